What follows belongs to an exercise in optimizing a design on an open flow for small area; a production flow would make more cautious choices. Where RTL was checked, it was by simulation tests only, not by an equivalence proof against the original. Order is by start time. A run may have started before the one above it ended, and the first run may already hold edits. Some runs may be left out. An edit can pass the tests and still lose a function that they never use. For runs 3 and 4, only the layout was checked, not whether the RTL still works. Power figures rest on the tool's default switching activity, not on a simulated workload. The clock port is modelled as an ideal driver; clocking choices that lean on that would not hold on a real chip.

[design/flow/design.v]
`timescale 1ns / 1ps
module rot_event(rst,clk,rot_a,rot_b,rot_event
    );
input rst;
input clk,rot_a,rot_b;
output rot_event;
reg rot_event;
always @(posedge clk) begin
	if(rst)
		rot_event <= 0;
	else begin
	if(rot_a == 1 & rot_b==1)
		rot_event <= 1;
	if(rot_a == 0 & rot_b==0)
		rot_event <= 0;
	end
end
endmodule
`timescale 1ns / 1ps
module regist(rst,z,clk,y,rot_event,first,second,cnt,inst
    );
input rst;
input clk,rot_event;
input [3:0] y;
input z;
output [127:0] first;
output [127:0] second;
output [10:0] cnt;
output [2:0] inst;
reg [2:0] inst;
reg [4:0] write_add;
reg [4:0] read_add1;
reg [4:0] read_add2;
reg [15:0] write_data;
reg prev;
reg [10:0] cnt;
reg [15:0] regist [0:31];
reg [127:0] first;
reg [127:0] second;
reg [15:0] a;
reg [15:0] b;
reg [15:0] c;
reg [3:0] shift;
always @(posedge clk) begin
	if(rst) begin
		prev <= 0;
		cnt <= 0;
	end
	else begin
	if(z==1)
		cnt<=0;
	if(prev==0 & rot_event==1) begin
		if(cnt==0)
			cnt<=1;
		if(cnt==1) begin
			inst<=y[2:0];
			cnt<=cnt+1;
		end
		if(inst==0) begin
			if(cnt==2) begin
				write_add[3:0] <= y;
				cnt<=cnt+1;
			end
			else if(cnt==3) begin
				write_add[4]<= y[0];
				cnt<=cnt+1;
			end
			else if(cnt==4) begin
				write_data[3:0]<= y;
				cnt<=cnt+1;
			end
			else if(cnt==5) begin
				write_data[7:4]<= y;
				cnt<=cnt+1;
			end
			else if(cnt==6) begin
				write_data[11:8]<= y;
				cnt<=cnt+1;
			end
			else if(cnt==7) begin
				write_data[15:12]<= y;
				cnt<=cnt+1;
			end
			else if(cnt==8) begin
				regist[write_add]<= write_data;
				first[127:120] <= write_add[4]+48;
				first[119:112] <= write_add[3]+48;
				first[111:104] <= write_add[2]+48;
				first[103:96] <= write_add[1]+48;
				first[95:88] <= write_add[0]+48;
				first[87:0] <= "           ";
				second[127:120] <= write_data[15]+48;
				second[119:112] <= write_data[14]+48;
				second[111:104] <= write_data[13]+48;
				second[103:96] <= write_data[12]+48;
				second[95:88] <= write_data[11]+48;
				second[87:80] <= write_data[10]+48;
				second[79:72] <= write_data[9]+48;
				second[71:64] <= write_data[8]+48;
				second[63:56] <= write_data[7]+48;
				second[55:48] <= write_data[6]+48;
				second[47:40] <= write_data[5]+48;
				second[39:32] <= write_data[4]+48;
				second[31:24] <= write_data[3]+48;
				second[23:16] <= write_data[2]+48;
				second[15:8] <= write_data[1]+48;
				second[7:0] <= write_data[0]+48;
				cnt <= cnt+1;
			end
			else if(cnt==9) begin
				cnt <=0;
			end	
		end
		else if(inst==1) begin
			if(cnt==2) begin
				read_add1[3:0] <= y;
				cnt<=cnt+1;
			end
			else if(cnt==3) begin
				read_add1[4]<= y[0];
				cnt<=cnt+1;
			end
			else if(cnt==4) begin
				a<=regist[read_add1];
				cnt<=cnt+1;
			end
			else if(cnt==5) begin
				first[127:120] <= read_add1[4]+48;
				first[119:112] <= read_add1[3]+48;
				first[111:104] <= read_add1[2]+48;
				first[103:96] <= read_add1[1]+48;
				first[95:88] <= read_add1[0]+48;
				first[87:0] <= "           ";
				second[127:120] <= a[15]+48;
				second[119:112] <= a[14]+48;
				second[111:104] <= a[13]+48;
				second[103:96] <= a[12]+48;
				second[95:88] <= a[11]+48;
				second[87:80] <= a[10]+48;
				second[79:72] <= a[9]+48;
				second[71:64] <= a[8]+48;
				second[63:56] <= a[7]+48;
				second[55:48] <= a[6]+48;
				second[47:40] <= a[5]+48;
				second[39:32] <= a[4]+48;
				second[31:24] <= a[3]+48;
				second[23:16] <= a[2]+48;
				second[15:8] <= a[1]+48;
				second[7:0] <= a[0]+48;
				cnt <= cnt+1;
			end
			else if(cnt==6) begin
				cnt <= 0;
			end
		end
		else if(inst==2) begin
			if(cnt==2) begin
				read_add1[3:0] <= y;
				cnt<=cnt+1;
			end
			else if(cnt==3) begin
				read_add1[4]<= y[0];
				cnt<=cnt+1;
			end
			else if(cnt==4) begin
				read_add2[3:0] <= y;
				cnt<=cnt+1;
			end
			else if(cnt==5) begin
				read_add2[4]<= y[0];
				cnt<=cnt+1;
			end
			else if(cnt==6) begin
				a<=regist[read_add1];
				b<=regist[read_add2];
				cnt<=cnt+1;
			end
			else if(cnt==7) begin
				first[127:120] <= a[15]+48;
				first[119:112] <= a[14]+48;
				first[111:104] <= a[13]+48;
				first[103:96] <= a[12]+48;
				first[95:88] <= a[11]+48;
				first[87:80] <= a[10]+48;
				first[79:72] <= a[9]+48;
				first[71:64] <= a[8]+48;
				first[63:56] <= a[7]+48;
				first[55:48] <= a[6]+48;
				first[47:40] <= a[5]+48;
				first[39:32] <= a[4]+48;
				first[31:24] <= a[3]+48;
				first[23:16] <= a[2]+48;
				first[15:8] <= a[1]+48;
				first[7:0] <= a[0]+48;
				second[127:120] <= b[15]+48;
				second[119:112] <= b[14]+48;
				second[111:104] <= b[13]+48;
				second[103:96] <= b[12]+48;
				second[95:88] <= b[11]+48;
				second[87:80] <= b[10]+48;
				second[79:72] <= b[9]+48;
				second[71:64] <= b[8]+48;
				second[63:56] <= b[7]+48;
				second[55:48] <= b[6]+48;
				second[47:40] <= b[5]+48;
				second[39:32] <= b[4]+48;
				second[31:24] <= b[3]+48;
				second[23:16] <= b[2]+48;
				second[15:8] <= b[1]+48;
				second[7:0] <= b[0]+48;
				cnt <= cnt+1;
			end
			else if(cnt==8) begin
				cnt <= 0;
			end
		end
		else if(inst==3) begin
			if(cnt==2) begin
				read_add1[3:0] <= y;
				cnt<=cnt+1;
			end
			else if(cnt==3) begin
				read_add1[4]<= y[0];
				cnt<=cnt+1;
			end
			else if(cnt==4) begin
				write_add[3:0] <= y;
				cnt<=cnt+1;
			end
			else if(cnt==5) begin
				write_add[4]<= y[0];
				a<=regist[read_add1];
				cnt<=cnt+1;
			end
			else if(cnt==6) begin
				write_data[3:0]<= y;
				cnt<=cnt+1;
			end
			else if(cnt==7) begin
				write_data[7:4]<= y;
				cnt<=cnt+1;
			end
			else if(cnt==8) begin
				write_data[11:8]<= y;
				cnt<=cnt+1;
			end
			else if(cnt==9) begin
				write_data[15:12]<= y;
				cnt<=cnt+1;
			end
			else if(cnt==10) begin
				regist[write_add]<= write_data;
				first[127:120] <= read_add1[4]+48;
				first[119:112] <= read_add1[3]+48;
				first[111:104] <= read_add1[2]+48;
				first[103:96] <= read_add1[1]+48;
				first[95:88] <= read_add1[0]+48;
				first[87:0] <= "           ";
				second[127:120] <= a[15]+48;
				second[119:112] <= a[14]+48;
				second[111:104] <= a[13]+48;
				second[103:96] <= a[12]+48;
				second[95:88] <= a[11]+48;
				second[87:80] <= a[10]+48;
				second[79:72] <= a[9]+48;
				second[71:64] <= a[8]+48;
				second[63:56] <= a[7]+48;
				second[55:48] <= a[6]+48;
				second[47:40] <= a[5]+48;
				second[39:32] <= a[4]+48;
				second[31:24] <= a[3]+48;
				second[23:16] <= a[2]+48;
				second[15:8] <= a[1]+48;
				second[7:0] <= a[0]+48;
				cnt <= cnt+1;
			end
			else if(cnt==11) begin
				cnt <= 0;
			end
		end
		else if(inst==4) begin
			if(cnt==2) begin
				read_add1[3:0] <= y;
				cnt<=cnt+1;
			end
			else if(cnt==3) begin
				read_add1[4]<= y[0];
				cnt<=cnt+1;
			end
			else if(cnt==4) begin
				read_add2[3:0] <= y;
				cnt<=cnt+1;
			end
			else if(cnt==5) begin
				read_add2[4]<= y[0];
				cnt<=cnt+1;
			end
			else if(cnt==6) begin
				write_add[3:0] <= y;
				cnt<=cnt+1;
			end
			else if(cnt==7) begin
				write_add[4]<= y[0];
				a<=regist[read_add1];
				b<=regist[read_add2];
				cnt<=cnt+1;
			end
			else if(cnt==8) begin
				write_data[3:0]<= y;
				cnt<=cnt+1;
			end
			else if(cnt==9) begin
				write_data[7:4]<= y;
				cnt<=cnt+1;
			end
			else if(cnt==10) begin
				write_data[11:8]<= y;
				cnt<=cnt+1;
			end
			else if(cnt==11) begin
				write_data[15:12]<= y;
				cnt<=cnt+1;
			end
			else if(cnt==12) begin
				regist[write_add]<= write_data;
				first[127:120] <= a[15]+48;
				first[119:112] <= a[14]+48;
				first[111:104] <= a[13]+48;
				first[103:96] <= a[12]+48;
				first[95:88] <= a[11]+48;
				first[87:80] <= a[10]+48;
				first[79:72] <= a[9]+48;
				first[71:64] <= a[8]+48;
				first[63:56] <= a[7]+48;
				first[55:48] <= a[6]+48;
				first[47:40] <= a[5]+48;
				first[39:32] <= a[4]+48;
				first[31:24] <= a[3]+48;
				first[23:16] <= a[2]+48;
				first[15:8] <= a[1]+48;
				first[7:0] <= a[0]+48;
				second[127:120] <= b[15]+48;
				second[119:112] <= b[14]+48;
				second[111:104] <= b[13]+48;
				second[103:96] <= b[12]+48;
				second[95:88] <= b[11]+48;
				second[87:80] <= b[10]+48;
				second[79:72] <= b[9]+48;
				second[71:64] <= b[8]+48;
				second[63:56] <= b[7]+48;
				second[55:48] <= b[6]+48;
				second[47:40] <= b[5]+48;
				second[39:32] <= b[4]+48;
				second[31:24] <= b[3]+48;
				second[23:16] <= b[2]+48;
				second[15:8] <= b[1]+48;
				second[7:0] <= b[0]+48;
				cnt <= cnt+1;
			end
			else if(cnt==13) begin
				cnt <= 0;
			end
		end
		else if(inst==5) begin
			if(cnt==2) begin
				read_add1[3:0] <= y;
				cnt<=cnt+1;
			end
			else if(cnt==3) begin
				read_add1[4]<= y[0];
				cnt<=cnt+1;
			end
			else if(cnt==4) begin
				read_add2[3:0] <= y;
				cnt<=cnt+1;
			end
			else if(cnt==5) begin
				read_add2[4]<= y[0];
				cnt<=cnt+1;
			end
			else if(cnt==6) begin
				write_add[3:0] <= y;
				a<=regist[read_add1];
				b<=regist[read_add2];
				cnt<=cnt+1;
			end
			else if(cnt==7) begin
				write_add[4]<= y[0];
				c<= a+b;
				cnt<=cnt+1;
			end
			else if(cnt==8) begin
				regist[write_add]<= c;
				first[127:120] <= write_add[4]+48;
				first[119:112] <= write_add[3]+48;
				first[111:104] <= write_add[2]+48;
				first[103:96] <= write_add[1]+48;
				first[95:88] <= write_add[0]+48;
				first[87:0] <= "           ";
				second[127:120] <= c[15]+48;
				second[119:112] <= c[14]+48;
				second[111:104] <= c[13]+48;
				second[103:96] <= c[12]+48;
				second[95:88] <= c[11]+48;
				second[87:80] <= c[10]+48;
				second[79:72] <= c[9]+48;
				second[71:64] <= c[8]+48;
				second[63:56] <= c[7]+48;
				second[55:48] <= c[6]+48;
				second[47:40] <= c[5]+48;
				second[39:32] <= c[4]+48;
				second[31:24] <= c[3]+48;
				second[23:16] <= c[2]+48;
				second[15:8] <= c[1]+48;
				second[7:0] <= c[0]+48;
				cnt <= cnt+1;
			end
			else if(cnt==9) begin
				cnt <= 0;
			end
		end
		else if(inst==6) begin
			if(cnt==2) begin
				read_add1[3:0] <= y;
				cnt<=cnt+1;
			end
			else if(cnt==3) begin
				read_add1[4]<= y[0];
				cnt<=cnt+1;
			end
			else if(cnt==4) begin
				read_add2[3:0] <= y;
				cnt<=cnt+1;
			end
			else if(cnt==5) begin
				read_add2[4]<= y[0];
				cnt<=cnt+1;
			end
			else if(cnt==6) begin
				write_add[3:0] <= y;
				a<=regist[read_add1];
				b<=regist[read_add2];
				cnt<=cnt+1;
			end
			else if(cnt==7) begin
				write_add[4]<= y[0];
				c<= a-b;
				cnt<=cnt+1;
			end
			else if(cnt==8) begin
				regist[write_add]<= c;
				first[127:120] <= write_add[4]+48;
				first[119:112] <= write_add[3]+48;
				first[111:104] <= write_add[2]+48;
				first[103:96] <= write_add[1]+48;
				first[95:88] <= write_add[0]+48;
				first[87:0] <= "           ";
				second[127:120] <= c[15]+48;
				second[119:112] <= c[14]+48;
				second[111:104] <= c[13]+48;
				second[103:96] <= c[12]+48;
				second[95:88] <= c[11]+48;
				second[87:80] <= c[10]+48;
				second[79:72] <= c[9]+48;
				second[71:64] <= c[8]+48;
				second[63:56] <= c[7]+48;
				second[55:48] <= c[6]+48;
				second[47:40] <= c[5]+48;
				second[39:32] <= c[4]+48;
				second[31:24] <= c[3]+48;
				second[23:16] <= c[2]+48;
				second[15:8] <= c[1]+48;
				second[7:0] <= c[0]+48;
				cnt <= cnt+1;
			end
			else if(cnt==9) begin
				cnt <= 0;
			end
		end		
		else if(inst==7) begin
			if(cnt==2) begin
				read_add1[3:0] <= y;
				cnt<=cnt+1;
			end
			else if(cnt==3) begin
				read_add1[4]<= y[0];
				cnt<=cnt+1;
			end
			else if(cnt==4) begin
				shift<=y;
				cnt<=cnt+1;
			end
			else if(cnt==5) begin
				write_add[3:0] <= y;
				a<=regist[read_add1];
				cnt<=cnt+1;
			end
			else if(cnt==6) begin
				write_add[4]<= y[0];
				c<= (a << shift);
				cnt<=cnt+1;
			end
			else if(cnt==7) begin
				regist[write_add]<= c;
				first[127:120] <= write_add[4]+48;
				first[119:112] <= write_add[3]+48;
				first[111:104] <= write_add[2]+48;
				first[103:96] <= write_add[1]+48;
				first[95:88] <= write_add[0]+48;
				first[87:0] <= "           ";
				second[127:120] <= c[15]+48;
				second[119:112] <= c[14]+48;
				second[111:104] <= c[13]+48;
				second[103:96] <= c[12]+48;
				second[95:88] <= c[11]+48;
				second[87:80] <= c[10]+48;
				second[79:72] <= c[9]+48;
				second[71:64] <= c[8]+48;
				second[63:56] <= c[7]+48;
				second[55:48] <= c[6]+48;
				second[47:40] <= c[5]+48;
				second[39:32] <= c[4]+48;
				second[31:24] <= c[3]+48;
				second[23:16] <= c[2]+48;
				second[15:8] <= c[1]+48;
				second[7:0] <= c[0]+48;
				cnt <= cnt+1;
			end
			else if(cnt==8) begin
				cnt <= 0;
			end
		end
	end
	prev <= rot_event;
	end
end
endmodule
`timescale 1ns / 1ps
module driver(rst,cnti,inst,first,second,clk,LCD_RS,LCD_W,LCD_E,data
    );
    input [2:0] inst;
	input [10:0] cnti;
input [127:0] first;
input [127:0] second;
input rst;
input clk;
output LCD_RS,LCD_W,LCD_E;
output [3:0] data;
reg LCD_RS,LCD_W,LCD_E;
reg [3:0] data;
reg [3:0] cnt;
reg [5:0] state;
reg [5:0] lstep;
reg [2:0] temp;
reg [8:0] pos;
reg [8:0] pos1;
reg [5:0] count;
always @(posedge clk) begin
	if(rst) begin
cnt <= 0;
state <= 1;
lstep <= 0;
temp <= 0;
pos <= 127;
pos1 <= 127;
count <= 0;
LCD_RS <= 0;
LCD_W <= 0;
LCD_E <= 0;
data <= 0;
	end
	else begin
	cnt <= cnt + 1;
	if( (cnti==9 && inst==0) || (cnti==6 && inst==1) || (cnti==8 && inst==2) || (cnti==11 && inst==3) || (cnti==13 && inst==4) || (cnti==9 && inst==5) || (cnti==9 && inst==6) || (cnti==8 && inst==7)) begin
	if(state == 1) begin
		if(cnt == 15) begin
			cnt <= 0;
			if(temp == 3) begin
				if(lstep == 0) begin
					LCD_E <= 0; lstep <= 1;
				end
				else if(lstep == 1) begin
					LCD_RS <= 0;LCD_W <= 0;data <= 4'b0010;
					lstep <= 2;
				end
				else if(lstep == 2) begin
					LCD_E <= 1;
					state <= 2;lstep <= 0;
				end
			end
			else begin
				if(lstep == 0) begin
					LCD_E <= 0;	lstep <= 1;
				end
				else if(lstep == 1) begin
					LCD_RS <= 0;LCD_W <= 0; data <= 4'b0011;
					lstep <= 2;
				end
				else if(lstep == 2) begin
					LCD_E <= 1; lstep <= 0;
					temp <= temp + 1;
				end
			end
		end
	end
	else if(state == 2) begin
		if(cnt == 15) begin
			cnt <= 0;
			if(lstep == 0) begin
				LCD_E <= 0;lstep <= 1;
			end
			else if(lstep == 1) begin
				LCD_RS <= 0;LCD_W <= 0; data <= 4'b0010;
				lstep <= 2;
			end
			else if(lstep == 2) begin
				LCD_E <= 1; lstep <= 3;
			end
			else if(lstep == 3) begin
				LCD_E <= 0;lstep <= 4;
			end
			else if(lstep == 4) begin
				LCD_RS <= 0;LCD_W <= 0; data <= 4'b1000;
				lstep <= 5;
			end
			else if(lstep == 5) begin
				LCD_E <= 1; lstep <= 0; state <= 3;
			end
		end
	end
	else if(state == 3) begin
		if(cnt == 15) begin
			cnt <= 0;
			if(lstep == 0) begin
				LCD_E <= 0;lstep <= 1;
			end
			else if(lstep == 1) begin
				LCD_RS <= 0;LCD_W <= 0; data <= 4'b0000;
				lstep <= 2;
			end
			else if(lstep == 2) begin
				LCD_E <= 1; lstep <= 3;
			end
			else if(lstep == 3) begin
				LCD_E <= 0;lstep <= 4;
			end
			else if(lstep == 4) begin
				LCD_RS <= 0;LCD_W <= 0; data <= 4'b0110;
				lstep <= 5;
			end
			else if(lstep == 5) begin
				LCD_E <= 1; lstep <= 0; state <= 4;
			end
		end
	end
	else if(state == 4) begin
		if(cnt == 15) begin
			cnt <= 0;
			if(lstep == 0) begin
				LCD_E <= 0;lstep <= 1;
			end
			else if(lstep == 1) begin
				LCD_RS <= 0;LCD_W <= 0; data <= 4'b0000;
				lstep <= 2;
			end
			else if(lstep == 2) begin
				LCD_E <= 1; lstep <= 3;
			end
			else if(lstep == 3) begin
				LCD_E <= 0;lstep <= 4;
			end
			else if(lstep == 4) begin
				LCD_RS <= 0;LCD_W <= 0; data <= 4'b1100;
				lstep <= 5;
			end
			else if(lstep == 5) begin
				LCD_E <= 1; lstep <= 0; state <= 5;
			end
		end
	end
	else if(state == 5) begin
		if(cnt == 15) begin
			cnt <= 0;
			if(lstep == 0) begin
				LCD_E <= 0;lstep <= 1;
			end
			else if(lstep == 1) begin
				LCD_RS <= 0;LCD_W <= 0; data <= 4'b0000;
				lstep <= 2;
			end
			else if(lstep == 2) begin
				LCD_E <= 1; lstep <= 3;
			end
			else if(lstep == 3) begin
				LCD_E <= 0;lstep <= 4;
			end
			else if(lstep == 4) begin
				LCD_RS <= 0;LCD_W <= 0; data <= 4'b0001;
				lstep <= 5;
			end
			else if(lstep == 5) begin
				LCD_E <= 1; lstep <= 0; state <= 6;
			end
		end
	end
	else if(state == 6) begin
		if(cnt == 15) begin
			cnt <= 0;
			if(lstep == 0) begin
				LCD_E <= 0;lstep <= 1;
			end
			else if(lstep == 1) begin
				LCD_RS <= 0;LCD_W <= 0; data <= 4'b1000;
				lstep <= 2;
			end
			else if(lstep == 2) begin
				LCD_E <= 1; lstep <= 3;
			end
			else if(lstep == 3) begin
				LCD_E <= 0;lstep <= 4;
			end
			else if(lstep == 4) begin
				LCD_RS <= 0;LCD_W <= 0; data <= 4'b0000;
				lstep <= 5;
			end
			else if(lstep == 5) begin
				LCD_E <= 1; lstep <= 0; state <= 7;
			end
		end
	end
	else if(state == 7) begin
		if(cnt == 15) begin
			cnt <= 0;
			if(count != 16) begin
				if(lstep == 0) begin
					LCD_E <= 0;lstep <= 1;
				end
				else if(lstep == 1) begin
					LCD_RS <= 1;LCD_W <= 0; data <= first[pos-:4];
					lstep <= 2;
				end
				else if(lstep == 2) begin
						LCD_E <= 1; lstep <= 3;pos <= pos - 4;
					end
				else if(lstep == 3) begin
					LCD_E <= 0;lstep <= 4;
				end
				else if(lstep == 4) begin
					LCD_RS <= 1;LCD_W <= 0; data <= first[pos-:4];
					lstep <= 5;
				end
				else if(lstep == 5) begin
					LCD_E <= 1; lstep <= 0; pos <= pos - 4;count <= count + 1;
				end
			end
			else begin
				pos <= 127;state <= 8; count <= 0;
			end
		end
	end
	else if(state == 8) begin
		if(cnt == 15) begin
			cnt <= 0;
			if(lstep == 0) begin
				LCD_E <= 0;lstep <= 1;
			end
			else if(lstep == 1) begin
				LCD_RS <= 0;LCD_W <= 0; data <= 4'b1100;
				lstep <= 2;
			end
			else if(lstep == 2) begin
				LCD_E <= 1; lstep <= 3;
			end
			else if(lstep == 3) begin
				LCD_E <= 0;lstep <= 4;
			end
			else if(lstep == 4) begin
				LCD_RS <= 0;LCD_W <= 0; data <= 4'b0000;
				lstep <= 5;
			end
			else if(lstep == 5) begin
				LCD_E <= 1; lstep <= 0; state <= 9;
			end
		end
	end
	else if(state == 9) begin
		if(cnt == 15) begin
			cnt <= 0;
			if(count != 16) begin
				if(lstep == 0) begin
					LCD_E <= 0;lstep <= 1;
				end
				else if(lstep == 1) begin
					LCD_RS <= 1;LCD_W <= 0; data <= second[pos1-:4];
					lstep <= 2;
				end
				else if(lstep == 2) begin
						LCD_E <= 1; lstep <= 3;pos1 <= pos1 - 4;
					end
				else if(lstep == 3) begin
					LCD_E <= 0;lstep <= 4;
				end
				else if(lstep == 4) begin
					LCD_RS <= 1;LCD_W <= 0; data <= second[pos1-:4];
					lstep <= 5;
				end
				else if(lstep == 5) begin
					LCD_E <= 1; lstep <= 0; pos1 <= pos1 - 4;count <= count + 1;
				end
			end
			else begin
				LCD_E <= 0;
				cnt <= 0;
state <= 1;
lstep <= 0;
temp <= 0;
pos <= 127;
pos1 <= 127;
count <= 0;
			end
		end
	end
	end
	end
end
endmodule
`timescale 1ns / 1ps
module top(rst,z,clk,rot_a,rot_b,y,LCD_RS,LCD_W,LCD_E,data
    );
input rst;
input clk,rot_a,rot_b;
input [3:0] y;
input z;
output LCD_RS,LCD_W,LCD_E;
output [3:0] data;
wire LCD_RS,LCD_W,LCD_E;
wire [3:0] data;
wire rot_event;
wire [127:0] first;
wire [127:0] second;
wire [10:0] cnti;
wire [2:0] inst;
rot_event u1(rst,clk,rot_a,rot_b,rot_event);
regist u2(rst,z,clk,y,rot_event,first,second,cnti,inst);
driver de(rst,cnti,inst,first,second,clk,LCD_RS,LCD_W,LCD_E,data);
endmodule
[design/flow/run.sh]
#!/bin/bash
# synth_recipe.tcl (not shown) runs the flow's synth.tcl, then flattens the netlist and writes it again
# the make line also repeats each setting of config.mk as NAME=value (left out here)
make -C /OpenROAD-flow-scripts/flow DESIGN_CONFIG=/design/flow/config.mk WORK_HOME=/design/flow/orfs CLKGATE_MAP_FILE= SYNTH_SCRIPT=/design/flow/synth_recipe.tcl finish
[design/flow/config.mk]
export PLATFORM = sky130hd
export DESIGN_NAME = top
export DESIGN_NICKNAME = top
export VERILOG_FILES = /design/flow/design.v
export SDC_FILE = /design/flow/constraint.sdc
export NUM_CORES = 4
export LEC_CHECK = 0
export CAP_MARGIN = 20
export CORE_MARGIN = 2
export CORE_UTILIZATION = 40
export SLEW_MARGIN = 20
[design/flow/constraint.sdc]
create_clock -name core_clock -period 8.0 [get_ports {clk}]
set_input_delay 1.6000 -clock core_clock [delete_from_list [all_inputs] [get_ports {clk}]]
set_output_delay 1.6000 -clock core_clock [all_outputs]
set_load 0.01 [all_outputs]
==> results of run 1 <==
worst register-to-register path: cells and delay by family, from the launching register on:
family	cells	cell delay, ps
adders and majority gates	2	1750
AOI/OAI and AO/OA	2	450
DFF	1	960
buffers and inverters	2	640
muxes	3	1120
final timing paths:
path	end	start	slack (ps)	depth (start not counted)
worst min register to register	de.cnt[0]	de.cnt[0]	450	1
worst min-delay path	de.cnt[0]	de.cnt[0]	450	1
worst max-delay path	de.data[2]	de.pos[0]	2910	9
worst max register to register	de.data[2]	de.pos[0]	2910	9
synthesized netlist by cell type (all sizes together), types with 69 or more instances:
cell,instances,area (um2)
edfxtp,854,25600
mux4,449,10100
nand2,287,1080
nor2,252,953
a21oi,177,886
clkbuf,174,653
o21ai,117,586
mux2i,114,1140
and2,101,632
and3,90,563
buf,87,382
dfxtp,69,1380
cells by family after synthesis:
family,count (synthesis),share of synthesized area
flops,923,0.547
simple gates,1011,0.102
mux,599,0.236
compound gates,532,0.0686
buf+inv,318,0.0253
fa+ha+maj,50,0.0130
xor+xnor,46,0.00876
registers in the layout, summed over array words and instances, names as in the netlist, 4 cells and up, named ones only:
name,flops
de.lstep,6
de.state,4
de.count,6
u2.a,16
u2.cnt,11
u2.shift,4
u2.b,16
de.pos,8
u2.write_add,5
u2.regist,512
de.pos1,8
u2.first,128
u2.read_add2,5
u2.c,16
u2.write_data,16
de.cnt,4
de.data,4
u2.second,128
u2.read_add1,5
final cells by class:
type / count / area (um2)
multi-input combinational: 2238 / 21300
inverter: 57 / 214
timing repair buffer: 92 / 782
sequential: 923 / 27100
clock buffer: 118 / 2590
tap: 1625 / 2030
fill: 10700 / 67500
clock inverter: 63 / 737
metrics by stage:
| stage | total power [mW] | area (um2) |
|---|---|---|
| floorplan | 5.66 | 49400 |
| CTS | 10.5 | 54700 |
| global placement | 5.79 | 51400 |
| detailed placement | 5.80 | 51400 |
| global route | 10.7 | 54700 |
| finish | 10.4 | 54700 |
report_power, final:
part | switching, mW | internal [mW]
clock | 2.00 | 2.74
combinational | 0.246 | 0.191
sequential | 0.0321 | 5.23
total | 2.28 | 8.16
per-layer routing:
metal | global-route usage | vias to the layer above | wire, um
met2 | 0.331 | 1304 | 63000
met4 | 0.0762 | 0 | 5320
met5 | 0 | - | 0
met3 | 0.0303 | 276 | 9170
li1 | - | 13700 | -
met1 | 0.308 | 16000 | 57700
==> load_flow_metrics.sql, run 1 <==
INSERT INTO impl_metrics (metric_group, metric, value, unit) VALUES
('cts', 'hold_buffers', '0', ''),
('sta', 'period_share', '0.636', ''),
('cells_and_area', 'mostFrequentLayoutCells', 'sky130_fd_sc_hd__edfxtp_1 (854), sky130_fd_sc_hd__mux4_2 (449), sky130_fd_sc_hd__nand2_1 (286)', ''),
('cts', 'cts_resized', '0', ''),
('placed_design', 'port_buffers', '15', ''),
('die', 'fp.coreArea', '122000', 'um2'),
('cts', 'clock_tree.buffer_depth', '3', ''),
('cts', 'cts_max_level', '3', ''),
('synth', 'postSynthCellCount', '3479', ''),
('critical_path', 'crit_path_frequent_cell', 'sky130_fd_sc_hd__mux4_2', ''),
('cells_and_area', 'num-nets-final', '3471', ''),
('cts', 'numClockSinks', '923', ''),
('global_route', 'antenna_violations_before_repair', '1', ''),
('synth', 'synthesis.area', '49400', 'um2'),
('synth', 'ys_warn_count', '3', ''),
('cells_and_area', 'syn_to_final_growth', '10.8', '%'),
('cts', 'clock_latency', '740', 'ps'),
('cells_and_area', 'antennaDiodeCount', '0', ''),
('synth', 'synth-seq-area-share', '0.547', ''),
('global_route', 'first_global_vias', '30300', ''),
('placed_design', 'place.gp.congestion', '0.923', ''),
('sta', 'max_clock_freq', '196', 'MHz'),
('critical_path', 'crit_required', '8560', 'ps'),
('critical_path', 'timing.critical_path.slowest_stage_cell', 'sky130_fd_sc_hd__dfxtp_4', ''),
('sta', 'rsz0062_at_grt', 'false', ''),
('sta', 'fin_crit', '5090', 'ps'),
('placed_design', 'hpwlAfterDp', '84.4', 'mm'),
('routing', 'detail_route.iter0.violations', '3600', ''),
('cells_and_area', 'finish.cell_count_without_fillers', '5116', ''),
('min_path', 'hold_path.class', 'reg2reg', ''),
('cts', 'clock_tree_from_tritoncts', 'yes', ''),
('outcome', 'status', 'timing/DRC/antenna clean', ''),
('placed_design', 'place_inst', '4933', ''),
('routing', 'drt-total-wl', '135', 'mm'),
('global_route', 'grt_start_max_net_pins', '129', ''),
('routing', 'length_of_the_first_detailed_routing_pass_in_iterations', '6', ''),
('sta', 'finalWorstSetupSlack', '2910', 'ps'),
('routing', 'route.vias.total', '31300', ''),
('synth', 'synth_ff_type', 'sky130_fd_sc_hd__edfxtp_1', ''),
('power', 'power-per-cell-area', '191', 'nW/um2'),
('cells_and_area', 'layout-drive-gt1-share', '0.227', ''),
('routing', 'ant_nets', '0', ''),
('critical_path', 'worst_setup_path_end_kind', 'flop', ''),
('sta', 'minimum_hold_slack', '449', 'ps'),
('global_route', 'global_route.usage.total', '0.213', ''),
('die', 'io_pins', '16', ''),
('die', 'std_cell_rows', '128', ''),
('cts', 'tritoncts.num_buffers', '100', ''),
('sta', 'timing.clock.skew', '39.5', 'ps'),
('flow_run', 'drv.max_cap_violation_count', '0', ''),
('die', 'initial_utilization', '0.404', ''),
('synth', 'synthArstFlopShare', '0', ''),
('routing', 'via_per_inst', '6.12', ''),
('routing', 'route.detailed.drc', '0', ''),
('global_route', 'global_route_wire_length_before_repair', '203', 'mm'),
('die', 'fp.dieArea', '126000', 'um2'),
('routing', 'drt-wirelength-per-cell', '26.4', 'um'),
('sta', 'setup_viol', '0', ''),
('critical_path', 'path_cells', 'ha_4, inv_1, ha_1, buf_4, mux4_2, mux4_2, mux2_2, o21ai_0, a311oi_1', ''),
('synth', 'synthesis.area_per_instance', '14.2', 'um2'),
('critical_path', 'timing.critical_path.fanout_max', '73', ''),
('cells_and_area', 'layout_commonest_cell', 'sky130_fd_sc_hd__edfxtp_1', ''),
('synth', 'mappedNetlistNets', '3538', ''),
('die', 'width_of_the_chip', '356', 'um'),
('critical_path', 'slowest_delay', '960', 'ps'),
('global_route', 'global_route.overflow_total', '0', ''),
('cts', 'cts.root.buffer_cell', 'sky130_fd_sc_hd__clkbuf_16', ''),
('critical_path', 'worst_path_dominant_cell_family', 'adder cells', ''),
('synth', 'post_synth_num_cell_types', '92', ''),
('sta', 'totalNegativeSetupSlack', '0', 'ps'),
('sta', 'hold_violations', '0', '');
==> run 2, diff against run 1 <==
==> design/flow/design.v (replaced) <==
module rot_event(rst,clk,rot_a,rot_b,rot_event);
input rst;
input clk,rot_a,rot_b;
output rot_event;
reg rot_event;
always @(posedge clk) begin
	if(rst)
		rot_event <= 0;
	else begin
		if(rot_a & rot_b)
			rot_event <= 1;
		if(~rot_a & ~rot_b)
			rot_event <= 0;
	end
end
endmodule
module regist(rst,z,clk,y,rot_event,cidx,line2,run,tbit,tspace);
input rst;
input clk,rot_event;
input [3:0] y;
input z;
input [3:0] cidx;
input line2;
output run;
output tbit;
output tspace;
reg prev;
reg [3:0] S;
reg [2:0] op;
reg [4:0] A;
reg [4:0] Wa;
reg [15:0] F;
reg [15:0] G;
reg [15:0] W;
reg pend;
reg [4:0] ph;
reg [511:0] ring;
wire ev = rot_event & ~prev & ~rst;
reg [3:0] T;
always @* begin
	case(op)
		3'd0: T = 4'd9;
		3'd1: T = 4'd6;
		3'd2: T = 4'd8;
		3'd3: T = 4'd11;
		3'd4: T = 4'd13;
		3'd5: T = 4'd9;
		3'd6: T = 4'd9;
		default: T = 4'd8;
	endcase
end
wire done = (S == T);
wire last = (S == T - 4'd1);
wire op0 = (op == 3'd0);
wire op1 = (op == 3'd1);
wire op2 = (op == 3'd2);
wire op3 = (op == 3'd3);
wire op4 = (op == 3'd4);
wire op5 = (op == 3'd5);
wire op6 = (op == 3'd6);
wire op7 = (op == 3'd7);
wire two = op2 | op4 | op5 | op6;    
assign run = done;
always @(posedge clk) begin
	if(rst) begin
		prev <= 0;
		S <= 0;
	end
	else begin
		prev <= rot_event;
		if(ev)
			S <= done ? 4'd0 : S + 4'd1;
		else if(z)
			S <= 0;
	end
end
always @(posedge clk) begin
	if(ev && S == 4'd1)
		op <= y[2:0];
end
wire winA = (S == 4'd4) | (S == 4'd5);
wire winB = (S == 4'd6) | (S == 4'd7);
wire [4:0] asel = pend ? Wa : (winB ? W[4:0] : A);
wire [4:0] j = asel + ph;
wire hit4 = (j[1:0] == 2'b11);
wire hit8 = (j[2:0] == 3'b111);
wire [15:0] Rd = ring[{j[4:2], 6'd48} +: 16];
always @(posedge clk) begin
	ph <= ph + 5'd1;
end
genvar p;
generate
	for(p = 0; p < 32; p = p + 1) begin : slot
		if(p % 8 == 0) begin : wr
			wire we = pend & hit8 & (j[4:3] == (p / 8 + 3) % 4);
			always @(posedge clk)
				ring[16*p +: 16] <= we ? W : ring[16*((p+31)%32) +: 16];
		end
		else begin : sh
			always @(posedge clk)
				ring[16*p +: 16] <= ring[16*(p-1) +: 16];
		end
	end
endgenerate
always @(posedge clk) begin
	if(ev && last && !op1 && !op2)
		pend <= 1;
	else if(hit8)
		pend <= 0;
end
always @(posedge clk) begin
	if(ev && S == 4'd2)
		A[3:0] <= y;
	if(ev && S == 4'd3)
		A[4] <= y[0];
end
always @(posedge clk) begin
	if(ev) begin
		if(op0 && S == 4'd3)
			Wa <= {y[0], A[3:0]};
		if((op3 && S == 4'd4) || ((op4 | op5 | op6) && S == 4'd6) || (op7 && S == 4'd5))
			Wa[3:0] <= y;
		if((op3 && S == 4'd5) || ((op4 | op5 | op6) && S == 4'd7) || (op7 && S == 4'd6))
			Wa[4] <= y[0];
	end
end
always @(posedge clk) begin
	if(hit4 && winA && two)
		F <= Rd;
	if(hit4 && ((winA && (op1 | op3 | op7)) || (winB && two)))
		G <= Rd;
end
wire [15:0] ax = op7 ? 16'd0 : F;
wire [15:0] ay = op7 ? (G << W[3:0]) : (op6 ? ~G : G);
wire [15:0] sum = ax + ay + {15'd0, op6};
wire [1:0] ni = {S[1] ^ op3, S[0]};
always @(posedge clk) begin
	if(ev && last && (op5 | op6 | op7))
		W <= sum;
	else if(ev && S >= 4'd4 && S <= T - 4'd2)
		W[4*ni +: 4] <= y;
end
wire amode = ~(op2 | op4);
wire [4:0] adr = (op5 | op6 | op7) ? Wa : A;
wire [15:0] l2 = (op0 | op5 | op6 | op7) ? W : G;
wire [3:0] ci = ~cidx;
assign tspace = ~line2 & amode & (cidx > 4'd4);
assign tbit = line2 ? l2[ci] : (amode ? adr[3'd4 - cidx[2:0]] : F[ci]);
endmodule
module driver(rst,clk,run,tbit,tspace,cidx,line2,LCD_RS,LCD_W,LCD_E,data);
input rst;
input clk;
input run;
input tbit;
input tspace;
output [3:0] cidx;
output line2;
output LCD_RS,LCD_W,LCD_E;
output [3:0] data;
reg LCD_RS;
reg [3:0] data;
reg [3:0] tmr;
reg [6:0] m;
reg [1:0] ss;
assign cidx = m[4:1];
assign line2 = m[6];
assign LCD_W = 1'b0;
assign LCD_E = (ss == 2'd3) | ((ss == 2'd0) & (m != 7'd18));
reg [3:0] nib;
always @* begin
	if(m[5])
		nib = m[0] ? {3'b000, tbit & ~tspace} : {3'b001, ~tspace};
	else begin
		case({m[6], m[4:0]})
			6'd18, 6'd19, 6'd20: nib = 4'h3;
			6'd21, 6'd22: nib = 4'h2;
			6'd23, 6'd30: nib = 4'h8;
			6'd25: nib = 4'h6;
			6'd27, 6'd62: nib = 4'hC;
			6'd29: nib = 4'h1;
			default: nib = 4'h0;
		endcase
	end
end
always @(posedge clk) begin
	if(rst) begin
		tmr <= 0;
		m <= 7'd18;
		ss <= 0;
		LCD_RS <= 0;
		data <= 0;
	end
	else begin
		tmr <= tmr + 4'd1;
		if(run && tmr == 4'd15) begin
			case(ss)
				2'd0: ss <= 2'd1;
				2'd1: begin
					ss <= 2'd2;
					LCD_RS <= m[5];
					data <= nib;
				end
				2'd2: begin
					if(m[5:0] == 6'd63)
						ss <= 2'd3;
					else begin
						ss <= 2'd0;
						m <= m + 7'd1;
					end
				end
				default: begin
					ss <= 2'd0;
					m <= m[6] ? 7'd18 : 7'd94;
				end
			endcase
		end
	end
end
endmodule
module top(rst,z,clk,rot_a,rot_b,y,LCD_RS,LCD_W,LCD_E,data);
input rst;
input clk,rot_a,rot_b;
input [3:0] y;
input z;
output LCD_RS,LCD_W,LCD_E;
output [3:0] data;
wire rot_event;
wire run, tbit, tspace, line2;
wire [3:0] cidx;
rot_event u1(rst,clk,rot_a,rot_b,rot_event);
regist u2(rst,z,clk,y,rot_event,cidx,line2,run,tbit,tspace);
driver de(rst,clk,run,tbit,tspace,cidx,line2,LCD_RS,LCD_W,LCD_E,data);
endmodule
==> run 2 against run 1 <==
First-iteration DRC count fell by 79%. Final cell count fell by 60%. Maximum frequency increased by 12%. Clock-buffer cell count down 36. Global-route usage shrank 5.4 points. Die area down 61%. Clock power decreased by 42%. Area after synthesis fell by 62%. Total power shrank 44%. Critical path type unchanged. Clock skew down 20 ps. Register-to-register slack better by 540 ps.
==> load_flow_metrics.sql, run 2 <==
INSERT INTO impl_metrics (metric_group, metric, value, unit) VALUES
('outcome', 'status', 'timing/DRC/antenna clean', ''),
('synth', 'synthesis.area_per_instance', '13.7', 'um2'),
('power', 'power_frac_clock', '0.471', ''),
('routing', 'via_per_inst', '5.05', ''),
('critical_path', 'worst_path_dominant_cell_family', 'simple AND/OR/NAND/NOR gates', ''),
('sta', 'finalWorstSetupSlack', '3440', 'ps'),
('synth', 'yosysTopAreaCell', 'sky130_fd_sc_hd__dfxtp_1', ''),
('critical_path', 'critPathBufInv', '3', ''),
('min_path', 'min_delay_path_depth', '0', ''),
('synth', 'synth_ff_type', 'sky130_fd_sc_hd__dfxtp_1', ''),
('synth', 'synth_enable_flop_cells', '61', ''),
('routing', 'drt-total-wl', '39.0', 'mm'),
('critical_path', 'cp_data_arrival_time', '5050', 'ps'),
('routing', 'route.vias.total', '10500', ''),
('sta', 'rsz0062_at_grt', 'false', ''),
('critical_path', 'path_depth', '15', ''),
('cts', 'cts_max_level', '2', ''),
('synth', 'ys_warn_count', '3', ''),
('cts', 'cts_resized', '0', ''),
('sta', 'totalNegativeSetupSlack', '0', 'ps'),
('synth', 'yosys.area.top_type_share', '0.570', ''),
('routing', 'drt-wirelength-per-cell', '18.8', 'um'),
('power', 'power.net_switching', '1.16', 'mW'),
('die', 'floorplan.die.height', '222', 'um'),
('die', 'initial_utilization', '0.407', ''),
('synth', 'postSynthCellCount', '1390', ''),
('placed_design', 'hpwlAfterDp', '25.2', 'mm'),
('critical_path', 'r2r.worst_path.cells', '15', ''),
('synth', 'mappedNetlistNets', '1442', ''),
('flow_run', 'drv.max_cap_violation_count', '0', ''),
('critical_path', 'timing.critical_path.from_type', 'flop', ''),
('cts', 'clk_pin_slew_worst_paths', '60', 'ps'),
('sta', 'period_share', '0.569', ''),
('synth', 'synth-seq-cells', '603', ''),
('power', 'switching_share', '0.198', ''),
('synth', 'synth-seq-area-share', '0.667', ''),
('global_route', 'global_route.usage.total', '0.159', ''),
('placed_design', 'place.gp.congestion', '0.900', ''),
('critical_path', 'path_cells', 'inv_1, ha_1, nor2_1, nor2_1, mux2i_1, o21ai_0, ha_1, inv_1, fa_1, xor2_4, buf_4, nor2_1, nand3b_1, and2b_2, mux2_2', ''),
('critical_path', 'timing.critical_path.fanout_max', '33', ''),
('cells_and_area', 'syn_to_final_growth', '14.5', '%'),
('power', 'power.internal', '4.70', 'mW'),
('cts', 'clock_latency', '610', 'ps'),
('global_route', 'global_route.overflow_total', '0', ''),
('cells_and_area', 'antennaDiodeCount', '0', ''),
('cts', 'clock_tree.buffer_depth', '3', ''),
('placed_design', 'dp_worst_setup_slack', '3060', 'ps'),
('cts', 'cts.root.buffer_cell', 'sky130_fd_sc_hd__clkbuf_16', ''),
('sta', 'setup_viol', '0', ''),
('critical_path', 'slowest_delay', '680', 'ps'),
('routing', 'ant_nets', '0', ''),
('cts', 'tritoncts.num_buffers', '57', ''),
('cells_and_area', 'layout-drive-gt1-share', '0.182', ''),
('cells_and_area', 'mostFrequentLayoutCells', 'sky130_fd_sc_hd__dfxtp_1 (542), sky130_fd_sc_hd__mux2_2 (76), sky130_fd_sc_hd__edfxtp_1 (61)', ''),
('placed_design', 'port_buffers', '14', ''),
('global_route', 'first_global_vias', '10500', ''),
('min_path', 'hold_path.class', 'reg2reg', ''),
('critical_path', 'critical_path_class', 'reg2reg', ''),
('critical_path', 'crit_path_frequent_cell', 'sky130_fd_sc_hd__nor2_1', ''),
('global_route', 'global_route_wire_length_before_repair', '61.3', 'mm'),
('sta', 'hold_violations', '0', ''),
('sta', 'max_clock_freq', '220', 'MHz'),
('cells_and_area', 'largest_register', 'u2.ring', ''),
('cells_and_area', 'num-nets-final', '1470', ''),
('cells_and_area', 'largest_register_ff_count', '512', ''),
('power', 'seq_power_share', '0.522', ''),
('critical_path', 'timing.critical_path.slowest_stage_cell', 'sky130_fd_sc_hd__and2b_2', ''),
('synth', 'post-synth-top-count-cell', 'sky130_fd_sc_hd__dfxtp_1', ''),
('die', 'fp.coreArea', '46800', 'um2'),
('cts', 'clock_tree_from_tritoncts', 'yes', ''),
('cts', 'cts_setup_buffers', '0', ''),
('cts', 'hold_buffers', '0', ''),
('power', 'comb_power_share', '0.007', ''),
('synth', 'most_common_library_cells_after_synthesis', 'sky130_fd_sc_hd__dfxtp_1 (542), sky130_fd_sc_hd__mux2_2 (76), sky130_fd_sc_hd__edfxtp_1 (61)', ''),
('sta', 'timing.clock.skew', '19.4', 'ps'),
('routing', 'route.detailed.drc', '0', ''),
('sta', 'slew_violations', '0', ''),
('routing', 'detail_route.iter0.violations', '774', ''),
('die', 'io_pins', '16', ''),
('synth', 'ys_top_cells_by_area', 'sky130_fd_sc_hd__dfxtp_1 (57%), sky130_fd_sc_hd__edfxtp_1 (9.6%), sky130_fd_sc_hd__mux4_2 (6.2%), sky130_fd_sc_hd__mux2_2 (4.5%), sky130_fd_sc_hd__ha_1 (2.6%)', ''),
('global_route', 'antenna_violations_before_repair', '0', ''),
('synth', 'synthesis.area', '19000', 'um2'),
('synth', 'post_synth_num_cell_types', '70', ''),
('routing', 'length_of_the_first_detailed_routing_pass_in_iterations', '5', ''),
('synth', 'synthArstFlopShare', '0', ''),
('sta', 'fin_crit', '4560', 'ps'),
('die', 'width_of_the_chip', '222', 'um'),
('cells_and_area', 'layout_commonest_cell', 'sky130_fd_sc_hd__dfxtp_1', ''),
('global_route', 'grt_start_max_net_pins', '35', ''),
('power', 'total_leakage_power', '8.49', 'nW'),
('sta', 'slew_headroom', '0.326', ''),
('power', 'ir_worst_vdd', '0.190', 'mV'),
('power', 'power-per-cell-area', '269', 'nW/um2'),
('sta', 'minimum_hold_slack', '320', 'ps'),
('critical_path', 'worst_setup_path_end_kind', 'flop', ''),
('die', 'fp.dieArea', '49300', 'um2'),
('cts', 'numClockSinks', '603', ''),
('die', 'std_cell_rows', '79', ''),
('sta', 'tightest_slew', '1010', 'ps'),
('critical_path', 'crit_required', '8490', 'ps');
[run 2: cell count changes after synthesis, moves of 72 or more]
cell,before,now
sky130_fd_sc_hd__mux4_2,449,52
sky130_fd_sc_hd__o21ai_0,109,37
sky130_fd_sc_hd__and3_1,90,12
sky130_fd_sc_hd__nor2_1,251,60
sky130_fd_sc_hd__clkbuf_1,174,33
sky130_fd_sc_hd__and2_1,100,19
sky130_fd_sc_hd__a21oi_1,177,57
sky130_fd_sc_hd__nand2_1,287,55
sky130_fd_sc_hd__dfxtp_1,69,542
sky130_fd_sc_hd__edfxtp_1,854,61
sky130_fd_sc_hd__mux2i_1,114,31
[run 2: power groups by stage]
| stage | Sequential (mW) | Combinational (mW) | Clock [mW] |
|---|---|---|---|
| final | 3.06 | 0.0385 | 2.76 |
| after global routing | 3.06 | 0.0418 | 2.94 |
| after CTS | 3.06 | 0.0387 | 2.83 |
| after detailed placement | 3.13 | 0.0386 | 0 |
| after global placement | 3.13 | 0.0377 | 0 |
| after floorplan | 3.13 | 0.0238 | 0 |
[run 2: final timing paths]
path | slack, ps | endpoint | from
worst min register to register | 320 | u2.ring[161] | u2.ring[145]
worst max-delay path | 3440 | u2.ring[129] | u2.S[0]
worst min-delay path | 320 | u2.ring[161] | u2.ring[145]
worst max register to register | 3440 | u2.ring[129] | u2.S[0]
[run 2: layout make-up]
type	count	area (um2)
multi-input cells	693	5970
inverters	32	120
well taps	607	759
clock buffers	82	1710
clock inverters	23	265
fillers	4100	25000
repair buffers	31	268
flip-flops and latches	603	12700
[run 2: logic make-up (layout without fill, tap and decap cells)]
| logic type | Yosys count | in the layout | synth area share |
|---|---|---|---|
| other | 1 | 1 | 0.000197 |
| AND/OR/NAND/NOR | 251 | 251 | 0.0664 |
| XOR/XNOR | 43 | 43 | 0.0212 |
| flip-flops | 603 | 603 | 0.667 |
| AO/OA/AOI/OAI | 186 | 186 | 0.0630 |
| adder cells (fa/ha/maj) | 43 | 43 | 0.0295 |
| multiplexers | 169 | 169 | 0.131 |
| buffers and inverters | 94 | 168 | 0.0223 |
[run 2: per-layer routing]
layer	routed length (um)	vias up	GRT usage	share of wire
met4	1500	0	0.0706	0.038
met5	0	-	0	0
met1	18400	5100	0.222	0.47
met3	2100	87	0.0296	0.054
li1	-	4991	-	-
met2	17000	284	0.242	0.44
[run 2: per-stage QoR]
| step | instance area, um2 | total power [mW] | std cells | utilization |
|---|---|---|---|---|
| after CTS | 21800 | 5.93 | 2071 | 0.466 |
| after floorplan | 19000 | 3.15 | 1390 | - |
| final | 21800 | 5.86 | 2071 | 0.466 |
| after global routing | 21800 | 6.05 | 2071 | 0.466 |
| after global placement | 19800 | 3.17 | 1966 | 0.423 |
| after detailed placement | 19800 | 3.17 | 1966 | 0.423 |
[run 2: worst register-to-register path, delay by kind of cell, from the launching register on]
family / cells / cell delay (ps)
xor gates and xnor gates: 1 / 180
muxes: 2 / 550
and+or+nand+nor: 5 / 1590
buffers and inverters: 3 / 650
AOI/OAI and AO/OA: 1 / 190
DFF: 1 / 390
adders and majority gates: 3 / 930
==> run 3, diff against run 2 <==
--- a/design/flow/design.v
+++ b/design/flow/design.v
@@ -80,7 +80,7 @@
 end
 wire winA = (S == 4'd4) | (S == 4'd5);
 wire winB = (S == 4'd6) | (S == 4'd7);
-wire [4:0] asel = pend ? Wa : (winB ? W[4:0] : A);
+wire [4:0] asel = pend ? Wa : ((winB & two) ? W[4:0] : A);
 wire [4:0] j = asel + ph;
 wire hit4 = (j[1:0] == 2'b11);
 wire hit8 = (j[2:0] == 3'b111);
@@ -124,15 +124,25 @@
 			Wa[4] <= y[0];
 	end
 end
+wire winS = (S == 4'd5) | (S == 4'd6);
+wire [15:0] Rs = Rd << (W[3:0] & {4{op7}});
 always @(posedge clk) begin
 	if(hit4 && winA && two)
-		F <= Rd;
-	if(hit4 && ((winA && (op1 | op3 | op7)) || (winB && two)))
-		G <= Rd;
-end
-wire [15:0] ax = op7 ? 16'd0 : F;
-wire [15:0] ay = op7 ? (G << W[3:0]) : (op6 ? ~G : G);
-wire [15:0] sum = ax + ay + {15'd0, op6};
+		F <= Rs;
+	if(hit4 && ((winA && (op1 | op3)) || (winS && op7) || (winB && two)))
+		G <= Rs;
+end
+wire [15:0] ax = F & {16{~op7}};
+wire [15:0] ay = G ^ {16{op6}};
+wire [16:0] cy;
+assign cy[0] = op6;
+genvar b;
+generate
+	for(b = 0; b < 16; b = b + 1) begin : add
+		assign cy[b+1] = (ax[b] & ay[b]) | (ax[b] & cy[b]) | (ay[b] & cy[b]);
+	end
+endgenerate
+wire [15:0] sum = ax ^ ay ^ cy[15:0];
 wire [1:0] ni = {S[1] ^ op3, S[0]};
 always @(posedge clk) begin
 	if(ev && last && (op5 | op6 | op7))
@@ -141,11 +151,15 @@
 		W[4*ni +: 4] <= y;
 end
 wire amode = ~(op2 | op4);
-wire [4:0] adr = (op5 | op6 | op7) ? Wa : A;
-wire [15:0] l2 = (op0 | op5 | op6 | op7) ? W : G;
 wire [3:0] ci = ~cidx;
+wire [2:0] ai = 3'd4 - cidx[2:0];
+wire bW = W[ci];
+wire bG = G[ci];
+wire bF = F[ci];
+wire bA = A[ai];
+wire bWa = Wa[ai];
 assign tspace = ~line2 & amode & (cidx > 4'd4);
-assign tbit = line2 ? l2[ci] : (amode ? adr[3'd4 - cidx[2:0]] : F[ci]);
+assign tbit = line2 ? ((op0 | op5 | op6 | op7) ? bW : bG) : (amode ? ((op5 | op6 | op7) ? bWa : bA) : bF);
 endmodule
 module driver(rst,clk,run,tbit,tspace,cidx,line2,LCD_RS,LCD_W,LCD_E,data);
 input rst;
==> design/flow/config.mk (replaced) <==
export PLATFORM = sky130hd
export DESIGN_NAME = top
export DESIGN_NICKNAME = top
export VERILOG_FILES = /design/flow/design.v
export SDC_FILE = /design/flow/constraint.sdc
export NUM_CORES = 4
export LEC_CHECK = 0
export CAP_MARGIN = 0
export CORE_MARGIN = 2
export CORE_UTILIZATION = 40
export CTS_BUF_LIST = sky130_fd_sc_hd__clkbuf_16
export CTS_CLUSTER_DIAMETER = 60
export CTS_CLUSTER_SIZE = 30
export SLEW_MARGIN = 0
==> run 3 against run 2 <==
Highest routed layer unchanged. Final cell count fell by 3.4%. Clock-buffer cell count fell by 45. Register-to-register slack worse by 2900 ps. Worst setup slack got worse by 2900 ps. Total power decreased by 9.3%. Sequential power about the same. Wire length is 9.3% lower. Largest power group unchanged. Design area is 5.3% lower. Core utilization down 1.1 points. Critical path depth is 8 higher. Non-clock buffer count decreased by 1. Global-route usage shrank 0.74 points.
==> load_flow_metrics.sql, run 3 <==
INSERT INTO impl_metrics (metric_group, metric, value, unit) VALUES
('outcome', 'status', 'timing/DRC/antenna clean', ''),
('cells_and_area', 'num-nets-final', '1423', ''),
('critical_path', 'critPathBufInv', '1', ''),
('cts', 'clock_tree_from_tritoncts', 'yes', ''),
('synth', 'synthesis.area_per_instance', '13.6', 'um2'),
('sta', 'slew_headroom', '0.314', ''),
('min_path', 'hold_path.class', 'reg2reg', ''),
('sta', 'slew_violations', '0', ''),
('cts', 'cts_resized', '0', ''),
('die', 'initial_utilization', '0.406', ''),
('critical_path', 'r2r.worst_path.cells', '23', ''),
('global_route', 'first_global_vias', '9466', ''),
('flow_run', 'drv.max_cap_violation_count', '0', ''),
('critical_path', 'worst_path_dominant_cell_family', 'adder cells', ''),
('sta', 'timing.clock.skew', '33.4', 'ps'),
('synth', 'synth-seq-area-share', '0.689', ''),
('die', 'io_pins', '16', ''),
('cts', 'cts.root.buffer_cell', 'sky130_fd_sc_hd__clkbuf_16', ''),
('cts', 'numClockSinks', '603', ''),
('cts', 'clk_pin_slew_worst_paths', '100', 'ps'),
('synth', 'mappedNetlistNets', '1405', ''),
('global_route', 'global_route_wire_length_before_repair', '55.3', 'mm'),
('synth', 'yosys.area.top_type_share', '0.590', ''),
('power', 'ir_worst_vdd', '0.205', 'mV'),
('global_route', 'global_route.overflow_total', '0', ''),
('critical_path', 'path_cells', 'nor2b_1, nand2_1, o21ai_0, fa_1, inv_1, fa_1, fa_1, fa_1, fa_1, fa_1, fa_1, fa_1, fa_1, fa_1, fa_1, fa_1, fa_1, fa_1, xnor2_1, xnor2_1, xnor2_1, nor2_1, a21oi_1', ''),
('synth', 'most_common_library_cells_after_synthesis', 'sky130_fd_sc_hd__dfxtp_1 (542), sky130_fd_sc_hd__nand2_1 (110), sky130_fd_sc_hd__o21ai_0 (78)', ''),
('sta', 'rsz0062_at_grt', 'false', ''),
('cells_and_area', 'finish.utilization', '0.454', ''),
('routing', 'drt-total-wl', '35.4', 'mm'),
('die', 'floorplan.die.height', '218', 'um'),
('cts', 'cts_setup_buffers', '0', ''),
('sta', 'hold_violations', '0', ''),
('synth', 'post-synth-top-count-cell', 'sky130_fd_sc_hd__dfxtp_1', ''),
('synth', 'synth_ff_type', 'sky130_fd_sc_hd__dfxtp_1', ''),
('die', 'std_cell_rows', '78', ''),
('critical_path', 'slowest_delay', '540', 'ps'),
('routing', 'ant_nets', '0', ''),
('placed_design', 'place.gp.congestion', '0.885', ''),
('placed_design', 'port_buffers', '14', ''),
('cts', 'clock_latency', '580', 'ps'),
('synth', 'synthesis.area', '18400', 'um2'),
('routing', 'length_of_the_first_detailed_routing_pass_in_iterations', '5', ''),
('cts', 'clock_tree.buffer_depth', '3', ''),
('die', 'fp.dieArea', '47700', 'um2'),
('synth', 'synthArstFlopShare', '0', ''),
('routing', 'route.detailed.drc', '0', ''),
('sta', 'period_share', '0.930', ''),
('global_route', 'antenna_violations_before_repair', '0', ''),
('routing', 'route.vias.total', '9725', ''),
('synth', 'postSynthCellCount', '1355', ''),
('cts', 'tritoncts.num_buffers', '36', ''),
('sta', 'setup_viol', '0', ''),
('critical_path', 'timing.critical_path.slowest_stage_cell', 'sky130_fd_sc_hd__edfxtp_1', ''),
('routing', 'drt-wirelength-per-cell', '17.7', 'um'),
('critical_path', 'crit_path_frequent_cell', 'sky130_fd_sc_hd__fa_1', ''),
('min_path', 'min_delay_path_depth', '0', ''),
('global_route', 'grt_start_max_net_pins', '34', ''),
('sta', 'fin_crit', '7440', 'ps'),
('cts', 'hold_buffers', '0', ''),
('cts', 'cts_max_level', '2', ''),
('sta', 'max_clock_freq', '134', 'MHz'),
('critical_path', 'timing.critical_path.fanout_max', '12', ''),
('cells_and_area', 'antennaDiodeCount', '0', ''),
('synth', 'ys_warn_count', '3', ''),
('cells_and_area', 'layout-drive-gt1-share', '0.144', ''),
('die', 'width_of_the_chip', '218', 'um'),
('cells_and_area', 'largest_register_ff_count', '512', ''),
('synth', 'post_synth_num_cell_types', '65', ''),
('global_route', 'global_route.usage.total', '0.152', ''),
('sta', 'tightest_slew', '1030', 'ps'),
('critical_path', 'cp_data_arrival_time', '7750', 'ps'),
('cells_and_area', 'mostFrequentLayoutCells', 'sky130_fd_sc_hd__dfxtp_1 (542), sky130_fd_sc_hd__nand2_1 (110), sky130_fd_sc_hd__o21ai_0 (78)', ''),
('sta', 'totalNegativeSetupSlack', '0', 'ps'),
('synth', 'synth-seq-cells', '603', ''),
('critical_path', 'timing.critical_path.from_type', 'flop', ''),
('cells_and_area', 'largest_register', 'u2.ring', ''),
('placed_design', 'hpwlAfterDp', '23.9', 'mm'),
('synth', 'synth_enable_flop_cells', '61', ''),
('critical_path', 'crit_required', '8310', 'ps'),
('synth', 'ys_top_cells_by_area', 'sky130_fd_sc_hd__dfxtp_1 (59%), sky130_fd_sc_hd__edfxtp_1 (10%), sky130_fd_sc_hd__mux4_2 (5.8%), sky130_fd_sc_hd__mux2_2 (3.6%), sky130_fd_sc_hd__nand2_1 (2.2%)', ''),
('synth', 'yosysTopAreaCell', 'sky130_fd_sc_hd__dfxtp_1', ''),
('cells_and_area', 'layout_commonest_cell', 'sky130_fd_sc_hd__dfxtp_1', ''),
('power', 'total_leakage_power', '7.88', 'nW'),
('critical_path', 'critical_path_class', 'reg2reg', ''),
('routing', 'via_per_inst', '4.86', ''),
('critical_path', 'worst_setup_path_end_kind', 'flop', ''),
('critical_path', 'path_depth', '23', ''),
('cells_and_area', 'syn_to_final_growth', '12.0', '%'),
('die', 'fp.coreArea', '45400', 'um2'),
('routing', 'detail_route.iter0.violations', '779', ''),
('power', 'power-per-cell-area', '258', 'nW/um2');
[run 3: path summary, 6_finish.rpt]
| kind | from | slack [ps] | to |
|---|---|---|---|
| setup / recovery | u2.op[0] | 560 | u2.W[15] |
| hold / removal | u2.ring[204] | 310 | u2.ring[220] |
| setup reg to reg | u2.op[0] | 560 | u2.W[15] |
| hold reg to reg | u2.ring[204] | 310 | u2.ring[220] |
[run 3: kinds of logic (layout without fill, tap and decap cells)]
| logic type | count (synthesis) | count (layout) | share of synthesized area |
|---|---|---|---|
| compound gates | 167 | 167 | 0.0550 |
| xor+xnor | 39 | 39 | 0.0196 |
| fa+ha+maj | 41 | 41 | 0.0340 |
| buf+inv | 81 | 126 | 0.0183 |
| flops | 603 | 603 | 0.689 |
| mux | 132 | 132 | 0.108 |
| other cells | 1 | 1 | 0.000204 |
| simple gates | 291 | 291 | 0.0758 |
[run 3: worst register-to-register path: stages (launching register included)]
cell and delay, ps:
sky130_fd_sc_hd__edfxtp_1 540, sky130_fd_sc_hd__nor2b_1 280, sky130_fd_sc_hd__nand2_1 160, sky130_fd_sc_hd__o21ai_0 290, sky130_fd_sc_hd__fa_1 220, sky130_fd_sc_hd__inv_1 50, sky130_fd_sc_hd__fa_1 370, sky130_fd_sc_hd__fa_1 380
sky130_fd_sc_hd__fa_1 390, sky130_fd_sc_hd__fa_1 380, sky130_fd_sc_hd__fa_1 390, sky130_fd_sc_hd__fa_1 430, sky130_fd_sc_hd__fa_1 400, sky130_fd_sc_hd__fa_1 390, sky130_fd_sc_hd__fa_1 390, sky130_fd_sc_hd__fa_1 390
sky130_fd_sc_hd__fa_1 410, sky130_fd_sc_hd__fa_1 390, sky130_fd_sc_hd__fa_1 390, sky130_fd_sc_hd__xnor2_1 180, sky130_fd_sc_hd__xnor2_1 160, sky130_fd_sc_hd__xnor2_1 80, sky130_fd_sc_hd__nor2_1 90, sky130_fd_sc_hd__a21oi_1 50
[run 3: through the flow]
step	std cells	worst slack, ps	cell area, um2	hold WS [ps]	total power, mW
3_3_place_gp	1935	705	19300	310	3.24
3_5_place_dp	1935	619	19300	312	3.24
5_1_grt	2000	294	20600	311	5.50
4_1_cts	2000	636	20600	313	5.38
6_report	2000	560	20600	312	5.31
2_1_floorplan	1355	496	18400	310	3.21
[run 3: area by class of cell]
class                           instances  area [um2]
Inverter                               31         116
Clock inverter                         28         438
Clock buffer                           37         926
Fill cell                            3976       24800
Tap cell                              600         751
Multi-Input combinational cell        671        5440
Sequential cell                       603       12700
Timing Repair Buffer                   30         260
[run 3: where the power goes]
| group | leakage, nW | switching (mW) | internal (mW) |
|---|---|---|---|
| Clock | 0.657 | 1.14 | 1.01 |
| Sequential | 4.93 | 0.00979 | 3.07 |
| Combinational | 2.29 | 0.0516 | 0.0365 |
[run 3: routing by layer]
| layer | vias up | share of wire | GRT usage |
|---|---|---|---|
| met5 | - | 0 | 0 |
| li1 | 4721 | - | - |
| met1 | 4754 | 0.49 | 0.218 |
| met4 | 0 | 0.026 | 0.0544 |
| met2 | 198 | 0.44 | 0.232 |
| met3 | 52 | 0.046 | 0.0259 |
==> run 4, diff against run 3 <==
--- a/design/flow/config.mk
+++ b/design/flow/config.mk
@@ -8,7 +8,7 @@
 export CAP_MARGIN = 0
 export CORE_MARGIN = 2
 export CORE_UTILIZATION = 40
-export CTS_BUF_LIST = sky130_fd_sc_hd__clkbuf_16
-export CTS_CLUSTER_DIAMETER = 60
-export CTS_CLUSTER_SIZE = 30
+export CTS_BUF_LIST = sky130_fd_sc_hd__clkbuf_8 sky130_fd_sc_hd__clkbuf_16
+export CTS_CLUSTER_DIAMETER = 40
+export CTS_CLUSTER_SIZE = 16
 export SLEW_MARGIN = 0
==> run 4 against run 3 <==
Hold slack worse by 2.2 ps. First-iteration DRC count up 7.8%. Final cell count up 2.6%. Maximum frequency up 0.94%. Clock-buffer cell count up 34. Synthesized cell count unchanged. Worst setup slack better by 69 ps. Sequential cell count unchanged. Sequential power about the same. Critical endpoint unchanged.
==> load_flow_metrics.sql, run 4 <==
INSERT INTO impl_metrics (metric_group, metric, value, unit) VALUES
('outcome', 'status', 'timing/DRC/antenna clean', ''),
('placed_design', 'port_buffers', '14', ''),
('routing', 'drt-wirelength-per-cell', '17.5', 'um'),
('critical_path', 'regToRegStartpoint', 'u2.op[0]', ''),
('critical_path', 'worstReg2RegEnd', 'u2.W[15]', ''),
('synth', 'synthArstFlopShare', '0', ''),
('die', 'io_pins', '16', ''),
('routing', 'drt-total-wl', '35.9', 'mm'),
('cells_and_area', 'num-nets-final', '1454', ''),
('die', 'std_cell_rows', '78', ''),
('min_path', 'timing.hold.worst_endpoint', 'u2.ring[341]', ''),
('synth', 'ys_warn_count', '3', ''),
('power', 'power.total', '6.26', 'mW'),
('cts', 'hold_buffers', '0', ''),
('cts', 'cts.root.buffer_cell', 'sky130_fd_sc_hd__clkbuf_16', ''),
('synth', 'synth_enable_flop_cells', '61', ''),
('power', 'power-per-cell-area', '291', 'nW/um2'),
('global_route', 'global_route_wire_length_before_repair', '56.7', 'mm'),
('cts', 'clk_pin_slew_worst_paths', '60', 'ps'),
('synth', 'post_synth_and_or_nand_nor_area_fraction', '0.0758', ''),
('cells_and_area', 'finish.utilization', '0.475', ''),
('synth', 'synthesis.area_per_instance', '13.6', 'um2'),
('cts', 'clock_latency', '580', 'ps'),
('critical_path', 'timing.critical_path.slowest_stage_cell', 'sky130_fd_sc_hd__edfxtp_1', ''),
('critical_path', 'timing.critical_path.fanout_max', '14', ''),
('synth', 'post_synth_num_cell_types', '65', ''),
('sta', 'slew_headroom', '0.305', ''),
('synth', 'synthesis.area', '18400', 'um2'),
('sta', 'period_share', '0.921', ''),
('critical_path', 'path_cells', 'nor2b_1, nand2_1, buf_4, xor2_1, fa_1, fa_1, fa_1, fa_1, fa_1, fa_1, fa_1, fa_1, fa_1, fa_1, fa_1, fa_1, fa_1, xnor2_1, xnor2_1, xnor2_1, nor2_1, a21oi_1', ''),
('synth', 'synth-compound-area-share', '0.0550', ''),
('global_route', 'global_route.overflow_total', '0', ''),
('cells_and_area', 'final_cell_area', '21500', 'um2'),
('sta', 'finalWorstSetupSlack', '629', 'ps'),
('synth', 'synthAdderAreaFrac', '0.0340', ''),
('placed_design', 'place.gp.congestion', '0.885', ''),
('synth', 'synth.mux.area_fraction', '0.108', ''),
('cells_and_area', 'nFillCells', '3917', ''),
('flow_run', 'drv.max_cap_violation_count', '0', ''),
('synth', 'yosysTopAreaCell', 'sky130_fd_sc_hd__dfxtp_1', ''),
('min_path', 'worstHoldStart', 'u2.ring[325]', ''),
('cts', 'cts_setup_buffers', '0', ''),
('synth', 'ys_top_cells_by_area', 'sky130_fd_sc_hd__dfxtp_1 (59%), sky130_fd_sc_hd__edfxtp_1 (10%), sky130_fd_sc_hd__mux4_2 (5.8%), sky130_fd_sc_hd__mux2_2 (3.6%), sky130_fd_sc_hd__nand2_1 (2.2%)', ''),
('routing', 'ant_nets', '0', ''),
('routing', 'length_of_the_first_detailed_routing_pass_in_iterations', '6', ''),
('cells_and_area', 'syn_to_final_growth', '17.1', '%'),
('global_route', 'first_global_vias', '9828', ''),
('critical_path', 'timing.reg2reg.setup_slack', '630', 'ps'),
('critical_path', 'crit_path_frequent_cell', 'sky130_fd_sc_hd__fa_1', ''),
('sta', 'max_clock_freq', '136', 'MHz'),
('min_path', 'min_delay_path_depth', '0', ''),
('placed_design', 'hpwlAfterDp', '23.9', 'mm'),
('synth', 'yosys.area.top_type_share', '0.590', ''),
('synth', 'postSynthCellCount', '1355', ''),
('routing', 'detail_route.iter0.violations', '840', ''),
('global_route', 'global_route.usage.total', '0.156', ''),
('die', 'initial_utilization', '0.406', ''),
('sta', 'timing.clock.skew', '32.8', 'ps'),
('die', 'fp.coreArea', '45400', 'um2'),
('global_route', 'antenna_violations_before_repair', '0', ''),
('die', 'width_of_the_chip', '218', 'um'),
('routing', 'route.vias.total', '9976', ''),
('routing', 'via_per_inst', '4.86', ''),
('synth', 'synth_ff_type', 'sky130_fd_sc_hd__dfxtp_1', ''),
('placed_design', 'dp_worst_setup_slack', '619', 'ps'),
('critical_path', 'cp_data_arrival_time', '7660', 'ps'),
('cells_and_area', 'mostFrequentLayoutCells', 'sky130_fd_sc_hd__dfxtp_1 (542), sky130_fd_sc_hd__nand2_1 (110), sky130_fd_sc_hd__o21ai_0 (78)', ''),
('power', 'ir_worst_vdd', '0.164', 'mV'),
('sta', 'rsz0062_at_grt', 'false', ''),
('cts', 'numClockSinks', '603', ''),
('critical_path', 'worst_setup_path_end_kind', 'flop', ''),
('cells_and_area', 'layout_commonest_cell', 'sky130_fd_sc_hd__dfxtp_1', ''),
('synth', 'mappedNetlistNets', '1405', ''),
('sta', 'slew_violations', '0', ''),
('cts', 'clock_tree_from_tritoncts', 'yes', ''),
('cts', 'cts_max_level', '3', ''),
('sta', 'minimum_hold_slack', '309', 'ps'),
('synth', 'synth_top_family_by_area', 'multiplexers', ''),
('cells_and_area', 'layout-drive-gt1-share', '0.170', ''),
('sta', 'fin_crit', '7370', 'ps'),
('cells_and_area', 'largest_register_ff_count', '512', ''),
('sta', 'hold_violations', '0', ''),
('critical_path', 'timing.critical_path.from_type', 'flop', ''),
('synth', 'most_common_library_cells_after_synthesis', 'sky130_fd_sc_hd__dfxtp_1 (542), sky130_fd_sc_hd__nand2_1 (110), sky130_fd_sc_hd__o21ai_0 (78)', ''),
('cts', 'clock_tree.buffer_depth', '3', ''),
('cells_and_area', 'largest_register', 'u2.ring', ''),
('sta', 'tightest_slew', '1040', 'ps'),
('global_route', 'grt_start_max_net_pins', '34', ''),
('synth', 'synth-seq-area-share', '0.689', ''),
('die', 'floorplan.die.height', '218', 'um'),
('sta', 'totalNegativeSetupSlack', '0', 'ps'),
('die', 'fp.dieArea', '47700', 'um2'),
('sta', 'setup_viol', '0', ''),
('synth', 'post-synth-top-count-cell', 'sky130_fd_sc_hd__dfxtp_1', ''),
('critical_path', 'crit_required', '8290', 'ps'),
('power', 'total_leakage_power', '8.36', 'nW'),
('critical_path', 'critical_path_class', 'reg2reg', ''),
('min_path', 'hold_path.class', 'reg2reg', ''),
('placed_design', 'place_inst', '1935', ''),
('synth', 'synth_xor_area_frac', '0.0196', ''),
('cells_and_area', 'finish.cell_count_without_fillers', '2052', ''),
('cts', 'cts_resized', '0', ''),
('cts', 'tritoncts.num_buffers', '67', ''),
('routing', 'route.detailed.drc', '0', ''),
('cells_and_area', 'antennaDiodeCount', '0', ''),
('synth', 'synth-seq-cells', '603', ''),
('critical_path', 'r2r.worst_path.cells', '22', ''),
('placed_design', 'post_dp_cell_area', '19300', 'um2'),
('critical_path', 'slowest_delay', '520', 'ps');
[run 4: cell counts after synthesis]
No cell type changed its count.
[run 4: metal layers]
metal	routed length [um]	global-route usage	up-vias
li1	-	-	4827
met1	17200	0.220	4842
met2	15800	0.235	241
met3	2040	0.0330	66
met4	835	0.0580	0
met5	0	0	-
[run 4: worst max-delay path, delay by kind of cell (launching register included)]
family	cells	cell delay [ps]
compound gates	1	50
simple gates	3	520
flops	1	520
buf+inv	1	260
fa+ha+maj	13	5130
xor+xnor	4	600
[run 4: worst max-delay path by stage]
stage,to,slack (ps),start,depth (start not counted)
final,u2.W[15],630,u2.op[0],22
after detailed placement,u2.W[15],620,u2.op[1],23
after global placement,u2.W[15],710,u2.op[1],23
after CTS,u2.W[15],620,u2.op[1],23
after global routing,u2.W[15],280,u2.op[0],23
after floorplan,u2.W[15],500,u2.op[0],25
[run 4: logic make-up (layout without fill, tap and decap cells)]
kind of cell	Yosys count	after routing
AOI/OAI and AO/OA	167	167
xor gates and xnor gates	39	39
adders and majority gates	41	41
buffers and inverters	81	178
DFF	603	603
muxes	132	132
other	1	1
and+or+nand+nor	291	291
[run 4: cell type report]
| cell class | instances | area [um2] | area share |
|---|---|---|---|
| Sequential cell | 603 | 12700 | 0.589 |
| Inverter | 31 | 116 | 0.00540 |
| Clock buffer | 71 | 1750 | 0.0814 |
| Multi-Input combinational cell | 671 | 5440 | 0.253 |
| Tap cell | 600 | 751 | 0.0348 |
| Clock inverter | 46 | 538 | 0.0250 |
| Timing Repair Buffer | 30 | 260 | 0.0121 |
[run 4: where the power goes]
group	switching, mW	internal, mW	total, mW
registers	0.00979	3.07	3.08
clock network	1.24	1.85	3.09
logic	0.0513	0.0365	0.0878
total	1.30	4.96	6.26
==> run 5, diff against run 4 <==
--- a/design/flow/design.v
+++ b/design/flow/design.v
@@ -108,32 +108,32 @@
 	else if(hit8)
 		pend <= 0;
 end
-always @(posedge clk) begin
-	if(ev && S == 4'd2)
+wire wlo = (op3 && S == 4'd4) || ((op4 | op5 | op6) && S == 4'd6) || (op7 && S == 4'd5);
+wire whi = (op3 && S == 4'd5) || ((op4 | op5 | op6) && S == 4'd7) || (op7 && S == 4'd6);
+always @(posedge clk) begin
+	if(ev && (S == 4'd2 || (wlo && (op5 | op6 | op7))))
 		A[3:0] <= y;
-	if(ev && S == 4'd3)
+	if(ev && (S == 4'd3 || (whi && (op5 | op6 | op7))))
 		A[4] <= y[0];
 end
 always @(posedge clk) begin
 	if(ev) begin
 		if(op0 && S == 4'd3)
 			Wa <= {y[0], A[3:0]};
-		if((op3 && S == 4'd4) || ((op4 | op5 | op6) && S == 4'd6) || (op7 && S == 4'd5))
+		if(wlo)
 			Wa[3:0] <= y;
-		if((op3 && S == 4'd5) || ((op4 | op5 | op6) && S == 4'd7) || (op7 && S == 4'd6))
+		if(whi)
 			Wa[4] <= y[0];
 	end
 end
-wire winS = (S == 4'd5) | (S == 4'd6);
-wire [15:0] Rs = Rd << (W[3:0] & {4{op7}});
 always @(posedge clk) begin
 	if(hit4 && winA && two)
-		F <= Rs;
-	if(hit4 && ((winA && (op1 | op3)) || (winS && op7) || (winB && two)))
-		G <= Rs;
+		F <= Rd;
+	if(hit4 && ((winA && (op1 | op3 | op7)) || (winB && two)))
+		G <= Rd;
 end
 wire [15:0] ax = F & {16{~op7}};
-wire [15:0] ay = G ^ {16{op6}};
+wire [15:0] ay = (G << (W[3:0] & {4{op7}})) ^ {16{op6}};
 wire [16:0] cy;
 assign cy[0] = op6;
 genvar b;
@@ -152,14 +152,13 @@
 end
 wire amode = ~(op2 | op4);
 wire [3:0] ci = ~cidx;
-wire [2:0] ai = 3'd4 - cidx[2:0];
+wire [4:0] Ar = {A[0], A[1], A[2], A[3], A[4]};
 wire bW = W[ci];
 wire bG = G[ci];
 wire bF = F[ci];
-wire bA = A[ai];
-wire bWa = Wa[ai];
+wire bA = Ar[cidx[2:0]];
 assign tspace = ~line2 & amode & (cidx > 4'd4);
-assign tbit = line2 ? ((op0 | op5 | op6 | op7) ? bW : bG) : (amode ? ((op5 | op6 | op7) ? bWa : bA) : bF);
+assign tbit = line2 ? ((op0 | op5 | op6 | op7) ? bW : bG) : (amode ? bA : bF);
 endmodule
 module driver(rst,clk,run,tbit,tspace,cidx,line2,LCD_RS,LCD_W,LCD_E,data);
 input rst;
==> design/flow/config.mk (replaced) <==
export PLATFORM = sky130hd
export DESIGN_NAME = top
export DESIGN_NICKNAME = top
export VERILOG_FILES = /design/flow/design.v
export SDC_FILE = /design/flow/constraint.sdc
export NUM_CORES = 4
export LEC_CHECK = 0
export CAP_MARGIN = 0
export CORE_MARGIN = 2
export CORE_UTILIZATION = 60
export CTS_BUF_LIST = sky130_fd_sc_hd__clkbuf_16
export CTS_CLUSTER_DIAMETER = 60
export CTS_CLUSTER_SIZE = 40
export PLACE_DENSITY = 0.75
export SLEW_MARGIN = 0
==> run 5 against run 4 <==
Via count down 2.6%. Sequential share of layout area grew 3.5 points. Global-route usage up 7.2 points. Total power down 18%. Clock skew up 14 ps. Final cell count is 14% lower. Highest routed layer unchanged. Sequential power hardly changed. Design area decreased by 5.7%. Combinational power shrank 18%. Hold slack improved by 13 ps. First-iteration DRC count down 16%. Area after synthesis increased by 0.26%.
==> load_flow_metrics.sql, run 5 <==
INSERT INTO impl_metrics (metric_group, metric, value, unit) VALUES
('sta', 'setup_viol', '0', ''),
('power', 'ir_worst_vdd', '0.170', 'mV'),
('cells_and_area', 'num-nets-final', '1396', ''),
('cts', 'numClockSinks', '603', ''),
('synth', 'synth_ff_type', 'sky130_fd_sc_hd__dfxtp_1', ''),
('die', 'initial_utilization', '0.606', ''),
('die', 'fp.coreArea', '30400', 'um2'),
('min_path', 'hold_path.class', 'reg2reg', ''),
('cts', 'cts_setup_buffers', '0', ''),
('synth', 'post_synth_num_cell_types', '74', ''),
('sta', 'max_clock_freq', '135', 'MHz'),
('placed_design', 'place.gp.congestion', '0.910', ''),
('cells_and_area', 'finish.cell_count_without_fillers', '1768', ''),
('synth', 'synthesis.area_per_instance', '13.9', 'um2'),
('critical_path', 'worstSetupStartpoint', 'u2.op[2]', ''),
('critical_path', 'r2r.worst_path.cells', '23', ''),
('synth', 'ys_warn_count', '3', ''),
('power', 'power.internal', '3.95', 'mW'),
('synth', 'synth-seq-cells', '603', ''),
('synth', 'synthArstFlopShare', '0', ''),
('routing', 'via_per_inst', '5.49', ''),
('cells_and_area', 'largest_register_ff_count', '512', ''),
('critical_path', 'worst_setup_path_end_kind', 'flop', ''),
('synth', 'most_common_library_cells_after_synthesis', 'sky130_fd_sc_hd__dfxtp_1 (542), sky130_fd_sc_hd__mux2_2 (90), sky130_fd_sc_hd__nand2_1 (75)', ''),
('cts', 'clock_tree_from_tritoncts', 'yes', ''),
('critical_path', 'timing.critical_path.from_type', 'flop', ''),
('global_route', 'global_route.usage.total', '0.227', ''),
('cts', 'cts.root.buffer_cell', 'sky130_fd_sc_hd__clkbuf_16', ''),
('power', 'seq_power_share', '0.603', ''),
('routing', 'detail_route.iter0.violations', '709', ''),
('critical_path', 'regToRegStartpoint', 'u2.op[2]', ''),
('global_route', 'antenna_violations_before_repair', '0', ''),
('cts', 'clock_latency', '600', 'ps'),
('synth', 'synth-seq-area-share', '0.687', ''),
('synth', 'synthesis.area', '18500', 'um2'),
('cells_and_area', 'largest_register', 'u2.ring', ''),
('min_path', 'min_delay_path_depth', '0', ''),
('die', 'io_pins', '16', ''),
('power', 'power-per-cell-area', '251', 'nW/um2'),
('critical_path', 'crit_required', '8340', 'ps'),
('power', 'comb_power_share', '0.014', ''),
('power', 'power.net_switching', '1.16', 'mW'),
('critical_path', 'critical_path_class', 'reg2reg', ''),
('routing', 'ant_nets', '0', ''),
('synth', 'yosysTopAreaCell', 'sky130_fd_sc_hd__dfxtp_1', ''),
('sta', 'slew_violations', '0', ''),
('routing', 'length_of_the_first_detailed_routing_pass_in_iterations', '5', ''),
('routing', 'route.detailed.drc', '0', ''),
('synth', 'ys_top_cells_by_area', 'sky130_fd_sc_hd__dfxtp_1 (59%), sky130_fd_sc_hd__edfxtp_1 (9.9%), sky130_fd_sc_hd__mux2_2 (5.5%), sky130_fd_sc_hd__mux4_2 (3.3%), sky130_fd_sc_hd__mux2i_1 (2.3%)', ''),
('routing', 'drt-wirelength-per-cell', '20.1', 'um'),
('flow_run', 'drv.max_cap_violation_count', '0', ''),
('die', 'std_cell_rows', '64', ''),
('routing', 'drt-total-wl', '35.5', 'mm'),
('global_route', 'first_global_vias', '9699', ''),
('placed_design', 'post_dp_cell_area', '19100', 'um2'),
('power', 'power_frac_clock', '0.383', ''),
('cells_and_area', 'mostFrequentLayoutCells', 'sky130_fd_sc_hd__dfxtp_1 (542), sky130_fd_sc_hd__mux2_2 (90), sky130_fd_sc_hd__nand2_1 (75)', ''),
('synth', 'postSynthCellCount', '1331', ''),
('synth', 'yosys.area.top_type_share', '0.588', ''),
('cts', 'tritoncts.num_buffers', '30', ''),
('cells_and_area', 'antennaDiodeCount', '0', ''),
('die', 'fp.dieArea', '32200', 'um2'),
('sta', 'slew_headroom', '0.374', ''),
('outcome', 'status', 'timing/DRC/antenna clean', ''),
('cts', 'clk_pin_slew_worst_paths', '120', 'ps'),
('global_route', 'global_route_wire_length_before_repair', '55.5', 'mm'),
('critical_path', 'cp_data_arrival_time', '7750', 'ps'),
('sta', 'totalNegativeSetupSlack', '0', 'ps'),
('placed_design', 'place_inst', '1712', ''),
('sta', 'fin_crit', '7400', 'ps'),
('min_path', 'worstHoldStart', 'u2.ring[32]', ''),
('die', 'floorplan.die.height', '179', 'um'),
('critical_path', 'timing.critical_path.fanout_max', '21', ''),
('placed_design', 'port_buffers', '14', ''),
('global_route', 'global_route.overflow_total', '0', ''),
('synth', 'mappedNetlistNets', '1379', ''),
('critical_path', 'timing.reg2reg.setup_slack', '600', 'ps'),
('cts', 'cts_max_level', '1', ''),
('cells_and_area', 'syn_to_final_growth', '10.2', '%'),
('cells_and_area', 'layout-drive-gt1-share', '0.161', ''),
('cts', 'hold_buffers', '0', ''),
('sta', 'timing.clock.skew', '47.0', 'ps'),
('power', 'total_leakage_power', '8.04', 'nW'),
('cells_and_area', 'layout_commonest_cell', 'sky130_fd_sc_hd__dfxtp_1', ''),
('die', 'width_of_the_chip', '179', 'um'),
('min_path', 'timing.hold.worst_endpoint', 'u2.ring[48]', ''),
('sta', 'period_share', '0.926', ''),
('sta', 'rsz0062_at_grt', 'false', ''),
('cts', 'clock_tree.buffer_depth', '3', ''),
('power', 'switching_share', '0.227', ''),
('sta', 'tightest_slew', '937', 'ps'),
('global_route', 'grt_start_max_net_pins', '41', ''),
('routing', 'route.vias.total', '9714', ''),
('sta', 'hold_violations', '0', ''),
('critical_path', 'worstReg2RegEnd', 'u2.W[15]', ''),
('sta', 'minimum_hold_slack', '322', 'ps'),
('cts', 'cts_resized', '0', ''),
('synth', 'synth_enable_flop_cells', '61', ''),
('cells_and_area', 'final_cell_area', '20300', 'um2'),
('placed_design', 'hpwlAfterDp', '23.7', 'mm'),
('synth', 'post-synth-top-count-cell', 'sky130_fd_sc_hd__dfxtp_1', '');
run 5: changes by cell type in the layout (fill, tap and decap cells not counted), moves of 17 or more:
| cell | delta |
|---|---|
| sky130_fd_sc_hd__mux2_2 | +31 |
| sky130_fd_sc_hd__mux2i_1 | +18 |
| sky130_fd_sc_hd__o21ai_0 | -35 |
| sky130_fd_sc_hd__nand2_1 | -35 |
| sky130_fd_sc_hd__nand3_1 | -17 |
| sky130_fd_sc_hd__clkbuf_16 | -38 |
| sky130_fd_sc_hd__mux4_2 | -20 |
run 5: logic make-up after synthesis:
family                   Yosys count  synth area share
XOR/XNOR                          38            0.0193
AO/OA/AOI/OAI                    149            0.0498
buffers and inverters             83            0.0194
multiplexers                     173             0.125
flip-flops                       603             0.687
other                              1          0.000203
adder cells (fa/ha/maj)           39            0.0326
AND/OR/NAND/NOR                  245            0.0668
run 5: how the worst max path moves through the flow:
| stage | cells past startpoint | endpoint | slack, ps |
|---|---|---|---|
| after global placement | 24 | u2.W[15] | 750 |
| final | 23 | u2.W[15] | 600 |
| after detailed placement | 23 | u2.W[15] | 610 |
| after CTS | 24 | u2.W[15] | 620 |
| after floorplan | 25 | u2.W[15] | 490 |
| after global routing | 24 | u2.W[15] | 230 |
run 5: power by group through the flow:
stage	Sequential (mW)	Combinational, mW	Clock [mW]
final	3.08	0.0717	1.96
after CTS	3.08	0.0730	1.99
after floorplan	3.14	0.0482	0
after global placement	3.15	0.0709	0
after global routing	3.08	0.0777	2.12
after detailed placement	3.15	0.0719	0
run 5: layout make-up:
| type | instances | area (um2) |
|---|---|---|
| Fill cell | 2175 | 10100 |
| Multi-Input combinational cell | 645 | 5460 |
| Clock inverter | 25 | 484 |
| Inverter | 31 | 116 |
| Timing Repair Buffer | 37 | 313 |
| Clock buffer | 31 | 776 |
| Tap cell | 396 | 495 |
| Sequential cell | 603 | 12700 |
run 5: per-stage QoR:
step	setup slack, ps	utilization	power (mW)
final	596	0.668	5.11
after detailed placement	615	0.627	3.22
after global placement	753	0.627	3.22
after CTS	623	0.668	5.15
after floorplan	489	-	3.19
after global routing	228	0.668	5.28
run 5: critical path, stage by stage, from the launching register on:
cell,delay (ps)
sky130_fd_sc_hd__edfxtp_1,400
sky130_fd_sc_hd__buf_4,220
sky130_fd_sc_hd__nand4_2,180
sky130_fd_sc_hd__buf_4,260
sky130_fd_sc_hd__mux2i_1,280
sky130_fd_sc_hd__mux2i_1,150
sky130_fd_sc_hd__nor2b_1,170
sky130_fd_sc_hd__xnor2_1,160
sky130_fd_sc_hd__fa_1,410
sky130_fd_sc_hd__fa_1,390
sky130_fd_sc_hd__fa_1,400
sky130_fd_sc_hd__fa_1,390
sky130_fd_sc_hd__fa_1,390
sky130_fd_sc_hd__fa_1,390
sky130_fd_sc_hd__fa_1,390
sky130_fd_sc_hd__fa_1,390
sky130_fd_sc_hd__fa_1,390
sky130_fd_sc_hd__fa_1,400
sky130_fd_sc_hd__fa_1,400
sky130_fd_sc_hd__fa_1,400
sky130_fd_sc_hd__xnor2_1,210
sky130_fd_sc_hd__xnor2_1,160
sky130_fd_sc_hd__xnor2_1,150
sky130_fd_sc_hd__o21ai_1,70
run 5: routing by layer:
layer	global-route usage	share of wire	up-vias
met1	0.321	0.46	4743
met4	0.0961	0.044	0
li1	-	-	4632
met2	0.356	0.44	264
met5	0	0	-
met3	0.0297	0.050	75
==> run 6, diff against run 5 <==
==> design/flow/flow/run.sh (new file) <==
#!/bin/bash
# Own layout flow: the standard synthesis, then the combinational logic between
# the standard synthesis's flip-flops re-mapped for area (the flip-flops, their
# names and cell types are kept as they are), then the standard layout steps.
set -euo pipefail
work=$(pwd)
res=$work/orfs/results/${FLOW_PLATFORM:-sky130hd}/top/base
yosys_bin=yosys
if [[ -x "$FLOW_HOME/../tools/install/yosys/bin/yosys" ]]; then
  yosys_bin="$FLOW_HOME/../tools/install/yosys/bin/yosys"
fi

bash standard.sh synth > "$work/flow_synth.log" 2>&1

cp "$res/1_2_yosys.v" "$work/std_netlist.v"
LIB="$FLOW_HOME/platforms/sky130hd/lib/sky130_fd_sc_hd__tt_025C_1v80.lib" \
  IN="$work/std_netlist.v" OUT="$work/remap_netlist.v" \
  "$yosys_bin" -c "$work/flow/remap.tcl" > "$work/flow_remap.log" 2>&1

cp "$work/remap_netlist.v" "$res/1_2_yosys.v"
rm -f "$res/1_synth.odb" "$res/1_synth.sdc"

bash standard.sh finish > "$work/flow_finish.log" 2>&1
==> design/flow/flow/remap.tcl (new file) <==
yosys -import
set lib $::env(LIB)
set dont_use {
  sky130_fd_sc_hd__probe_p_8 sky130_fd_sc_hd__probec_p_8 sky130_fd_sc_hd__lpflow_bleeder_1
  sky130_fd_sc_hd__lpflow_clkbufkapwr_1 sky130_fd_sc_hd__lpflow_clkbufkapwr_16
  sky130_fd_sc_hd__lpflow_clkbufkapwr_2 sky130_fd_sc_hd__lpflow_clkbufkapwr_4
  sky130_fd_sc_hd__lpflow_clkbufkapwr_8 sky130_fd_sc_hd__lpflow_clkinvkapwr_1
  sky130_fd_sc_hd__lpflow_clkinvkapwr_16 sky130_fd_sc_hd__lpflow_clkinvkapwr_2
  sky130_fd_sc_hd__lpflow_clkinvkapwr_4 sky130_fd_sc_hd__lpflow_clkinvkapwr_8
  sky130_fd_sc_hd__lpflow_decapkapwr_12 sky130_fd_sc_hd__lpflow_decapkapwr_3
  sky130_fd_sc_hd__lpflow_decapkapwr_4 sky130_fd_sc_hd__lpflow_decapkapwr_6
  sky130_fd_sc_hd__lpflow_decapkapwr_8 sky130_fd_sc_hd__lpflow_inputiso0n_1
  sky130_fd_sc_hd__lpflow_inputiso0p_1 sky130_fd_sc_hd__lpflow_inputiso1n_1
  sky130_fd_sc_hd__lpflow_inputiso1p_1 sky130_fd_sc_hd__lpflow_inputisolatch_1
  sky130_fd_sc_hd__lpflow_isobufsrc_1 sky130_fd_sc_hd__lpflow_isobufsrc_16
  sky130_fd_sc_hd__lpflow_isobufsrc_2 sky130_fd_sc_hd__lpflow_isobufsrc_4
  sky130_fd_sc_hd__lpflow_isobufsrc_8 sky130_fd_sc_hd__lpflow_isobufsrckapwr_16
  sky130_fd_sc_hd__lpflow_lsbuf_lh_hl_isowell_tap_1 sky130_fd_sc_hd__lpflow_lsbuf_lh_hl_isowell_tap_2
  sky130_fd_sc_hd__lpflow_lsbuf_lh_hl_isowell_tap_4 sky130_fd_sc_hd__lpflow_lsbuf_lh_isowell_4
  sky130_fd_sc_hd__lpflow_lsbuf_lh_isowell_tap_1 sky130_fd_sc_hd__lpflow_lsbuf_lh_isowell_tap_2
  sky130_fd_sc_hd__lpflow_lsbuf_lh_isowell_tap_4
}
set du_args {}
foreach c $dont_use { lappend du_args -dont_use $c }

read_liberty -ignore_miss_func $lib
read_verilog $::env(IN)
hierarchy -top top
# every sequential cell and the tie cell stay as the standard synthesis made them
blackbox sky130_fd_sc_hd__conb_1
foreach c {dfxtp_1 dfxtp_2 dfxtp_4 edfxtp_1 dfrtp_1 dfrtp_2 dfrtp_4 dfstp_1 dfstp_2 dfstp_4 dfxbp_1 dfxbp_2 dfrbp_1 dfrbp_2 dfsbp_1 dfsbp_2 edfxbp_1 sdfxtp_1 dfbbp_1 dfbbn_1 dfrtn_1 dlxtp_1 dlxtn_1} {
  blackbox sky130_fd_sc_hd__$c
}
flatten
opt_clean -purge
tee -o $::env(OUT).before.txt stat -liberty $lib
abc -liberty $lib {*}$du_args -script "+strash;dch -f;amap;strash;dch -f;amap;"
opt_clean -purge
hilomap -singleton -hicell sky130_fd_sc_hd__conb_1 HI -locell sky130_fd_sc_hd__conb_1 LO
splitnets
opt_clean -purge
tee -o $::env(OUT).after.txt stat -liberty $lib
read_liberty -lib -ignore_redef $lib
check -assert
select -module top
write_verilog -noattr -nohex -nodec -selected $::env(OUT)
==> design/flow/standard.sh (new file) <==
#!/bin/bash
# synth_recipe.tcl (not shown) runs the flow's synth.tcl, then flattens the netlist and writes it again
# the make line also repeats each setting of config.mk as NAME=value (left out here)
make -C /OpenROAD-flow-scripts/flow DESIGN_CONFIG=/design/flow/config.mk WORK_HOME=/design/flow/orfs CLKGATE_MAP_FILE= SYNTH_SCRIPT=/design/flow/synth_recipe.tcl "${@:-finish}"
--- a/design/flow/config.mk
+++ b/design/flow/config.mk
@@ -7,9 +7,8 @@
 export LEC_CHECK = 0
 export CAP_MARGIN = 0
 export CORE_MARGIN = 2
-export CORE_UTILIZATION = 60
+export CORE_UTILIZATION = 40
 export CTS_BUF_LIST = sky130_fd_sc_hd__clkbuf_16
 export CTS_CLUSTER_DIAMETER = 60
-export CTS_CLUSTER_SIZE = 40
-export PLACE_DENSITY = 0.75
+export CTS_CLUSTER_SIZE = 30
 export SLEW_MARGIN = 0
removed: design/flow/run.sh
==> run 6 against run 5 <==
Still clean. Final cell count increased by 18%. Via count increased by 14%. Area after synthesis decreased by 7.0%. Core utilization fell by 21 points. Clock-buffer cell count grew 4. Register-to-register slack better by 430 ps. Clock power is essentially flat. Combinational power is 56% higher. Worst setup slack better by 430 ps. Global-route usage fell by 4.8 points. Non-clock buffer count increased by 1. Total power grew 0.77%. Critical path type unchanged.
==> load_flow_metrics.sql, run 6 <==
INSERT INTO impl_metrics (metric_group, metric, value, unit) VALUES
('global_route', 'global_route_wire_length_before_repair', '61.3', 'mm'),
('cts', 'clock_latency', '560', 'ps'),
('outcome', 'status', 'timing/DRC/antenna clean', ''),
('synth', 'postSynthCellCount', '1453', ''),
('cts', 'clock_tree_from_tritoncts', 'yes', ''),
('die', 'std_cell_rows', '75', ''),
('cells_and_area', 'final_cell_area', '19400', 'um2'),
('die', 'fp.dieArea', '44600', 'um2'),
('critical_path', 'slowest_delay', '480', 'ps'),
('cells_and_area', 'layout_commonest_cell', 'sky130_fd_sc_hd__dfxtp_1', ''),
('die', 'floorplan.die.height', '211', 'um'),
('global_route', 'global_route.usage.total', '0.179', ''),
('synth', 'synthesis.area_per_instance', '11.8', 'um2'),
('placed_design', 'post_dp_cell_area', '18200', 'um2'),
('cts', 'hold_buffers', '0', ''),
('cells_and_area', 'syn_to_final_growth', '12.9', '%'),
('global_route', 'first_global_vias', '10400', ''),
('critical_path', 'cp_data_arrival_time', '7280', 'ps'),
('sta', 'setup_viol', '0', ''),
('cells_and_area', 'finish.utilization', '0.460', ''),
('critical_path', 'crit_required', '8310', 'ps'),
('critical_path', 'worst_path_dominant_cell_family', 'compound AO/OA/AOI/OAI gates', ''),
('cells_and_area', 'finish.cell_count_without_fillers', '2089', ''),
('sta', 'rsz0062_at_grt', 'false', ''),
('die', 'io_pins', '16', ''),
('cts', 'cts_max_level', '2', ''),
('cells_and_area', 'multi_input_gate_area', '4130', 'um2'),
('placed_design', 'dp_worst_setup_slack', '369', 'ps'),
('cells_and_area', 'largest_register_ff_count', '512', ''),
('cells_and_area', 'mostFrequentLayoutCells', 'sky130_fd_sc_hd__dfxtp_1 (542), sky130_fd_sc_hd__nor2_1 (153), sky130_fd_sc_hd__nand2_1 (109)', ''),
('sta', 'fin_crit', '6980', 'ps'),
('routing', 'detail_route.iter0.violations', '1116', ''),
('critical_path', 'critPathBufInv', '7', ''),
('cts', 'numClockSinks', '603', ''),
('sta', 'slew_violations', '0', ''),
('sta', 'tightest_slew', '854', 'ps'),
('sta', 'finalWorstSetupSlack', '1020', 'ps'),
('critical_path', 'worst_setup_path_end_kind', 'flop', ''),
('routing', 'length_of_the_first_detailed_routing_pass_in_iterations', '6', ''),
('sta', 'max_clock_freq', '143', 'MHz'),
('min_path', 'hold_path.class', 'reg2reg', ''),
('die', 'width_of_the_chip', '211', 'um'),
('power', 'total_leakage_power', '6.98', 'nW'),
('sta', 'hold_violations', '0', ''),
('placed_design', 'place.gp.congestion', '0.933', ''),
('synth', 'ys_warn_count', '3', ''),
('sta', 'period_share', '0.872', ''),
('flow_run', 'drv.max_cap_violation_count', '0', ''),
('die', 'initial_utilization', '0.407', ''),
('cts', 'cts.root.buffer_cell', 'sky130_fd_sc_hd__clkbuf_16', ''),
('cts', 'clk_pin_slew_worst_paths', '100', 'ps'),
('sta', 'totalNegativeSetupSlack', '0', 'ps'),
('routing', 'drt-total-wl', '39.8', 'mm'),
('placed_design', 'port_buffers', '14', ''),
('sta', 'slew_headroom', '0.416', ''),
('synth', 'mappedNetlistNets', '1462', ''),
('cells_and_area', 'largest_register', 'u2.ring', ''),
('routing', 'ant_nets', '0', ''),
('routing', 'via_per_inst', '5.30', ''),
('sta', 'timing.clock.skew', '35.3', 'ps'),
('placed_design', 'hpwlAfterDp', '26.7', 'mm'),
('placed_design', 'place_inst', '2027', ''),
('cells_and_area', 'antennaDiodeCount', '0', ''),
('critical_path', 'timing.critical_path.slowest_stage_cell', 'sky130_fd_sc_hd__edfxtp_1', ''),
('power', 'power.total', '5.15', 'mW'),
('power', 'power-per-cell-area', '266', 'nW/um2'),
('global_route', 'antenna_violations_before_repair', '0', ''),
('cts', 'tritoncts.num_buffers', '34', ''),
('global_route', 'grt_start_max_net_pins', '35', ''),
('critical_path', 'timing.critical_path.fanout_max', '15', ''),
('routing', 'route.vias.total', '11100', ''),
('cts', 'clock_tree.buffer_depth', '3', ''),
('cells_and_area', 'num-nets-final', '1536', ''),
('cells_and_area', 'layout-drive-gt1-share', '0.0568', ''),
('cells_and_area', 'seqCellArea', '12700', 'um2'),
('sta', 'minimum_hold_slack', '323', 'ps'),
('routing', 'drt-wirelength-per-cell', '19.1', 'um'),
('synth', 'synthesis.area', '17200', 'um2'),
('global_route', 'global_route.overflow_total', '0', ''),
('power', 'ir_worst_vdd', '0.136', 'mV'),
('critical_path', 'crit_path_frequent_cell', 'sky130_fd_sc_hd__nor2_1', ''),
('critical_path', 'timing.critical_path.from_type', 'flop', ''),
('routing', 'route.detailed.drc', '0', ''),
('cells_and_area', 'nFillCells', '3836', ''),
('critical_path', 'critical_path_class', 'reg2reg', ''),
('die', 'fp.coreArea', '42100', 'um2');
-- run 6: final cells by class --
class                           count  area share
Multi-Input combinational cell    751       0.213
Clock inverter                     24      0.0153
Sequential cell                   603       0.655
Tap cell                          539      0.0348
Inverter                           99      0.0196
Timing Repair Buffer               38      0.0165
Clock buffer                       35      0.0452
-- run 6: final timing paths --
kind          startpoint           to  slack [ps]  cells after the start
max             u2.op[1]     u2.W[15]        1020                     36
min          u2.ring[10]  u2.ring[26]         320                      0
max reg2reg     u2.op[1]     u2.W[15]        1020                     36
min reg2reg  u2.ring[10]  u2.ring[26]         320                      0
-- run 6: power by group --
group	internal [mW]	switching, mW	total (mW)
sequential	3.07	0.00677	3.07
combinational	0.0350	0.0772	0.112
clock	0.905	1.06	1.96
-- run 6: what timing repair did --
item / CTS / global route
buffers inserted: 0 / 3
resized for setup: 0 / 4
endpoints found under the setup margin: 0 / 5
-- run 6: per-layer routing --
metal	share of wire	vias to the layer above	wire (um)	GRT usage
met2	0.43	376	17300	0.269
met1	0.47	5287	18900	0.255
met5	0	-	0	0
li1	-	5357	-	-
met4	0.031	0	1250	0.0665
met3	0.062	60	2480	0.0384
==> run 7, diff against run 6 <==
--- a/design/flow/flow/run.sh
+++ b/design/flow/flow/run.sh
@@ -20,4 +20,6 @@
 cp "$work/remap_netlist.v" "$res/1_2_yosys.v"
 rm -f "$res/1_synth.odb" "$res/1_synth.sdc"
 
+# clock tree: large leaf clusters on clkbuf_16, no dummy load cells
+export CTS_ARGS="-sink_clustering_enable -repair_clock_nets -dont_use_dummy_load -sink_clustering_size 34 -sink_clustering_max_diameter 55 -buf_list sky130_fd_sc_hd__clkbuf_16"
 bash standard.sh finish > "$work/flow_finish.log" 2>&1
==> run 7 against run 6 <==
Die area is the same. Wire length decreased by 0.43%. Via count down 0.60%. Synthesized cell count is the same. Combinational power about the same. Sequential power about the same. Critical path type unchanged. Critical endpoint unchanged. Largest cell class unchanged. Largest power group unchanged. Highest routed layer unchanged.
==> load_flow_metrics.sql, run 7 <==
INSERT INTO impl_metrics (metric_group, metric, value, unit) VALUES
('global_route', 'global_route_wire_length_before_repair', '61.0', 'mm'),
('critical_path', 'timing.reg2reg.setup_slack', '1020', 'ps'),
('critical_path', 'slowest_delay', '470', 'ps'),
('placed_design', 'hpwlAfterDp', '26.7', 'mm'),
('sta', 'slew_violations', '0', ''),
('sta', 'rsz0062_at_grt', 'false', ''),
('critical_path', 'worst_setup_path_end_kind', 'flop', ''),
('cts', 'hold_buffers', '0', ''),
('critical_path', 'r2r.worst_path.cells', '36', ''),
('synth', 'mappedNetlistNets', '1462', ''),
('critical_path', 'crit_path_frequent_cell', 'sky130_fd_sc_hd__nor2_1', ''),
('global_route', 'global_route.overflow_total', '0', ''),
('die', 'fp.coreArea', '42100', 'um2'),
('cts', 'clock_latency', '560', 'ps'),
('synth', 'synthesis.area_per_instance', '11.8', 'um2'),
('sta', 'setup_viol', '0', ''),
('min_path', 'hold_path.class', 'reg2reg', ''),
('sta', 'hold_violations', '0', ''),
('critical_path', 'timing.critical_path.fanout_max', '15', ''),
('placed_design', 'port_buffers', '14', ''),
('die', 'floorplan.die.height', '211', 'um'),
('cts', 'clock_tree_from_tritoncts', 'yes', ''),
('sta', 'fin_crit', '6980', 'ps'),
('cells_and_area', 'num-nets-final', '1539', ''),
('die', 'std_cell_rows', '75', ''),
('cells_and_area', 'mostFrequentLayoutCells', 'sky130_fd_sc_hd__dfxtp_1 (542), sky130_fd_sc_hd__nor2_1 (153), sky130_fd_sc_hd__nand2_1 (109)', ''),
('die', 'fp.dieArea', '44600', 'um2'),
('routing', 'drt-total-wl', '39.7', 'mm'),
('global_route', 'antenna_violations_before_repair', '0', ''),
('routing', 'ant_nets', '0', ''),
('critical_path', 'worstReg2RegEnd', 'u2.W[15]', ''),
('critical_path', 'critical_path_class', 'reg2reg', ''),
('sta', 'slew_headroom', '0.410', ''),
('synth', 'synthesis.area', '17200', 'um2'),
('critical_path', 'timing.critical_path.from_type', 'flop', ''),
('cells_and_area', 'antennaDiodeCount', '0', ''),
('cts', 'cts_max_level', '2', ''),
('cts', 'clk_pin_slew_worst_paths', '110', 'ps'),
('cells_and_area', 'nFillCells', '3851', ''),
('synth', 'postSynthCellCount', '1453', ''),
('cts', 'clock_tree.buffer_depth', '3', ''),
('sta', 'totalNegativeSetupSlack', '0', 'ps'),
('placed_design', 'place.gp.congestion', '0.933', ''),
('power', 'power.total', '4.89', 'mW'),
('cells_and_area', 'largest_register', 'u2.ring', ''),
('power', 'power-per-cell-area', '256', 'nW/um2'),
('routing', 'detail_route.iter0.violations', '1099', ''),
('sta', 'timing.clock.skew', '71.1', 'ps'),
('cells_and_area', 'layout-drive-gt1-share', '0.0452', ''),
('routing', 'route.vias.total', '11000', ''),
('sta', 'minimum_hold_slack', '277', 'ps'),
('critical_path', 'worstSetupStartpoint', 'u2.op[1]', ''),
('cells_and_area', 'largest_register_ff_count', '512', ''),
('cells_and_area', 'syn_to_final_growth', '11.4', '%'),
('global_route', 'first_global_vias', '10400', ''),
('global_route', 'global_route.usage.total', '0.179', ''),
('synth', 'ys_warn_count', '3', ''),
('cells_and_area', 'layout_commonest_cell', 'sky130_fd_sc_hd__dfxtp_1', ''),
('sta', 'period_share', '0.873', ''),
('die', 'initial_utilization', '0.407', ''),
('critical_path', 'regToRegStartpoint', 'u2.op[1]', ''),
('routing', 'via_per_inst', '5.33', ''),
('routing', 'route.detailed.drc', '0', ''),
('cts', 'cts.root.buffer_cell', 'sky130_fd_sc_hd__clkbuf_16', ''),
('critical_path', 'endpoint', 'u2.W[15]', ''),
('outcome', 'status', 'timing/DRC/antenna clean', ''),
('critical_path', 'timing.critical_path.slowest_stage_cell', 'sky130_fd_sc_hd__edfxtp_1', ''),
('sta', 'tightest_slew', '862', 'ps'),
('critical_path', 'cp_data_arrival_time', '7270', 'ps'),
('cts', 'tritoncts.num_buffers', '37', ''),
('routing', 'length_of_the_first_detailed_routing_pass_in_iterations', '6', ''),
('power', 'ir_worst_vdd', '0.133', 'mV'),
('cts', 'numClockSinks', '603', ''),
('die', 'io_pins', '16', ''),
('power', 'total_leakage_power', '6.85', 'nW'),
('global_route', 'grt_start_max_net_pins', '35', ''),
('flow_run', 'drv.max_cap_violation_count', '0', ''),
('critical_path', 'crit_required', '8290', 'ps'),
('routing', 'drt-wirelength-per-cell', '19.2', 'um'),
('sta', 'max_clock_freq', '143', 'MHz'),
('die', 'width_of_the_chip', '211', 'um');
run 7: worst min-delay path by stage:
stage,slack [ps],endpoint,from,cells past startpoint
after floorplan,310,u2.ring[100],u2.ring[84],0
after global placement,310,u2.ring[425],u2.ring[409],0
after detailed placement,310,u2.ring[496],u2.ring[480],0
after CTS,280,u2.ring[36],u2.ring[20],0
after global routing,290,u2.ring[36],u2.ring[20],0
final,280,u2.ring[36],u2.ring[20],0
run 7: per-stage QoR:
step           instances  utilization  cell area, um2  setup slack [ps]
6_report            2067        0.454           19100              1020
5_1_grt             2067        0.454           19100              81.1
4_1_cts             2064        0.453           19100               388
3_5_place_dp        2027        0.431           18200               369
3_3_place_gp        2027        0.431           18200               646
2_1_floorplan       1453            -           17200               690
run 7: report_power, final:
part	leakage (nW)	internal (mW)	switching, mW
sequential	4.93	3.07	0.00669
clock	0.456	0.822	0.884
combinational	1.46	0.0350	0.0767
run 7: layout make-up:
cell class              instances  area, um2  share of cell area
flip-flops and latches        603      12700               0.663
multi-input cells             751       4130               0.216
clock buffers                  37        926              0.0484
well taps                     539        674              0.0353
inverters                      99        379              0.0198
repair buffers                 38        320              0.0168
run 7: layer usage:
| layer | global-route usage | vias to the layer above | part of all wire |
|---|---|---|---|
| met3 | 0.0361 | 87 | 0.058 |
| met5 | 0 | - | 0 |
| met2 | 0.268 | 365 | 0.43 |
| met4 | 0.0716 | 0 | 0.037 |
| li1 | - | 5343 | - |
| met1 | 0.254 | 5219 | 0.47 |
run 7: timing repair:
action,in CTS,in global routing
buffers inserted,0,3
endpoints found under the setup margin,0,5
hold endpoints to repair,0,0
resized for setup,0,4
run 7: critical path: cells and delay by family (launching register included):
family / cells / cell delay [ps]
compound gates: 15 / 3090
simple gates: 14 / 1760
buf+inv: 7 / 1450
flops: 1 / 470
==> run 8, diff against run 7 <==
--- a/design/flow/flow/run.sh
+++ b/design/flow/flow/run.sh
@@ -21,5 +21,5 @@
 rm -f "$res/1_synth.odb" "$res/1_synth.sdc"
 
 # clock tree: large leaf clusters on clkbuf_16, no dummy load cells
-export CTS_ARGS="-sink_clustering_enable -repair_clock_nets -dont_use_dummy_load -sink_clustering_size 34 -sink_clustering_max_diameter 55 -buf_list sky130_fd_sc_hd__clkbuf_16"
+export CTS_ARGS="-sink_clustering_enable -repair_clock_nets -dont_use_dummy_load -sink_clustering_size 37 -sink_clustering_max_diameter 62 -buf_list sky130_fd_sc_hd__clkbuf_16"
 bash standard.sh finish > "$work/flow_finish.log" 2>&1
==> run 8 against run 7 <==
Still clean on timing, DRC and antenna. Wire length is essentially flat. Design area shrank 0.92%. Hold slack gained 16 ps. First-iteration DRC count shrank 4.7%. Non-clock buffer count is the same. Sequential share of layout area grew 0.61 points. Critical path type unchanged. Highest routed layer unchanged.
==> load_flow_metrics.sql, run 8 <==
INSERT INTO impl_metrics (metric_group, metric, value, unit) VALUES
('die', 'io_pins', '16', ''),
('sta', 'finalWorstSetupSlack', '974', 'ps'),
('critical_path', 'slowest_delay', '470', 'ps'),
('cells_and_area', 'final_cell_area', '18900', 'um2'),
('cells_and_area', 'antennaDiodeCount', '0', ''),
('sta', 'slew_violations', '0', ''),
('sta', 'timing.clock.skew', '68.7', 'ps'),
('sta', 'hold_violations', '0', ''),
('cells_and_area', 'mostFrequentLayoutCells', 'sky130_fd_sc_hd__dfxtp_1 (542), sky130_fd_sc_hd__nor2_1 (153), sky130_fd_sc_hd__nand2_1 (109)', ''),
('critical_path', 'worstReg2RegEnd', 'u2.W[15]', ''),
('critical_path', 'cp_data_arrival_time', '7360', 'ps'),
('cts', 'clock_latency', '620', 'ps'),
('cts', 'clock_tree.buffer_depth', '3', ''),
('cells_and_area', 'num-nets-final', '1532', ''),
('critical_path', 'regToRegStartpoint', 'u2.op[1]', ''),
('power', 'total_leakage_power', '6.76', 'nW'),
('placed_design', 'place.gp.congestion', '0.933', ''),
('critical_path', 'crit_path_frequent_cell', 'sky130_fd_sc_hd__nor2_1', ''),
('placed_design', 'place_inst', '2027', ''),
('min_path', 'min_delay_path_depth', '0', ''),
('synth', 'ys_warn_count', '3', ''),
('routing', 'drt-wirelength-per-cell', '19.3', 'um'),
('cts', 'tritoncts.num_buffers', '30', ''),
('cts', 'cts_max_level', '1', ''),
('sta', 'fin_crit', '7030', 'ps'),
('cells_and_area', 'nFillCells', '3860', ''),
('die', 'fp.coreArea', '42100', 'um2'),
('sta', 'minimum_hold_slack', '293', 'ps'),
('critical_path', 'timing.reg2reg.setup_slack', '970', 'ps'),
('critical_path', 'worst_setup_path_end_kind', 'flop', ''),
('power', 'seq_power_share', '0.652', ''),
('synth', 'postSynthCellCount', '1453', ''),
('global_route', 'grt_start_max_net_pins', '38', ''),
('cells_and_area', 'finish.cell_count_without_fillers', '2060', ''),
('routing', 'ant_nets', '0', ''),
('cells_and_area', 'seqCellArea', '12700', 'um2'),
('critical_path', 'critical_path_class', 'reg2reg', ''),
('placed_design', 'dp_worst_setup_slack', '369', 'ps'),
('critical_path', 'timing.critical_path.fanout_max', '18', ''),
('min_path', 'hold_path.class', 'reg2reg', ''),
('die', 'width_of_the_chip', '211', 'um'),
('placed_design', 'hpwlAfterDp', '26.7', 'mm'),
('sta', 'slew_headroom', '0.404', ''),
('power', 'power.net_switching', '0.947', 'mW'),
('flow_run', 'drv.max_cap_violation_count', '0', ''),
('synth', 'synthesis.area_per_instance', '11.8', 'um2'),
('critical_path', 'crit_required', '8330', 'ps'),
('cells_and_area', 'layout_commonest_cell', 'sky130_fd_sc_hd__dfxtp_1', ''),
('sta', 'setup_viol', '0', ''),
('routing', 'detail_route.iter0.violations', '1047', ''),
('critical_path', 'r2r.worst_path.cells', '37', ''),
('routing', 'length_of_the_first_detailed_routing_pass_in_iterations', '6', ''),
('cts', 'clock_tree_from_tritoncts', 'yes', ''),
('sta', 'totalNegativeSetupSlack', '0', 'ps'),
('critical_path', 'timing.critical_path.from_type', 'flop', ''),
('cells_and_area', 'largest_register', 'u2.ring', ''),
('cells_and_area', 'layout-drive-gt1-share', '0.0408', ''),
('cells_and_area', 'largest_register_ff_count', '512', ''),
('routing', 'drt-total-wl', '39.7', 'mm'),
('min_path', 'worstHoldStart', 'u2.ring[135]', ''),
('global_route', 'first_global_vias', '10300', ''),
('die', 'std_cell_rows', '75', ''),
('global_route', 'antenna_violations_before_repair', '0', ''),
('critical_path', 'worstSetupStartpoint', 'u2.op[1]', ''),
('global_route', 'global_route.usage.total', '0.177', ''),
('sta', 'period_share', '0.878', ''),
('die', 'floorplan.die.height', '211', 'um'),
('sta', 'rsz0062_at_grt', 'false', ''),
('power', 'ir_worst_vdd', '0.169', 'mV'),
('cts', 'numClockSinks', '603', ''),
('cells_and_area', 'syn_to_final_growth', '10.4', '%'),
('cts', 'clk_pin_slew_worst_paths', '110', 'ps'),
('global_route', 'global_route.overflow_total', '0', ''),
('sta', 'max_clock_freq', '142', 'MHz'),
('die', 'initial_utilization', '0.407', ''),
('critical_path', 'timing.critical_path.slowest_stage_cell', 'sky130_fd_sc_hd__edfxtp_1', ''),
('die', 'fp.dieArea', '44600', 'um2'),
('power', 'comb_power_share', '0.024', ''),
('sta', 'tightest_slew', '872', 'ps'),
('routing', 'via_per_inst', '5.31', ''),
('power', 'power-per-cell-area', '249', 'nW/um2'),
('cts', 'cts.root.buffer_cell', 'sky130_fd_sc_hd__clkbuf_16', ''),
('outcome', 'status', 'timing/DRC/antenna clean', ''),
('routing', 'route.vias.total', '10900', ''),
('min_path', 'timing.hold.worst_endpoint', 'u2.ring[151]', ''),
('power', 'switching_share', '0.201', ''),
('power', 'power.internal', '3.77', 'mW'),
('global_route', 'global_route_wire_length_before_repair', '60.7', 'mm'),
('placed_design', 'post_dp_cell_area', '18200', 'um2'),
('cells_and_area', 'multi_input_gate_area', '4130', 'um2'),
('placed_design', 'port_buffers', '14', ''),
('power', 'power_frac_clock', '0.324', ''),
('synth', 'synthesis.area', '17200', 'um2'),
('synth', 'mappedNetlistNets', '1462', ''),
('routing', 'route.detailed.drc', '0', '');
run 8: cell types whose count changed in the layout (fill, tap and decap cells not counted):
cell,previous run,this run
sky130_fd_sc_hd__clkbuf_16,37,30
run 8: metal layers:
layer / wire length, um / global-route usage
met4: 1300 / 0.0636
met5: 0 / 0
met1: 19000 / 0.253
met2: 17100 / 0.269
met3: 2260 / 0.0321
run 8: metrics by stage:
stage	power (mW)	utilization
floorplan	3.20	-
global placement	3.25	0.431
detailed placement	3.25	0.431
CTS	4.76	0.449
global route	4.88	0.450
finish	4.71	0.450
run 8: timing repair:
| item | 4_1_cts | 5_1_grt |
|---|---|---|
| hold buffers | 0 | 0 |
| setup buffers | 0 | 3 |
| hold endpoints to repair | 0 | 0 |
| setup endpoints to repair | 0 | 5 |
| resized for setup | 0 | 4 |
run 8: worst max-delay path, delay by kind of cell (launching register included):
family | cells | cell delay, ps
compound gates | 15 | 3020
buf+inv | 7 | 1460
flops | 1 | 470
simple gates | 15 | 1840
run 8: area by class of cell:
type,instances,share of cell area
sequential,603,0.670
timing repair buffer,38,0.0169
inverter,99,0.0200
tap,539,0.0356
clock buffer,30,0.0396
multi-input combinational,751,0.218
run 8: power groups by stage:
stage / sequential, mW / combinational, mW / clock (mW)
2_1_floorplan: 3.14 / 0.0630 / 0
3_3_place_gp: 3.14 / 0.111 / 0
3_5_place_dp: 3.14 / 0.112 / 0
4_1_cts: 3.07 / 0.112 / 1.57
5_1_grt: 3.08 / 0.121 / 1.68
6_report: 3.07 / 0.112 / 1.53
run 8: how the worst max path moves through the flow:
stage | end | slack, ps | cells after the start
3_5_place_dp | u2.W[15] | 370 | 36
4_1_cts | u2.W[15] | 370 | 36
3_3_place_gp | u2.W[15] | 650 | 36
5_1_grt | u2.W[15] | 60 | 37
6_report | u2.W[15] | 970 | 37
2_1_floorplan | u2.F[2] | 690 | 17
==> run 9, diff against run 8 <==
--- a/design/flow/config.mk
+++ b/design/flow/config.mk
@@ -7,8 +7,9 @@
 export LEC_CHECK = 0
 export CAP_MARGIN = 0
 export CORE_MARGIN = 2
-export CORE_UTILIZATION = 40
+export CORE_UTILIZATION = 55
 export CTS_BUF_LIST = sky130_fd_sc_hd__clkbuf_16
 export CTS_CLUSTER_DIAMETER = 60
 export CTS_CLUSTER_SIZE = 30
+export PLACE_DENSITY = 0.7
 export SLEW_MARGIN = 0
==> run 9 against run 8 <==
Still clean. Clock skew is 12 ps higher. Combinational power hardly changed. Maximum frequency is 2.0% lower. Hold slack better by 9.8 ps. Area after synthesis stayed put. Critical endpoint unchanged. Largest cell class unchanged. Highest routed layer unchanged.
==> load_flow_metrics.sql, run 9 <==
INSERT INTO impl_metrics (metric_group, metric, value, unit) VALUES
('routing', 'drt-wirelength-per-cell', '19.8', 'um'),
('placed_design', 'place_inst', '1881', ''),
('synth', 'synthesis.area_per_instance', '11.8', 'um2'),
('critical_path', 'slowest_delay', '480', 'ps'),
('power', 'power_frac_clock', '0.317', ''),
('cts', 'hold_buffers', '0', ''),
('sta', 'timing.clock.skew', '80.5', 'ps'),
('cts', 'clock_tree.buffer_depth', '3', ''),
('sta', 'fin_crit', '7170', 'ps'),
('die', 'io_pins', '16', ''),
('die', 'std_cell_rows', '64', ''),
('cts', 'clock_latency', '600', 'ps'),
('routing', 'met3_wirelength', '2.35', 'mm'),
('placed_design', 'dp_worst_setup_slack', '558', 'ps'),
('sta', 'setup_viol', '0', ''),
('sta', 'period_share', '0.896', ''),
('min_path', 'hold_path.class', 'reg2reg', ''),
('cells_and_area', 'antennaDiodeCount', '0', ''),
('routing', 'route.met2.wl', '16.0', 'mm'),
('outcome', 'status', 'timing/DRC/antenna clean', ''),
('critical_path', 'worst_setup_path_end_kind', 'flop', ''),
('synth', 'mappedNetlistNets', '1462', ''),
('sta', 'slew_violations', '0', ''),
('placed_design', 'place.gp.congestion', '0.957', ''),
('routing', 'ant_nets', '0', ''),
('die', 'floorplan.die.height', '181', 'um'),
('routing', 'length_of_the_first_detailed_routing_pass_in_iterations', '8', ''),
('cts', 'cts_max_level', '1', ''),
('cts', 'clock_tree_from_tritoncts', 'yes', ''),
('min_path', 'worstHoldStart', 'u2.ring[268]', ''),
('critical_path', 'r2r.worst_path.cells', '35', ''),
('routing', 'via_per_inst', '5.75', ''),
('sta', 'totalNegativeSetupSlack', '0', 'ps'),
('cells_and_area', 'largest_register_ff_count', '512', ''),
('min_path', 'timing.hold.worst_endpoint', 'u2.ring[284]', ''),
('cells_and_area', 'num-nets-final', '1531', ''),
('sta', 'max_clock_freq', '139', 'MHz'),
('critical_path', 'timing.critical_path.slowest_stage_cell', 'sky130_fd_sc_hd__edfxtp_1', ''),
('routing', 'route.detailed.drc', '0', ''),
('die', 'fp.coreArea', '30700', 'um2'),
('power', 'power-per-cell-area', '249', 'nW/um2'),
('routing', 'detail_route.iter0.violations', '1063', ''),
('sta', 'hold_violations', '0', ''),
('critical_path', 'crit_path_frequent_cell', 'sky130_fd_sc_hd__nor2_1', ''),
('routing', 'route.vias.total', '11000', ''),
('synth', 'synthesis.area', '17200', 'um2'),
('global_route', 'grt_start_max_net_pins', '40', ''),
('cts', 'numClockSinks', '603', ''),
('min_path', 'min_delay_path_depth', '0', ''),
('global_route', 'antenna_violations_before_repair', '0', ''),
('power', 'ir_worst_vdd', '0.174', 'mV'),
('cells_and_area', 'nFillCells', '2465', ''),
('global_route', 'first_global_vias', '10200', ''),
('critical_path', 'crit_required', '8290', 'ps'),
('critical_path', 'timing.critical_path.fanout_max', '15', ''),
('die', 'width_of_the_chip', '181', 'um'),
('sta', 'finalWorstSetupSlack', '829', 'ps'),
('die', 'initial_utilization', '0.559', ''),
('critical_path', 'timing.critical_path.from_type', 'flop', ''),
('routing', 'met1Wirelength', '17.9', 'mm'),
('cells_and_area', 'largest_register', 'u2.ring', ''),
('critical_path', 'regToRegStartpoint', 'u2.op[1]', ''),
('power', 'switching_share', '0.196', ''),
('power', 'power.internal', '3.75', 'mW'),
('synth', 'ys_warn_count', '3', ''),
('sta', 'tightest_slew', '897', 'ps'),
('synth', 'postSynthCellCount', '1453', ''),
('power', 'power.net_switching', '0.916', 'mW'),
('sta', 'slew_headroom', '0.397', ''),
('cts', 'tritoncts.num_buffers', '29', ''),
('global_route', 'global_route.overflow_total', '0', ''),
('cells_and_area', 'syn_to_final_growth', '9.20', '%'),
('routing', 'topRoutingLayerUsed', 'met4', ''),
('die', 'fp.dieArea', '32600', 'um2'),
('critical_path', 'critical_path_class', 'reg2reg', ''),
('cts', 'clk_pin_slew_worst_paths', '120', 'ps'),
('placed_design', 'hpwlAfterDp', '25.4', 'mm'),
('flow_run', 'drv.max_cap_violation_count', '0', ''),
('cts', 'cts.root.buffer_cell', 'sky130_fd_sc_hd__clkbuf_16', ''),
('cells_and_area', 'layout-drive-gt1-share', '0.0408', ''),
('power', 'seq_power_share', '0.659', ''),
('critical_path', 'timing.reg2reg.setup_slack', '830', 'ps'),
('placed_design', 'port_buffers', '14', ''),
('power', 'total_leakage_power', '6.75', 'nW'),
('cells_and_area', 'mostFrequentLayoutCells', 'sky130_fd_sc_hd__dfxtp_1 (542), sky130_fd_sc_hd__nor2_1 (152), sky130_fd_sc_hd__nand2_1 (109)', ''),
('power', 'comb_power_share', '0.024', ''),
('cells_and_area', 'layout_commonest_cell', 'sky130_fd_sc_hd__dfxtp_1', ''),
('global_route', 'global_route_wire_length_before_repair', '58.6', 'mm'),
('cells_and_area', 'finish.cell_count_without_fillers', '1916', ''),
('critical_path', 'cp_data_arrival_time', '7470', 'ps'),
('global_route', 'global_route.usage.total', '0.229', ''),
('critical_path', 'worstReg2RegEnd', 'u2.W[15]', ''),
('routing', 'drt-total-wl', '38.0', 'mm');
[run 9: worst max-delay path: cells and delay by family (launching register included)]
family | cells | cell delay (ps)
AO/OA/AOI/OAI | 15 | 3120
buffers and inverters | 6 | 1390
flip-flops | 1 | 480
AND/OR/NAND/NOR | 14 | 1900
[run 9: routing by layer]
metal | vias to the layer above | track usage
li1 | 5345 | -
met1 | 5246 | 0.340
met2 | 349 | 0.336
met3 | 85 | 0.0317
met4 | 0 | 0.102
met5 | - | 0
[run 9: area by class of cell]
cell class | instances | area [um2] | area share
multi-input cells | 751 | 4130 | 0.220
well taps | 396 | 495 | 0.0264
repair buffers | 38 | 320 | 0.0171
inverters | 99 | 379 | 0.0202
flip-flops and latches | 603 | 12700 | 0.677
clock buffers | 29 | 726 | 0.0387
[run 9: how the worst max path moves through the flow]
stage             start        to  slack, ps  cells past startpoint
6_report       u2.op[1]  u2.W[15]        830                     35
3_3_place_gp   u2.op[1]  u2.W[15]        770                     36
4_1_cts        u2.op[1]  u2.W[15]        540                     36
3_5_place_dp   u2.op[1]  u2.W[15]        560                     36
5_1_grt        u2.op[1]  u2.W[15]        -30                     35
2_1_floorplan  u2.op[1]   u2.F[2]        690                     17
[run 9: timing repair]
action	4_1_cts	5_1_grt
buffers inserted	0	6
gates resized for setup	0	4
endpoints found under the hold margin	0	0
setup endpoints to repair	0	4
[run 9: through the flow]
step / cell area, um2 / util / power (mW) / hold slack, ps
2_1_floorplan: 17200 / - / 3.20 / 310
3_3_place_gp: 17900 / 0.585 / 3.25 / 310
3_5_place_dp: 17900 / 0.585 / 3.25 / 312
4_1_cts: 18700 / 0.609 / 4.70 / 305
5_1_grt: 18700 / 0.611 / 4.82 / 303
6_report: 18700 / 0.611 / 4.66 / 303
[run 9: power groups by stage]
stage          Combinational (mW)  Clock, mW  Sequential, mW
2_1_floorplan              0.0630          0            3.14
3_3_place_gp                0.108          0            3.14
3_5_place_dp                0.109          0            3.14
4_1_cts                     0.110       1.51            3.07
5_1_grt                     0.120       1.62            3.08
6_report                    0.110       1.48            3.07
==> run 10, diff against run 9 <==
--- a/design/flow/flow/run.sh
+++ b/design/flow/flow/run.sh
@@ -22,4 +22,6 @@
 
 # clock tree: large leaf clusters on clkbuf_16, no dummy load cells
 export CTS_ARGS="-sink_clustering_enable -repair_clock_nets -dont_use_dummy_load -sink_clustering_size 37 -sink_clustering_max_diameter 62 -buf_list sky130_fd_sc_hd__clkbuf_16"
+# port buffers: the smallest buffer cell
+export BUFFER_PORTS_ARGS="-buffer_cell sky130_fd_sc_hd__buf_1"
 bash standard.sh finish > "$work/flow_finish.log" 2>&1
--- a/design/flow/config.mk
+++ b/design/flow/config.mk
@@ -7,9 +7,8 @@
 export LEC_CHECK = 0
 export CAP_MARGIN = 0
 export CORE_MARGIN = 2
-export CORE_UTILIZATION = 55
+export CORE_UTILIZATION = 40
 export CTS_BUF_LIST = sky130_fd_sc_hd__clkbuf_16
 export CTS_CLUSTER_DIAMETER = 60
 export CTS_CLUSTER_SIZE = 30
-export PLACE_DENSITY = 0.7
 export SLEW_MARGIN = 0
==> run 10 against run 9 <==
Still clean. Sequential cell count is the same. Area after synthesis is the same. Die area is 37% higher. Sequential share of layout area down 0.41 points. Worst setup slack better by 210 ps. Hold slack got worse by 44 ps. First-iteration DRC count down 1.9%. Highest routed layer unchanged.
==> load_flow_metrics.sql, run 10 <==
INSERT INTO impl_metrics (metric_group, metric, value, unit) VALUES
('outcome', 'status', 'timing/DRC/antenna clean', ''),
('sta', 'fin_crit', '6960', 'ps'),
('routing', 'route.detailed.drc', '0', ''),
('global_route', 'global_route.usage.total', '0.171', ''),
('cells_and_area', 'final_cell_area', '18800', 'um2'),
('synth', 'synthesis.area_per_instance', '11.8', 'um2'),
('global_route', 'first_global_vias', '10200', ''),
('global_route', 'antenna_violations_before_repair', '0', ''),
('cells_and_area', 'antennaDiodeCount', '0', ''),
('routing', 'detail_route.iter0.violations', '1043', ''),
('routing', 'via_per_inst', '5.35', ''),
('sta', 'hold_violations', '0', ''),
('critical_path', 'slowest_delay', '480', 'ps'),
('cts', 'clk_pin_slew_worst_paths', '120', 'ps'),
('sta', 'tightest_slew', '996', 'ps'),
('die', 'fp.dieArea', '44600', 'um2'),
('synth', 'postSynthCellCount', '1453', ''),
('cells_and_area', 'largest_register', 'u2.ring', ''),
('cells_and_area', 'finish.utilization', '0.447', ''),
('power', 'ir_worst_vdd', '0.132', 'mV'),
('critical_path', 'worst_setup_path_end_kind', 'flop', ''),
('sta', 'max_clock_freq', '144', 'MHz'),
('cells_and_area', 'layout-drive-gt1-share', '0.0395', ''),
('cells_and_area', 'largest_register_ff_count', '512', ''),
('min_path', 'hold_path.class', 'reg2reg', ''),
('routing', 'drt-total-wl', '38.4', 'mm'),
('flow_run', 'drv.max_cap_violation_count', '0', ''),
('sta', 'timing.clock.skew', '86.4', 'ps'),
('critical_path', 'cp_data_arrival_time', '7260', 'ps'),
('critical_path', 'timing.critical_path.from_type', 'flop', ''),
('global_route', 'global_route_wire_length_before_repair', '59.0', 'mm'),
('power', 'power-per-cell-area', '251', 'nW/um2'),
('routing', 'route.met2.wl', '16.6', 'mm'),
('sta', 'setup_viol', '0', ''),
('synth', 'mappedNetlistNets', '1462', ''),
('routing', 'met3_wirelength', '2.24', 'mm'),
('synth', 'ys_warn_count', '3', ''),
('power', 'total_leakage_power', '6.72', 'nW'),
('cts', 'clock_tree.buffer_depth', '3', ''),
('die', 'std_cell_rows', '75', ''),
('placed_design', 'hpwlAfterDp', '25.3', 'mm'),
('sta', 'rsz0062_at_grt', 'false', ''),
('routing', 'met1Wirelength', '18.2', 'mm'),
('critical_path', 'crit_path_frequent_cell', 'sky130_fd_sc_hd__nor2_1', ''),
('routing', 'drt-wirelength-per-cell', '18.6', 'um'),
('die', 'fp.coreArea', '42100', 'um2'),
('sta', 'minimum_hold_slack', '259', 'ps'),
('critical_path', 'timing.critical_path.fanout_max', '15', ''),
('placed_design', 'place.gp.congestion', '0.949', ''),
('routing', 'route.vias.total', '11000', ''),
('sta', 'slew_headroom', '0.332', ''),
('global_route', 'grt_start_max_net_pins', '38', ''),
('critical_path', 'timing.critical_path.slowest_stage_cell', 'sky130_fd_sc_hd__edfxtp_1', ''),
('cts', 'hold_buffers', '0', ''),
('cts', 'numClockSinks', '603', ''),
('cells_and_area', 'nFillCells', '3849', ''),
('cts', 'cts_max_level', '1', ''),
('die', 'width_of_the_chip', '211', 'um'),
('cts', 'cts.root.buffer_cell', 'sky130_fd_sc_hd__clkbuf_16', ''),
('routing', 'topRoutingLayerUsed', 'met4', ''),
('cts', 'tritoncts.num_buffers', '31', ''),
('sta', 'totalNegativeSetupSlack', '0', 'ps'),
('cts', 'clock_latency', '630', 'ps'),
('global_route', 'global_route.overflow_total', '0', ''),
('sta', 'period_share', '0.870', ''),
('cells_and_area', 'mostFrequentLayoutCells', 'sky130_fd_sc_hd__dfxtp_1 (542), sky130_fd_sc_hd__nor2_1 (153), sky130_fd_sc_hd__nand2_1 (109)', ''),
('die', 'io_pins', '16', ''),
('placed_design', 'port_buffers', '14', ''),
('placed_design', 'place_inst', '2022', ''),
('cells_and_area', 'num-nets-final', '1529', ''),
('die', 'floorplan.die.height', '211', 'um'),
('placed_design', 'dp_worst_setup_slack', '515', 'ps'),
('critical_path', 'crit_required', '8300', 'ps'),
('power', 'power.total', '4.73', 'mW'),
('cells_and_area', 'layout_commonest_cell', 'sky130_fd_sc_hd__dfxtp_1', ''),
('cells_and_area', 'seqCellArea', '12700', 'um2'),
('critical_path', 'critical_path_class', 'reg2reg', ''),
('cells_and_area', 'finish.cell_count_without_fillers', '2057', ''),
('cts', 'clock_tree_from_tritoncts', 'yes', ''),
('sta', 'finalWorstSetupSlack', '1040', 'ps'),
('cells_and_area', 'multi_input_gate_area', '4130', 'um2'),
('routing', 'ant_nets', '0', ''),
('sta', 'slew_violations', '0', ''),
('cells_and_area', 'syn_to_final_growth', '9.86', '%'),
('synth', 'synthesis.area', '17200', 'um2'),
('routing', 'length_of_the_first_detailed_routing_pass_in_iterations', '9', ''),
('die', 'initial_utilization', '0.407', ''),
('placed_design', 'post_dp_cell_area', '18000', 'um2');
run 10: final timing paths:
path	startpoint	end	slack [ps]	cells after the start
setup / recovery	u2.op[1]	u2.W[15]	1040	36
hold / removal	u2.ring[345]	u2.ring[361]	260	0
setup reg to reg	u2.op[1]	u2.W[15]	1040	36
hold reg to reg	u2.ring[345]	u2.ring[361]	260	0
run 10: where the power goes:
group          internal [mW]  switching [mW]
Sequential              3.07         0.00659
Clock                  0.685           0.862
Combinational         0.0319          0.0762
Total                   3.78           0.944
run 10: timing repair:
item	in CTS	in global routing
resized for setup	0	5
setup endpoints to repair	0	3
setup buffers	0	4
run 10: cell type report:
type / instances / share of cell area
clock buffer: 31 / 0.0412
inverter: 99 / 0.0201
multi-input combinational: 751 / 0.219
sequential: 603 / 0.673
tap: 539 / 0.0358
timing repair buffer: 34 / 0.0108
run 10: critical path: cells and delay by family (launching register included):
kind	cells	cell delay (ps)
flip-flops	1	480
buffers and inverters	7	1470
AND/OR/NAND/NOR	14	1720
AO/OA/AOI/OAI	15	3030
run 10: per-layer routing:
metal  up-vias  global-route usage
met2       329               0.265
met1      5252               0.244
met5         -                   0
met3        91              0.0275
met4         0              0.0568
li1       5331                   -
==> run 11, diff against run 10 <==
--- a/design/flow/flow/run.sh
+++ b/design/flow/flow/run.sh
@@ -21,7 +21,7 @@
 rm -f "$res/1_synth.odb" "$res/1_synth.sdc"
 
 # clock tree: large leaf clusters on clkbuf_16, no dummy load cells
-export CTS_ARGS="-sink_clustering_enable -repair_clock_nets -dont_use_dummy_load -sink_clustering_size 37 -sink_clustering_max_diameter 62 -buf_list sky130_fd_sc_hd__clkbuf_16"
+export CTS_ARGS="-sink_clustering_enable -repair_clock_nets -dont_use_dummy_load -sink_clustering_size 32 -sink_clustering_max_diameter 100 -buf_list sky130_fd_sc_hd__clkbuf_16"
 # port buffers: the smallest buffer cell
 export BUFFER_PORTS_ARGS="-buffer_cell sky130_fd_sc_hd__buf_1"
 bash standard.sh finish > "$work/flow_finish.log" 2>&1
==> run 11 against run 10 <==
Sequential power barely moved. Combinational power barely moved. Clock skew fell by 31 ps. Largest cell class unchanged. Final cell count fell by 0.39%. Still clean on timing, DRC and antenna. Largest power group unchanged. Clock-buffer cell count fell by 8. Hold slack improved by 17 ps. Via count fell by 1.0%. Sequential cell count did not move. Register-to-register slack barely moved. Clock power fell by 13%. Highest routed layer unchanged. Non-clock buffer count did not move.
==> load_flow_metrics.sql, run 11 <==
INSERT INTO impl_metrics (metric_group, metric, value, unit) VALUES
('cts', 'clock_tree_from_tritoncts', 'yes', ''),
('cells_and_area', 'nFillCells', '3851', ''),
('sta', 'totalNegativeSetupSlack', '0', 'ps'),
('die', 'initial_utilization', '0.407', ''),
('routing', 'detail_route.iter0.violations', '1056', ''),
('cells_and_area', 'finish.cell_count_without_fillers', '2049', ''),
('synth', 'mappedNetlistNets', '1462', ''),
('cells_and_area', 'finish.utilization', '0.443', ''),
('routing', 'drt-total-wl', '38.2', 'mm'),
('critical_path', 'timing.critical_path.from_type', 'flop', ''),
('cts', 'clock_latency', '570', 'ps'),
('critical_path', 'slowest_delay', '490', 'ps'),
('critical_path', 'critical_path_class', 'reg2reg', ''),
('routing', 'via_per_inst', '5.32', ''),
('critical_path', 'worst_setup_path_end_kind', 'flop', ''),
('sta', 'period_share', '0.871', ''),
('die', 'std_cell_rows', '75', ''),
('placed_design', 'post_dp_cell_area', '18000', 'um2'),
('placed_design', 'hpwlAfterDp', '25.3', 'mm'),
('sta', 'setup_viol', '0', ''),
('global_route', 'global_route.usage.total', '0.170', ''),
('critical_path', 'timing.critical_path.fanout_max', '15', ''),
('routing', 'drt-wirelength-per-cell', '18.6', 'um'),
('cells_and_area', 'final_cell_area', '18600', 'um2'),
('routing', 'ant_nets', '0', ''),
('synth', 'postSynthCellCount', '1453', ''),
('power', 'power.total', '4.53', 'mW'),
('cells_and_area', 'layout_commonest_cell', 'sky130_fd_sc_hd__dfxtp_1', ''),
('critical_path', 'timing.critical_path.slowest_stage_cell', 'sky130_fd_sc_hd__edfxtp_1', ''),
('synth', 'synthesis.area_per_instance', '11.8', 'um2'),
('global_route', 'global_route_wire_length_before_repair', '58.7', 'mm'),
('sta', 'tightest_slew', '1010', 'ps'),
('sta', 'slew_headroom', '0.325', ''),
('cells_and_area', 'syn_to_final_growth', '8.69', '%'),
('sta', 'fin_crit', '6960', 'ps'),
('critical_path', 'cp_data_arrival_time', '7280', 'ps'),
('routing', 'route.vias.total', '10900', ''),
('critical_path', 'crit_path_frequent_cell', 'sky130_fd_sc_hd__nor2_1', ''),
('die', 'width_of_the_chip', '211', 'um'),
('cells_and_area', 'mostFrequentLayoutCells', 'sky130_fd_sc_hd__dfxtp_1 (542), sky130_fd_sc_hd__nor2_1 (153), sky130_fd_sc_hd__nand2_1 (109)', ''),
('power', 'ir_worst_vdd', '0.127', 'mV'),
('cells_and_area', 'layout-drive-gt1-share', '0.0344', ''),
('cts', 'numClockSinks', '603', ''),
('routing', 'length_of_the_first_detailed_routing_pass_in_iterations', '7', ''),
('global_route', 'global_route.overflow_total', '0', ''),
('cts', 'cts_max_level', '1', ''),
('cts', 'cts.root.buffer_cell', 'sky130_fd_sc_hd__clkbuf_16', ''),
('power', 'total_leakage_power', '6.63', 'nW'),
('die', 'floorplan.die.height', '211', 'um'),
('synth', 'ys_warn_count', '3', ''),
('power', 'power-per-cell-area', '243', 'nW/um2'),
('routing', 'route.detailed.drc', '0', ''),
('sta', 'rsz0062_at_grt', 'false', ''),
('global_route', 'first_global_vias', '10100', ''),
('cts', 'tritoncts.num_buffers', '23', ''),
('cts', 'clock_tree.buffer_depth', '3', ''),
('min_path', 'hold_path.class', 'reg2reg', ''),
('global_route', 'grt_start_max_net_pins', '37', ''),
('die', 'fp.coreArea', '42100', 'um2'),
('cells_and_area', 'antennaDiodeCount', '0', ''),
('placed_design', 'port_buffers', '14', ''),
('cells_and_area', 'num-nets-final', '1521', ''),
('cells_and_area', 'largest_register', 'u2.ring', ''),
('cts', 'clk_pin_slew_worst_paths', '120', 'ps'),
('sta', 'hold_violations', '0', ''),
('die', 'fp.dieArea', '44600', 'um2'),
('flow_run', 'drv.max_cap_violation_count', '0', ''),
('critical_path', 'crit_required', '8320', 'ps'),
('sta', 'max_clock_freq', '144', 'MHz'),
('sta', 'slew_violations', '0', ''),
('placed_design', 'place.gp.congestion', '0.949', ''),
('cts', 'hold_buffers', '0', ''),
('cells_and_area', 'largest_register_ff_count', '512', ''),
('synth', 'synthesis.area', '17200', 'um2'),
('sta', 'timing.clock.skew', '55.5', 'ps'),
('outcome', 'status', 'timing/DRC/antenna clean', ''),
('global_route', 'antenna_violations_before_repair', '0', ''),
('placed_design', 'place_inst', '2022', ''),
('die', 'io_pins', '16', '');
run 11: worst paths after layout:
check         startpoint     endpoint  slack, ps  cells after the start
max             u2.op[1]     u2.W[15]       1040                     36
min reg2reg  u2.ring[44]  u2.ring[60]        280                      0
max reg2reg     u2.op[1]     u2.W[15]       1040                     36
min          u2.ring[44]  u2.ring[60]        280                      0
run 11: per-layer routing:
metal | vias to the layer above | wire length, um | track usage
li1 | 5310 | - | -
met1 | 5204 | 18400 | 0.245
met4 | 0 | 1130 | 0.0442
met5 | - | 0 | 0
met2 | 303 | 16500 | 0.266
met3 | 74 | 2140 | 0.0263
run 11: metrics by stage:
step                      setup slack (ps)  hold slack, ps
after floorplan                        690             310
after global placement                 789             310
after detailed placement               515             312
after CTS                              527             275
after global routing                   119             270
final                                 1040             275
run 11: area by class of cell:
| class | count | area [um2] | area share |
|---|---|---|---|
| flip-flops and latches | 603 | 12700 | 0.680 |
| multi-input cells | 751 | 4130 | 0.222 |
| inverters | 99 | 379 | 0.0203 |
| repair buffers | 34 | 203 | 0.0109 |
| well taps | 539 | 674 | 0.0362 |
| clock buffers | 23 | 576 | 0.0309 |
run 11: power breakdown:
part	leakage (nW)	internal [mW]	switching (mW)
combinational	1.41	0.0319	0.0767
sequential	4.93	3.07	0.00656
clock	0.283	0.520	0.830
run 11: what timing repair did:
action | CTS | global route
setup buffers | 0 | 4
resized for setup | 0 | 5
endpoints found under the setup margin | 0 | 4
run 11: critical path: cells and delay by family, from the launching register on:
kind            cells  cell delay [ps]
simple gates       14             1710
flops               1              490
buf+inv             7             1470
compound gates     15             3070
==> run 12, diff against run 11 <==
--- a/design/flow/flow/run.sh
+++ b/design/flow/flow/run.sh
@@ -21,7 +21,7 @@
 rm -f "$res/1_synth.odb" "$res/1_synth.sdc"
 
 # clock tree: large leaf clusters on clkbuf_16, no dummy load cells
-export CTS_ARGS="-sink_clustering_enable -repair_clock_nets -dont_use_dummy_load -sink_clustering_size 32 -sink_clustering_max_diameter 100 -buf_list sky130_fd_sc_hd__clkbuf_16"
+export CTS_ARGS="-sink_clustering_enable -repair_clock_nets -dont_use_dummy_load -sink_clustering_size 28 -sink_clustering_max_diameter 80 -buf_list sky130_fd_sc_hd__clkbuf_16"
 # port buffers: the smallest buffer cell
 export BUFFER_PORTS_ARGS="-buffer_cell sky130_fd_sc_hd__buf_1"
 bash standard.sh finish > "$work/flow_finish.log" 2>&1
==> run 12 against run 11 <==
Maximum frequency shrank 0.88%. First-iteration DRC count grew 5.9%. Via count is essentially flat. Clock power grew 7%. Still clean on timing, DRC and antenna. Sequential cell count is the same. Critical endpoint unchanged. Area after synthesis is the same. Sequential share of layout area shrank 0.35 points.
==> load_flow_metrics.sql, run 12 <==
INSERT INTO impl_metrics (metric_group, metric, value, unit) VALUES
('sta', 'slew_violations', '0', ''),
('sta', 'setup_viol', '0', ''),
('sta', 'slew_headroom', '0.323', ''),
('cts', 'tritoncts.num_buffers', '27', ''),
('sta', 'totalNegativeSetupSlack', '0', 'ps'),
('global_route', 'first_global_vias', '10100', ''),
('critical_path', 'timing.critical_path.slowest_stage_cell', 'sky130_fd_sc_hd__edfxtp_1', ''),
('critical_path', 'cp_data_arrival_time', '7350', 'ps'),
('cells_and_area', 'finish.utilization', '0.445', ''),
('routing', 'drt-wirelength-per-cell', '18.6', 'um'),
('critical_path', 'worst_setup_path_end_kind', 'flop', ''),
('cts', 'cts_max_level', '1', ''),
('global_route', 'global_route_wire_length_before_repair', '58.9', 'mm'),
('cells_and_area', 'largest_register', 'u2.ring', ''),
('routing', 'ant_nets', '0', ''),
('power', 'total_leakage_power', '6.67', 'nW'),
('global_route', 'global_route.overflow_total', '0', ''),
('placed_design', 'hpwlAfterDp', '25.3', 'mm'),
('sta', 'timing.clock.skew', '49.8', 'ps'),
('sta', 'rsz0062_at_grt', 'false', ''),
('cts', 'clock_tree.buffer_depth', '3', ''),
('cts', 'numClockSinks', '603', ''),
('cts', 'clock_tree_from_tritoncts', 'yes', ''),
('cells_and_area', 'largest_register_ff_count', '512', ''),
('die', 'width_of_the_chip', '211', 'um'),
('routing', 'via_per_inst', '5.31', ''),
('placed_design', 'post_dp_cell_area', '18000', 'um2'),
('min_path', 'hold_path.class', 'reg2reg', ''),
('die', 'std_cell_rows', '75', ''),
('synth', 'postSynthCellCount', '1453', ''),
('cts', 'clock_latency', '580', 'ps'),
('sta', 'fin_crit', '7030', 'ps'),
('placed_design', 'port_buffers', '14', ''),
('critical_path', 'timing.critical_path.fanout_max', '15', ''),
('critical_path', 'critical_path_class', 'reg2reg', ''),
('cells_and_area', 'syn_to_final_growth', '9.25', '%'),
('synth', 'mappedNetlistNets', '1462', ''),
('routing', 'drt-total-wl', '38.2', 'mm'),
('power', 'power-per-cell-area', '247', 'nW/um2'),
('cells_and_area', 'antennaDiodeCount', '0', ''),
('die', 'fp.coreArea', '42100', 'um2'),
('outcome', 'status', 'timing/DRC/antenna clean', ''),
('cells_and_area', 'seqCellArea', '12700', 'um2'),
('critical_path', 'worst_path_dominant_cell_family', 'compound AO/OA/AOI/OAI gates', ''),
('cts', 'cts.root.buffer_cell', 'sky130_fd_sc_hd__clkbuf_16', ''),
('synth', 'synthesis.area_per_instance', '11.8', 'um2'),
('cells_and_area', 'layout-drive-gt1-share', '0.0370', ''),
('die', 'fp.dieArea', '44600', 'um2'),
('power', 'comb_power_share', '0.023', ''),
('sta', 'period_share', '0.878', ''),
('cts', 'hold_buffers', '0', ''),
('routing', 'route.vias.total', '10900', ''),
('flow_run', 'drv.max_cap_violation_count', '0', ''),
('routing', 'route.detailed.drc', '0', ''),
('die', 'initial_utilization', '0.407', ''),
('global_route', 'antenna_violations_before_repair', '0', ''),
('power', 'switching_share', '0.200', ''),
('sta', 'max_clock_freq', '142', 'MHz'),
('critical_path', 'slowest_delay', '480', 'ps'),
('global_route', 'global_route.usage.total', '0.171', ''),
('power', 'power_frac_clock', '0.312', ''),
('cells_and_area', 'nFillCells', '3865', ''),
('cells_and_area', 'layout_commonest_cell', 'sky130_fd_sc_hd__dfxtp_1', ''),
('sta', 'tightest_slew', '1010', 'ps'),
('synth', 'synthesis.area', '17200', 'um2'),
('power', 'power.net_switching', '0.924', 'mW'),
('power', 'ir_worst_vdd', '0.130', 'mV'),
('cells_and_area', 'multi_input_gate_area', '4130', 'um2'),
('die', 'io_pins', '16', ''),
('critical_path', 'crit_required', '8320', 'ps'),
('synth', 'ys_warn_count', '3', ''),
('power', 'seq_power_share', '0.664', ''),
('routing', 'length_of_the_first_detailed_routing_pass_in_iterations', '6', ''),
('sta', 'hold_violations', '0', ''),
('critical_path', 'critPathBufInv', '7', ''),
('cts', 'clk_pin_slew_worst_paths', '100', 'ps'),
('critical_path', 'timing.critical_path.from_type', 'flop', ''),
('critical_path', 'crit_path_frequent_cell', 'sky130_fd_sc_hd__nor2_1', ''),
('routing', 'detail_route.iter0.violations', '1118', ''),
('global_route', 'grt_start_max_net_pins', '37', ''),
('power', 'power.internal', '3.70', 'mW'),
('placed_design', 'place.gp.congestion', '0.949', ''),
('cells_and_area', 'mostFrequentLayoutCells', 'sky130_fd_sc_hd__dfxtp_1 (542), sky130_fd_sc_hd__nor2_1 (153), sky130_fd_sc_hd__nand2_1 (109)', ''),
('die', 'floorplan.die.height', '211', 'um'),
('cells_and_area', 'num-nets-final', '1525', ''),
('cells_and_area', 'final_cell_area', '18700', 'um2');
==> run 12: power by group through the flow <==
| stage | clock, mW | combinational (mW) | sequential [mW] |
|---|---|---|---|
| after global routing | 1.60 | 0.117 | 3.08 |
| after CTS | 1.50 | 0.109 | 3.07 |
| after global placement | 0 | 0.107 | 3.14 |
| final | 1.44 | 0.108 | 3.07 |
| after floorplan | 0 | 0.0630 | 3.14 |
| after detailed placement | 0 | 0.109 | 3.14 |
==> run 12: what timing repair did <==
action / in CTS / in global routing
setup buffers: 0 / 4
gates resized for setup: 0 / 4
setup endpoints to repair: 0 / 3
==> run 12: final cells by class <==
cell class | count | share of cell area
Inverter | 99 | 0.0202
Multi-Input combinational cell | 751 | 0.220
Sequential cell | 603 | 0.677
Clock buffer | 27 | 0.0361
Timing Repair Buffer | 34 | 0.0108
Tap cell | 539 | 0.0360
==> run 12: metal layers <==
layer	GRT usage	wire (um)
met3	0.0299	2330
met5	0	0
met1	0.247	18200
met4	0.0529	1210
met2	0.261	16400
==> run 12: stage by stage <==
step	power (mW)	std cells	worst slack [ps]	hold slack, ps
global placement	3.25	2022	789	310
CTS	4.68	2049	534	297
finish	4.62	2053	974	298
global route	4.80	2053	17.5	301
floorplan	3.20	1453	690	310
detailed placement	3.25	2022	515	312
==> run 12: worst register-to-register path, delay by kind of cell, from the launching register on <==
kind                   cells  cell delay, ps
AO/OA/AOI/OAI             15            3040
AND/OR/NAND/NOR           14            1810
buffers and inverters      7            1460
flip-flops                 1             480
==> run 12: path summary, 6_finish.rpt <==
check        depth (start not counted)      endpoint    startpoint  slack [ps]
max                                 36      u2.W[15]      u2.op[1]         970
min                                  0  u2.ring[178]  u2.ring[162]         300
max reg2reg                         36      u2.W[15]      u2.op[1]         970
min reg2reg                          0  u2.ring[178]  u2.ring[162]         300
==> run 13, diff against run 12 <==
--- a/design/flow/flow/run.sh
+++ b/design/flow/flow/run.sh
@@ -21,7 +21,7 @@
 rm -f "$res/1_synth.odb" "$res/1_synth.sdc"
 
 # clock tree: large leaf clusters on clkbuf_16, no dummy load cells
-export CTS_ARGS="-sink_clustering_enable -repair_clock_nets -dont_use_dummy_load -sink_clustering_size 28 -sink_clustering_max_diameter 80 -buf_list sky130_fd_sc_hd__clkbuf_16"
+export CTS_ARGS="-sink_clustering_enable -repair_clock_nets -dont_use_dummy_load -sink_clustering_size 30 -sink_clustering_max_diameter 70 -buf_list sky130_fd_sc_hd__clkbuf_16"
 # port buffers: the smallest buffer cell
 export BUFFER_PORTS_ARGS="-buffer_cell sky130_fd_sc_hd__buf_1"
 bash standard.sh finish > "$work/flow_finish.log" 2>&1
==> run 13 against run 12 <==
Register-to-register slack gained 50 ps. First-iteration DRC count increased by 5.3%. Via count grew 0.43%. Critical path depth unchanged. Sequential power barely moved. Clock skew down 7.4 ps. Hold slack better by 8.8 ps. Non-clock buffer count unchanged. Clock power is essentially flat. Worst setup slack improved by 46 ps. Sequential cell count unchanged. Core utilization about the same. Critical path type unchanged. Critical endpoint unchanged. Largest power group unchanged.
==> load_flow_metrics.sql, run 13 <==
INSERT INTO impl_metrics (metric_group, metric, value, unit) VALUES
('cts', 'clock_tree.buffer_depth', '3', ''),
('critical_path', 'timing.critical_path.from_type', 'flop', ''),
('sta', 'rsz0062_at_grt', 'false', ''),
('power', 'power.net_switching', '0.923', 'mW'),
('sta', 'slew_violations', '0', ''),
('die', 'width_of_the_chip', '211', 'um'),
('critical_path', 'timing.critical_path.slowest_stage_cell', 'sky130_fd_sc_hd__edfxtp_1', ''),
('critical_path', 'crit_path_frequent_cell', 'sky130_fd_sc_hd__nor2_1', ''),
('die', 'fp.coreArea', '42100', 'um2'),
('power', 'power.internal', '3.68', 'mW'),
('power', 'power-per-cell-area', '246', 'nW/um2'),
('die', 'std_cell_rows', '75', ''),
('power', 'ir_worst_vdd', '0.150', 'mV'),
('global_route', 'antenna_violations_before_repair', '0', ''),
('synth', 'mappedNetlistNets', '1462', ''),
('synth', 'synthesis.area', '17200', 'um2'),
('critical_path', 'cp_data_arrival_time', '7290', 'ps'),
('cts', 'tritoncts.num_buffers', '26', ''),
('die', 'fp.dieArea', '44600', 'um2'),
('sta', 'slew_headroom', '0.330', ''),
('placed_design', 'place_inst', '2022', ''),
('power', 'power.total', '4.60', 'mW'),
('placed_design', 'place.gp.congestion', '0.949', ''),
('global_route', 'global_route.usage.total', '0.171', ''),
('routing', 'detail_route.iter0.violations', '1177', ''),
('routing', 'route.detailed.drc', '0', ''),
('routing', 'drt-total-wl', '38.2', 'mm'),
('sta', 'period_share', '0.873', ''),
('sta', 'totalNegativeSetupSlack', '0', 'ps'),
('critical_path', 'slowest_delay', '490', 'ps'),
('routing', 'length_of_the_first_detailed_routing_pass_in_iterations', '6', ''),
('global_route', 'global_route_wire_length_before_repair', '59.1', 'mm'),
('placed_design', 'dp_worst_setup_slack', '515', 'ps'),
('power', 'comb_power_share', '0.023', ''),
('sta', 'hold_violations', '0', ''),
('power', 'power_frac_clock', '0.309', ''),
('power', 'total_leakage_power', '6.66', 'nW'),
('power', 'seq_power_share', '0.668', ''),
('cts', 'hold_buffers', '0', ''),
('cts', 'cts.root.buffer_cell', 'sky130_fd_sc_hd__clkbuf_16', ''),
('min_path', 'hold_path.class', 'reg2reg', ''),
('placed_design', 'port_buffers', '14', ''),
('sta', 'max_clock_freq', '143', 'MHz'),
('cells_and_area', 'layout_commonest_cell', 'sky130_fd_sc_hd__dfxtp_1', ''),
('outcome', 'status', 'timing/DRC/antenna clean', ''),
('cells_and_area', 'syn_to_final_growth', '9.13', '%'),
('synth', 'synthesis.area_per_instance', '11.8', 'um2'),
('routing', 'route.vias.total', '10900', ''),
('sta', 'finalWorstSetupSlack', '1020', 'ps'),
('cells_and_area', 'layout-drive-gt1-share', '0.0364', ''),
('sta', 'tightest_slew', '998', 'ps'),
('cells_and_area', 'mostFrequentLayoutCells', 'sky130_fd_sc_hd__dfxtp_1 (542), sky130_fd_sc_hd__nor2_1 (153), sky130_fd_sc_hd__nand2_1 (109)', ''),
('cts', 'clock_tree_from_tritoncts', 'yes', ''),
('die', 'floorplan.die.height', '211', 'um'),
('global_route', 'global_route.overflow_total', '0', ''),
('cts', 'numClockSinks', '603', ''),
('global_route', 'grt_start_max_net_pins', '37', ''),
('power', 'switching_share', '0.201', ''),
('die', 'io_pins', '16', ''),
('routing', 'drt-wirelength-per-cell', '18.6', 'um'),
('synth', 'ys_warn_count', '3', ''),
('routing', 'via_per_inst', '5.33', ''),
('critical_path', 'timing.critical_path.fanout_max', '15', ''),
('critical_path', 'critical_path_class', 'reg2reg', ''),
('cells_and_area', 'antennaDiodeCount', '0', ''),
('cells_and_area', 'largest_register_ff_count', '512', ''),
('cells_and_area', 'num-nets-final', '1524', ''),
('cts', 'clock_latency', '570', 'ps'),
('cts', 'clk_pin_slew_worst_paths', '100', 'ps'),
('flow_run', 'drv.max_cap_violation_count', '0', ''),
('routing', 'ant_nets', '0', ''),
('sta', 'minimum_hold_slack', '307', 'ps'),
('placed_design', 'hpwlAfterDp', '25.3', 'mm'),
('critical_path', 'worst_setup_path_end_kind', 'flop', ''),
('sta', 'timing.clock.skew', '42.4', 'ps'),
('die', 'initial_utilization', '0.407', ''),
('sta', 'fin_crit', '6980', 'ps'),
('critical_path', 'crit_required', '8310', 'ps'),
('cells_and_area', 'finish.cell_count_without_fillers', '2052', ''),
('global_route', 'first_global_vias', '10100', ''),
('sta', 'setup_viol', '0', ''),
('cts', 'cts_max_level', '1', ''),
('synth', 'postSynthCellCount', '1453', ''),
('cells_and_area', 'largest_register', 'u2.ring', '');
## run 13: changes by cell type in the layout (fill, tap and decap cells not counted), sizes merged
cell    previous run  this run
clkbuf            27        26
## run 13: critical path: cells and delay by family, from the launching register on
family          cells  cell delay (ps)
compound gates     15             3060
buf+inv             7             1470
flops               1              490
simple gates       14             1740
## run 13: through the flow
stage | instance area (um2) | util
after CTS | 18700 | 0.443
after detailed placement | 18000 | 0.428
final | 18700 | 0.444
after global placement | 18000 | 0.428
after global routing | 18700 | 0.444
after floorplan | 17200 | -
## run 13: final cells by class
cell class / count / area (um2)
fillers: 3861 / 23400
flip-flops and latches: 603 / 12700
multi-input cells: 751 / 4130
well taps: 539 / 674
clock buffers: 26 / 651
inverters: 99 / 379
repair buffers: 34 / 203
## run 13: worst paths after layout
check / startpoint / endpoint / slack (ps) / cells after the start
min reg2reg: u2.ring[34] / u2.ring[50] / 310 / 0
max: u2.op[1] / u2.W[15] / 1020 / 36
min: u2.ring[34] / u2.ring[50] / 310 / 0
max reg2reg: u2.op[1] / u2.W[15] / 1020 / 36
## run 13: power by group through the flow
stage          Clock (mW)  Combinational [mW]  Sequential, mW
2_1_floorplan           0              0.0630            3.14
3_3_place_gp            0               0.107            3.14
3_5_place_dp            0               0.109            3.14
4_1_cts              1.47               0.109            3.07
5_1_grt              1.57               0.118            3.08
6_report             1.42               0.108            3.07
## run 13: repair_timing
action	in CTS	in global routing
endpoints found under the setup margin	0	3
buffers inserted	0	4
gates resized for setup	0	5
## run 13: routing by layer
layer	up-vias	wire length (um)	global-route usage
li1	5318	-	-
met1	5215	18300	0.247
met2	341	16500	0.265
met3	71	2260	0.0265
met4	0	1170	0.0495
met5	-	0	0
==> run 14, diff against run 13 <==
--- a/design/flow/config.mk
+++ b/design/flow/config.mk
@@ -9,6 +9,7 @@
 export CORE_MARGIN = 2
 export CORE_UTILIZATION = 40
 export CTS_BUF_LIST = sky130_fd_sc_hd__clkbuf_16
-export CTS_CLUSTER_DIAMETER = 60
+export CTS_CLUSTER_DIAMETER = 70
 export CTS_CLUSTER_SIZE = 30
+export GPL_TIMING_DRIVEN = 0
 export SLEW_MARGIN = 0
==> run 14 against run 13 <==
Die area unchanged. Wire length fell by 2.7%. Clock-buffer cell count increased by 2. Worst setup slack got worse by 180 ps. Clock power grew 4%.
==> load_flow_metrics.sql, run 14 <==
INSERT INTO impl_metrics (metric_group, metric, value, unit) VALUES
('power', 'switching_share', '0.199', ''),
('placed_design', 'port_buffers', '14', ''),
('synth', 'mappedNetlistNets', '1462', ''),
('routing', 'topRoutingLayerUsed', 'met4', ''),
('critical_path', 'worst_setup_path_end_kind', 'flop', ''),
('synth', 'synthesis.area', '17200', 'um2'),
('outcome', 'status', 'timing/DRC/antenna clean', ''),
('routing', 'route.detailed.drc', '0', ''),
('cts', 'clock_tree.buffer_depth', '3', ''),
('power', 'power-per-cell-area', '246', 'nW/um2'),
('critical_path', 'endpoint', 'u2.W[15]', ''),
('placed_design', 'place.gp.congestion', '0.913', ''),
('critical_path', 'worstReg2RegEnd', 'u2.W[15]', ''),
('cells_and_area', 'layout_commonest_cell', 'sky130_fd_sc_hd__dfxtp_1', ''),
('critical_path', 'crit_path_frequent_cell', 'sky130_fd_sc_hd__nor2_1', ''),
('sta', 'slew_headroom', '0.145', ''),
('cts', 'clock_latency', '590', 'ps'),
('synth', 'postSynthCellCount', '1453', ''),
('power', 'power.total', '4.65', 'mW'),
('cts', 'hold_buffers', '0', ''),
('sta', 'setup_viol', '0', ''),
('sta', 'timing.clock.skew', '52.4', 'ps'),
('critical_path', 'timing.critical_path.from_type', 'flop', ''),
('cells_and_area', 'mostFrequentLayoutCells', 'sky130_fd_sc_hd__dfxtp_1 (542), sky130_fd_sc_hd__nor2_1 (149), sky130_fd_sc_hd__nand2_1 (109)', ''),
('routing', 'via_per_inst', '5.32', ''),
('die', 'initial_utilization', '0.407', ''),
('cells_and_area', 'largest_register_ff_count', '512', ''),
('cts', 'cts_max_level', '1', ''),
('critical_path', 'timing.critical_path.slowest_stage_cell', 'sky130_fd_sc_hd__edfxtp_1', ''),
('global_route', 'grt_start_max_net_pins', '41', ''),
('power', 'seq_power_share', '0.660', ''),
('die', 'fp.coreArea', '42100', 'um2'),
('global_route', 'global_route_wire_length_before_repair', '58.1', 'mm'),
('power', 'total_leakage_power', '6.71', 'nW'),
('critical_path', 'critical_path_class', 'reg2reg', ''),
('critical_path', 'timing.critical_path.fanout_max', '18', ''),
('global_route', 'global_route.overflow_total', '0', ''),
('cts', 'clk_pin_slew_worst_paths', '100', 'ps'),
('sta', 'period_share', '0.895', ''),
('cells_and_area', 'syn_to_final_growth', '10.1', '%'),
('critical_path', 'slowest_delay', '480', 'ps'),
('cts', 'numClockSinks', '603', ''),
('sta', 'tightest_slew', '1280', 'ps'),
('critical_path', 'worstSetupStartpoint', 'u2.op[1]', ''),
('flow_run', 'drv.max_cap_violation_count', '0', ''),
('sta', 'rsz0062_at_grt', 'false', ''),
('sta', 'slew_violations', '0', ''),
('critical_path', 'regToRegStartpoint', 'u2.op[1]', ''),
('die', 'std_cell_rows', '75', ''),
('die', 'width_of_the_chip', '211', 'um'),
('cells_and_area', 'seqCellArea', '12700', 'um2'),
('min_path', 'hold_path.class', 'reg2reg', ''),
('cells_and_area', 'antennaDiodeCount', '0', ''),
('global_route', 'first_global_vias', '10200', ''),
('die', 'io_pins', '16', ''),
('routing', 'met3_wirelength', '2.10', 'mm'),
('routing', 'drt-wirelength-per-cell', '18.1', 'um'),
('routing', 'ant_nets', '0', ''),
('cts', 'tritoncts.num_buffers', '28', ''),
('power', 'ir_worst_vdd', '0.145', 'mV'),
('routing', 'route.vias.total', '10900', ''),
('die', 'fp.dieArea', '44600', 'um2'),
('cts', 'cts.root.buffer_cell', 'sky130_fd_sc_hd__clkbuf_16', ''),
('synth', 'synthesis.area_per_instance', '11.8', 'um2'),
('sta', 'fin_crit', '7160', 'ps'),
('sta', 'max_clock_freq', '140', 'MHz'),
('sta', 'minimum_hold_slack', '299', 'ps'),
('critical_path', 'r2r.worst_path.cells', '34', ''),
('die', 'floorplan.die.height', '211', 'um'),
('cts', 'clock_tree_from_tritoncts', 'yes', ''),
('routing', 'route.met2.wl', '15.9', 'mm'),
('power', 'power_frac_clock', '0.316', ''),
('cells_and_area', 'num-nets-final', '1521', ''),
('power', 'comb_power_share', '0.024', ''),
('global_route', 'antenna_violations_before_repair', '0', ''),
('cells_and_area', 'largest_register', 'u2.ring', ''),
('routing', 'drt-total-wl', '37.2', 'mm'),
('power', 'power.net_switching', '0.928', 'mW'),
('sta', 'hold_violations', '0', ''),
('cells_and_area', 'nFillCells', '3876', ''),
('critical_path', 'cp_data_arrival_time', '7450', 'ps'),
('routing', 'detail_route.iter0.violations', '1016', ''),
('global_route', 'global_route.usage.total', '0.167', ''),
('cells_and_area', 'layout-drive-gt1-share', '0.0371', ''),
('routing', 'length_of_the_first_detailed_routing_pass_in_iterations', '6', ''),
('placed_design', 'hpwlAfterDp', '25.5', 'mm'),
('critical_path', 'timing.reg2reg.setup_slack', '840', 'ps'),
('critical_path', 'crit_required', '8290', 'ps'),
('synth', 'ys_warn_count', '3', ''),
('routing', 'met1Wirelength', '17.8', 'mm'),
('power', 'power.internal', '3.73', 'mW'),
('cells_and_area', 'multi_input_gate_area', '4170', 'um2');
[run 14: final cells by class]
class / instances / area share
multi-input cells: 751 / 0.221
flip-flops and latches: 603 / 0.671
inverters: 99 / 0.0203
repair buffers: 29 / 0.0150
well taps: 539 / 0.0357
clock buffers: 28 / 0.0371
[run 14: routing by layer]
layer  GRT usage  vias to the layer above
li1            -                     5322
met1       0.237                     5208
met4      0.0634                        0
met2       0.254                      301
met5           0                        -
met3      0.0306                       67
[run 14: worst min-delay path by stage]
stage,from,endpoint,slack [ps],cells past startpoint
finish,u2.ring[34],u2.ring[50],300,0
global route,u2.ring[34],u2.ring[50],300,0
CTS,u2.ring[34],u2.ring[50],300,0
detailed placement,u2.ring[134],u2.ring[150],310,0
global placement,u2.ring[386],u2.ring[402],310,0
floorplan,u2.ring[84],u2.ring[100],310,0
[run 14: worst max-delay path: cells and delay by family (launching register included)]
kind	cells	cell delay (ps)
flops	1	480
compound gates	15	3150
buf+inv	5	1180
simple gates	14	2080
[run 14: metrics by stage]
step | cells | cell area (um2) | setup slack (ps) | setup TNS [ps] | utilization
2_1_floorplan | 1453 | 17200 | 690 | 0 | -
3_3_place_gp | 2006 | 17900 | -4320 | -231090 | 0.424
3_5_place_dp | 2017 | 18100 | -742 | -1530 | 0.430
4_1_cts | 2045 | 18800 | 254 | 0 | 0.447
5_1_grt | 2049 | 18900 | 6.72 | 0 | 0.448
6_report | 2049 | 18900 | 841 | 0 | 0.448
[run 14: power groups by stage]
stage / Sequential (mW) / Combinational (mW) / Clock, mW
floorplan: 3.14 / 0.0630 / 0
global placement: 3.14 / 0.102 / 0
detailed placement: 3.14 / 0.112 / 0
CTS: 3.07 / 0.113 / 1.52
global route: 3.08 / 0.123 / 1.62
finish: 3.07 / 0.113 / 1.47
[run 14: what timing repair did]
item                                    4_1_cts  5_1_grt
gates resized for setup                       4        7
pin swaps                                     0        0
endpoints found under the setup margin        4        4
buffers inserted                              0        4
==> run 15, diff against run 14 <==
--- a/design/flow/flow/run.sh
+++ b/design/flow/flow/run.sh
@@ -21,7 +21,7 @@
 rm -f "$res/1_synth.odb" "$res/1_synth.sdc"
 
 # clock tree: large leaf clusters on clkbuf_16, no dummy load cells
-export CTS_ARGS="-sink_clustering_enable -repair_clock_nets -dont_use_dummy_load -sink_clustering_size 30 -sink_clustering_max_diameter 70 -buf_list sky130_fd_sc_hd__clkbuf_16"
+export CTS_ARGS="-sink_clustering_enable -repair_clock_nets -dont_use_dummy_load -sink_clustering_size 33 -sink_clustering_max_diameter 70 -buf_list sky130_fd_sc_hd__clkbuf_16"
 # port buffers: the smallest buffer cell
 export BUFFER_PORTS_ARGS="-buffer_cell sky130_fd_sc_hd__buf_1"
 bash standard.sh finish > "$work/flow_finish.log" 2>&1
--- a/design/flow/config.mk
+++ b/design/flow/config.mk
@@ -9,7 +9,6 @@
 export CORE_MARGIN = 2
 export CORE_UTILIZATION = 40
 export CTS_BUF_LIST = sky130_fd_sc_hd__clkbuf_16
-export CTS_CLUSTER_DIAMETER = 70
+export CTS_CLUSTER_DIAMETER = 60
 export CTS_CLUSTER_SIZE = 30
-export GPL_TIMING_DRIVEN = 0
 export SLEW_MARGIN = 0
==> run 15 against run 14 <==
Clock power decreased by 3%. Critical path type unchanged. Critical path depth increased by 3. Total power decreased by 1.1%. Largest cell class unchanged. Largest power group unchanged. First-iteration DRC count increased by 11%. Wire length increased by 2.8%. Area after synthesis unchanged. Sequential cell count unchanged. Non-clock buffer count increased by 5. Design area decreased by 0.90%.
==> load_flow_metrics.sql, run 15 <==
INSERT INTO impl_metrics (metric_group, metric, value, unit) VALUES
('outcome', 'status', 'timing/DRC/antenna clean', ''),
('cts', 'cts_max_level', '1', ''),
('routing', 'route.detailed.drc', '0', ''),
('critical_path', 'timing.critical_path.from_type', 'flop', ''),
('placed_design', 'place.gp.congestion', '0.949', ''),
('synth', 'ys_warn_count', '3', ''),
('cells_and_area', 'largest_register_ff_count', '512', ''),
('sta', 'minimum_hold_slack', '276', 'ps'),
('min_path', 'timing.hold.worst_endpoint', 'u2.ring[87]', ''),
('die', 'floorplan.die.height', '211', 'um'),
('sta', 'max_clock_freq', '142', 'MHz'),
('synth', 'mappedNetlistNets', '1462', ''),
('critical_path', 'regToRegStartpoint', 'u2.op[1]', ''),
('flow_run', 'drv.max_cap_violation_count', '0', ''),
('power', 'power-per-cell-area', '246', 'nW/um2'),
('sta', 'rsz0062_at_grt', 'false', ''),
('global_route', 'global_route_wire_length_before_repair', '59.1', 'mm'),
('cts', 'clock_tree.buffer_depth', '3', ''),
('sta', 'fin_crit', '7060', 'ps'),
('routing', 'route.vias.total', '11000', ''),
('cells_and_area', 'finish.cell_count_without_fillers', '2052', ''),
('cts', 'clk_pin_slew_worst_paths', '110', 'ps'),
('synth', 'postSynthCellCount', '1453', ''),
('die', 'width_of_the_chip', '211', 'um'),
('min_path', 'worstHoldStart', 'u2.ring[71]', ''),
('placed_design', 'dp_worst_setup_slack', '515', 'ps'),
('power', 'ir_worst_vdd', '0.126', 'mV'),
('critical_path', 'slowest_delay', '490', 'ps'),
('global_route', 'first_global_vias', '10200', ''),
('critical_path', 'cp_data_arrival_time', '7330', 'ps'),
('critical_path', 'worstSetupStartpoint', 'u2.op[1]', ''),
('global_route', 'global_route.overflow_total', '0', ''),
('critical_path', 'timing.critical_path.slowest_stage_cell', 'sky130_fd_sc_hd__edfxtp_1', ''),
('cts', 'cts.root.buffer_cell', 'sky130_fd_sc_hd__clkbuf_16', ''),
('sta', 'finalWorstSetupSlack', '937', 'ps'),
('critical_path', 'crit_path_frequent_cell', 'sky130_fd_sc_hd__nor2_1', ''),
('global_route', 'global_route.usage.total', '0.171', ''),
('cts', 'tritoncts.num_buffers', '26', ''),
('critical_path', 'crit_required', '8260', 'ps'),
('placed_design', 'hpwlAfterDp', '25.3', 'mm'),
('cts', 'numClockSinks', '603', ''),
('cells_and_area', 'mostFrequentLayoutCells', 'sky130_fd_sc_hd__dfxtp_1 (542), sky130_fd_sc_hd__nor2_1 (153), sky130_fd_sc_hd__nand2_1 (109)', ''),
('routing', 'drt-total-wl', '38.2', 'mm'),
('sta', 'period_share', '0.883', ''),
('synth', 'synthesis.area_per_instance', '11.8', 'um2'),
('routing', 'detail_route.iter0.violations', '1123', ''),
('critical_path', 'timing.reg2reg.setup_slack', '940', 'ps'),
('sta', 'slew_violations', '0', ''),
('routing', 'drt-wirelength-per-cell', '18.6', 'um'),
('cells_and_area', 'largest_register', 'u2.ring', ''),
('sta', 'tightest_slew', '980', 'ps'),
('die', 'initial_utilization', '0.407', ''),
('cells_and_area', 'num-nets-final', '1524', ''),
('global_route', 'grt_start_max_net_pins', '37', ''),
('sta', 'totalNegativeSetupSlack', '0', 'ps'),
('placed_design', 'port_buffers', '14', ''),
('power', 'total_leakage_power', '6.66', 'nW'),
('routing', 'ant_nets', '0', ''),
('sta', 'hold_violations', '0', ''),
('cells_and_area', 'syn_to_final_growth', '9.13', '%'),
('critical_path', 'worstReg2RegEnd', 'u2.W[15]', ''),
('sta', 'slew_headroom', '0.342', ''),
('min_path', 'hold_path.class', 'reg2reg', ''),
('sta', 'timing.clock.skew', '50.8', 'ps'),
('placed_design', 'post_dp_cell_area', '18000', 'um2'),
('cells_and_area', 'layout_commonest_cell', 'sky130_fd_sc_hd__dfxtp_1', ''),
('sta', 'setup_viol', '0', ''),
('routing', 'length_of_the_first_detailed_routing_pass_in_iterations', '6', ''),
('critical_path', 'r2r.worst_path.cells', '37', ''),
('die', 'fp.dieArea', '44600', 'um2'),
('synth', 'synthesis.area', '17200', 'um2'),
('critical_path', 'critical_path_class', 'reg2reg', ''),
('cells_and_area', 'antennaDiodeCount', '0', ''),
('die', 'fp.coreArea', '42100', 'um2'),
('die', 'std_cell_rows', '75', ''),
('cells_and_area', 'layout-drive-gt1-share', '0.0364', ''),
('routing', 'via_per_inst', '5.34', ''),
('die', 'io_pins', '16', ''),
('critical_path', 'timing.critical_path.fanout_max', '18', ''),
('global_route', 'antenna_violations_before_repair', '0', ''),
('cts', 'clock_latency', '580', 'ps'),
('critical_path', 'worst_setup_path_end_kind', 'flop', ''),
('placed_design', 'place_inst', '2022', ''),
('cells_and_area', 'final_cell_area', '18700', 'um2'),
('cts', 'clock_tree_from_tritoncts', 'yes', ''),
('min_path', 'min_delay_path_depth', '0', '');
[run 15: area by class of cell]
type	count	area (um2)
Clock buffer	26	651
Multi-Input combinational cell	751	4130
Sequential cell	603	12700
Tap cell	539	674
Fill cell	3857	23400
Timing Repair Buffer	34	203
Inverter	99	379
[run 15: critical path, delay by kind of cell, from the launching register on]
family,cells,cell delay [ps]
buffers and inverters,7,1430
and+or+nand+nor,15,1830
AOI/OAI and AO/OA,15,3040
DFF,1,490
[run 15: worst max-delay path by stage]
stage | end | slack (ps) | cells past startpoint
floorplan | u2.F[2] | 690 | 17
global placement | u2.W[15] | 790 | 36
detailed placement | u2.W[15] | 520 | 36
CTS | u2.W[15] | 440 | 34
global route | u2.W[15] | 50 | 36
finish | u2.W[15] | 940 | 37
[run 15: metrics by stage]
step	utilization	power, mW
floorplan	-	3.20
global placement	0.428	3.25
detailed placement	0.428	3.25
CTS	0.443	4.65
global route	0.444	4.77
finish	0.444	4.60
[run 15: repair_timing]
action / CTS / global route
hold buffers: 0 / 0
setup endpoints to repair: 0 / 3
resized for setup: 0 / 5
buffers inserted: 0 / 4
[run 15: power breakdown]
group / internal (mW) / switching, mW / total, mW
combinational: 0.0319 / 0.0762 / 0.108
sequential: 3.07 / 0.00656 / 3.07
clock: 0.582 / 0.840 / 1.42
total: 3.68 / 0.923 / 4.60
[run 15: per-layer routing]
metal	wire, um	vias to the layer above	share of wire	track usage
met1	18000	5226	0.47	0.245
met5	0	-	0	0
met4	1180	0	0.031	0.0512
met2	16500	344	0.43	0.265
li1	-	5322	-	-
met3	2520	75	0.066	0.0312
==> run 16, diff against run 15 <==
--- a/design/flow/flow/run.sh
+++ b/design/flow/flow/run.sh
@@ -21,7 +21,7 @@
 rm -f "$res/1_synth.odb" "$res/1_synth.sdc"
 
 # clock tree: large leaf clusters on clkbuf_16, no dummy load cells
-export CTS_ARGS="-sink_clustering_enable -repair_clock_nets -dont_use_dummy_load -sink_clustering_size 33 -sink_clustering_max_diameter 70 -buf_list sky130_fd_sc_hd__clkbuf_16"
+export CTS_ARGS="-sink_clustering_enable -repair_clock_nets -dont_use_dummy_load -sink_clustering_size 30 -sink_clustering_max_diameter 70 -buf_list sky130_fd_sc_hd__clkbuf_16"
 # port buffers: the smallest buffer cell
 export BUFFER_PORTS_ARGS="-buffer_cell sky130_fd_sc_hd__buf_1"
 bash standard.sh finish > "$work/flow_finish.log" 2>&1
--- a/design/flow/config.mk
+++ b/design/flow/config.mk
@@ -9,6 +9,6 @@
 export CORE_MARGIN = 2
 export CORE_UTILIZATION = 40
 export CTS_BUF_LIST = sky130_fd_sc_hd__clkbuf_16
-export CTS_CLUSTER_DIAMETER = 60
+export CTS_CLUSTER_DIAMETER = 70
 export CTS_CLUSTER_SIZE = 30
 export SLEW_MARGIN = 0
==> run 16 against run 15 <==
Total power about the same. Non-clock buffer count stayed put. Hold slack better by 31 ps. Final cell count did not move. Area after synthesis unchanged. Register-to-register slack improved by 80 ps. Synthesized cell count is the same. Global-route usage decreased by 0.071 points. Clock skew shrank 8.4 ps. Die area is the same. Sequential power hardly changed. First-iteration DRC count grew 4.8%. Highest routed layer unchanged.
==> load_flow_metrics.sql, run 16 <==
INSERT INTO impl_metrics (metric_group, metric, value, unit) VALUES
('critical_path', 'slowest_delay', '490', 'ps'),
('placed_design', 'hpwlAfterDp', '25.3', 'mm'),
('global_route', 'global_route_wire_length_before_repair', '59.1', 'mm'),
('sta', 'period_share', '0.873', ''),
('global_route', 'first_global_vias', '10100', ''),
('cts', 'clock_tree.buffer_depth', '3', ''),
('routing', 'route.detailed.drc', '0', ''),
('synth', 'synthesis.area_per_instance', '11.8', 'um2'),
('cells_and_area', 'layout_commonest_cell', 'sky130_fd_sc_hd__dfxtp_1', ''),
('routing', 'drt-total-wl', '38.2', 'mm'),
('cts', 'cts.root.buffer_cell', 'sky130_fd_sc_hd__clkbuf_16', ''),
('cells_and_area', 'nFillCells', '3861', ''),
('routing', 'ant_nets', '0', ''),
('sta', 'totalNegativeSetupSlack', '0', 'ps'),
('cells_and_area', 'mostFrequentLayoutCells', 'sky130_fd_sc_hd__dfxtp_1 (542), sky130_fd_sc_hd__nor2_1 (153), sky130_fd_sc_hd__nand2_1 (109)', ''),
('critical_path', 'timing.critical_path.fanout_max', '15', ''),
('die', 'floorplan.die.height', '211', 'um'),
('outcome', 'status', 'timing/DRC/antenna clean', ''),
('power', 'ir_worst_vdd', '0.150', 'mV'),
('sta', 'hold_violations', '0', ''),
('critical_path', 'timing.critical_path.from_type', 'flop', ''),
('placed_design', 'place.gp.congestion', '0.949', ''),
('global_route', 'grt_start_max_net_pins', '37', ''),
('cts', 'cts_max_level', '1', ''),
('routing', 'via_per_inst', '5.33', ''),
('sta', 'fin_crit', '6980', 'ps'),
('sta', 'slew_headroom', '0.330', ''),
('sta', 'slew_violations', '0', ''),
('critical_path', 'worst_setup_path_end_kind', 'flop', ''),
('cts', 'clk_pin_slew_worst_paths', '100', 'ps'),
('routing', 'length_of_the_first_detailed_routing_pass_in_iterations', '6', ''),
('cells_and_area', 'largest_register_ff_count', '512', ''),
('global_route', 'global_route.overflow_total', '0', ''),
('cells_and_area', 'syn_to_final_growth', '9.13', '%'),
('critical_path', 'crit_required', '8310', 'ps'),
('sta', 'max_clock_freq', '143', 'MHz'),
('die', 'std_cell_rows', '75', ''),
('cells_and_area', 'num-nets-final', '1524', ''),
('synth', 'synthesis.area', '17200', 'um2'),
('cts', 'clock_latency', '570', 'ps'),
('cells_and_area', 'layout-drive-gt1-share', '0.0364', ''),
('critical_path', 'timing.critical_path.slowest_stage_cell', 'sky130_fd_sc_hd__edfxtp_1', ''),
('power', 'total_leakage_power', '6.66', 'nW'),
('power', 'power-per-cell-area', '246', 'nW/um2'),
('global_route', 'antenna_violations_before_repair', '0', ''),
('synth', 'ys_warn_count', '3', ''),
('sta', 'setup_viol', '0', ''),
('cts', 'clock_tree_from_tritoncts', 'yes', ''),
('critical_path', 'cp_data_arrival_time', '7290', 'ps'),
('critical_path', 'crit_path_frequent_cell', 'sky130_fd_sc_hd__nor2_1', ''),
('routing', 'detail_route.iter0.violations', '1177', ''),
('placed_design', 'port_buffers', '14', ''),
('die', 'fp.coreArea', '42100', 'um2'),
('cells_and_area', 'largest_register', 'u2.ring', ''),
('sta', 'rsz0062_at_grt', 'false', ''),
('sta', 'tightest_slew', '998', 'ps'),
('die', 'io_pins', '16', ''),
('flow_run', 'drv.max_cap_violation_count', '0', ''),
('die', 'initial_utilization', '0.407', ''),
('global_route', 'global_route.usage.total', '0.171', ''),
('routing', 'route.vias.total', '10900', ''),
('min_path', 'hold_path.class', 'reg2reg', ''),
('die', 'fp.dieArea', '44600', 'um2'),
('routing', 'drt-wirelength-per-cell', '18.6', 'um'),
('critical_path', 'critical_path_class', 'reg2reg', ''),
('cts', 'numClockSinks', '603', ''),
('die', 'width_of_the_chip', '211', 'um'),
('sta', 'timing.clock.skew', '42.4', 'ps'),
('cts', 'tritoncts.num_buffers', '26', ''),
('cells_and_area', 'antennaDiodeCount', '0', ''),
('synth', 'mappedNetlistNets', '1462', ''),
('synth', 'postSynthCellCount', '1453', ''),
('sta', 'minimum_hold_slack', '307', 'ps');
run 16: area by class of cell:
type	count	area, um2	area share
Multi-Input combinational cell	751	4130	0.221
Timing Repair Buffer	34	203	0.0108
Tap cell	539	674	0.0360
Clock buffer	26	651	0.0348
Inverter	99	379	0.0202
Sequential cell	603	12700	0.677
run 16: where the power goes:
part	total [mW]	internal, mW	switching [mW]	leakage (nW)
clock	1.42	0.582	0.840	0.320
combinational	0.108	0.0319	0.0760	1.41
sequential	3.07	3.07	0.00659	4.93
total	4.60	3.68	0.923	6.66
run 16: layer usage:
layer	vias up	global-route usage	share of wire
met1	5215	0.247	0.48
met2	341	0.265	0.43
li1	5318	-	-
met5	-	0	0
met4	0	0.0495	0.031
met3	71	0.0265	0.059
run 16: metrics by stage:
step	total power [mW]	worst slack, ps	cell area [um2]	cells	utilization
2_1_floorplan	3.20	690	17200	1453	-
3_3_place_gp	3.25	789	18000	2022	0.428
3_5_place_dp	3.25	515	18000	2022	0.428
4_1_cts	4.65	518	18700	2048	0.443
5_1_grt	4.77	113	18700	2052	0.444
6_report	4.60	1020	18700	2052	0.444
run 16: what timing repair did:
item,4_1_cts,5_1_grt
setup buffers,0,4
hold buffers,0,0
resized for setup,0,5
endpoints found under the setup margin,0,3
run 16: final timing paths:
kind | to | slack [ps] | cells after the start | startpoint
max | u2.W[15] | 1020 | 36 | u2.op[1]
min | u2.ring[50] | 310 | 0 | u2.ring[34]
max reg2reg | u2.W[15] | 1020 | 36 | u2.op[1]
min reg2reg | u2.ring[50] | 310 | 0 | u2.ring[34]
run 16: worst max-delay path, delay by kind of cell, from the launching register on:
| family | cells | cell delay (ps) |
|---|---|---|
| simple gates | 14 | 1740 |
| flops | 1 | 490 |
| buf+inv | 7 | 1470 |
| compound gates | 15 | 3060 |
==> run 17, diff against run 16 <==
--- a/design/flow/config.mk
+++ b/design/flow/config.mk
@@ -7,8 +7,9 @@
 export LEC_CHECK = 0
 export CAP_MARGIN = 0
 export CORE_MARGIN = 2
-export CORE_UTILIZATION = 40
+export CORE_UTILIZATION = 55
 export CTS_BUF_LIST = sky130_fd_sc_hd__clkbuf_16
 export CTS_CLUSTER_DIAMETER = 70
 export CTS_CLUSTER_SIZE = 30
+export PLACE_DENSITY = 0.7
 export SLEW_MARGIN = 0
==> run 17 against run 16 <==
Final cell count is 7.0% lower. Wire length is 0.48% lower. Total power is 0.52% higher. Sequential power hardly changed. Clock skew is 14 ps higher. First-iteration DRC count is 0.17% higher. Sequential share of layout area is 0.54 points higher. Area after synthesis stayed put. Register-to-register slack better by 90 ps. Hold slack worse by 50 ps.
==> load_flow_metrics.sql, run 17 <==
INSERT INTO impl_metrics (metric_group, metric, value, unit) VALUES
('outcome', 'status', 'timing/DRC/antenna clean', ''),
('cts', 'clk_pin_slew_worst_paths', '100', 'ps'),
('critical_path', 'timing.critical_path.fanout_max', '13', ''),
('synth', 'postSynthCellCount', '1453', ''),
('power', 'power-per-cell-area', '249', 'nW/um2'),
('global_route', 'grt_most_used_layer', 'met2', ''),
('power', 'switching_share', '0.200', ''),
('placed_design', 'hpwlAfterDp', '25.4', 'mm'),
('critical_path', 'timing.critical_path.slowest_stage_cell', 'sky130_fd_sc_hd__edfxtp_1', ''),
('cts', 'cts.root.buffer_cell', 'sky130_fd_sc_hd__clkbuf_16', ''),
('die', 'std_cell_rows', '64', ''),
('cts', 'numClockSinks', '603', ''),
('cts', 'hold_buffers', '0', ''),
('sta', 'period_share', '0.862', ''),
('routing', 'route.detailed.drc', '0', ''),
('power', 'power.internal', '3.70', 'mW'),
('sta', 'max_clock_freq', '145', 'MHz'),
('global_route', 'use_met3', '0.0263', ''),
('min_path', 'hold_path.class', 'reg2reg', ''),
('global_route', 'grt_start_max_net_pins', '38', ''),
('placed_design', 'port_buffers', '14', ''),
('sta', 'hold_violations', '0', ''),
('synth', 'synthesis.area', '17200', 'um2'),
('global_route', 'global_route_wire_length_before_repair', '58.3', 'mm'),
('cts', 'clock_tree_from_tritoncts', 'yes', ''),
('critical_path', 'crit_required', '8300', 'ps'),
('global_route', 'global_route.usage.met2', '0.345', ''),
('critical_path', 'regToRegStartpoint', 'u2.op[1]', ''),
('power', 'comb_power_share', '0.023', ''),
('routing', 'length_of_the_first_detailed_routing_pass_in_iterations', '6', ''),
('die', 'floorplan.die.height', '181', 'um'),
('power', 'power.net_switching', '0.926', 'mW'),
('synth', 'mappedNetlistNets', '1462', ''),
('cells_and_area', 'num-nets-final', '1524', ''),
('global_route', 'global_route.overflow_total', '0', ''),
('routing', 'drt-total-wl', '38.1', 'mm'),
('routing', 'drt-wirelength-per-cell', '19.9', 'um'),
('global_route', 'global_route.usage.total', '0.228', ''),
('die', 'io_pins', '16', ''),
('cells_and_area', 'mostFrequentLayoutCells', 'sky130_fd_sc_hd__dfxtp_1 (542), sky130_fd_sc_hd__nor2_1 (153), sky130_fd_sc_hd__nand2_1 (109)', ''),
('power', 'total_leakage_power', '6.68', 'nW'),
('sta', 'setup_viol', '0', ''),
('cts', 'tritoncts.num_buffers', '27', ''),
('cells_and_area', 'largest_register_ff_count', '512', ''),
('sta', 'timing.clock.skew', '56.5', 'ps'),
('min_path', 'min_delay_path_depth', '0', ''),
('global_route', 'grt_use_met1', '0.339', ''),
('synth', 'synthesis.area_per_instance', '11.8', 'um2'),
('routing', 'via_per_inst', '5.76', ''),
('cts', 'clock_tree.buffer_depth', '3', ''),
('power', 'power.total', '4.63', 'mW'),
('placed_design', 'place.gp.congestion', '0.951', ''),
('sta', 'rsz0062_at_grt', 'false', ''),
('critical_path', 'worstReg2RegEnd', 'u2.W[15]', ''),
('routing', 'detail_route.iter0.violations', '1179', ''),
('die', 'fp.dieArea', '32600', 'um2'),
('sta', 'slew_violations', '0', ''),
('sta', 'tightest_slew', '931', 'ps'),
('synth', 'ys_warn_count', '3', ''),
('critical_path', 'timing.critical_path.from_type', 'flop', ''),
('flow_run', 'drv.max_cap_violation_count', '0', ''),
('cts', 'clock_latency', '580', 'ps'),
('critical_path', 'crit_path_frequent_cell', 'sky130_fd_sc_hd__nor2_1', ''),
('critical_path', 'timing.reg2reg.setup_slack', '1110', 'ps'),
('critical_path', 'slowest_delay', '470', 'ps'),
('sta', 'fin_crit', '6890', 'ps'),
('die', 'fp.coreArea', '30700', 'um2'),
('routing', 'ant_nets', '0', ''),
('critical_path', 'r2r.worst_path.cells', '34', ''),
('sta', 'totalNegativeSetupSlack', '0', 'ps'),
('cells_and_area', 'antennaDiodeCount', '0', ''),
('cells_and_area', 'finish.utilization', '0.606', ''),
('routing', 'route.vias.total', '11000', ''),
('power', 'seq_power_share', '0.664', ''),
('power', 'ir_worst_vdd', '0.182', 'mV'),
('min_path', 'worstHoldStart', 'u2.ring[85]', ''),
('sta', 'minimum_hold_slack', '257', 'ps'),
('die', 'initial_utilization', '0.559', ''),
('critical_path', 'worst_setup_path_end_kind', 'flop', ''),
('critical_path', 'critical_path_class', 'reg2reg', ''),
('critical_path', 'cp_data_arrival_time', '7200', 'ps'),
('placed_design', 'dp_worst_setup_slack', '491', 'ps'),
('cells_and_area', 'layout-drive-gt1-share', '0.0364', ''),
('cells_and_area', 'layout_commonest_cell', 'sky130_fd_sc_hd__dfxtp_1', ''),
('min_path', 'timing.hold.worst_endpoint', 'u2.ring[101]', ''),
('global_route', 'first_global_vias', '10200', ''),
('power', 'power_frac_clock', '0.313', ''),
('die', 'width_of_the_chip', '181', 'um'),
('cts', 'cts_max_level', '1', ''),
('cells_and_area', 'largest_register', 'u2.ring', ''),
('global_route', 'antenna_violations_before_repair', '0', ''),
('sta', 'slew_headroom', '0.377', ''),
('sta', 'finalWorstSetupSlack', '1110', 'ps'),
('cells_and_area', 'syn_to_final_growth', '8.26', '%');
run 17: worst max-delay path by stage:
| stage | start | slack, ps | endpoint | depth (start not counted) |
|---|---|---|---|---|
| final | u2.op[1] | 1110 | u2.W[15] | 34 |
| after global routing | u2.op[1] | 100 | u2.W[15] | 34 |
| after CTS | u2.op[1] | 500 | u2.W[15] | 36 |
| after detailed placement | u2.op[1] | 490 | u2.W[15] | 36 |
| after global placement | u2.op[1] | 750 | u2.W[15] | 36 |
| after floorplan | u2.op[1] | 690 | u2.F[2] | 17 |
run 17: power groups by stage:
stage	clock network, mW	logic, mW	registers, mW
after detailed placement	0	0.104	3.14
final	1.45	0.107	3.07
after global placement	0	0.102	3.14
after CTS	1.48	0.105	3.07
after global routing	1.58	0.114	3.08
after floorplan	0	0.0630	3.14
run 17: what timing repair did:
item,CTS,global route
gates resized for setup,0,5
setup endpoints to repair,0,4
buffers inserted,0,4
run 17: stage by stage:
stage | instances | instance area, um2
2_1_floorplan | 1453 | 17200
3_3_place_gp | 1878 | 17800
3_5_place_dp | 1878 | 17800
4_1_cts | 1905 | 18500
5_1_grt | 1909 | 18600
6_report | 1909 | 18600
run 17: area by class of cell:
class / count / area [um2]
multi-input combinational: 751 / 4150
tap: 396 / 495
clock buffer: 27 / 676
sequential: 603 / 12700
inverter: 99 / 379
fill: 2467 / 12100
timing repair buffer: 33 / 195
run 17: metal layers:
layer,wire (um),vias up
met1,18100,5236
met2,16300,370
met3,2000,81
met5,0,-
li1,-,5317
met4,1600,0
run 17: critical path: cells and delay by family (launching register included):
family	cells	cell delay (ps)
AND/OR/NAND/NOR	15	2300
AO/OA/AOI/OAI	14	2640
buffers and inverters	5	1260
flip-flops	1	470
==> run 18, diff against run 17 <==
--- a/design/flow/flow/run.sh
+++ b/design/flow/flow/run.sh
@@ -21,7 +21,7 @@
 rm -f "$res/1_synth.odb" "$res/1_synth.sdc"
 
 # clock tree: large leaf clusters on clkbuf_16, no dummy load cells
-export CTS_ARGS="-sink_clustering_enable -repair_clock_nets -dont_use_dummy_load -sink_clustering_size 30 -sink_clustering_max_diameter 70 -buf_list sky130_fd_sc_hd__clkbuf_16"
+export CTS_ARGS="-sink_clustering_enable -repair_clock_nets -dont_use_dummy_load -sink_clustering_size 32 -sink_clustering_max_diameter 65 -buf_list sky130_fd_sc_hd__clkbuf_16"
 # port buffers: the smallest buffer cell
 export BUFFER_PORTS_ARGS="-buffer_cell sky130_fd_sc_hd__buf_1"
 bash standard.sh finish > "$work/flow_finish.log" 2>&1
--- a/design/flow/config.mk
+++ b/design/flow/config.mk
@@ -7,9 +7,8 @@
 export LEC_CHECK = 0
 export CAP_MARGIN = 0
 export CORE_MARGIN = 2
-export CORE_UTILIZATION = 55
+export CORE_UTILIZATION = 40
 export CTS_BUF_LIST = sky130_fd_sc_hd__clkbuf_16
 export CTS_CLUSTER_DIAMETER = 70
 export CTS_CLUSTER_SIZE = 30
-export PLACE_DENSITY = 0.7
 export SLEW_MARGIN = 0
==> run 18 against run 17 <==
Still clean. Design area is 1.3% higher. Sequential share of layout area is 0.90 points lower. Clock-buffer cell count is 3 higher. Clock power is 6% higher. First-iteration DRC count is 8.1% lower. Clock skew is 8.9 ps higher. Wire length is 1.0% higher. Hold slack better by 26 ps. Critical endpoint unchanged. Largest cell class unchanged.
==> load_flow_metrics.sql, run 18 <==
INSERT INTO impl_metrics (metric_group, metric, value, unit) VALUES
('outcome', 'status', 'timing/DRC/antenna clean', ''),
('die', 'fp.coreArea', '42100', 'um2'),
('cts', 'numClockSinks', '603', ''),
('cells_and_area', 'largest_register', 'u2.ring', ''),
('synth', 'postSynthCellCount', '1453', ''),
('sta', 'tightest_slew', '1010', 'ps'),
('global_route', 'global_route.overflow_total', '0', ''),
('cts', 'clock_tree.buffer_depth', '3', ''),
('sta', 'timing.clock.skew', '65.4', 'ps'),
('critical_path', 'timing.critical_path.from_type', 'flop', ''),
('power', 'total_leakage_power', '6.71', 'nW'),
('routing', 'detail_route.iter0.violations', '1083', ''),
('critical_path', 'regToRegStartpoint', 'u2.op[1]', ''),
('cells_and_area', 'layout-drive-gt1-share', '0.0389', ''),
('cts', 'cts.root.buffer_cell', 'sky130_fd_sc_hd__clkbuf_16', ''),
('global_route', 'first_global_vias', '10200', ''),
('sta', 'period_share', '0.875', ''),
('routing', 'length_of_the_first_detailed_routing_pass_in_iterations', '6', ''),
('cts', 'cts_max_level', '1', ''),
('power', 'power.total', '4.71', 'mW'),
('global_route', 'use_met3', '0.0314', ''),
('sta', 'fin_crit', '7000', 'ps'),
('cts', 'clock_tree_from_tritoncts', 'yes', ''),
('critical_path', 'r2r.worst_path.cells', '36', ''),
('critical_path', 'timing.reg2reg.setup_slack', '1000', 'ps'),
('sta', 'slew_headroom', '0.320', ''),
('global_route', 'grt_use_met1', '0.245', ''),
('critical_path', 'cp_data_arrival_time', '7300', 'ps'),
('cells_and_area', 'finish.cell_count_without_fillers', '2056', ''),
('routing', 'drt-wirelength-per-cell', '18.7', 'um'),
('flow_run', 'drv.max_cap_violation_count', '0', ''),
('die', 'fp.dieArea', '44600', 'um2'),
('die', 'io_pins', '16', ''),
('sta', 'finalWorstSetupSlack', '998', 'ps'),
('cells_and_area', 'largest_register_ff_count', '512', ''),
('sta', 'hold_violations', '0', ''),
('global_route', 'grt_start_max_net_pins', '37', ''),
('cts', 'clock_latency', '610', 'ps'),
('global_route', 'grt_most_used_layer', 'met2', ''),
('critical_path', 'worst_setup_path_end_kind', 'flop', ''),
('min_path', 'hold_path.class', 'reg2reg', ''),
('critical_path', 'crit_required', '8300', 'ps'),
('global_route', 'global_route.usage.met2', '0.262', ''),
('power', 'power-per-cell-area', '250', 'nW/um2'),
('cells_and_area', 'num-nets-final', '1528', ''),
('routing', 'drt-total-wl', '38.4', 'mm'),
('critical_path', 'critical_path_class', 'reg2reg', ''),
('sta', 'max_clock_freq', '143', 'MHz'),
('placed_design', 'place_inst', '2022', ''),
('global_route', 'global_route_wire_length_before_repair', '59.1', 'mm'),
('global_route', 'global_route.usage.total', '0.172', ''),
('power', 'ir_worst_vdd', '0.149', 'mV'),
('sta', 'setup_viol', '0', ''),
('synth', 'synthesis.area_per_instance', '11.8', 'um2'),
('cells_and_area', 'antennaDiodeCount', '0', ''),
('sta', 'totalNegativeSetupSlack', '0', 'ps'),
('cells_and_area', 'mostFrequentLayoutCells', 'sky130_fd_sc_hd__dfxtp_1 (542), sky130_fd_sc_hd__nor2_1 (153), sky130_fd_sc_hd__nand2_1 (109)', ''),
('synth', 'ys_warn_count', '3', ''),
('die', 'floorplan.die.height', '211', 'um'),
('critical_path', 'crit_path_frequent_cell', 'sky130_fd_sc_hd__nor2_1', ''),
('routing', 'via_per_inst', '5.32', ''),
('cts', 'hold_buffers', '0', ''),
('cells_and_area', 'layout_commonest_cell', 'sky130_fd_sc_hd__dfxtp_1', ''),
('critical_path', 'timing.critical_path.fanout_max', '15', ''),
('cts', 'tritoncts.num_buffers', '30', ''),
('critical_path', 'timing.critical_path.slowest_stage_cell', 'sky130_fd_sc_hd__edfxtp_1', ''),
('routing', 'ant_nets', '0', ''),
('critical_path', 'slowest_delay', '480', 'ps'),
('placed_design', 'dp_worst_setup_slack', '515', 'ps'),
('placed_design', 'port_buffers', '14', ''),
('die', 'initial_utilization', '0.407', ''),
('routing', 'route.detailed.drc', '0', ''),
('sta', 'rsz0062_at_grt', 'false', ''),
('routing', 'route.vias.total', '10900', ''),
('cells_and_area', 'syn_to_final_growth', '9.71', '%'),
('die', 'std_cell_rows', '75', ''),
('placed_design', 'hpwlAfterDp', '25.3', 'mm'),
('placed_design', 'place.gp.congestion', '0.949', ''),
('global_route', 'antenna_violations_before_repair', '0', ''),
('cts', 'clk_pin_slew_worst_paths', '110', 'ps'),
('min_path', 'timing.hold.worst_endpoint', 'u2.ring[50]', ''),
('synth', 'mappedNetlistNets', '1462', ''),
('placed_design', 'post_dp_cell_area', '18000', 'um2'),
('min_path', 'worstHoldStart', 'u2.ring[34]', ''),
('min_path', 'min_delay_path_depth', '0', ''),
('sta', 'slew_violations', '0', ''),
('cells_and_area', 'final_cell_area', '18800', 'um2'),
('critical_path', 'worstReg2RegEnd', 'u2.W[15]', ''),
('synth', 'synthesis.area', '17200', 'um2'),
('die', 'width_of_the_chip', '211', 'um');
run 18: worst max-delay path by stage:
stage	start	end
6_report	u2.op[1]	u2.W[15]
2_1_floorplan	u2.op[1]	u2.F[2]
3_3_place_gp	u2.op[1]	u2.W[15]
4_1_cts	u2.op[1]	u2.W[15]
3_5_place_dp	u2.op[1]	u2.W[15]
5_1_grt	u2.op[1]	u2.W[15]
run 18: area by class of cell:
cell class,instances,area [um2]
Inverter,99,379
Multi-Input combinational cell,751,4130
Timing Repair Buffer,34,203
Tap cell,539,674
Clock buffer,30,751
Fill cell,3842,23300
Sequential cell,603,12700
run 18: where the power goes:
group          internal [mW]  leakage [nW]  switching (mW)  total (mW)
Clock                  0.665         0.370           0.861        1.53
Combinational         0.0319          1.41          0.0765       0.108
Sequential              3.07          4.93         0.00660        3.07
Total                   3.76          6.71           0.944        4.71
run 18: worst max-delay path: cells and delay by family (launching register included):
kind	cells	cell delay, ps
flip-flops	1	480
buffers and inverters	7	1480
AO/OA/AOI/OAI	15	3050
AND/OR/NAND/NOR	14	1740
run 18: stage by stage:
| stage | utilization | hold WS (ps) |
|---|---|---|
| 6_report | 0.447 | 283 |
| 5_1_grt | 0.447 | 284 |
| 4_1_cts | 0.446 | 279 |
| 2_1_floorplan | - | 310 |
| 3_3_place_gp | 0.428 | 310 |
| 3_5_place_dp | 0.428 | 312 |
run 18: what timing repair did:
item	CTS	global route
buffers inserted	0	4
resized for setup	0	5
setup endpoints to repair	0	3
run 18: per-layer routing:
layer  vias to the layer above  share of wire
li1                       5320              -
met1                      5201           0.48
met2                       324           0.43
met3                        93          0.059
met4                         0          0.038
met5                         -              0
==> run 19, diff against run 18 <==
--- a/design/flow/flow/run.sh
+++ b/design/flow/flow/run.sh
@@ -21,7 +21,7 @@
 rm -f "$res/1_synth.odb" "$res/1_synth.sdc"
 
 # clock tree: large leaf clusters on clkbuf_16, no dummy load cells
-export CTS_ARGS="-sink_clustering_enable -repair_clock_nets -dont_use_dummy_load -sink_clustering_size 32 -sink_clustering_max_diameter 65 -buf_list sky130_fd_sc_hd__clkbuf_16"
+export CTS_ARGS="-sink_clustering_enable -repair_clock_nets -dont_use_dummy_load -sink_clustering_size 30 -sink_clustering_max_diameter 70 -buf_list sky130_fd_sc_hd__clkbuf_8 -sink_clustering_buffer sky130_fd_sc_hd__clkbuf_16 -root_buf sky130_fd_sc_hd__clkbuf_8"
 # port buffers: the smallest buffer cell
 export BUFFER_PORTS_ARGS="-buffer_cell sky130_fd_sc_hd__buf_1"
 bash standard.sh finish > "$work/flow_finish.log" 2>&1
==> run 19 against run 18 <==
Register-to-register slack about the same. Die area unchanged. Clock-buffer cell count decreased by 4. Global-route usage decreased by 0.096 points. Clock skew decreased by 24 ps. Core utilization decreased by 0.32 points. Final cell count decreased by 0.19%. Hold slack improved by 26 ps. Critical endpoint unchanged. Combinational power about the same. Highest routed layer unchanged. Synthesized cell count unchanged. Maximum frequency about the same. Largest power group unchanged. Via count about the same.
==> load_flow_metrics.sql, run 19 <==
INSERT INTO impl_metrics (metric_group, metric, value, unit) VALUES
('cts', 'clock_tree_from_tritoncts', 'yes', ''),
('cells_and_area', 'syn_to_final_growth', '8.93', '%'),
('critical_path', 'timing.critical_path.slowest_stage_cell', 'sky130_fd_sc_hd__edfxtp_1', ''),
('min_path', 'hold_path.class', 'reg2reg', ''),
('cells_and_area', 'layout_commonest_cell', 'sky130_fd_sc_hd__dfxtp_1', ''),
('die', 'fp.coreArea', '42100', 'um2'),
('global_route', 'global_route.overflow_total', '0', ''),
('routing', 'detail_route.iter0.violations', '1174', ''),
('synth', 'synthesis.area_per_instance', '11.8', 'um2'),
('cells_and_area', 'largest_register', 'u2.ring', ''),
('global_route', 'antenna_violations_before_repair', '0', ''),
('cts', 'cts_max_level', '1', ''),
('global_route', 'first_global_vias', '10100', ''),
('routing', 'route.vias.total', '10900', ''),
('critical_path', 'critical_path_class', 'reg2reg', ''),
('synth', 'synthesis.area', '17200', 'um2'),
('cts', 'hold_buffers', '0', ''),
('sta', 'minimum_hold_slack', '309', 'ps'),
('critical_path', 'slowest_delay', '490', 'ps'),
('global_route', 'grt_start_max_net_pins', '37', ''),
('cells_and_area', 'antennaDiodeCount', '0', ''),
('critical_path', 'crit_path_frequent_cell', 'sky130_fd_sc_hd__nor2_1', ''),
('sta', 'rsz0062_at_grt', 'false', ''),
('placed_design', 'hpwlAfterDp', '25.3', 'mm'),
('die', 'initial_utilization', '0.407', ''),
('placed_design', 'post_dp_cell_area', '18000', 'um2'),
('cells_and_area', 'layout-drive-gt1-share', '0.0364', ''),
('placed_design', 'port_buffers', '14', ''),
('critical_path', 'worstReg2RegEnd', 'u2.W[15]', ''),
('critical_path', 'cp_data_arrival_time', '7410', 'ps'),
('cts', 'tritoncts.num_buffers', '26', ''),
('routing', 'drt-wirelength-per-cell', '18.7', 'um'),
('sta', 'hold_violations', '0', ''),
('die', 'std_cell_rows', '75', ''),
('sta', 'max_clock_freq', '143', 'MHz'),
('sta', 'setup_viol', '0', ''),
('min_path', 'worstHoldStart', 'u2.ring[34]', ''),
('sta', 'fin_crit', '7000', 'ps'),
('flow_run', 'drv.max_cap_violation_count', '0', ''),
('power', 'total_leakage_power', '6.65', 'nW'),
('global_route', 'global_route_wire_length_before_repair', '59.0', 'mm'),
('cts', 'numClockSinks', '603', ''),
('routing', 'route.detailed.drc', '0', ''),
('power', 'ir_worst_vdd', '0.115', 'mV'),
('routing', 'topRoutingLayerUsed', 'met4', ''),
('routing', 'ant_nets', '0', ''),
('die', 'fp.dieArea', '44600', 'um2'),
('routing', 'drt-total-wl', '38.3', 'mm'),
('synth', 'mappedNetlistNets', '1462', ''),
('routing', 'met3_wirelength', '2.50', 'mm'),
('routing', 'route.met2.wl', '16.5', 'mm'),
('cts', 'clk_pin_slew_worst_paths', '110', 'ps'),
('sta', 'slew_headroom', '0.323', ''),
('critical_path', 'timing.reg2reg.setup_slack', '1000', 'ps'),
('sta', 'slew_violations', '0', ''),
('power', 'power-per-cell-area', '244', 'nW/um2'),
('sta', 'tightest_slew', '1010', 'ps'),
('sta', 'totalNegativeSetupSlack', '0', 'ps'),
('routing', 'length_of_the_first_detailed_routing_pass_in_iterations', '8', ''),
('placed_design', 'place.gp.congestion', '0.949', ''),
('cts', 'cts.root.buffer_cell', 'sky130_fd_sc_hd__clkbuf_8', ''),
('sta', 'timing.clock.skew', '41.8', 'ps'),
('die', 'floorplan.die.height', '211', 'um'),
('cts', 'clock_latency', '670', 'ps'),
('die', 'io_pins', '16', ''),
('cells_and_area', 'num-nets-final', '1524', ''),
('die', 'width_of_the_chip', '211', 'um'),
('critical_path', 'timing.critical_path.from_type', 'flop', ''),
('synth', 'postSynthCellCount', '1453', ''),
('synth', 'ys_warn_count', '3', ''),
('min_path', 'timing.hold.worst_endpoint', 'u2.ring[50]', ''),
('outcome', 'status', 'timing/DRC/antenna clean', ''),
('critical_path', 'worst_setup_path_end_kind', 'flop', ''),
('cells_and_area', 'largest_register_ff_count', '512', ''),
('cells_and_area', 'final_cell_area', '18700', 'um2'),
('min_path', 'min_delay_path_depth', '0', ''),
('cts', 'clock_tree.buffer_depth', '3', ''),
('critical_path', 'r2r.worst_path.cells', '36', ''),
('critical_path', 'regToRegStartpoint', 'u2.op[1]', ''),
('critical_path', 'crit_required', '8410', 'ps'),
('sta', 'period_share', '0.875', ''),
('cells_and_area', 'mostFrequentLayoutCells', 'sky130_fd_sc_hd__dfxtp_1 (542), sky130_fd_sc_hd__nor2_1 (153), sky130_fd_sc_hd__nand2_1 (109)', ''),
('global_route', 'global_route.usage.total', '0.171', ''),
('routing', 'via_per_inst', '5.34', ''),
('routing', 'met1Wirelength', '18.1', 'mm'),
('critical_path', 'timing.critical_path.fanout_max', '15', '');
## run 19: per-stage QoR
stage | setup WS (ps) | std cells | util | power, mW
6_report | 1000 | 2052 | 0.444 | 4.56
3_5_place_dp | 515 | 2022 | 0.428 | 3.25
5_1_grt | 109 | 2052 | 0.444 | 4.72
4_1_cts | 520 | 2048 | 0.442 | 4.61
3_3_place_gp | 789 | 2022 | 0.428 | 3.25
2_1_floorplan | 690 | 1453 | - | 3.20
## run 19: worst max path at each step
| stage | start | cells after the start | slack (ps) | to |
|---|---|---|---|---|
| 3_5_place_dp | u2.op[1] | 36 | 520 | u2.W[15] |
| 2_1_floorplan | u2.op[1] | 17 | 690 | u2.F[2] |
| 6_report | u2.op[1] | 36 | 1000 | u2.W[15] |
| 3_3_place_gp | u2.op[1] | 36 | 790 | u2.W[15] |
| 4_1_cts | u2.op[1] | 36 | 520 | u2.W[15] |
| 5_1_grt | u2.op[1] | 36 | 110 | u2.W[15] |
## run 19: worst max-delay path, delay by kind of cell (launching register included)
| family | cells | cell delay (ps) |
|---|---|---|
| AO/OA/AOI/OAI | 15 | 3070 |
| AND/OR/NAND/NOR | 14 | 1710 |
| buffers and inverters | 7 | 1480 |
| flip-flops | 1 | 490 |
## run 19: final cells by class
cell class	instances	area, um2
clock buffer	26	617
fill	3863	23400
inverter	99	379
multi-input combinational	751	4130
sequential	603	12700
tap	539	674
timing repair buffer	34	203
## run 19: repair_timing
item / 4_1_cts / 5_1_grt
setup endpoints to repair: 0 / 3
buffers inserted: 0 / 4
resized for setup: 0 / 5
## run 19: metal layers
| layer | global-route usage | vias to the layer above |
|---|---|---|
| li1 | - | 5315 |
| met1 | 0.247 | 5197 |
| met2 | 0.265 | 356 |
| met3 | 0.0265 | 80 |
| met4 | 0.0495 | 0 |
| met5 | 0 | - |
## run 19: where the power goes
part / switching [mW] / internal [mW] / total [mW]
combinational: 0.0765 / 0.0319 / 0.108
sequential: 0.00656 / 3.07 / 3.07
clock: 0.840 / 0.542 / 1.38

[re-timing with driven ports]
The flow's constraints put no driver on any port. The routed layouts listed below were extracted and timed again, unchanged, in two steps. Step 1, drivers: a clkbuf_16 drives clk and a buf_2 each remaining input, both assumed. Step 2 adds t to the input delays and takes it off the output delays; t is the mean of the earliest and latest rising clock arrival at the registers after step 1. Input paths then give back, and output paths get back, about the clock's delay inside the block. a / b / c = ideal / step 1 / step 2; a / b = the first two.
run | shift t [ns] | setup slack, ns | slew at the worst register clock pin (ns) | worst slew at a driven data input, ns | cell pins on the clock port's net
run 1 | 0.782 | 2.909 / 2.909 / 2.909 | 0.06 / 0.06 | 0.13 | 1
run 2 | 0.654 | 3.445 / 3.445 / 3.203 | 0.07 / 0.07 | 0.05 | 1
run 3 | 0.619 | 0.560 / 0.560 / 0.560 | 0.11 / 0.11 | 0.03 | 1
run 4 | 0.625 | 0.629 / 0.629 / 0.629 | 0.07 / 0.07 | 0.03 | 1
run 5 | 0.631 | 0.596 / 0.596 / 0.596 | 0.13 / 0.13 | 0.04 | 1
run 6 | 0.597 | 1.022 / 1.022 / 1.022 | 0.11 / 0.11 | 0.04 | 1
run 7 | 0.582 | 1.019 / 1.019 / 1.019 | 0.11 / 0.11 | 0.04 | 1
run 8 | 0.642 | 0.974 / 0.974 / 0.974 | 0.12 / 0.12 | 0.04 | 1
run 9 | 0.618 | 0.829 / 0.829 / 0.829 | 0.12 / 0.12 | 0.03 | 1
run 10 | 0.638 | 1.043 / 1.043 / 1.043 | 0.12 / 0.12 | 0.04 | 1
run 11 | 0.597 | 1.036 / 1.036 / 1.036 | 0.12 / 0.12 | 0.04 | 1
run 12 | 0.614 | 0.974 / 0.974 / 0.974 | 0.10 / 0.10 | 0.04 | 1
run 13 | 0.605 | 1.019 / 1.019 / 1.019 | 0.11 / 0.11 | 0.04 | 1
run 14 | 0.615 | 0.841 / 0.841 / 0.841 | 0.11 / 0.11 | 0.05 | 1
run 15 | 0.611 | 0.937 / 0.937 / 0.937 | 0.11 / 0.11 | 0.04 | 1
run 16 | 0.605 | 1.019 / 1.019 / 1.019 | 0.11 / 0.11 | 0.04 | 1
run 17 | 0.605 | 1.107 / 1.107 / 1.107 | 0.10 / 0.10 | 0.04 | 1
run 18 | 0.631 | 0.998 / 0.998 / 0.998 | 0.11 / 0.11 | 0.05 | 1
run 19 | 0.696 | 1.002 / 1.002 / 1.002 | 0.11 / 0.11 | 0.04 | 1
After both steps setup and hold are still met in every run listed. The setup slack of run 2, which loses most, moves by 0.000 ns with the drivers and by -0.242 ns with both steps.
